This design comes from an exercise in tuning for small area, a short achievable clock period and few clock cycles on the open sky130 flow, not from production work.
At most, simulation tests tie the RTL to the original design; equivalence was not proved.
The runs stand in the order in which they began. Some may have run side by side, so a run need not build on the results above it, and the first need not be the original design.
Not every run is shown, and edits may drop behaviour that the tests do not exercise.
Function not checked in run 5: the RTL went through the layout flow alone.
Power is estimated from default activity; no workload was simulated.

### run.sh
#!/bin/bash
# synth_recipe.tcl (not shown) runs the flow's synth.tcl, then flattens the netlist and writes it again
# the make line also repeats each setting of config.mk as NAME=value (left out here)
make -C /OpenROAD-flow-scripts/flow DESIGN_CONFIG=/design/flow/config.mk WORK_HOME=/design/flow/orfs CLKGATE_MAP_FILE= SYNTH_SCRIPT=/design/flow/synth_recipe.tcl finish
### config.mk
export PLATFORM = sky130hd
export DESIGN_NAME = scr1_pipe_ialu
export DESIGN_NICKNAME = scr1_pipe_ialu
export VERILOG_FILES = /design/flow/design.v
export SDC_FILE = /design/flow/constraint.sdc
export NUM_CORES = 4
export LEC_CHECK = 0
export CAP_MARGIN = 20
export CORE_MARGIN = 2
export CORE_UTILIZATION = 40
export SLEW_MARGIN = 20
### constraint.sdc
create_clock -name core_clock -period 16.5 [get_ports {clk}]
set_input_delay 3.3000 -clock core_clock [delete_from_list [all_inputs] [get_ports {clk}]]
set_output_delay 3.3000 -clock core_clock [all_outputs]
set_load 0.01 [all_outputs]
### design.v
parameter int unsigned SCR1_MTVEC_BASE_WR_BITS = 26;     
parameter int unsigned SCR1_TDU_TRIG_NUM = 2;    
parameter bit [32-1:0]          SCR1_ARCH_RST_VECTOR        = 'h200;             
parameter bit [32-1:0]          SCR1_ARCH_MTVEC_BASE        = 'h1C0;             
parameter bit [32-1:0]   SCR1_TCM_ADDR_MASK          = 'hFFFF0000;        
parameter bit [32-1:0]   SCR1_TCM_ADDR_PATTERN       = 'h00480000;        
parameter bit [32-1:0]   SCR1_TIMER_ADDR_MASK        = 'hFFFFFFE0;        
parameter bit [32-1:0]   SCR1_TIMER_ADDR_PATTERN     = 'h00490000;        
localparam [32-1:0]      SCR1_SIM_EXIT_ADDR      = 32'h0000_00F8;
localparam [32-1:0]      SCR1_SIM_PRINT_ADDR     = 32'hF000_0000;
localparam [32-1:0]      SCR1_SIM_EXT_IRQ_ADDR   = 32'hF000_0100;
localparam [32-1:0]      SCR1_SIM_SOFT_IRQ_ADDR  = 32'hF000_0200;
typedef logic [32-1:0]  type_scr1_mprf_v;
typedef logic [32-1:0]  type_scr1_pc_v;
parameter int unsigned  SCR1_CSR_ADDR_WIDTH             = 12;
parameter int unsigned  SCR1_CSR_MTVEC_BASE_ZERO_BITS   = 6;
parameter int unsigned  SCR1_CSR_MTVEC_BASE_VAL_BITS    = 32-SCR1_CSR_MTVEC_BASE_ZERO_BITS;
parameter bit [32-1:SCR1_CSR_MTVEC_BASE_ZERO_BITS]  SCR1_CSR_MTVEC_BASE_WR_RST_VAL    =
                                      SCR1_CSR_MTVEC_BASE_VAL_BITS'(SCR1_ARCH_MTVEC_BASE >> SCR1_CSR_MTVEC_BASE_ZERO_BITS);
parameter int unsigned  SCR1_CSR_MTVEC_BASE_RO_BITS = (32-(SCR1_CSR_MTVEC_BASE_ZERO_BITS+SCR1_MTVEC_BASE_WR_BITS));
parameter int unsigned SCR1_EXC_CODE_WIDTH_E    = 4;
typedef enum logic [SCR1_EXC_CODE_WIDTH_E-1:0] {
    SCR1_EXC_CODE_INSTR_MISALIGN        = 4'd0,      
    SCR1_EXC_CODE_INSTR_ACCESS_FAULT    = 4'd1,      
    SCR1_EXC_CODE_ILLEGAL_INSTR         = 4'd2,      
    SCR1_EXC_CODE_BREAKPOINT            = 4'd3,      
    SCR1_EXC_CODE_LD_ADDR_MISALIGN      = 4'd4,      
    SCR1_EXC_CODE_LD_ACCESS_FAULT       = 4'd5,      
    SCR1_EXC_CODE_ST_ADDR_MISALIGN      = 4'd6,      
    SCR1_EXC_CODE_ST_ACCESS_FAULT       = 4'd7,      
    SCR1_EXC_CODE_ECALL_M               = 4'd11      
} type_scr1_exc_code_e;
parameter bit [SCR1_EXC_CODE_WIDTH_E-1:0] SCR1_EXC_CODE_IRQ_M_SOFTWARE      = 4'd3;
parameter bit [SCR1_EXC_CODE_WIDTH_E-1:0] SCR1_EXC_CODE_IRQ_M_TIMER         = 4'd7;
parameter bit [SCR1_EXC_CODE_WIDTH_E-1:0] SCR1_EXC_CODE_IRQ_M_EXTERNAL      = 4'd11;
parameter bit [SCR1_EXC_CODE_WIDTH_E-1:0] SCR1_EXC_CODE_RESET               = 4'd0;
typedef enum logic [1:0] {
    SCR1_OP_WIDTH_BYTE  = 2'b00,
    SCR1_OP_WIDTH_HALF  = 2'b01,
    SCR1_OP_WIDTH_WORD  = 2'b10
} type_scr1_op_width_e;
typedef enum logic [1:0] {
    SCR1_INSTR_RVC0     = 2'b00,
    SCR1_INSTR_RVC1     = 2'b01,
    SCR1_INSTR_RVC2     = 2'b10,
    SCR1_INSTR_RVI      = 2'b11
} type_scr1_instr_type_e;
typedef enum logic [6:2] {
    SCR1_OPCODE_LOAD        = 5'b00000,
    SCR1_OPCODE_MISC_MEM    = 5'b00011,
    SCR1_OPCODE_OP_IMM      = 5'b00100,
    SCR1_OPCODE_AUIPC       = 5'b00101,
    SCR1_OPCODE_STORE       = 5'b01000,
    SCR1_OPCODE_OP          = 5'b01100,
    SCR1_OPCODE_LUI         = 5'b01101,
    SCR1_OPCODE_BRANCH      = 5'b11000,
    SCR1_OPCODE_JALR        = 5'b11001,
    SCR1_OPCODE_JAL         = 5'b11011,
    SCR1_OPCODE_SYSTEM      = 5'b11100
} type_scr1_rvi_opcode_e;
localparam SCR1_IALU_OP_ALL_NUM_E = 2;
localparam SCR1_IALU_OP_WIDTH_E   = $clog2(SCR1_IALU_OP_ALL_NUM_E);
typedef enum logic [SCR1_IALU_OP_WIDTH_E-1:0] {
    SCR1_IALU_OP_REG_IMM,           
    SCR1_IALU_OP_REG_REG            
} type_scr1_ialu_op_sel_e;
localparam SCR1_IALU_CMD_ALL_NUM_E    = 23;
localparam SCR1_IALU_CMD_WIDTH_E      = $clog2(SCR1_IALU_CMD_ALL_NUM_E);
typedef enum logic [SCR1_IALU_CMD_WIDTH_E-1:0] {
    SCR1_IALU_CMD_NONE  = '0,    
    SCR1_IALU_CMD_AND,           
    SCR1_IALU_CMD_OR,            
    SCR1_IALU_CMD_XOR,           
    SCR1_IALU_CMD_ADD,           
    SCR1_IALU_CMD_SUB,           
    SCR1_IALU_CMD_SUB_LT,        
    SCR1_IALU_CMD_SUB_LTU,       
    SCR1_IALU_CMD_SUB_EQ,        
    SCR1_IALU_CMD_SUB_NE,        
    SCR1_IALU_CMD_SUB_GE,        
    SCR1_IALU_CMD_SUB_GEU,       
    SCR1_IALU_CMD_SLL,           
    SCR1_IALU_CMD_SRL,           
    SCR1_IALU_CMD_SRA            
    ,
    SCR1_IALU_CMD_MUL,           
    SCR1_IALU_CMD_MULHU,         
    SCR1_IALU_CMD_MULHSU,        
    SCR1_IALU_CMD_MULH,          
    SCR1_IALU_CMD_DIV,           
    SCR1_IALU_CMD_DIVU,          
    SCR1_IALU_CMD_REM,           
    SCR1_IALU_CMD_REMU           
} type_scr1_ialu_cmd_sel_e;
localparam SCR1_SUM2_OP_ALL_NUM_E    = 2;
localparam SCR1_SUM2_OP_WIDTH_E      = $clog2(SCR1_SUM2_OP_ALL_NUM_E);
typedef enum logic [SCR1_SUM2_OP_WIDTH_E-1:0] {
    SCR1_SUM2_OP_PC_IMM,         
    SCR1_SUM2_OP_REG_IMM         
} type_scr1_ialu_sum2_op_sel_e;
localparam SCR1_LSU_CMD_ALL_NUM_E   = 9;
localparam SCR1_LSU_CMD_WIDTH_E     = $clog2(SCR1_LSU_CMD_ALL_NUM_E);
typedef enum logic [SCR1_LSU_CMD_WIDTH_E-1:0] {
    SCR1_LSU_CMD_NONE = '0,
    SCR1_LSU_CMD_LB,
    SCR1_LSU_CMD_LH,
    SCR1_LSU_CMD_LW,
    SCR1_LSU_CMD_LBU,
    SCR1_LSU_CMD_LHU,
    SCR1_LSU_CMD_SB,
    SCR1_LSU_CMD_SH,
    SCR1_LSU_CMD_SW
} type_scr1_lsu_cmd_sel_e;
localparam SCR1_CSR_OP_ALL_NUM_E   = 2;
localparam SCR1_CSR_OP_WIDTH_E     = $clog2(SCR1_CSR_OP_ALL_NUM_E);
typedef enum logic [SCR1_CSR_OP_WIDTH_E-1:0] {
    SCR1_CSR_OP_IMM,
    SCR1_CSR_OP_REG
} type_scr1_csr_op_sel_e;
localparam SCR1_CSR_CMD_ALL_NUM_E   = 4;
localparam SCR1_CSR_CMD_WIDTH_E     = $clog2(SCR1_CSR_CMD_ALL_NUM_E);
typedef enum logic [SCR1_CSR_CMD_WIDTH_E-1:0] {
    SCR1_CSR_CMD_NONE = '0,
    SCR1_CSR_CMD_WRITE,
    SCR1_CSR_CMD_SET,
    SCR1_CSR_CMD_CLEAR
} type_scr1_csr_cmd_sel_e;
localparam SCR1_RD_WB_ALL_NUM_E = 7;
localparam SCR1_RD_WB_WIDTH_E   = $clog2(SCR1_RD_WB_ALL_NUM_E);
typedef enum logic [SCR1_RD_WB_WIDTH_E-1:0] {
    SCR1_RD_WB_NONE = '0,
    SCR1_RD_WB_IALU,             
    SCR1_RD_WB_SUM2,             
    SCR1_RD_WB_IMM,              
    SCR1_RD_WB_INC_PC,           
    SCR1_RD_WB_LSU,              
    SCR1_RD_WB_CSR               
} type_scr1_rd_wb_sel_e;
localparam SCR1_GPR_FIELD_WIDTH = 5;
typedef struct packed {
    logic                               instr_rvc;       
    type_scr1_ialu_op_sel_e             ialu_op;
    type_scr1_ialu_cmd_sel_e            ialu_cmd;
    type_scr1_ialu_sum2_op_sel_e        sum2_op;
    type_scr1_lsu_cmd_sel_e             lsu_cmd;
    type_scr1_csr_op_sel_e              csr_op;
    type_scr1_csr_cmd_sel_e             csr_cmd;
    type_scr1_rd_wb_sel_e               rd_wb_sel;
    logic                               jump_req;
    logic                               branch_req;
    logic                               mret_req;
    logic                               fencei_req;
    logic                               wfi_req;
    logic [SCR1_GPR_FIELD_WIDTH-1:0]    rs1_addr;        
    logic [SCR1_GPR_FIELD_WIDTH-1:0]    rs2_addr;
    logic [SCR1_GPR_FIELD_WIDTH-1:0]    rd_addr;
    logic [32-1:0]              imm;             
    logic                               exc_req;
    type_scr1_exc_code_e                exc_code;
} type_scr1_exu_cmd_s;
module scr1_pipe_ialu (
    input   logic                           clk,                         
    input   logic                           rst_n,                       
    input   logic                           exu2ialu_rvm_cmd_vd_i,       
    output  logic                           ialu2exu_rvm_res_rdy_o,      
    input   logic [32-1:0]          exu2ialu_main_op1_i,         
    input   logic [32-1:0]          exu2ialu_main_op2_i,         
    input   logic [SCR1_IALU_CMD_WIDTH_E-1:0] exu2ialu_cmd_i,             
    output  logic [32-1:0]          ialu2exu_main_res_o,         
    output  logic                           ialu2exu_cmp_res_o,          
    input   logic [32-1:0]          exu2ialu_addr_op1_i,         
    input   logic [32-1:0]          exu2ialu_addr_op2_i,         
    output  logic [32-1:0]          ialu2exu_addr_res_o          
);
localparam SCR1_MUL_WIDTH     = 32;
localparam SCR1_MUL_RES_WIDTH = 2 * 32;
localparam SCR1_MDU_SUM_WIDTH = 32 + 1;
localparam SCR1_DIV_WIDTH     = 1;
localparam SCR1_DIV_CNT_INIT  = 32'b1 << (32/SCR1_DIV_WIDTH - 2);
typedef struct packed {
    logic       z;       
    logic       s;       
    logic       o;       
    logic       c;       
} type_scr1_ialu_flags_s;
typedef enum logic [1:0] {
    SCR1_IALU_MDU_FSM_IDLE,
    SCR1_IALU_MDU_FSM_ITER,
    SCR1_IALU_MDU_FSM_CORR
} type_scr1_ialu_fsm_state;
typedef enum logic [1:0] {
   SCR1_IALU_MDU_NONE,
   SCR1_IALU_MDU_MUL,
   SCR1_IALU_MDU_DIV
} type_scr1_ialu_mdu_cmd;
logic        [32:0]                 main_sum_res;        
type_scr1_ialu_flags_s                      main_sum_flags;      
logic                                       main_sum_pos_ovflw;  
logic                                       main_sum_neg_ovflw;  
logic                                       main_ops_diff_sgn;   
logic                                       main_ops_non_zero;   
logic                                       ialu_cmd_shft;       
logic signed [32-1:0]               shft_op1;            
logic        [4:0]                          shft_op2;            
logic        [1:0]                          shft_cmd;            
logic        [32-1:0]               shft_res;            
logic                                       mdu_cmd_is_iter;     
logic                                       mdu_iter_req;        
logic                                       mdu_iter_rdy;        
logic                                       mdu_corr_req;        
logic                                       div_corr_req;        
logic                                       rem_corr_req;        
type_scr1_ialu_fsm_state                    mdu_fsm_ff;          
type_scr1_ialu_fsm_state                    mdu_fsm_next;        
logic                                       mdu_fsm_idle;        
logic                                       mdu_fsm_corr;        
type_scr1_ialu_mdu_cmd                      mdu_cmd;             
logic                                       mdu_cmd_mul;         
logic                                       mdu_cmd_div;         
logic        [1:0]                          mul_cmd;             
logic                                       mul_cmd_hi;          
logic        [1:0]                          div_cmd;             
logic                                       div_cmd_div;         
logic                                       div_cmd_rem;         
logic                                       mul_op1_is_sgn;      
logic                                       mul_op2_is_sgn;      
logic                                       mul_op1_sgn;         
logic                                       mul_op2_sgn;         
logic signed [32:0]                 mul_op1;             
logic signed [SCR1_MUL_WIDTH:0]             mul_op2;             
logic signed [SCR1_MUL_RES_WIDTH-1:0]       mul_res;             
logic                                       div_ops_are_sgn;
logic                                       div_op1_is_neg;
logic                                       div_op2_is_neg;
logic                                       div_res_rem_c;
logic        [32-1:0]               div_res_rem;
logic        [32-1:0]               div_res_quo;
logic                                       div_quo_bit;
logic                                       div_dvdnd_lo_upd;
logic        [32-1:0]               div_dvdnd_lo_ff;
logic        [32-1:0]               div_dvdnd_lo_next;
logic                                       mdu_sum_sub;         
logic signed [SCR1_MDU_SUM_WIDTH-1:0]       mdu_sum_op1;         
logic signed [SCR1_MDU_SUM_WIDTH-1:0]       mdu_sum_op2;         
logic signed [SCR1_MDU_SUM_WIDTH-1:0]       mdu_sum_res;         
logic                                       mdu_iter_cnt_en;
logic        [32-1:0]               mdu_iter_cnt;
logic        [32-1:0]               mdu_iter_cnt_next;
logic                                       mdu_res_upd;
logic                                       mdu_res_c_ff;
logic                                       mdu_res_c_next;
logic        [32-1:0]               mdu_res_hi_ff;
logic        [32-1:0]               mdu_res_hi_next;
logic        [32-1:0]               mdu_res_lo_ff;
logic        [32-1:0]               mdu_res_lo_next;
always_comb begin
    main_sum_res = (exu2ialu_cmd_i != SCR1_IALU_CMD_ADD)
                 ? ({1'b0, exu2ialu_main_op1_i} - {1'b0, exu2ialu_main_op2_i})    
                 : ({1'b0, exu2ialu_main_op1_i} + {1'b0, exu2ialu_main_op2_i});   
    main_sum_pos_ovflw = ~exu2ialu_main_op1_i[32-1]
                       &  exu2ialu_main_op2_i[32-1]
                       &  main_sum_res[32-1];
    main_sum_neg_ovflw =  exu2ialu_main_op1_i[32-1]
                       & ~exu2ialu_main_op2_i[32-1]
                       & ~main_sum_res[32-1];
    main_sum_flags.c = main_sum_res[32];
    main_sum_flags.z = ~|main_sum_res[32-1:0];
    main_sum_flags.s = main_sum_res[32-1];
    main_sum_flags.o = main_sum_pos_ovflw | main_sum_neg_ovflw;
end
assign ialu2exu_addr_res_o = exu2ialu_addr_op1_i + exu2ialu_addr_op2_i;
assign ialu_cmd_shft = (exu2ialu_cmd_i == SCR1_IALU_CMD_SLL)
                     | (exu2ialu_cmd_i == SCR1_IALU_CMD_SRL)
                     | (exu2ialu_cmd_i == SCR1_IALU_CMD_SRA);
assign shft_cmd      = ialu_cmd_shft
                     ? {(exu2ialu_cmd_i != SCR1_IALU_CMD_SLL),
                        (exu2ialu_cmd_i == SCR1_IALU_CMD_SRA)}
                     : 2'b00;
always_comb begin
    shft_op1 = exu2ialu_main_op1_i;
    shft_op2 = exu2ialu_main_op2_i[4:0];
    case (shft_cmd)
        2'b10   : shft_res = shft_op1  >> shft_op2;
        2'b11   : shft_res = shft_op1 >>> shft_op2;
        default : shft_res = shft_op1  << shft_op2;
    endcase
end
assign mdu_cmd_div = (exu2ialu_cmd_i == SCR1_IALU_CMD_DIV)
                   | (exu2ialu_cmd_i == SCR1_IALU_CMD_DIVU)
                   | (exu2ialu_cmd_i == SCR1_IALU_CMD_REM)
                   | (exu2ialu_cmd_i == SCR1_IALU_CMD_REMU);
assign mdu_cmd_mul = (exu2ialu_cmd_i == SCR1_IALU_CMD_MUL)
                   | (exu2ialu_cmd_i == SCR1_IALU_CMD_MULH)
                   | (exu2ialu_cmd_i == SCR1_IALU_CMD_MULHU)
                   | (exu2ialu_cmd_i == SCR1_IALU_CMD_MULHSU);
assign mdu_cmd     = mdu_cmd_div ? SCR1_IALU_MDU_DIV
                   : mdu_cmd_mul ? SCR1_IALU_MDU_MUL
                                 : SCR1_IALU_MDU_NONE;
assign main_ops_non_zero = |exu2ialu_main_op1_i & |exu2ialu_main_op2_i;
assign main_ops_diff_sgn = exu2ialu_main_op1_i[32-1]
                         ^ exu2ialu_main_op2_i[32-1];
    assign mdu_cmd_is_iter = mdu_cmd_div;
assign mdu_iter_req = mdu_cmd_is_iter ? (main_ops_non_zero & mdu_fsm_idle) : 1'b0;
assign mdu_iter_rdy = mdu_iter_cnt[0];
assign div_cmd_div = (div_cmd == 2'b00);
assign div_cmd_rem = div_cmd[1];
assign div_corr_req = div_cmd_div & main_ops_diff_sgn;
assign rem_corr_req = div_cmd_rem & |div_res_rem & (div_op1_is_neg ^ div_res_rem_c);
assign mdu_corr_req = mdu_cmd_div & (div_corr_req | rem_corr_req);
assign mdu_iter_cnt_en = exu2ialu_rvm_cmd_vd_i & ~ialu2exu_rvm_res_rdy_o;
always_ff @(posedge clk) begin
    if (mdu_iter_cnt_en) begin
        mdu_iter_cnt <= mdu_iter_cnt_next;
    end
end
assign mdu_iter_cnt_next = ~mdu_fsm_idle ? mdu_iter_cnt >> 1
                         : mdu_cmd_div   ? SCR1_DIV_CNT_INIT
                                         : mdu_iter_cnt;
always_ff @(posedge clk, negedge rst_n) begin
    if (~rst_n) begin
        mdu_fsm_ff <= SCR1_IALU_MDU_FSM_IDLE;
    end else begin
        mdu_fsm_ff <= mdu_fsm_next;
    end
end
always_comb begin
    mdu_fsm_next = SCR1_IALU_MDU_FSM_IDLE;
    if (exu2ialu_rvm_cmd_vd_i) begin
        case (mdu_fsm_ff)
            SCR1_IALU_MDU_FSM_IDLE : begin
                mdu_fsm_next = mdu_iter_req  ? SCR1_IALU_MDU_FSM_ITER
                                             : SCR1_IALU_MDU_FSM_IDLE;
            end
            SCR1_IALU_MDU_FSM_ITER : begin
                mdu_fsm_next = ~mdu_iter_rdy ? SCR1_IALU_MDU_FSM_ITER
                             : mdu_corr_req  ? SCR1_IALU_MDU_FSM_CORR
                                             : SCR1_IALU_MDU_FSM_IDLE;
            end
            SCR1_IALU_MDU_FSM_CORR : begin
                mdu_fsm_next = SCR1_IALU_MDU_FSM_IDLE;
            end
        endcase
    end
end
assign mdu_fsm_idle = (mdu_fsm_ff == SCR1_IALU_MDU_FSM_IDLE);
assign mdu_fsm_corr = (mdu_fsm_ff == SCR1_IALU_MDU_FSM_CORR);
assign mul_cmd  = {((exu2ialu_cmd_i == SCR1_IALU_CMD_MULHU) | (exu2ialu_cmd_i == SCR1_IALU_CMD_MULHSU)),
                   ((exu2ialu_cmd_i == SCR1_IALU_CMD_MULHU) | (exu2ialu_cmd_i == SCR1_IALU_CMD_MULH))};
assign mul_cmd_hi     = |mul_cmd;
assign mul_op1_is_sgn = ~&mul_cmd;
assign mul_op2_is_sgn = ~mul_cmd[1];
assign mul_op1_sgn    = mul_op1_is_sgn & exu2ialu_main_op1_i[32-1];
assign mul_op2_sgn    = mul_op2_is_sgn & exu2ialu_main_op2_i[32-1];
assign mul_op1 = mdu_cmd_mul ? $signed({mul_op1_sgn, exu2ialu_main_op1_i}) : '0;
assign mul_op2 = mdu_cmd_mul ? $signed({mul_op2_sgn, exu2ialu_main_op2_i}) : '0;
assign mul_res = mdu_cmd_mul ? mul_op1 * mul_op2                           : $signed('0);
assign div_cmd  = {((exu2ialu_cmd_i == SCR1_IALU_CMD_REM)   | (exu2ialu_cmd_i == SCR1_IALU_CMD_REMU)),
                   ((exu2ialu_cmd_i == SCR1_IALU_CMD_REMU)  | (exu2ialu_cmd_i == SCR1_IALU_CMD_DIVU))};
assign div_ops_are_sgn = ~div_cmd[0];
assign div_op1_is_neg  = div_ops_are_sgn & exu2ialu_main_op1_i[32-1];
assign div_op2_is_neg  = div_ops_are_sgn & exu2ialu_main_op2_i[32-1];
always_comb begin
    div_res_rem_c = '0;
    div_res_rem   = '0;
    div_res_quo   = '0;
    div_quo_bit   = 1'b0;
    if (mdu_cmd_div & ~mdu_fsm_corr) begin
        div_res_rem_c = mdu_sum_res[SCR1_MDU_SUM_WIDTH-1];
        div_res_rem   = mdu_sum_res[SCR1_MDU_SUM_WIDTH-2:0];
        div_quo_bit   = ~(div_op1_is_neg ^ div_res_rem_c)
                      | (div_op1_is_neg & ({mdu_sum_res, div_dvdnd_lo_next} == '0));
        div_res_quo   = mdu_fsm_idle
                      ? {'0, div_quo_bit}
                      : {mdu_res_lo_ff[32-2:0], div_quo_bit};
    end
end
assign div_dvdnd_lo_upd = exu2ialu_rvm_cmd_vd_i & ~ialu2exu_rvm_res_rdy_o;
always_ff @(posedge clk) begin
    if (div_dvdnd_lo_upd) begin
        div_dvdnd_lo_ff <= div_dvdnd_lo_next;
    end
end
assign div_dvdnd_lo_next = (~mdu_cmd_div | mdu_fsm_corr) ? '0
                         : mdu_fsm_idle                  ? exu2ialu_main_op1_i << 1
                                                         : div_dvdnd_lo_ff     << 1;
always_comb begin
    mdu_sum_sub    = 1'b0;
    mdu_sum_op1    = '0;
    mdu_sum_op2    = '0;
    case (mdu_cmd)
        SCR1_IALU_MDU_DIV : begin
            logic           sgn;
            logic           inv;
            sgn         = mdu_fsm_corr ? div_op1_is_neg ^ mdu_res_c_ff
                        : mdu_fsm_idle ? 1'b0
                                       : ~mdu_res_lo_ff[0];
            inv         = div_ops_are_sgn & main_ops_diff_sgn;
            mdu_sum_sub = ~inv ^ sgn;
            mdu_sum_op1 = mdu_fsm_corr ? $signed({1'b0, mdu_res_hi_ff})
                        : mdu_fsm_idle ? $signed({div_op1_is_neg, exu2ialu_main_op1_i[32-1]})
                                       : $signed({mdu_res_hi_ff, div_dvdnd_lo_ff[32-1]});
            mdu_sum_op2 = $signed({div_op2_is_neg, exu2ialu_main_op2_i});
        end
        default : begin end
    endcase
    mdu_sum_res = mdu_sum_sub
                ? (mdu_sum_op1 - mdu_sum_op2)
                : (mdu_sum_op1 + mdu_sum_op2);
end
assign mdu_res_upd = exu2ialu_rvm_cmd_vd_i & ~ialu2exu_rvm_res_rdy_o;
always_ff @(posedge clk) begin
    if (mdu_res_upd) begin
        mdu_res_c_ff  <= mdu_res_c_next;
        mdu_res_hi_ff <= mdu_res_hi_next;
        mdu_res_lo_ff <= mdu_res_lo_next;
    end
end
assign mdu_res_c_next  = mdu_cmd_div ? div_res_rem_c : mdu_res_c_ff;
assign mdu_res_hi_next = mdu_cmd_div ? div_res_rem
                                     : mdu_res_hi_ff;
assign mdu_res_lo_next = mdu_cmd_div ? div_res_quo
                                     : mdu_res_lo_ff;
always_comb begin
    ialu2exu_main_res_o    = '0;
    ialu2exu_cmp_res_o     = 1'b0;
    ialu2exu_rvm_res_rdy_o = 1'b1;
    case (exu2ialu_cmd_i)
        SCR1_IALU_CMD_AND : begin
            ialu2exu_main_res_o = exu2ialu_main_op1_i & exu2ialu_main_op2_i;
        end
        SCR1_IALU_CMD_OR : begin
            ialu2exu_main_res_o = exu2ialu_main_op1_i | exu2ialu_main_op2_i;
        end
        SCR1_IALU_CMD_XOR : begin
            ialu2exu_main_res_o = exu2ialu_main_op1_i ^ exu2ialu_main_op2_i;
        end
        SCR1_IALU_CMD_ADD : begin
            ialu2exu_main_res_o = main_sum_res[32-1:0];
        end
        SCR1_IALU_CMD_SUB : begin
            ialu2exu_main_res_o = main_sum_res[32-1:0];
        end
        SCR1_IALU_CMD_SUB_LT : begin
            ialu2exu_main_res_o = {31'd0, main_sum_flags.s ^ main_sum_flags.o};
            ialu2exu_cmp_res_o  = main_sum_flags.s ^ main_sum_flags.o;
        end
        SCR1_IALU_CMD_SUB_LTU : begin
            ialu2exu_main_res_o = {31'd0, main_sum_flags.c};
            ialu2exu_cmp_res_o  = main_sum_flags.c;
        end
        SCR1_IALU_CMD_SUB_EQ : begin
            ialu2exu_main_res_o = {31'd0, main_sum_flags.z};
            ialu2exu_cmp_res_o  = main_sum_flags.z;
        end
        SCR1_IALU_CMD_SUB_NE : begin
            ialu2exu_main_res_o = {31'd0, ~main_sum_flags.z};
            ialu2exu_cmp_res_o  = ~main_sum_flags.z;
        end
        SCR1_IALU_CMD_SUB_GE : begin
            ialu2exu_main_res_o = {31'd0, ~(main_sum_flags.s ^ main_sum_flags.o)};
            ialu2exu_cmp_res_o  = ~(main_sum_flags.s ^ main_sum_flags.o);
        end
        SCR1_IALU_CMD_SUB_GEU : begin
            ialu2exu_main_res_o = {31'd0, ~main_sum_flags.c};
            ialu2exu_cmp_res_o  = ~main_sum_flags.c;
        end
        SCR1_IALU_CMD_SLL,
        SCR1_IALU_CMD_SRL,
        SCR1_IALU_CMD_SRA: begin
            ialu2exu_main_res_o = shft_res;
        end
        SCR1_IALU_CMD_MUL,
        SCR1_IALU_CMD_MULHU,
        SCR1_IALU_CMD_MULHSU,
        SCR1_IALU_CMD_MULH : begin
            ialu2exu_main_res_o = mul_cmd_hi
                                ? mul_res[SCR1_MUL_RES_WIDTH-1:32]
                                : mul_res[32-1:0];
        end
        SCR1_IALU_CMD_DIV,
        SCR1_IALU_CMD_DIVU,
        SCR1_IALU_CMD_REM,
        SCR1_IALU_CMD_REMU : begin
            case (mdu_fsm_ff)
                SCR1_IALU_MDU_FSM_IDLE : begin
                    ialu2exu_main_res_o    = (|exu2ialu_main_op2_i | div_cmd_rem)
                                           ? exu2ialu_main_op1_i
                                           : '1;
                    ialu2exu_rvm_res_rdy_o = ~mdu_iter_req;
                end
                SCR1_IALU_MDU_FSM_ITER : begin
                    ialu2exu_main_res_o    = div_cmd_rem ? div_res_rem : div_res_quo;
                    ialu2exu_rvm_res_rdy_o = mdu_iter_rdy & ~mdu_corr_req;
                end
                SCR1_IALU_MDU_FSM_CORR : begin
                    ialu2exu_main_res_o    = div_cmd_rem
                                           ? mdu_sum_res[32-1:0]
                                           : -mdu_res_lo_ff[32-1:0];
                    ialu2exu_rvm_res_rdy_o = 1'b1;
                end
            endcase
        end
        default : begin end
    endcase
end
endmodule
==> flow_results.xml, run 1 <==
<?xml version="1.0" encoding="UTF-8"?>
<metrics>
  <group name="global_routing">
    <metric name="globalRoute.totalOverflow" unit="">0</metric>
    <metric name="grt_use_total" unit="%">32.37</metric>
    <metric name="first_global_vias" unit="">54880</metric>
    <metric name="antenna_found_initial" unit="">24</metric>
    <metric name="grt_pass1_wl" unit="um">362600</metric>
    <metric name="grt_start_max_net_pins" unit="">111</metric>
  </group>
  <group name="worst_setup_path">
    <metric name="startpoint_type" unit="">input pin</metric>
    <metric name="timing.reg2reg.worst_path_depth" unit="">22</metric>
    <metric name="critical-path-top-delay-family" unit="">adder cells</metric>
    <metric name="path_buf_inv" unit="">15</metric>
    <metric name="setup.worst_path.class" unit="">input pin to output pin</metric>
    <metric name="ff2ff_setup_slack" unit="ns">7.77</metric>
    <metric name="worst_path_most_repeated_cell" unit="">sky130_fd_sc_hd__fa_1</metric>
    <metric name="cpMaxStageDelayCell" unit="">sky130_fd_sc_hd__clkdlybuf4s50_1</metric>
    <metric name="worstPathArrival" unit="ns">12.97</metric>
    <metric name="timing.critical_path.slowest_cell_delay" unit="ns">0.61</metric>
    <metric name="crit-reg2reg-launch" unit="">mdu_fsm_ff[1]$_DFF_PN0_</metric>
    <metric name="timing.critical_path.fanout_max" unit="">18</metric>
    <metric name="crit-reg2reg-capture" unit="">mdu_res_lo_ff[31]$_DFFE_PP_</metric>
    <metric name="end_kind" unit="">output pin</metric>
    <metric name="worst-endpoint-required" unit="ns">13.20</metric>
  </group>
  <group name="drt">
    <metric name="route.detailed.drc" unit="">0</metric>
    <metric name="routed_wl" unit="um">243900</metric>
    <metric name="initialDrtViolationCount" unit="">5184</metric>
    <metric name="antenna_left" unit="">0</metric>
    <metric name="via_per_inst" unit="">5.733</metric>
    <metric name="via_count" unit="">52720</metric>
    <metric name="routed_wire_length_per_instance" unit="um">26.53</metric>
    <metric name="drtPass1Iterations" unit="">6</metric>
  </group>
  <group name="logic_synthesis">
    <metric name="ys_seq_elements" unit="">129</metric>
    <metric name="synthesis.instances" unit="">7034</metric>
    <metric name="syn_avg_cell_area" unit="um2">8.345</metric>
    <metric name="yosysWarningCount" unit="">1</metric>
    <metric name="syn_nets" unit="">8675</metric>
    <metric name="synth_ff_type" unit="">sky130_fd_sc_hd__edfxtp_1</metric>
    <metric name="synthArstFlopShare" unit="%">1.550</metric>
    <metric name="ys_seq_area_share" unit="%">6.582</metric>
    <metric name="synth_cell_type_count" unit="">95</metric>
    <metric name="synth.cell_area" unit="um2">58700</metric>
    <metric name="synth-edff-count" unit="">127</metric>
  </group>
  <group name="floorplan">
    <metric name="io-pin-count" unit="">202</metric>
    <metric name="die-height" unit="um">387.1</metric>
    <metric name="die-width" unit="um">387.1</metric>
    <metric name="design.core.area" unit="um2">145700</metric>
    <metric name="rows" unit="">140</metric>
    <metric name="initial_core_utilization" unit="%">40.28</metric>
    <metric name="dieArea" unit="um2">149800</metric>
  </group>
  <group name="placed_design">
    <metric name="globalplace.congestion" unit="">1.029</metric>
    <metric name="dp.final_hpwl" unit="um">194900</metric>
    <metric name="post-place-cells" unit="">9130</metric>
    <metric name="io_buffer_count" unit="">201</metric>
    <metric name="placed_cell_area" unit="um2">65170</metric>
  </group>
  <group name="sta">
    <metric name="setup_viol_count_final" unit="">0</metric>
    <metric name="report.final.slew_viol_count" unit="">0</metric>
    <metric name="max-slew-margin-rel" unit="%">14.62</metric>
    <metric name="clock-skew-final" unit="ns">0.01069</metric>
    <metric name="finalHoldViolations" unit="">0</metric>
    <metric name="maxClockFrequency" unit="MHz">61.45</metric>
    <metric name="worst_pin_slew" unit="ns">1.270</metric>
    <metric name="final_min_period_over_clock_period" unit="%">98.62</metric>
    <metric name="setup_repair_after_global_routing_missed_its_margin" unit="">true</metric>
    <metric name="fin_crit" unit="ns">16.27</metric>
  </group>
  <group name="min_path">
    <metric name="min-delay-path-class" unit="">flip-flop to flip-flop</metric>
    <metric name="min_delay_worst_endpoint" unit="">mdu_iter_cnt[14]$_SDFFCE_PP0P_</metric>
    <metric name="min_delay_path_depth" unit="">1</metric>
    <metric name="holdCritStartpoint" unit="">mdu_iter_cnt[15]$_SDFFCE_PP0P_</metric>
  </group>
  <group name="finish">
    <metric name="drive_gt1_share" unit="%">8.928</metric>
    <metric name="final_nets" unit="">8886</metric>
    <metric name="final-instance-count-excl-fill" unit="">9196</metric>
    <metric name="finished_layout_cell_area" unit="um2">66220</metric>
    <metric name="mostFrequentLayoutCells" unit="">sky130_fd_sc_hd__inv_1 (1,243), sky130_fd_sc_hd__fa_1 (1,123), sky130_fd_sc_hd__nand2_1 (824)</metric>
    <metric name="syn_to_final_growth" unit="%">12.82</metric>
    <metric name="final_common_cell" unit="">sky130_fd_sc_hd__inv_1</metric>
  </group>
  <group name="power_and_ir_drop">
    <metric name="pwr-share-seq" unit="%">7.4</metric>
    <metric name="powerDensity" unit="nW/um2">73.81</metric>
    <metric name="power_switching" unit="mW">2.671</metric>
    <metric name="leakagePower" unit="nW">31.86</metric>
    <metric name="internal_power" unit="mW">2.218</metric>
    <metric name="peakVddDrop" unit="V">0.00006867</metric>
    <metric name="netSwitchingFraction" unit="%">54.63</metric>
    <metric name="power_frac_clock" unit="%">7.3</metric>
    <metric name="pwr-share-comb" unit="%">85.3</metric>
  </group>
  <group name="job">
    <metric name="drv_cap" unit="">0</metric>
  </group>
  <group name="clock_tree">
    <metric name="cts_inserted_buffers" unit="">17</metric>
    <metric name="cts.sinks" unit="">129</metric>
    <metric name="worst_setup_hold_path_clk_slew" unit="ns">0.06</metric>
    <metric name="clock_tree.root_cell" unit="">sky130_fd_sc_hd__clkbuf_16</metric>
    <metric name="hold_buffers" unit="">0</metric>
    <metric name="insertion_delay" unit="ns">0.44</metric>
    <metric name="cts_buffer_depth" unit="">2</metric>
    <metric name="tritoncts" unit="">yes</metric>
    <metric name="clock_tree.htree_level_count" unit="">4</metric>
  </group>
  <group name="outcome">
    <metric name="result_of_the_run" unit="">finished clean</metric>
  </group>
</metrics>
[cells by family after synthesis]
logic type | share of synthesized area [%]
simple gates | 18.74
buf+inv | 10.82
fa+ha+maj | 46.50
compound gates | 12.10
xor+xnor | 3.163
flops | 6.582
mux | 2.082
[what timing repair did]
action,4_1_cts,5_1_grt
gates resized for setup,3,62
cloned,0,6
buffers inserted,0,8
endpoints found under the setup margin,6,26
pin swaps,0,15
[state kept, by name (all words and copies together), names as in the netlist]
name,cells
mdu_res_hi_ff,32
mdu_res_c_ff,1
mdu_res_lo_ff,32
mdu_fsm_ff,2
mdu_iter_cnt,31
div_dvdnd_lo_ff,31
[Yosys cell counts (15+ instances only)]
cell	count	area share, %
sky130_fd_sc_hd__xnor2_1	149	2.2
sky130_fd_sc_hd__a211oi_1	34	0.43
sky130_fd_sc_hd__buf_1	28	0.18
sky130_fd_sc_hd__nand3_1	80	0.68
sky130_fd_sc_hd__clkbuf_1	414	2.6
sky130_fd_sc_hd__mux2i_1	85	1.4
sky130_fd_sc_hd__nand2_1	829	5.3
sky130_fd_sc_hd__a21oi_1	385	3.3
sky130_fd_sc_hd__or3_1	17	0.18
sky130_fd_sc_hd__o31ai_1	17	0.22
sky130_fd_sc_hd__edfxtp_1	127	6.5
sky130_fd_sc_hd__o22ai_1	34	0.36
sky130_fd_sc_hd__o21bai_1	16	0.20
sky130_fd_sc_hd__nand2b_1	50	0.53
sky130_fd_sc_hd__o211ai_1	46	0.59
sky130_fd_sc_hd__a221oi_1	39	0.58
sky130_fd_sc_hd__fa_1	1128	38
sky130_fd_sc_hd__o21ai_0	263	2.2
sky130_fd_sc_hd__ha_1	377	8.0
sky130_fd_sc_hd__a21o_1	71	0.91
sky130_fd_sc_hd__o21a_1	23	0.29
sky130_fd_sc_hd__nand4_1	36	0.38
sky130_fd_sc_hd__nor2b_1	26	0.28
sky130_fd_sc_hd__a31oi_1	38	0.40
sky130_fd_sc_hd__and2_1	520	5.5
sky130_fd_sc_hd__a22oi_1	16	0.20
sky130_fd_sc_hd__inv_1	1243	7.9
sky130_fd_sc_hd__nor2_1	397	2.5
sky130_fd_sc_hd__xor2_1	63	0.94
sky130_fd_sc_hd__or2_2	15	0.16
sky130_fd_sc_hd__and3_1	117	1.2
sky130_fd_sc_hd__nor3_1	84	0.72
sky130_fd_sc_hd__nor4_1	33	0.35
[metrics by stage]
| step | setup TNS, ns | util [%] | total power, mW | hold slack [ns] | setup WS (ns) |
|---|---|---|---|---|---|
| floorplan | 0 | - | 2.535 | 0.4967 | 1.220 |
| CTS | 0 | 45.09 | 4.771 | 0.5247 | 0.004417 |
| finish | 0 | 45.44 | 4.888 | 0.5210 | 0.2274 |
| global placement | -0.05679 | 44.72 | 4.367 | 0.5041 | -0.03248 |
| detailed placement | -0.4457 | 44.72 | 4.383 | 0.5070 | -0.1355 |
| global route | -1.106 | 45.43 | 5.236 | 0.5394 | -0.1803 |
[worst register-to-register path, cell delays in order (launching register included)]
cell and delay, ns:
sky130_fd_sc_hd__dfrtp_2 0.63, sky130_fd_sc_hd__buf_4 0.67, sky130_fd_sc_hd__a21oi_1 0.17, sky130_fd_sc_hd__o31a_1 0.30, sky130_fd_sc_hd__a311oi_4 0.60, sky130_fd_sc_hd__buf_4 0.42
sky130_fd_sc_hd__nor2_1 0.11, sky130_fd_sc_hd__xnor2_1 0.44, sky130_fd_sc_hd__nand2_1 0.22, sky130_fd_sc_hd__ha_1 0.44, sky130_fd_sc_hd__and3_1 0.25, sky130_fd_sc_hd__and2_1 0.18
sky130_fd_sc_hd__a221oi_1 0.61, sky130_fd_sc_hd__nand2_1 0.24, sky130_fd_sc_hd__a31oi_1 0.34, sky130_fd_sc_hd__o31ai_1 0.17, sky130_fd_sc_hd__xnor2_1 0.48, sky130_fd_sc_hd__inv_1 0.08
sky130_fd_sc_hd__or2_2 0.32, sky130_fd_sc_hd__nor4_2 0.58, sky130_fd_sc_hd__nand4b_1 0.50, sky130_fd_sc_hd__a211oi_4 0.11, sky130_fd_sc_hd__buf_4 0.46
[power by group through the flow]
stage	logic, mW	clock network (mW)	registers (mW)
4_1_cts	4.04	0.365	0.362
3_3_place_gp	4.00	0	0.369
2_1_floorplan	2.17	0	0.368
5_1_grt	4.50	0.375	0.363
3_5_place_dp	4.01	0	0.369
6_report	4.17	0.358	0.362
[worst max path at each step]
stage | start | endpoint | slack, ns | cells after the start
after floorplan | exu2ialu_cmd_i[2] | ialu2exu_main_res_o[24] | 1.22 | 34
after global placement | exu2ialu_cmd_i[4] | ialu2exu_main_res_o[22] | -0.03 | 39
after detailed placement | exu2ialu_cmd_i[4] | ialu2exu_main_res_o[24] | -0.14 | 39
after CTS | exu2ialu_cmd_i[4] | ialu2exu_main_res_o[17] | 0.004 | 39
after global routing | exu2ialu_cmd_i[4] | ialu2exu_main_res_o[17] | -0.18 | 39
final | exu2ialu_cmd_i[4] | ialu2exu_main_res_o[17] | 0.23 | 39
[per-layer routing]
metal	up-vias	global-route usage, %	part of all wire, %
li1	22760	-	-
met4	4	17.95	6.5
met2	2705	50.97	45
met3	604	5.794	9.2
met5	-	0	0.0098
met1	26660	42.22	39
[cell type report]
class                      instances  area, um2
antenna                           21      52.55
clock buffer                      20      436.7
clock inverter                    12      93.84
fill                           14490      79520
inverter                        1248       4684
multi-input combinational       5213      48970
sequential                       129       3869
tap                             1917       2399
timing repair buffer             636       5722
Testbench counts, summed over its fixed seeds: cycles 158,901.
==> run 2: changes to the inputs <==
==> design.v (replaced) <==
parameter int unsigned SCR1_MTVEC_BASE_WR_BITS = 26;     
parameter int unsigned SCR1_TDU_TRIG_NUM = 2;    
parameter bit [32-1:0]          SCR1_ARCH_RST_VECTOR        = 'h200;             
parameter bit [32-1:0]          SCR1_ARCH_MTVEC_BASE        = 'h1C0;             
parameter bit [32-1:0]   SCR1_TCM_ADDR_MASK          = 'hFFFF0000;        
parameter bit [32-1:0]   SCR1_TCM_ADDR_PATTERN       = 'h00480000;        
parameter bit [32-1:0]   SCR1_TIMER_ADDR_MASK        = 'hFFFFFFE0;        
parameter bit [32-1:0]   SCR1_TIMER_ADDR_PATTERN     = 'h00490000;        
localparam [32-1:0]      SCR1_SIM_EXIT_ADDR      = 32'h0000_00F8;
localparam [32-1:0]      SCR1_SIM_PRINT_ADDR     = 32'hF000_0000;
localparam [32-1:0]      SCR1_SIM_EXT_IRQ_ADDR   = 32'hF000_0100;
localparam [32-1:0]      SCR1_SIM_SOFT_IRQ_ADDR  = 32'hF000_0200;
typedef logic [32-1:0]  type_scr1_mprf_v;
typedef logic [32-1:0]  type_scr1_pc_v;
parameter int unsigned  SCR1_CSR_ADDR_WIDTH             = 12;
parameter int unsigned  SCR1_CSR_MTVEC_BASE_ZERO_BITS   = 6;
parameter int unsigned  SCR1_CSR_MTVEC_BASE_VAL_BITS    = 32-SCR1_CSR_MTVEC_BASE_ZERO_BITS;
parameter bit [32-1:SCR1_CSR_MTVEC_BASE_ZERO_BITS]  SCR1_CSR_MTVEC_BASE_WR_RST_VAL    =
                                      SCR1_CSR_MTVEC_BASE_VAL_BITS'(SCR1_ARCH_MTVEC_BASE >> SCR1_CSR_MTVEC_BASE_ZERO_BITS);
parameter int unsigned  SCR1_CSR_MTVEC_BASE_RO_BITS = (32-(SCR1_CSR_MTVEC_BASE_ZERO_BITS+SCR1_MTVEC_BASE_WR_BITS));
parameter int unsigned SCR1_EXC_CODE_WIDTH_E    = 4;
typedef enum logic [SCR1_EXC_CODE_WIDTH_E-1:0] {
    SCR1_EXC_CODE_INSTR_MISALIGN        = 4'd0,      
    SCR1_EXC_CODE_INSTR_ACCESS_FAULT    = 4'd1,      
    SCR1_EXC_CODE_ILLEGAL_INSTR         = 4'd2,      
    SCR1_EXC_CODE_BREAKPOINT            = 4'd3,      
    SCR1_EXC_CODE_LD_ADDR_MISALIGN      = 4'd4,      
    SCR1_EXC_CODE_LD_ACCESS_FAULT       = 4'd5,      
    SCR1_EXC_CODE_ST_ADDR_MISALIGN      = 4'd6,      
    SCR1_EXC_CODE_ST_ACCESS_FAULT       = 4'd7,      
    SCR1_EXC_CODE_ECALL_M               = 4'd11      
} type_scr1_exc_code_e;
parameter bit [SCR1_EXC_CODE_WIDTH_E-1:0] SCR1_EXC_CODE_IRQ_M_SOFTWARE      = 4'd3;
parameter bit [SCR1_EXC_CODE_WIDTH_E-1:0] SCR1_EXC_CODE_IRQ_M_TIMER         = 4'd7;
parameter bit [SCR1_EXC_CODE_WIDTH_E-1:0] SCR1_EXC_CODE_IRQ_M_EXTERNAL      = 4'd11;
parameter bit [SCR1_EXC_CODE_WIDTH_E-1:0] SCR1_EXC_CODE_RESET               = 4'd0;
typedef enum logic [1:0] {
    SCR1_OP_WIDTH_BYTE  = 2'b00,
    SCR1_OP_WIDTH_HALF  = 2'b01,
    SCR1_OP_WIDTH_WORD  = 2'b10
} type_scr1_op_width_e;
typedef enum logic [1:0] {
    SCR1_INSTR_RVC0     = 2'b00,
    SCR1_INSTR_RVC1     = 2'b01,
    SCR1_INSTR_RVC2     = 2'b10,
    SCR1_INSTR_RVI      = 2'b11
} type_scr1_instr_type_e;
typedef enum logic [6:2] {
    SCR1_OPCODE_LOAD        = 5'b00000,
    SCR1_OPCODE_MISC_MEM    = 5'b00011,
    SCR1_OPCODE_OP_IMM      = 5'b00100,
    SCR1_OPCODE_AUIPC       = 5'b00101,
    SCR1_OPCODE_STORE       = 5'b01000,
    SCR1_OPCODE_OP          = 5'b01100,
    SCR1_OPCODE_LUI         = 5'b01101,
    SCR1_OPCODE_BRANCH      = 5'b11000,
    SCR1_OPCODE_JALR        = 5'b11001,
    SCR1_OPCODE_JAL         = 5'b11011,
    SCR1_OPCODE_SYSTEM      = 5'b11100
} type_scr1_rvi_opcode_e;
localparam SCR1_IALU_OP_ALL_NUM_E = 2;
localparam SCR1_IALU_OP_WIDTH_E   = $clog2(SCR1_IALU_OP_ALL_NUM_E);
typedef enum logic [SCR1_IALU_OP_WIDTH_E-1:0] {
    SCR1_IALU_OP_REG_IMM,           
    SCR1_IALU_OP_REG_REG            
} type_scr1_ialu_op_sel_e;
localparam SCR1_IALU_CMD_ALL_NUM_E    = 23;
localparam SCR1_IALU_CMD_WIDTH_E      = $clog2(SCR1_IALU_CMD_ALL_NUM_E);
typedef enum logic [SCR1_IALU_CMD_WIDTH_E-1:0] {
    SCR1_IALU_CMD_NONE  = '0,    
    SCR1_IALU_CMD_AND,           
    SCR1_IALU_CMD_OR,            
    SCR1_IALU_CMD_XOR,           
    SCR1_IALU_CMD_ADD,           
    SCR1_IALU_CMD_SUB,           
    SCR1_IALU_CMD_SUB_LT,        
    SCR1_IALU_CMD_SUB_LTU,       
    SCR1_IALU_CMD_SUB_EQ,        
    SCR1_IALU_CMD_SUB_NE,        
    SCR1_IALU_CMD_SUB_GE,        
    SCR1_IALU_CMD_SUB_GEU,       
    SCR1_IALU_CMD_SLL,           
    SCR1_IALU_CMD_SRL,           
    SCR1_IALU_CMD_SRA            
    ,
    SCR1_IALU_CMD_MUL,           
    SCR1_IALU_CMD_MULHU,         
    SCR1_IALU_CMD_MULHSU,        
    SCR1_IALU_CMD_MULH,          
    SCR1_IALU_CMD_DIV,           
    SCR1_IALU_CMD_DIVU,          
    SCR1_IALU_CMD_REM,           
    SCR1_IALU_CMD_REMU           
} type_scr1_ialu_cmd_sel_e;
localparam SCR1_SUM2_OP_ALL_NUM_E    = 2;
localparam SCR1_SUM2_OP_WIDTH_E      = $clog2(SCR1_SUM2_OP_ALL_NUM_E);
typedef enum logic [SCR1_SUM2_OP_WIDTH_E-1:0] {
    SCR1_SUM2_OP_PC_IMM,         
    SCR1_SUM2_OP_REG_IMM         
} type_scr1_ialu_sum2_op_sel_e;
localparam SCR1_LSU_CMD_ALL_NUM_E   = 9;
localparam SCR1_LSU_CMD_WIDTH_E     = $clog2(SCR1_LSU_CMD_ALL_NUM_E);
typedef enum logic [SCR1_LSU_CMD_WIDTH_E-1:0] {
    SCR1_LSU_CMD_NONE = '0,
    SCR1_LSU_CMD_LB,
    SCR1_LSU_CMD_LH,
    SCR1_LSU_CMD_LW,
    SCR1_LSU_CMD_LBU,
    SCR1_LSU_CMD_LHU,
    SCR1_LSU_CMD_SB,
    SCR1_LSU_CMD_SH,
    SCR1_LSU_CMD_SW
} type_scr1_lsu_cmd_sel_e;
localparam SCR1_CSR_OP_ALL_NUM_E   = 2;
localparam SCR1_CSR_OP_WIDTH_E     = $clog2(SCR1_CSR_OP_ALL_NUM_E);
typedef enum logic [SCR1_CSR_OP_WIDTH_E-1:0] {
    SCR1_CSR_OP_IMM,
    SCR1_CSR_OP_REG
} type_scr1_csr_op_sel_e;
localparam SCR1_CSR_CMD_ALL_NUM_E   = 4;
localparam SCR1_CSR_CMD_WIDTH_E     = $clog2(SCR1_CSR_CMD_ALL_NUM_E);
typedef enum logic [SCR1_CSR_CMD_WIDTH_E-1:0] {
    SCR1_CSR_CMD_NONE = '0,
    SCR1_CSR_CMD_WRITE,
    SCR1_CSR_CMD_SET,
    SCR1_CSR_CMD_CLEAR
} type_scr1_csr_cmd_sel_e;
localparam SCR1_RD_WB_ALL_NUM_E = 7;
localparam SCR1_RD_WB_WIDTH_E   = $clog2(SCR1_RD_WB_ALL_NUM_E);
typedef enum logic [SCR1_RD_WB_WIDTH_E-1:0] {
    SCR1_RD_WB_NONE = '0,
    SCR1_RD_WB_IALU,             
    SCR1_RD_WB_SUM2,             
    SCR1_RD_WB_IMM,              
    SCR1_RD_WB_INC_PC,           
    SCR1_RD_WB_LSU,              
    SCR1_RD_WB_CSR               
} type_scr1_rd_wb_sel_e;
localparam SCR1_GPR_FIELD_WIDTH = 5;
typedef struct packed {
    logic                               instr_rvc;       
    type_scr1_ialu_op_sel_e             ialu_op;
    type_scr1_ialu_cmd_sel_e            ialu_cmd;
    type_scr1_ialu_sum2_op_sel_e        sum2_op;
    type_scr1_lsu_cmd_sel_e             lsu_cmd;
    type_scr1_csr_op_sel_e              csr_op;
    type_scr1_csr_cmd_sel_e             csr_cmd;
    type_scr1_rd_wb_sel_e               rd_wb_sel;
    logic                               jump_req;
    logic                               branch_req;
    logic                               mret_req;
    logic                               fencei_req;
    logic                               wfi_req;
    logic [SCR1_GPR_FIELD_WIDTH-1:0]    rs1_addr;        
    logic [SCR1_GPR_FIELD_WIDTH-1:0]    rs2_addr;
    logic [SCR1_GPR_FIELD_WIDTH-1:0]    rd_addr;
    logic [32-1:0]              imm;             
    logic                               exc_req;
    type_scr1_exc_code_e                exc_code;
} type_scr1_exu_cmd_s;
module scr1_pipe_ialu (
    input   logic                           clk,
    input   logic                           rst_n,
    input   logic                           exu2ialu_rvm_cmd_vd_i,
    output  logic                           ialu2exu_rvm_res_rdy_o,
    input   logic [32-1:0]          exu2ialu_main_op1_i,
    input   logic [32-1:0]          exu2ialu_main_op2_i,
    input   logic [SCR1_IALU_CMD_WIDTH_E-1:0] exu2ialu_cmd_i,
    output  logic [32-1:0]          ialu2exu_main_res_o,
    output  logic                           ialu2exu_cmp_res_o,
    input   logic [32-1:0]          exu2ialu_addr_op1_i,
    input   logic [32-1:0]          exu2ialu_addr_op2_i,
    output  logic [32-1:0]          ialu2exu_addr_res_o
);
logic [31:0] a, b;
logic [4:0]  cmd;
assign a   = exu2ialu_main_op1_i;
assign b   = exu2ialu_main_op2_i;
assign cmd = exu2ialu_cmd_i;
logic cmd_sll, cmd_sra, cmd_shr;
logic cmd_mul, cmd_div, cmd_mdu;
logic mul_hi, mul_a_sgn, mul_b_sgn;
logic div_sgn, div_rem;
assign cmd_sll   = (cmd == SCR1_IALU_CMD_SLL);
assign cmd_sra   = (cmd == SCR1_IALU_CMD_SRA);
assign cmd_shr   = (cmd == SCR1_IALU_CMD_SRL) | cmd_sra;
assign cmd_mul   = (cmd >= SCR1_IALU_CMD_MUL) & (cmd <= SCR1_IALU_CMD_MULH);
assign cmd_div   = (cmd >= SCR1_IALU_CMD_DIV) & (cmd <= SCR1_IALU_CMD_REMU);
assign cmd_mdu   = cmd_mul | cmd_div;
assign mul_hi    = (cmd != SCR1_IALU_CMD_MUL);
assign mul_a_sgn = (cmd == SCR1_IALU_CMD_MULH) | (cmd == SCR1_IALU_CMD_MULHSU);
assign mul_b_sgn = (cmd == SCR1_IALU_CMD_MULH);
assign div_sgn   = (cmd == SCR1_IALU_CMD_DIV) | (cmd == SCR1_IALU_CMD_REM);
assign div_rem   = (cmd == SCR1_IALU_CMD_REM) | (cmd == SCR1_IALU_CMD_REMU);
assign ialu2exu_addr_res_o = exu2ialu_addr_op1_i + exu2ialu_addr_op2_i;
logic        sum_sub;
logic [32:0] sum_res;
logic        cmp_lt, cmp_ltu, cmp_eq;
assign sum_sub = (cmd != SCR1_IALU_CMD_ADD);
assign sum_res = {1'b0, a} + {1'b0, b ^ {32{sum_sub}}} + {32'd0, sum_sub};
assign cmp_ltu = ~sum_res[32];
assign cmp_lt  = (a[31] ^ b[31]) ? a[31] : sum_res[31];
assign cmp_eq  = (a == b);
logic        busy_ff;            
logic [3:0]  cnt_ff, cnt_next;   
logic [31:0] hi_ff, hi_next;     
logic [31:0] lo_ff, lo_next;     
logic [31:0] dvs_ff;             
logic        dvs_ci_ff;          
logic        cnt_zero;
logic        mdu_rdy;
logic [31:0] mdu_res;
assign cnt_zero = (cnt_ff == 4'd0);
logic        div_a_neg, div_b_neg;
logic [31:0] div_a_abs;
logic [4:0]  lz_a, lz_b;
logic        z_a, z_b;
logic        div_b_zero;
logic [6:0]  div_q_est;          
logic        div_imm;            
logic [5:0]  div_qq;             
function automatic logic [5:0] lzc32(input logic [31:0] x);    
    logic [15:0] y16;
    logic [7:0]  y8;
    logic [3:0]  y4;
    logic [1:0]  y2;
    logic [4:0]  n;
    n[4] = ~|x[31:16];
    y16  = n[4] ? x[15:0] : x[31:16];
    n[3] = ~|y16[15:8];
    y8   = n[3] ? y16[7:0] : y16[15:8];
    n[2] = ~|y8[7:4];
    y4   = n[2] ? y8[3:0] : y8[7:4];
    n[1] = ~|y4[3:2];
    y2   = n[1] ? y4[1:0] : y4[3:2];
    n[0] = ~y2[1];
    lzc32 = {~|x, n};
endfunction
assign div_a_neg  = div_sgn & a[31];
assign div_b_neg  = div_sgn & b[31];
logic [31:0] neg_in, neg_out;
logic        neg_en;
assign neg_out   = (neg_in ^ {32{neg_en}}) + {31'd0, neg_en};
assign div_a_abs = neg_out;
assign {z_a, lz_a} = lzc32(a ^ {32{div_a_neg}});
assign {z_b, lz_b} = lzc32(b ^ {32{div_b_neg}});
assign div_b_zero = (b == 32'd0);
always_comb begin
    logic [6:0] nb_a, nb_b;
    nb_a = (z_a ? 7'd0 : 7'd32 - {2'd0, lz_a}) + {6'd0, div_a_neg};
    nb_b =  z_b ? 7'd0 : 7'd32 - {2'd0, lz_b};
    div_q_est = nb_a - nb_b + 7'd1;
end
always_comb begin
    logic [32:0] x, m;
    x = div_a_neg ? {~a, 1'b1} : {1'b0, a};
    m = x;
    for (int i = 1; i < 33; i = i * 2) m = m | (m >> i);
    div_imm = div_b_zero | |({1'b0, b ^ {32{div_b_neg}}} & ~m);
end
always_comb begin
    logic [6:0] q;
    q = (~div_q_est[6] & (div_q_est > 7'd32)) ? 7'd32 : div_q_est;
    div_qq = {q[5:1] + {4'd0, q[0]}, 1'b0};
end
logic [31:0] sh_in, sh_out, shft_res;
always_comb for (int i = 0; i < 32; i++) sh_in[i] = cmd_sll ? a[31-i] : a[i];
assign sh_out = 32'($signed({cmd_sra & a[31], sh_in}) >>> b[4:0]);
always_comb for (int i = 0; i < 32; i++) shft_res[i] = cmd_sll ? sh_out[31-i] : sh_out[i];
logic [31:0] nrm_hi, nrm_lo;
always_comb begin
    logic [63:0] v;
    v = {div_a_abs, 32'd0};
    if (div_qq[1]) v = {2'd0,  v[63:2]};
    if (div_qq[2]) v = {4'd0,  v[63:4]};
    if (div_qq[3]) v = {8'd0,  v[63:8]};
    if (div_qq[4]) v = {16'd0, v[63:16]};
    if (div_qq[5]) v = {32'd0, v[63:32]};
    nrm_hi = v[63:32];
    nrm_lo = v[31:0];
end
logic [31:0] div_r_next, div_q_next;
logic [31:0] div_res;
always_comb begin
    logic [32:0] t;
    logic [33:0] d;
    logic [31:0] r, q;
    r = hi_ff[31:0];
    q = lo_ff;
    for (int i = 0; i < 2; i++) begin
        t = {r, q[31]};
        d = {1'b0, t} + {2'b11, dvs_ff} + {33'd0, dvs_ci_ff};
        r = d[33] ? t[31:0] : d[31:0];
        q = {q[30:0], ~d[33]};
    end
    div_r_next = r;
    div_q_next = q;
end
assign neg_in = ~busy_ff ? a : div_rem ? div_r_next : div_q_next;
assign neg_en = ~busy_ff ? div_a_neg : div_rem ? div_a_neg : (div_a_neg ^ div_b_neg);
assign div_res = busy_ff ? neg_out : div_rem ? a : {32{div_b_zero}};
logic [31:0] mul_res;
logic [63:0] mul_acc_next;
logic [1:0]  mul_ny;             
function automatic logic [1:0] sig_bytes(input logic [31:0] y, input logic sgn);
    logic s;
    logic [3:0] ext;             
    s = sgn & y[31];
    for (int i = 1; i < 4; i++)
        ext[i] = (y[8*i +: 8] == {8{s}}) & (~sgn | (y[8*i-1] == s));
    ext[0] = 1'b0;
    if      (~ext[3])           sig_bytes = 2'd3;
    else if (~ext[2])           sig_bytes = 2'd2;
    else if (~ext[1])           sig_bytes = 2'd1;
    else                        sig_bytes = 2'd0;
endfunction
always_comb begin
    logic [1:0]  ny_a, ny_b, idx;
    logic        swap, first, sx, sy, cy;
    logic [31:0] x, y;
    logic [7:0]  c;
    logic [63:0] accrow, sxrow;
    ny_a  = sig_bytes(a, mul_a_sgn);
    ny_b  = sig_bytes(b, mul_b_sgn);
    swap  = (ny_a < ny_b);
    x     = swap ? b : a;
    y     = swap ? a : b;
    sx    = swap ? (mul_b_sgn & b[31]) : (mul_a_sgn & a[31]);
    sy    = swap ? mul_a_sgn : mul_b_sgn;
    mul_ny = swap ? ny_a : ny_b;
    first = ~busy_ff;
    idx   = first ? mul_ny : 2'(cnt_ff - 4'd1);
    c     = y[8*idx +: 8];
    cy    = first & sy & c[7];                   
    accrow = first ? {24'hFF_FFFF, ~(x & {32{cy}}), 8'd0} + 64'h100
                   : {hi_ff[23:0], lo_ff, 8'd0};
    sxrow  = {24'hFF_FFFF, ~(c & {8{sx}}), 32'd0} + 64'h1_0000_0000
           + {23'd0, sx & cy, 40'd0};
    mul_acc_next = accrow + sxrow + {32'd0, x} * {56'd0, c};
end
assign mul_res = mul_hi ? hi_ff[31:0] : lo_ff;
assign mdu_rdy = busy_ff ? cnt_zero : (cmd_div & div_imm);
assign mdu_res = cmd_mul ? mul_res : div_res;
always_comb begin
    if (busy_ff)      cnt_next = cnt_ff - 4'd1;
    else if (cmd_mul) cnt_next = {2'd0, mul_ny};
    else              cnt_next = 4'(div_qq[5:1] - 5'd1);
end
assign hi_next = ~cmd_mul ? (busy_ff ? div_r_next : nrm_hi)
                          : mul_acc_next[63:32];
assign lo_next = ~cmd_mul ? (busy_ff ? div_q_next : nrm_lo)
                          : mul_acc_next[31:0];
always_ff @(posedge clk, negedge rst_n) begin
    if (~rst_n) busy_ff <= 1'b0;
    else        busy_ff <= exu2ialu_rvm_cmd_vd_i & cmd_mdu & ~mdu_rdy;
end
always_ff @(posedge clk) begin
    cnt_ff    <= cnt_next;
    hi_ff     <= hi_next;
    lo_ff     <= lo_next;
    dvs_ff    <= b ^ {32{~div_b_neg}};
    dvs_ci_ff <= ~div_b_neg;
end
always_comb begin
    ialu2exu_main_res_o    = '0;
    ialu2exu_cmp_res_o     = 1'b0;
    ialu2exu_rvm_res_rdy_o = 1'b1;
    case (cmd)
        SCR1_IALU_CMD_AND     : ialu2exu_main_res_o = a & b;
        SCR1_IALU_CMD_OR      : ialu2exu_main_res_o = a | b;
        SCR1_IALU_CMD_XOR     : ialu2exu_main_res_o = a ^ b;
        SCR1_IALU_CMD_ADD,
        SCR1_IALU_CMD_SUB     : ialu2exu_main_res_o = sum_res[31:0];
        SCR1_IALU_CMD_SUB_LT  : ialu2exu_cmp_res_o  = cmp_lt;
        SCR1_IALU_CMD_SUB_LTU : ialu2exu_cmp_res_o  = cmp_ltu;
        SCR1_IALU_CMD_SUB_EQ  : ialu2exu_cmp_res_o  = cmp_eq;
        SCR1_IALU_CMD_SUB_NE  : ialu2exu_cmp_res_o  = ~cmp_eq;
        SCR1_IALU_CMD_SUB_GE  : ialu2exu_cmp_res_o  = ~cmp_lt;
        SCR1_IALU_CMD_SUB_GEU : ialu2exu_cmp_res_o  = ~cmp_ltu;
        SCR1_IALU_CMD_SLL,
        SCR1_IALU_CMD_SRL,
        SCR1_IALU_CMD_SRA     : ialu2exu_main_res_o = shft_res;
        SCR1_IALU_CMD_MUL,
        SCR1_IALU_CMD_MULHU,
        SCR1_IALU_CMD_MULHSU,
        SCR1_IALU_CMD_MULH,
        SCR1_IALU_CMD_DIV,
        SCR1_IALU_CMD_DIVU,
        SCR1_IALU_CMD_REM,
        SCR1_IALU_CMD_REMU    : begin
            ialu2exu_main_res_o    = mdu_res;
            ialu2exu_rvm_res_rdy_o = mdu_rdy;
        end
        default : begin end
    endcase
    if ((cmd >= SCR1_IALU_CMD_SUB_LT) & (cmd <= SCR1_IALU_CMD_SUB_GEU))
        ialu2exu_main_res_o = {31'd0, ialu2exu_cmp_res_o};
end
endmodule
--- a/config.mk
+++ b/config.mk
@@ -7,5 +7,6 @@
 export LEC_CHECK = 0
 export CAP_MARGIN = 20
 export CORE_MARGIN = 2
-export CORE_UTILIZATION = 40
+export CORE_UTILIZATION = 50
+export SETUP_SLACK_MARGIN = 5
 export SLEW_MARGIN = 20
==> run 2 against run 1 <==
Area after synthesis decreased by 38%. Routed wire length decreased by 13%. Maximum frequency increased by 26%. Via count decreased by 12%. Core utilization increased by 22 points. Clock skew increased by 0.010 ns. Critical path depth increased by 9. Critical endpoint is now hi_ff[30]$_DFF_P_. Final cell count decreased by 29%. Die area decreased by 50%. Still clean on timing, DRC and antenna. Hold slack improved by 0.058 ns. First-iteration DRC count increased by 48%. Critical path type is now input pin to flip-flop. Global-route usage increased by 21 points.
==> flow_results.xml, run 2 <==
<?xml version="1.0" encoding="UTF-8"?>
<metrics>
  <group name="logic_synthesis">
    <metric name="yosys-mux-area-fraction" unit="%">8.122</metric>
    <metric name="syn_avg_cell_area" unit="um2">7.281</metric>
    <metric name="synth_adder_area_share" unit="%">24.39</metric>
    <metric name="ys_seq_area_share" unit="%">5.602</metric>
    <metric name="synth_xor_xnor_area_share" unit="%">7.454</metric>
    <metric name="synth_cell_type_count" unit="">114</metric>
    <metric name="synth_simple_gate_area_share" unit="%">19.79</metric>
    <metric name="synth_compound_gate_area_share" unit="%">26.62</metric>
    <metric name="synth_ff_type" unit="">sky130_fd_sc_hd__dfxtp_1</metric>
    <metric name="post-synth-top-area-cell" unit="">sky130_fd_sc_hd__fa_1</metric>
    <metric name="synthMostInstantiatedCell" unit="">sky130_fd_sc_hd__nand2_1</metric>
    <metric name="syn_nets" unit="">5730</metric>
    <metric name="post_synth_most_frequent_cells" unit="">sky130_fd_sc_hd__nand2_1 (508), sky130_fd_sc_hd__nor2_1 (484), sky130_fd_sc_hd__inv_1 (453)</metric>
    <metric name="synth_top_family_by_area" unit="">compound AO/OA/AOI/OAI gates</metric>
    <metric name="yosysWarningCount" unit="">1</metric>
    <metric name="synth.top_cell.area_share" unit="%">12.55</metric>
    <metric name="largest_cells_by_area_after_synthesis" unit="">sky130_fd_sc_hd__fa_1 (13%), sky130_fd_sc_hd__ha_1 (12%), sky130_fd_sc_hd__xnor2_1 (5.8%)</metric>
    <metric name="synth-edff-count" unit="">0</metric>
    <metric name="ys_seq_elements" unit="">102</metric>
    <metric name="synthArstFlopShare" unit="%">0.9804</metric>
    <metric name="synth.cell_area" unit="um2">36540</metric>
    <metric name="synthesis.instances" unit="">5019</metric>
  </group>
  <group name="finish">
    <metric name="filler_cell_count" unit="">6115</metric>
    <metric name="largest_registers" unit="">dvs_ff (32), hi_ff (32), lo_ff (32)</metric>
    <metric name="syn_to_final_growth" unit="%">34.50</metric>
    <metric name="final_common_cell" unit="">sky130_fd_sc_hd__nand2_1</metric>
    <metric name="drive_gt1_share" unit="%">26.25</metric>
    <metric name="final_nets" unit="">6272</metric>
    <metric name="mostFrequentLayoutCells" unit="">sky130_fd_sc_hd__nand2_1 (481), sky130_fd_sc_hd__buf_4 (470), sky130_fd_sc_hd__nor2_1 (455)</metric>
    <metric name="finished_layout_cell_area" unit="um2">49150</metric>
  </group>
  <group name="drt">
    <metric name="via_count" unit="">46660</metric>
    <metric name="drtPass1Iterations" unit="">11</metric>
    <metric name="routed_wl" unit="um">213400</metric>
    <metric name="routed_wire_length_per_instance" unit="um">32.63</metric>
    <metric name="via_per_inst" unit="">7.135</metric>
    <metric name="route.detailed.drc" unit="">0</metric>
    <metric name="initialDrtViolationCount" unit="">7672</metric>
    <metric name="antenna_left" unit="">0</metric>
  </group>
  <group name="worst_setup_path">
    <metric name="startpoint_type" unit="">input pin</metric>
    <metric name="setup.worst_path.class" unit="">input pin to flip-flop</metric>
    <metric name="end_kind" unit="">flip-flop</metric>
    <metric name="worstPathArrival" unit="ns">13.28</metric>
    <metric name="timing.critical_path.slowest_cell_delay" unit="ns">0.70</metric>
    <metric name="cpMaxStageDelayCell" unit="">sky130_fd_sc_hd__clkdlybuf4s15_2</metric>
    <metric name="timing.critical_path.fanout_max" unit="">8</metric>
    <metric name="worst-endpoint-required" unit="ns">16.81</metric>
    <metric name="timing.reg2reg.worst_path_depth" unit="">43</metric>
  </group>
  <group name="clock_tree">
    <metric name="cts_inserted_buffers" unit="">9</metric>
    <metric name="cts.sinks" unit="">102</metric>
    <metric name="tritoncts" unit="">yes</metric>
    <metric name="worst_setup_hold_path_clk_slew" unit="ns">0.09</metric>
    <metric name="insertion_delay" unit="ns">0.42</metric>
    <metric name="cts_buffer_depth" unit="">2</metric>
    <metric name="clock_tree.htree_level_count" unit="">3</metric>
    <metric name="clock_tree.root_cell" unit="">sky130_fd_sc_hd__clkbuf_16</metric>
  </group>
  <group name="floorplan">
    <metric name="design.core.area" unit="um2">72710</metric>
    <metric name="io-pin-count" unit="">202</metric>
    <metric name="initial_core_utilization" unit="%">50.26</metric>
    <metric name="dieArea" unit="um2">75260</metric>
    <metric name="rows" unit="">99</metric>
    <metric name="die-width" unit="um">274.3</metric>
    <metric name="die-height" unit="um">274.3</metric>
  </group>
  <group name="placed_design">
    <metric name="dp.final_hpwl" unit="um">152100</metric>
    <metric name="placed_cell_area" unit="um2">40140</metric>
    <metric name="globalplace.congestion" unit="">1.114</metric>
    <metric name="io_buffer_count" unit="">201</metric>
    <metric name="preCtsSetupSlack" unit="ns">1.137</metric>
  </group>
  <group name="global_routing">
    <metric name="antenna_found_initial" unit="">13</metric>
    <metric name="first_global_vias" unit="">42190</metric>
    <metric name="grt_use_total" unit="%">53.42</metric>
    <metric name="grt_start_max_net_pins" unit="">71</metric>
    <metric name="globalRoute.totalOverflow" unit="">0</metric>
    <metric name="grt_pass1_wl" unit="um">292100</metric>
  </group>
  <group name="sta">
    <metric name="final.hold.worst_slack" unit="ns">0.5786</metric>
    <metric name="final_min_period_over_clock_period" unit="%">78.58</metric>
    <metric name="total_negative_slack" unit="ns">0</metric>
    <metric name="final_critical_path_setup_slack" unit="ns">3.535</metric>
    <metric name="setup_viol_count_final" unit="">0</metric>
    <metric name="worst_pin_slew" unit="ns">1.293</metric>
    <metric name="fin_crit" unit="ns">12.96</metric>
    <metric name="clock-skew-final" unit="ns">0.02093</metric>
    <metric name="maxClockFrequency" unit="MHz">77.13</metric>
    <metric name="setup_repair_after_global_routing_missed_its_margin" unit="">true</metric>
    <metric name="report.final.slew_viol_count" unit="">0</metric>
    <metric name="max-slew-margin-rel" unit="%">13.80</metric>
    <metric name="finalHoldViolations" unit="">0</metric>
  </group>
  <group name="outcome">
    <metric name="result_of_the_run" unit="">finished clean</metric>
  </group>
  <group name="min_path">
    <metric name="min_delay_path_depth" unit="">2</metric>
    <metric name="min-delay-path-class" unit="">flip-flop to flip-flop</metric>
  </group>
  <group name="job">
    <metric name="drv_cap" unit="">0</metric>
  </group>
</metrics>
==> run 2: cell types whose count changed in the layout (fill, tap and decap cells not counted), moves of 82 or more <==
cell,delta
sky130_fd_sc_hd__fa_1,-906
sky130_fd_sc_hd__inv_1,-814
sky130_fd_sc_hd__and2_1,-493
sky130_fd_sc_hd__nand2_1,-343
sky130_fd_sc_hd__edfxtp_1,-127
sky130_fd_sc_hd__ha_1,-93
sky130_fd_sc_hd__and3_1,-92
sky130_fd_sc_hd__mux2i_1,+91
sky130_fd_sc_hd__buf_6,+87
sky130_fd_sc_hd__buf_4,+82
==> run 2: repair_timing <==
item	CTS	global route
endpoints found under the setup margin	109	108
gates resized for setup	836	458
hold endpoints to repair	0	0
gates cloned	19	3
setup buffers	328	145
pin swaps	241	309
hold buffers	0	0
==> run 2: final timing paths <==
| kind | startpoint | to | slack [ns] |
|---|---|---|---|
| worst min-delay path | cnt_ff[2]$_DFF_P_ | cnt_ff[2]$_DFF_P_ | 0.58 |
| worst min register to register | cnt_ff[2]$_DFF_P_ | cnt_ff[2]$_DFF_P_ | 0.58 |
| min in group asynchronous | rst_n | busy_ff$_DFF_PN0_ | 3.03 |
| worst max register to register | busy_ff$_DFF_PN0_ | hi_ff[30]$_DFF_P_ | 6.78 |
| max in group asynchronous | rst_n | busy_ff$_DFF_PN0_ | 13.36 |
| worst max-delay path | exu2ialu_main_op2_i[27] | hi_ff[30]$_DFF_P_ | 3.54 |
==> run 2: layout make-up <==
cell class / instances / area (um2) / area share [%]
inverters: 461 / 1784 / 3.630
repair buffers: 829 / 7812 / 15.90
multi-input cells: 4157 / 35920 / 73.08
well taps: 959 / 1200 / 2.441
flip-flops and latches: 102 / 2100 / 4.272
clock inverters: 5 / 51.30 / 0.1044
diodes: 14 / 35.03 / 0.07128
clock buffers: 11 / 242.7 / 0.4939
repair inverters: 1 / 5.005 / 0.01018
==> run 2: cells by family (layout without fill, tap and decap cells) <==
| logic type | after synthesis | count (layout) |
|---|---|---|
| flip-flops | 102 | 102 |
| AO/OA/AOI/OAI | 1452 | 1453 |
| adder cells (fa/ha/maj) | 575 | 575 |
| multiplexers | 250 | 253 |
| buffers and inverters | 768 | 1307 |
| XOR/XNOR | 311 | 311 |
| other | 0 | 14 |
| AND/OR/NAND/NOR | 1561 | 1565 |
==> run 2: through the flow <==
stage          util [%]  cells
5_1_grt           67.55   6527
3_5_place_dp      55.20   6012
3_3_place_gp      55.19   6011
6_report          67.60   6539
2_1_floorplan         -   5019
4_1_cts           63.38   6375
==> run 2: worst max-delay path: cells and delay by family <==
family | cells | cell delay [ns]
mux | 1 | 0.30
fa+ha+maj | 8 | 2.93
simple gates | 11 | 1.46
compound gates | 21 | 3.88
buf+inv | 7 | 1.39
==> run 2: layer usage <==
metal / wire [um] / global-route usage [%]
met4: 23700 / 42.95
met5: 461 / 1.476
met1: 72470 / 62.28
met3: 34700 / 25.63
met2: 82020 / 73.91
Testbench counts for the RTL of run 2, summed over its fixed seeds: cycles 43,040.
Power of run 2 is not shown: the default activity estimate is doubtful for this run.
==> run 3: changes to the inputs <==
--- a/config.mk
+++ b/config.mk
@@ -5,8 +5,8 @@
 export SDC_FILE = /design/flow/constraint.sdc
 export NUM_CORES = 4
 export LEC_CHECK = 0
-export CAP_MARGIN = 20
+export CAP_MARGIN = 0
 export CORE_MARGIN = 2
-export CORE_UTILIZATION = 50
+export CORE_UTILIZATION = 65
 export SETUP_SLACK_MARGIN = 5
-export SLEW_MARGIN = 20
+export SLEW_MARGIN = 0
==> run 3 against run 2 <==
The run now fails in global routing. Synthesized cell count unchanged. Area after synthesis stayed put.
==> flow_results.xml, run 3 <==
<?xml version="1.0" encoding="UTF-8"?>
<metrics>
  <group name="logic_synthesis">
    <metric name="syn_nets" unit="">5730</metric>
    <metric name="synth.cell_area" unit="um2">36540</metric>
    <metric name="ys_seq_area_share" unit="%">5.602</metric>
    <metric name="synthMostInstantiatedCell" unit="">sky130_fd_sc_hd__nand2_1</metric>
    <metric name="largest_cells_by_area_after_synthesis" unit="">sky130_fd_sc_hd__fa_1 (13%), sky130_fd_sc_hd__ha_1 (12%), sky130_fd_sc_hd__xnor2_1 (5.8%)</metric>
    <metric name="post-synth-top-area-cell" unit="">sky130_fd_sc_hd__fa_1</metric>
    <metric name="syn_avg_cell_area" unit="um2">7.281</metric>
    <metric name="synth_cell_type_count" unit="">114</metric>
    <metric name="synth_ff_type" unit="">sky130_fd_sc_hd__dfxtp_1</metric>
    <metric name="synthArstFlopShare" unit="%">0.9804</metric>
    <metric name="ys_seq_elements" unit="">102</metric>
    <metric name="post_synth_most_frequent_cells" unit="">sky130_fd_sc_hd__nand2_1 (508), sky130_fd_sc_hd__nor2_1 (484), sky130_fd_sc_hd__inv_1 (453)</metric>
    <metric name="yosysWarningCount" unit="">1</metric>
    <metric name="synthesis.instances" unit="">5019</metric>
    <metric name="synth-edff-count" unit="">0</metric>
    <metric name="synth.top_cell.area_share" unit="%">12.55</metric>
  </group>
  <group name="floorplan">
    <metric name="initial_core_utilization" unit="%">66.07</metric>
    <metric name="die-height" unit="um">241.1</metric>
    <metric name="die-width" unit="um">241.1</metric>
    <metric name="io-pin-count" unit="">202</metric>
    <metric name="rows" unit="">86</metric>
  </group>
  <group name="placed_design">
    <metric name="dp.final_hpwl" unit="um">141800</metric>
    <metric name="post-place-cells" unit="">5778</metric>
    <metric name="io_buffer_count" unit="">201</metric>
    <metric name="globalplace.congestion" unit="">1.167</metric>
  </group>
  <group name="clock_tree">
    <metric name="cts.sinks" unit="">102</metric>
    <metric name="clock_tree.htree_level_count" unit="">3</metric>
    <metric name="cts_inserted_buffers" unit="">9</metric>
    <metric name="clock_tree.root_cell" unit="">sky130_fd_sc_hd__clkbuf_16</metric>
    <metric name="cts_buffer_depth" unit="">2</metric>
    <metric name="hold_buffers" unit="">0</metric>
  </group>
  <group name="global_routing">
    <metric name="first_global_vias" unit="">51820</metric>
    <metric name="globalRoute.totalOverflow" unit="">131</metric>
    <metric name="grt_start_max_net_pins" unit="">76</metric>
    <metric name="grt_use_total" unit="%">80.59</metric>
    <metric name="grt_pass1_wl" unit="um">348100</metric>
  </group>
  <group name="outcome">
    <metric name="error_that_ended_the_run" unit="">[ERROR GRT-0116] Global routing finished with congestion. Check the congestion regions in the DRC Viewer.</metric>
    <metric name="result_of_the_run" unit="">aborted with a tool error</metric>
    <metric name="failing_step" unit="">global routing</metric>
  </group>
</metrics>
## run 3: cell counts after synthesis
No cell type changed its count.
## run 3: logic make-up after synthesis
logic type,synth area share [%]
simple gates,19.79
compound gates,26.62
buf+inv,8.019
flops,5.602
xor+xnor,7.454
mux,8.122
fa+ha+maj,24.39
## run 3: per-stage QoR
step	worst slack (ns)	cell area [um2]
after CTS	4.012	45470
after detailed placement	1.245	39720
after global placement	1.536	39720
after floorplan	3.669	37030
## run 3: repair_timing
item	in CTS
setup buffers	305
endpoints found under the setup margin	109
endpoints found under the hold margin	0
gates resized for setup	821
cloned	19
pin swaps	209
## run 3: worst min-delay path by stage
stage                                   end  slack [ns]
after floorplan           cnt_ff[3]$_DFF_P_        0.53
after global placement    cnt_ff[3]$_DFF_P_        0.54
after detailed placement  cnt_ff[2]$_DFF_P_        0.55
after CTS                 cnt_ff[2]$_DFF_P_        0.57
## run 3: routing by layer
metal | GRT overflow | global-route usage [%]
met1 | 1 | 81.41
met2 | 70 | 93.90
met3 | 4 | 68.92
met4 | 54 | 78.45
met5 | 2 | 37.79
==> run 4: changes to the inputs <==
--- a/config.mk
+++ b/config.mk
@@ -5,8 +5,9 @@
 export SDC_FILE = /design/flow/constraint.sdc
 export NUM_CORES = 4
 export LEC_CHECK = 0
-export CAP_MARGIN = 0
+export ABC_AREA = 1
+export CAP_MARGIN = 20
 export CORE_MARGIN = 2
-export CORE_UTILIZATION = 65
+export CORE_UTILIZATION = 50
 export SETUP_SLACK_MARGIN = 5
-export SLEW_MARGIN = 0
+export SLEW_MARGIN = 20
==> run 4 against run 3 <==
The run now finishes clean. Area after synthesis rose by 3.7%. Synthesized cell count rose by 28%.
==> flow_results.xml, run 4 <==
<?xml version="1.0" encoding="UTF-8"?>
<metrics>
  <group name="outcome">
    <metric name="result_of_the_run" unit="">finished clean</metric>
  </group>
  <group name="clock_tree">
    <metric name="clock_tree.htree_level_count" unit="">3</metric>
    <metric name="cts_inserted_buffers" unit="">9</metric>
    <metric name="cts.sinks" unit="">102</metric>
    <metric name="cts_buffer_depth" unit="">2</metric>
    <metric name="worst_setup_hold_path_clk_slew" unit="ns">0.09</metric>
    <metric name="clock_tree.root_cell" unit="">sky130_fd_sc_hd__clkbuf_16</metric>
    <metric name="tritoncts" unit="">yes</metric>
    <metric name="insertion_delay" unit="ns">0.40</metric>
  </group>
  <group name="worst_setup_path">
    <metric name="timing.critical_path.fanout_max" unit="">8</metric>
    <metric name="setup.worst_path.class" unit="">input pin to flip-flop</metric>
    <metric name="critical-path-top-delay-family" unit="">adder cells</metric>
    <metric name="startpoint_type" unit="">input pin</metric>
    <metric name="end_kind" unit="">flip-flop</metric>
    <metric name="cpMaxStageDelayCell" unit="">sky130_fd_sc_hd__fa_1</metric>
    <metric name="worstPathArrival" unit="ns">12.36</metric>
    <metric name="timing.critical_path.slowest_cell_delay" unit="ns">0.73</metric>
    <metric name="path_buf_inv" unit="">18</metric>
    <metric name="worst-endpoint-required" unit="ns">16.79</metric>
    <metric name="worst_path_most_repeated_cell" unit="">sky130_fd_sc_hd__buf_6</metric>
  </group>
  <group name="drt">
    <metric name="route.detailed.drc" unit="">0</metric>
    <metric name="via_per_inst" unit="">6.384</metric>
    <metric name="initialDrtViolationCount" unit="">7699</metric>
    <metric name="routed_wire_length_per_instance" unit="um">26.75</metric>
    <metric name="antenna_left" unit="">0</metric>
    <metric name="via_count" unit="">49300</metric>
    <metric name="routed_wl" unit="um">206600</metric>
    <metric name="drtPass1Iterations" unit="">12</metric>
  </group>
  <group name="sta">
    <metric name="final_min_period_over_clock_period" unit="%">73.16</metric>
    <metric name="total_negative_slack" unit="ns">0</metric>
    <metric name="fin_crit" unit="ns">12.07</metric>
    <metric name="final.hold.worst_slack" unit="ns">0.5977</metric>
    <metric name="clock-skew-final" unit="ns">0.01801</metric>
    <metric name="max-slew-margin-rel" unit="%">17.07</metric>
    <metric name="finalHoldViolations" unit="">0</metric>
    <metric name="setup_viol_count_final" unit="">0</metric>
    <metric name="worst_pin_slew" unit="ns">1.244</metric>
    <metric name="report.final.slew_viol_count" unit="">0</metric>
    <metric name="maxClockFrequency" unit="MHz">82.84</metric>
    <metric name="setup_repair_after_global_routing_missed_its_margin" unit="">true</metric>
  </group>
  <group name="finish">
    <metric name="final-instance-count-excl-fill" unit="">7722</metric>
    <metric name="final_common_cell" unit="">sky130_fd_sc_hd__nand2_1</metric>
    <metric name="syn_to_final_growth" unit="%">21.72</metric>
    <metric name="filler_cell_count" unit="">6958</metric>
    <metric name="largest_registers" unit="">dvs_ff (32), hi_ff (32), lo_ff (32)</metric>
    <metric name="mostFrequentLayoutCells" unit="">sky130_fd_sc_hd__nand2_1 (1,695), sky130_fd_sc_hd__inv_1 (816), sky130_fd_sc_hd__nand3_1 (549)</metric>
    <metric name="ff_latch_area" unit="um2">2077</metric>
    <metric name="drive_gt1_share" unit="%">14.92</metric>
    <metric name="finished_layout_cell_area" unit="um2">46120</metric>
    <metric name="multi_input_comb_area" unit="um2">33550</metric>
    <metric name="final_nets" unit="">7449</metric>
  </group>
  <group name="placed_design">
    <metric name="dp.final_hpwl" unit="um">154600</metric>
    <metric name="placed_cell_area" unit="um2">40500</metric>
    <metric name="post-place-cells" unit="">7407</metric>
    <metric name="io_buffer_count" unit="">201</metric>
    <metric name="globalplace.congestion" unit="">1.109</metric>
  </group>
  <group name="global_routing">
    <metric name="first_global_vias" unit="">44600</metric>
    <metric name="grt_use_total" unit="%">49.15</metric>
    <metric name="grt_start_max_net_pins" unit="">76</metric>
    <metric name="globalRoute.totalOverflow" unit="">0</metric>
    <metric name="antenna_found_initial" unit="">24</metric>
    <metric name="grt_pass1_wl" unit="um">285000</metric>
  </group>
  <group name="logic_synthesis">
    <metric name="post-synth-top-area-cell" unit="">sky130_fd_sc_hd__nand2_1</metric>
    <metric name="syn_avg_cell_area" unit="um2">5.900</metric>
    <metric name="synth.cell_area" unit="um2">37890</metric>
    <metric name="synthesis.instances" unit="">6422</metric>
    <metric name="synth-edff-count" unit="">0</metric>
    <metric name="synthArstFlopShare" unit="%">0.9804</metric>
    <metric name="ys_seq_area_share" unit="%">5.403</metric>
    <metric name="yosysWarningCount" unit="">1</metric>
    <metric name="synth.top_cell.area_share" unit="%">17.28</metric>
    <metric name="post_synth_most_frequent_cells" unit="">sky130_fd_sc_hd__nand2_1 (1,744), sky130_fd_sc_hd__inv_1 (890), sky130_fd_sc_hd__nand3_1 (573)</metric>
    <metric name="largest_cells_by_area_after_synthesis" unit="">sky130_fd_sc_hd__nand2_1 (17%), sky130_fd_sc_hd__fa_1 (12%), sky130_fd_sc_hd__ha_1 (11%)</metric>
    <metric name="synth_ff_type" unit="">sky130_fd_sc_hd__dfxtp_1</metric>
    <metric name="synth_cell_type_count" unit="">78</metric>
    <metric name="syn_nets" unit="">7133</metric>
    <metric name="ys_seq_elements" unit="">102</metric>
    <metric name="synthMostInstantiatedCell" unit="">sky130_fd_sc_hd__nand2_1</metric>
  </group>
  <group name="floorplan">
    <metric name="initial_core_utilization" unit="%">50.72</metric>
    <metric name="design.core.area" unit="um2">74700</metric>
    <metric name="dieArea" unit="um2">77990</metric>
    <metric name="die-width" unit="um">279.3</metric>
    <metric name="die-height" unit="um">279.3</metric>
    <metric name="io-pin-count" unit="">202</metric>
    <metric name="rows" unit="">100</metric>
  </group>
  <group name="job">
    <metric name="drv_cap" unit="">0</metric>
  </group>
  <group name="min_path">
    <metric name="min-delay-path-class" unit="">flip-flop to flip-flop</metric>
  </group>
</metrics>
run 4: worst min-delay path: cells and delay by family (launching register included):
kind                   cells  cell delay, ns
AO/OA/AOI/OAI              1            0.06
buffers and inverters      1            0.08
flip-flops                 1            0.31
AND/OR/NAND/NOR            2            0.11
run 4: final timing paths:
kind / from / endpoint / slack (ns) / cells past startpoint
max in group asynchronous: rst_n / busy_ff$_DFF_PN0_ / 13.19 / 1
min reg2reg: cnt_ff[3]$_DFF_P_ / cnt_ff[3]$_DFF_P_ / 0.60 / 4
min in group asynchronous: rst_n / busy_ff$_DFF_PN0_ / 3.10 / 1
min: cnt_ff[3]$_DFF_P_ / cnt_ff[3]$_DFF_P_ / 0.60 / 4
max reg2reg: busy_ff$_DFF_PN0_ / hi_ff[17]$_DFF_P_ / 7.49 / 42
max: exu2ialu_main_op1_i[24] / hi_ff[17]$_DFF_P_ / 4.43 / 50
run 4: kinds of logic after synthesis:
group                    count (synthesis)  share of synthesized area (%)
buffers and inverters                 1193                          12.47
AND/OR/NAND/NOR                       3220                          36.65
AO/OA/AOI/OAI                         1113                          16.85
multiplexers                             6                         0.1585
XOR/XNOR                               213                          4.944
flip-flops                             102                          5.403
adder cells (fa/ha/maj)                575                          23.53
run 4: timing repair:
| action | CTS | global route |
|---|---|---|
| gates resized for setup | 400 | 402 |
| gates cloned | 10 | 10 |
| setup buffers | 141 | 128 |
| endpoints found under the setup margin | 101 | 99 |
| pin swaps | 110 | 161 |
| hold buffers | 0 | 0 |
run 4: through the flow:
stage / utilization (%) / worst slack (ns)
floorplan: - / 5.066
global placement: 54.22 / 2.116
detailed placement: 54.22 / 1.896
CTS: 58.02 / 4.880
global route: 61.71 / 4.225
finish: 61.74 / 4.428
run 4: metal layers:
layer | vias up | track usage [%] | routed length [um]
met1 | 22420 | 60.94 | 72670
met2 | 4076 | 71.18 | 81570
met3 | 1238 | 16.15 | 30680
li1 | 21550 | - | -
met4 | 20 | 35.14 | 21450
met5 | - | 1.438 | 199
run 4: layout make-up:
type	instances	share of cell area, %
sequential	102	4.504
inverter	938	8.063
timing repair buffer	548	11.23
clock buffer	9	0.4883
tap	969	2.629
timing repair inverter	5	0.07325
clock inverter	7	0.2170
antenna	10	0.05426
multi-input combinational	5134	72.74
Power of run 4 is not shown: the default activity estimate is doubtful for this run.
==> run 5: changes to the inputs <==
--- a/design.v
+++ b/design.v
@@ -204,9 +204,10 @@
 logic        busy_ff;            
 logic [3:0]  cnt_ff, cnt_next;   
 logic [31:0] hi_ff, hi_next;     
-logic [31:0] lo_ff, lo_next;     
+logic [32:0] lo_ff, lo_next;     
 logic [31:0] dvs_ff;             
 logic        dvs_ci_ff;          
+logic        neg_q_ff, neg_r_ff;  
 logic        cnt_zero;
 logic        mdu_rdy;
 logic [31:0] mdu_res;
@@ -218,7 +219,7 @@
 logic        div_b_zero;
 logic [6:0]  div_q_est;          
 logic        div_imm;            
-logic [5:0]  div_qq;             
+logic [3:0]  div_m;              
 function automatic logic [5:0] lzc32(input logic [31:0] x);    
     logic [15:0] y16;
     logic [7:0]  y8;
@@ -261,47 +262,55 @@
 always_comb begin
     logic [6:0] q;
     q = (~div_q_est[6] & (div_q_est > 7'd32)) ? 7'd32 : div_q_est;
-    div_qq = {q[5:1] + {4'd0, q[0]}, 1'b0};
+    div_m = 4'd1;
+    for (int i = 1; i <= 11; i++)
+        if (q > 7'(3 * i - 3) && q <= 7'(3 * i)) div_m = 4'(i);
 end
 logic [31:0] sh_in, sh_out, shft_res;
 always_comb for (int i = 0; i < 32; i++) sh_in[i] = cmd_sll ? a[31-i] : a[i];
 assign sh_out = 32'($signed({cmd_sra & a[31], sh_in}) >>> b[4:0]);
 always_comb for (int i = 0; i < 32; i++) shft_res[i] = cmd_sll ? sh_out[31-i] : sh_out[i];
-logic [31:0] nrm_hi, nrm_lo;
+logic [31:0] nrm_hi;
+logic [32:0] nrm_lo;
 always_comb begin
-    logic [63:0] v;
-    v = {div_a_abs, 32'd0};
-    if (div_qq[1]) v = {2'd0,  v[63:2]};
-    if (div_qq[2]) v = {4'd0,  v[63:4]};
-    if (div_qq[3]) v = {8'd0,  v[63:8]};
-    if (div_qq[4]) v = {16'd0, v[63:16]};
-    if (div_qq[5]) v = {32'd0, v[63:32]};
-    nrm_hi = v[63:32];
-    nrm_lo = v[31:0];
+    logic [64:0] v;
+    v = {div_a_abs, 33'd0};
+    if (div_m[0]) v = {3'd0,  v[64:3]};
+    if (div_m[1]) v = {6'd0,  v[64:6]};
+    if (div_m[2]) v = {12'd0, v[64:12]};
+    if (div_m[3]) v = {24'd0, v[64:24]};
+    nrm_hi = v[64:33];
+    nrm_lo = v[32:0];
 end
-logic [31:0] div_r_next, div_q_next;
+logic [31:0] div_r_next;
+logic [32:0] div_q_next;
 logic [31:0] div_res;
 always_comb begin
     logic [32:0] t;
     logic [33:0] d;
-    logic [31:0] r, q;
+    logic [31:0] r;
+    logic [32:0] q;
     r = hi_ff[31:0];
     q = lo_ff;
-    for (int i = 0; i < 2; i++) begin
-        t = {r, q[31]};
+    for (int i = 0; i < 3; i++) begin
+        t = {r, q[32]};
         d = {1'b0, t} + {2'b11, dvs_ff} + {33'd0, dvs_ci_ff};
         r = d[33] ? t[31:0] : d[31:0];
-        q = {q[30:0], ~d[33]};
+        q = {q[31:0], ~d[33]};
     end
     div_r_next = r;
     div_q_next = q;
 end
-assign neg_in = ~busy_ff ? a : div_rem ? div_r_next : div_q_next;
-assign neg_en = ~busy_ff ? div_a_neg : div_rem ? div_a_neg : (div_a_neg ^ div_b_neg);
+assign neg_in = ~busy_ff ? a : div_rem ? div_r_next : div_q_next[31:0];
+assign neg_en = ~busy_ff ? div_a_neg : div_rem ? neg_r_ff : neg_q_ff;
 assign div_res = busy_ff ? neg_out : div_rem ? a : {32{div_b_zero}};
 logic [31:0] mul_res;
 logic [63:0] mul_acc_next;
 logic [1:0]  mul_ny;             
+logic        mul_swap;
+logic [31:0] mul_x, mul_y;
+logic [31:0] mul_y_ff;
+logic        mul_sx_ff, mul_sy_ff, mul_first_ff;
 function automatic logic [1:0] sig_bytes(input logic [31:0] y, input logic sgn);
     logic s;
     logic [3:0] ext;             
@@ -315,41 +324,38 @@
     else                        sig_bytes = 2'd0;
 endfunction
 always_comb begin
-    logic [1:0]  ny_a, ny_b, idx;
-    logic        swap, first, sx, sy, cy;
-    logic [31:0] x, y;
+    logic [1:0] ny_a, ny_b;
+    ny_a     = sig_bytes(a, mul_a_sgn);
+    ny_b     = sig_bytes(b, mul_b_sgn);
+    mul_swap = (ny_a < ny_b);
+    mul_x    = mul_swap ? b : a;
+    mul_y    = mul_swap ? a : b;
+    mul_ny   = mul_swap ? ny_a : ny_b;
+end
+always_comb begin
+    logic        cy;
     logic [7:0]  c;
     logic [63:0] accrow, sxrow;
-    ny_a  = sig_bytes(a, mul_a_sgn);
-    ny_b  = sig_bytes(b, mul_b_sgn);
-    swap  = (ny_a < ny_b);
-    x     = swap ? b : a;
-    y     = swap ? a : b;
-    sx    = swap ? (mul_b_sgn & b[31]) : (mul_a_sgn & a[31]);
-    sy    = swap ? mul_a_sgn : mul_b_sgn;
-    mul_ny = swap ? ny_a : ny_b;
-    first = ~busy_ff;
-    idx   = first ? mul_ny : 2'(cnt_ff - 4'd1);
-    c     = y[8*idx +: 8];
-    cy    = first & sy & c[7];                   
-    accrow = first ? {24'hFF_FFFF, ~(x & {32{cy}}), 8'd0} + 64'h100
-                   : {hi_ff[23:0], lo_ff, 8'd0};
-    sxrow  = {24'hFF_FFFF, ~(c & {8{sx}}), 32'd0} + 64'h1_0000_0000
-           + {23'd0, sx & cy, 40'd0};
-    mul_acc_next = accrow + sxrow + {32'd0, x} * {56'd0, c};
+    c  = mul_y_ff[8*cnt_ff[1:0] +: 8];
+    cy = mul_first_ff & mul_sy_ff & c[7];         
+    accrow = mul_first_ff ? {24'hFF_FFFF, ~(dvs_ff & {32{cy}}), 8'd0} + 64'h100
+                          : {hi_ff[23:0], lo_ff[31:0], 8'd0};
+    sxrow  = {24'hFF_FFFF, ~(c & {8{mul_sx_ff}}), 32'd0} + 64'h1_0000_0000
+           + {23'd0, mul_sx_ff & cy, 40'd0};
+    mul_acc_next = accrow + sxrow + {32'd0, dvs_ff} * {56'd0, c};
 end
-assign mul_res = mul_hi ? hi_ff[31:0] : lo_ff;
+assign mul_res = mul_hi ? mul_acc_next[63:32] : mul_acc_next[31:0];
 assign mdu_rdy = busy_ff ? cnt_zero : (cmd_div & div_imm);
 assign mdu_res = cmd_mul ? mul_res : div_res;
 always_comb begin
     if (busy_ff)      cnt_next = cnt_ff - 4'd1;
     else if (cmd_mul) cnt_next = {2'd0, mul_ny};
-    else              cnt_next = 4'(div_qq[5:1] - 5'd1);
+    else              cnt_next = div_m - 4'd1;
 end
 assign hi_next = ~cmd_mul ? (busy_ff ? div_r_next : nrm_hi)
                           : mul_acc_next[63:32];
 assign lo_next = ~cmd_mul ? (busy_ff ? div_q_next : nrm_lo)
-                          : mul_acc_next[31:0];
+                          : {1'b0, mul_acc_next[31:0]};
 always_ff @(posedge clk, negedge rst_n) begin
     if (~rst_n) busy_ff <= 1'b0;
     else        busy_ff <= exu2ialu_rvm_cmd_vd_i & cmd_mdu & ~mdu_rdy;
@@ -358,8 +364,14 @@
     cnt_ff    <= cnt_next;
     hi_ff     <= hi_next;
     lo_ff     <= lo_next;
-    dvs_ff    <= b ^ {32{~div_b_neg}};
+    dvs_ff    <= cmd_mul ? mul_x : (b ^ {32{~div_b_neg}});
     dvs_ci_ff <= ~div_b_neg;
+    mul_y_ff  <= mul_y;
+    mul_sx_ff <= mul_swap ? (mul_b_sgn & b[31]) : (mul_a_sgn & a[31]);
+    mul_sy_ff <= mul_swap ? mul_a_sgn : mul_b_sgn;
+    mul_first_ff <= ~busy_ff;
+    neg_q_ff  <= div_a_neg ^ div_b_neg;
+    neg_r_ff  <= div_a_neg;
 end
 always_comb begin
     ialu2exu_main_res_o    = '0;
--- a/config.mk
+++ b/config.mk
@@ -8,6 +8,6 @@
 export ABC_AREA = 1
 export CAP_MARGIN = 20
 export CORE_MARGIN = 2
-export CORE_UTILIZATION = 50
+export CORE_UTILIZATION = 40
 export SETUP_SLACK_MARGIN = 5
 export SLEW_MARGIN = 20
==> run 5 against run 4 <==
Clock skew grew 0.0060 ns. Synthesized cell count up 7.1%. Sequential cell count grew 38. Clock-buffer cell count grew 10. Critical path type is now flip-flop to output pin. Highest routed layer unchanged.
==> flow_results.xml, run 5 <==
<?xml version="1.0" encoding="UTF-8"?>
<metrics>
  <group name="outcome">
    <metric name="result_of_the_run" unit="">finished clean</metric>
  </group>
  <group name="logic_synthesis">
    <metric name="syn_nets" unit="">7621</metric>
    <metric name="synth.top_cell.area_share" unit="%">17.56</metric>
    <metric name="synth.cell_area" unit="um2">40930</metric>
    <metric name="synthArstFlopShare" unit="%">0.7143</metric>
    <metric name="synthesis.instances" unit="">6879</metric>
    <metric name="synthMostInstantiatedCell" unit="">sky130_fd_sc_hd__nand2_1</metric>
    <metric name="ys_seq_elements" unit="">140</metric>
    <metric name="ys_seq_area_share" unit="%">6.859</metric>
    <metric name="yosysWarningCount" unit="">1</metric>
    <metric name="syn_avg_cell_area" unit="um2">5.950</metric>
    <metric name="post_synth_most_frequent_cells" unit="">sky130_fd_sc_hd__nand2_1 (1,915), sky130_fd_sc_hd__inv_1 (922), sky130_fd_sc_hd__nor2_1 (596)</metric>
    <metric name="post-synth-top-area-cell" unit="">sky130_fd_sc_hd__nand2_1</metric>
    <metric name="synth-edff-count" unit="">0</metric>
    <metric name="synth_ff_type" unit="">sky130_fd_sc_hd__dfxtp_1</metric>
    <metric name="largest_cells_by_area_after_synthesis" unit="">sky130_fd_sc_hd__nand2_1 (18%), sky130_fd_sc_hd__ha_1 (11%), sky130_fd_sc_hd__fa_1 (11%)</metric>
    <metric name="synth_cell_type_count" unit="">71</metric>
  </group>
  <group name="finish">
    <metric name="mostFrequentLayoutCells" unit="">sky130_fd_sc_hd__nand2_1 (1,753), sky130_fd_sc_hd__inv_1 (901), sky130_fd_sc_hd__nor2_1 (539)</metric>
    <metric name="drive_gt1_share" unit="%">18.60</metric>
    <metric name="final_common_cell" unit="">sky130_fd_sc_hd__nand2_1</metric>
    <metric name="largest_register_ffs" unit="">33</metric>
    <metric name="final_nets" unit="">7983</metric>
    <metric name="syn_to_final_growth" unit="%">27.21</metric>
    <metric name="max_flop_register" unit="">lo_ff</metric>
  </group>
  <group name="floorplan">
    <metric name="die-height" unit="um">323.9</metric>
    <metric name="design.core.area" unit="um2">101600</metric>
    <metric name="rows" unit="">117</metric>
    <metric name="initial_core_utilization" unit="%">40.29</metric>
    <metric name="die-width" unit="um">323.9</metric>
    <metric name="dieArea" unit="um2">104900</metric>
    <metric name="io-pin-count" unit="">202</metric>
  </group>
  <group name="clock_tree">
    <metric name="clock_tree.root_cell" unit="">sky130_fd_sc_hd__clkbuf_16</metric>
    <metric name="hold_buffers" unit="">0</metric>
    <metric name="cts_buffer_depth" unit="">2</metric>
    <metric name="cts.sinks" unit="">140</metric>
    <metric name="worst_setup_hold_path_clk_slew" unit="ns">0.06</metric>
    <metric name="insertion_delay" unit="ns">0.48</metric>
    <metric name="clock_tree.htree_level_count" unit="">4</metric>
    <metric name="cts_inserted_buffers" unit="">17</metric>
    <metric name="tritoncts" unit="">yes</metric>
  </group>
  <group name="min_path">
    <metric name="min-delay-path-class" unit="">flip-flop to flip-flop</metric>
    <metric name="min_delay_path_depth" unit="">2</metric>
    <metric name="min_delay_worst_endpoint" unit="">lo_ff[7]$_DFF_P_</metric>
    <metric name="holdCritStartpoint" unit="">lo_ff[4]$_DFF_P_</metric>
  </group>
  <group name="global_routing">
    <metric name="globalRoute.totalOverflow" unit="">0</metric>
    <metric name="antenna_found_initial" unit="">9</metric>
    <metric name="grt_start_max_net_pins" unit="">134</metric>
    <metric name="first_global_vias" unit="">46750</metric>
    <metric name="grt_pass1_wl" unit="um">316100</metric>
    <metric name="grt_use_total" unit="%">41.13</metric>
  </group>
  <group name="sta">
    <metric name="report.final.slew_viol_count" unit="">0</metric>
    <metric name="max-slew-margin-rel" unit="%">32.16</metric>
    <metric name="setup_repair_after_global_routing_missed_its_margin" unit="">true</metric>
    <metric name="final_min_period_over_clock_period" unit="%">73.32</metric>
    <metric name="worst_pin_slew" unit="ns">1.010</metric>
    <metric name="setup_viol_count_final" unit="">0</metric>
    <metric name="clock-skew-final" unit="ns">0.02405</metric>
    <metric name="finalHoldViolations" unit="">0</metric>
    <metric name="fin_crit" unit="ns">12.10</metric>
    <metric name="maxClockFrequency" unit="MHz">82.66</metric>
    <metric name="total_negative_slack" unit="ns">0</metric>
  </group>
  <group name="drt">
    <metric name="routed_wl" unit="um">226200</metric>
    <metric name="via_per_inst" unit="">5.972</metric>
    <metric name="route.detailed.drc" unit="">0</metric>
    <metric name="antenna_left" unit="">0</metric>
    <metric name="initialDrtViolationCount" unit="">6865</metric>
    <metric name="drtPass1Iterations" unit="">8</metric>
    <metric name="routed_wire_length_per_instance" unit="um">26.22</metric>
    <metric name="via_count" unit="">51520</metric>
  </group>
  <group name="worst_setup_path">
    <metric name="timing.critical_path.slowest_cell_delay" unit="ns">0.53</metric>
    <metric name="timing.reg2reg.worst_path_depth" unit="">46</metric>
    <metric name="timing.critical_path.fanout_max" unit="">4</metric>
    <metric name="startpoint_type" unit="">flip-flop</metric>
    <metric name="worstPathArrival" unit="ns">8.80</metric>
    <metric name="end_kind" unit="">output pin</metric>
    <metric name="cpMaxStageDelayCell" unit="">sky130_fd_sc_hd__fa_1</metric>
    <metric name="crit-reg2reg-launch" unit="">cnt_ff[0]$_DFF_P_</metric>
    <metric name="setup.worst_path.class" unit="">flip-flop to output pin</metric>
    <metric name="crit-reg2reg-capture" unit="">hi_ff[29]$_DFF_P_</metric>
    <metric name="ff2ff_setup_slack" unit="ns">7.71</metric>
    <metric name="worst-endpoint-required" unit="ns">13.20</metric>
  </group>
  <group name="placed_design">
    <metric name="dp.final_hpwl" unit="um">177500</metric>
    <metric name="globalplace.congestion" unit="">1.091</metric>
    <metric name="io_buffer_count" unit="">201</metric>
  </group>
  <group name="job">
    <metric name="drv_cap" unit="">0</metric>
  </group>
</metrics>
==> run 5: cell types whose count changed after synthesis, moves of 31 or more <==
cell	before	now
sky130_fd_sc_hd__o21ai_0	382	431
sky130_fd_sc_hd__inv_1	890	922
sky130_fd_sc_hd__dfxtp_1	101	139
sky130_fd_sc_hd__nand2_1	1744	1915
sky130_fd_sc_hd__nand3_1	573	505
sky130_fd_sc_hd__a21oi_1	359	439
sky130_fd_sc_hd__xnor2_1	46	77
==> run 5: layout make-up <==
cell class,count,area [um2]
Antenna cell,5,12.51
Clock buffer,19,442.9
Clock inverter,13,153.9
Fill cell,10580,49520
Inverter,988,3799
Multi-Input combinational cell,5516,37760
Sequential cell,140,2834
Tap cell,1368,1712
Timing Repair Buffer,577,5349
Timing Repair inverter,1,8.758
==> run 5: critical path: cells and delay by family, from the launching register on <==
family / cells / cell delay [ns]
fa+ha+maj: 6 / 2.67
flops: 1 / 0.37
simple gates: 20 / 2.63
xor+xnor: 2 / 0.35
buf+inv: 12 / 1.22
compound gates: 6 / 1.07
==> run 5: logic make-up (layout without fill, tap and decap cells) <==
group / Yosys count / count (layout) / share of synthesized area, %
and+or+nand+nor: 3388 / 3401 / 35.54
buffers and inverters: 1236 / 1598 / 11.84
muxes: 3 / 3 / 0.07337
AOI/OAI and AO/OA: 1235 / 1235 / 17.13
DFF: 140 / 140 / 6.859
adders and majority gates: 606 / 606 / 22.76
other: 0 / 5 / 0
xor gates and xnor gates: 271 / 271 / 5.799
==> run 5: worst max path at each step <==
stage / slack, ns / end / cells after the start / startpoint
2_1_floorplan: 5.58 / ialu2exu_main_res_o[16] / 48 / cnt_ff[0]$_DFF_P_
3_3_place_gp: 2.49 / ialu2exu_main_res_o[16] / 49 / cnt_ff[0]$_DFF_P_
3_5_place_dp: 2.44 / ialu2exu_main_res_o[16] / 49 / cnt_ff[0]$_DFF_P_
4_1_cts: 4.23 / ialu2exu_main_res_o[29] / 48 / cnt_ff[0]$_DFF_P_
5_1_grt: 4.18 / ialu2exu_main_res_o[29] / 47 / cnt_ff[0]$_DFF_P_
6_report: 4.40 / ialu2exu_main_res_o[23] / 46 / cnt_ff[0]$_DFF_P_
==> run 5: through the flow <==
stage / setup WS [ns] / hold WS [ns] / instances / utilization (%) / cell area (um2)
global route: 4.178 / 0.5489 / 8622 / 51.24 / 52060
global placement: 2.486 / 0.4861 / 8327 / 43.85 / 44550
detailed placement: 2.435 / 0.4913 / 8327 / 43.85 / 44550
finish: 4.402 / 0.5127 / 8627 / 51.25 / 52070
CTS: 4.230 / 0.5016 / 8492 / 47.95 / 48710
floorplan: 5.582 / 0.4716 / 6879 / - / 40930
==> run 5: timing repair <==
| item | in CTS | in global routing |
|---|---|---|
| pin swaps | 142 | 203 |
| endpoints found under the setup margin | 98 | 98 |
| buffers inserted | 124 | 119 |
| cloned | 9 | 11 |
| gates resized for setup | 668 | 506 |
==> run 5: per-layer routing <==
metal	GRT usage, %	vias to the layer above	wire length, um
met5	0	-	44
li1	-	23090	-
met1	55.15	24300	89200
met3	12.41	712	30590
met4	21.12	6	15220
met2	59.20	3418	91180
Power of run 5 is not shown: default switching activity piles up to over one toggle a cycle in this logic, so the estimate is an artifact.
==> run 6: changes to the inputs <==
--- a/design.v
+++ b/design.v
@@ -197,7 +197,7 @@
 logic [32:0] sum_res;
 logic        cmp_lt, cmp_ltu, cmp_eq;
 assign sum_sub = (cmd != SCR1_IALU_CMD_ADD);
-assign sum_res = {1'b0, a} + {1'b0, b ^ {32{sum_sub}}} + {32'd0, sum_sub};
+assign sum_res = 33'(({1'b0, a, 1'b1} + {1'b0, b ^ {32{sum_sub}}, sum_sub}) >> 1);
 assign cmp_ltu = ~sum_res[32];
 assign cmp_lt  = (a[31] ^ b[31]) ? a[31] : sum_res[31];
 assign cmp_eq  = (a == b);
@@ -285,6 +285,24 @@
 logic [31:0] div_r_next;
 logic [32:0] div_q_next;
 logic [31:0] div_res;
+function automatic logic [34:0] bk_add34(input logic [33:0] x, input logic [33:0] y, input logic ci);
+    logic [33:0] g, p, h;
+    g = x & y;
+    h = x ^ y;
+    p = h;
+    g[0] = g[0] | (p[0] & ci);
+    for (int d = 1; d < 34; d = d * 2)
+        for (int i = 2 * d - 1; i < 34; i = i + 2 * d) begin
+            g[i] = g[i] | (p[i] & g[i - d]);
+            p[i] = p[i] & p[i - d];
+        end
+    for (int d = 16; d >= 1; d = d / 2)
+        for (int i = 3 * d - 1; i < 34; i = i + 2 * d) begin
+            g[i] = g[i] | (p[i] & g[i - d]);
+            p[i] = p[i] & p[i - d];
+        end
+    bk_add34 = {g[33], h ^ {g[32:0], ci}};
+endfunction
 always_comb begin
     logic [32:0] t;
     logic [33:0] d;
@@ -294,7 +312,7 @@
     q = lo_ff;
     for (int i = 0; i < 3; i++) begin
         t = {r, q[32]};
-        d = {1'b0, t} + {2'b11, dvs_ff} + {33'd0, dvs_ci_ff};
+        d = 34'(bk_add34({1'b0, t}, {2'b11, dvs_ff}, dvs_ci_ff));
         r = d[33] ? t[31:0] : d[31:0];
         q = {q[31:0], ~d[33]};
     end
@@ -309,7 +327,8 @@
 logic [1:0]  mul_ny;             
 logic        mul_swap;
 logic [31:0] mul_x, mul_y;
-logic [31:0] mul_y_ff;
+logic [8:0]  mul_c_next;
+logic [8:0]  mul_c_ff;           
 logic        mul_sx_ff, mul_sy_ff, mul_first_ff;
 function automatic logic [1:0] sig_bytes(input logic [31:0] y, input logic sgn);
     logic s;
@@ -324,6 +343,11 @@
     else                        sig_bytes = 2'd0;
 endfunction
 always_comb begin
+    logic [1:0] idx;
+    idx = busy_ff ? 2'(cnt_ff - 4'd1) : mul_ny;
+    mul_c_next = {mul_y[8*idx +: 8], (idx == 2'd0) ? 1'b0 : mul_y[8*idx - 1]};
+end
+always_comb begin
     logic [1:0] ny_a, ny_b;
     ny_a     = sig_bytes(a, mul_a_sgn);
     ny_b     = sig_bytes(b, mul_b_sgn);
@@ -333,16 +357,31 @@
     mul_ny   = mul_swap ? ny_a : ny_b;
 end
 always_comb begin
-    logic        cy;
-    logic [7:0]  c;
-    logic [63:0] accrow, sxrow;
-    c  = mul_y_ff[8*cnt_ff[1:0] +: 8];
-    cy = mul_first_ff & mul_sy_ff & c[7];         
-    accrow = mul_first_ff ? {24'hFF_FFFF, ~(dvs_ff & {32{cy}}), 8'd0} + 64'h100
+    logic [32:0] xs;             
+    logic [8:0]  ce;             
+    logic        u;
+    logic [63:0] accrow, rows, negs;
+    xs   = {mul_sx_ff, dvs_ff};
+    ce   = mul_c_ff;
+    u    = mul_first_ff & ~mul_sy_ff & ce[8];
+    rows = '0;
+    negs = '0;
+    for (int j = 0; j < 4; j++) begin
+        logic [2:0]  t;
+        logic        neg, one, two;
+        logic [33:0] m, r;
+        t   = ce[2*j +: 3];
+        neg = t[2] & ~(t[1] & t[0]);
+        one = t[1] ^ t[0];
+        two = t[2] ? (~t[1] & ~t[0]) : (t[1] & t[0]);
+        m   = ({34{one}} & {xs[32], xs}) | ({34{two}} & {xs, 1'b0});
+        r   = m ^ {34{neg}};
+        rows = rows + ({30'd0, ~r[33], r[32:0]} << (2 * j));
+        negs[2*j] = neg;
+    end
+    accrow = mul_first_ff ? ({{31{u & xs[32]}}, xs & {33{u}}} << 8)
                           : {hi_ff[23:0], lo_ff[31:0], 8'd0};
-    sxrow  = {24'hFF_FFFF, ~(c & {8{mul_sx_ff}}), 32'd0} + 64'h1_0000_0000
-           + {23'd0, mul_sx_ff & cy, 40'd0};
-    mul_acc_next = accrow + sxrow + {32'd0, dvs_ff} * {56'd0, c};
+    mul_acc_next = accrow + rows + negs + 64'hFFFF_FF56_0000_0000;
 end
 assign mul_res = mul_hi ? mul_acc_next[63:32] : mul_acc_next[31:0];
 assign mdu_rdy = busy_ff ? cnt_zero : (cmd_div & div_imm);
@@ -366,7 +405,7 @@
     lo_ff     <= lo_next;
     dvs_ff    <= cmd_mul ? mul_x : (b ^ {32{~div_b_neg}});
     dvs_ci_ff <= ~div_b_neg;
-    mul_y_ff  <= mul_y;
+    mul_c_ff  <= mul_c_next;
     mul_sx_ff <= mul_swap ? (mul_b_sgn & b[31]) : (mul_a_sgn & a[31]);
     mul_sy_ff <= mul_swap ? mul_a_sgn : mul_b_sgn;
     mul_first_ff <= ~busy_ff;
==> run 6 against run 5 <==
Synthesized cell count fell by 16%. Clock-buffer cell count fell by 2. Largest cell class unchanged. Final cell count fell by 16%. First-iteration DRC count fell by 21%.
==> flow_results.xml, run 6 <==
<?xml version="1.0" encoding="UTF-8"?>
<metrics>
  <group name="logic_synthesis">
    <metric name="syn_nets" unit="">6444</metric>
    <metric name="synth_compound_gate_area_share" unit="%">22.17</metric>
    <metric name="synth_adder_area_share" unit="%">22.26</metric>
    <metric name="post-synth-top-area-cell" unit="">sky130_fd_sc_hd__nand2_1</metric>
    <metric name="synthMostInstantiatedCell" unit="">sky130_fd_sc_hd__nand2_1</metric>
    <metric name="synth-edff-count" unit="">0</metric>
    <metric name="post_synth_most_frequent_cells" unit="">sky130_fd_sc_hd__nand2_1 (1,367), sky130_fd_sc_hd__inv_1 (667), sky130_fd_sc_hd__nand3_1 (457)</metric>
    <metric name="synth_cell_type_count" unit="">76</metric>
    <metric name="ys_seq_area_share" unit="%">6.621</metric>
    <metric name="synthArstFlopShare" unit="%">0.8547</metric>
    <metric name="largest_cells_by_area_after_synthesis" unit="">sky130_fd_sc_hd__nand2_1 (14%), sky130_fd_sc_hd__ha_1 (14%), sky130_fd_sc_hd__fa_1 (8.2%)</metric>
    <metric name="synth.cell_area" unit="um2">35450</metric>
    <metric name="yosys-mux-area-fraction" unit="%">0.2294</metric>
    <metric name="synth_xor_xnor_area_share" unit="%">9.099</metric>
    <metric name="synth_simple_gate_area_share" unit="%">28.79</metric>
    <metric name="ys_seq_elements" unit="">117</metric>
    <metric name="yosysWarningCount" unit="">1</metric>
    <metric name="synth.top_cell.area_share" unit="%">14.47</metric>
    <metric name="synthesis.instances" unit="">5765</metric>
    <metric name="syn_avg_cell_area" unit="um2">6.149</metric>
    <metric name="synth_top_family_by_area" unit="">simple AND/OR/NAND/NOR gates</metric>
    <metric name="synth_ff_type" unit="">sky130_fd_sc_hd__dfxtp_1</metric>
  </group>
  <group name="sta">
    <metric name="maxClockFrequency" unit="MHz">83.66</metric>
    <metric name="max-slew-margin-rel" unit="%">6.741</metric>
    <metric name="clock-skew-final" unit="ns">0.02263</metric>
    <metric name="final_min_period_over_clock_period" unit="%">72.45</metric>
    <metric name="finalHoldViolations" unit="">0</metric>
    <metric name="total_negative_slack" unit="ns">0</metric>
    <metric name="fin_crit" unit="ns">11.95</metric>
    <metric name="setup_viol_count_final" unit="">0</metric>
    <metric name="worst_pin_slew" unit="ns">1.381</metric>
    <metric name="report.final.slew_viol_count" unit="">0</metric>
    <metric name="setup_repair_after_global_routing_missed_its_margin" unit="">true</metric>
  </group>
  <group name="job">
    <metric name="drv_cap" unit="">0</metric>
  </group>
  <group name="drt">
    <metric name="via_count" unit="">44510</metric>
    <metric name="routed_wire_length_per_instance" unit="um">28.52</metric>
    <metric name="drtPass1Iterations" unit="">6</metric>
    <metric name="antenna_left" unit="">0</metric>
    <metric name="route.detailed.drc" unit="">0</metric>
    <metric name="initialDrtViolationCount" unit="">5420</metric>
    <metric name="via_per_inst" unit="">6.127</metric>
    <metric name="routed_wl" unit="um">207200</metric>
  </group>
  <group name="worst_setup_path">
    <metric name="timing.reg2reg.worst_path_depth" unit="">88</metric>
    <metric name="crit-reg2reg-launch" unit="">dvs_ff[0]$_DFF_P_</metric>
    <metric name="startpoint_type" unit="">flip-flop</metric>
    <metric name="timing.critical_path.fanout_max" unit="">6</metric>
    <metric name="cpMaxStageDelayCell" unit="">sky130_fd_sc_hd__fa_1</metric>
    <metric name="ff2ff_setup_slack" unit="ns">5.11</metric>
    <metric name="path_buf_inv" unit="">9</metric>
    <metric name="worst-endpoint-required" unit="ns">13.20</metric>
    <metric name="end_kind" unit="">output pin</metric>
    <metric name="timing.critical_path.slowest_cell_delay" unit="ns">0.57</metric>
    <metric name="crit-reg2reg-capture" unit="">lo_ff[32]$_SDFF_PP0_</metric>
    <metric name="critical-path-top-delay-family" unit="">simple AND/OR/NAND/NOR gates</metric>
    <metric name="setup.worst_path.class" unit="">flip-flop to output pin</metric>
    <metric name="worst_path_most_repeated_cell" unit="">sky130_fd_sc_hd__nand2_2</metric>
    <metric name="worstPathArrival" unit="ns">8.65</metric>
  </group>
  <group name="clock_tree">
    <metric name="clock_tree.root_cell" unit="">sky130_fd_sc_hd__clkbuf_16</metric>
    <metric name="tritoncts" unit="">yes</metric>
    <metric name="insertion_delay" unit="ns">0.46</metric>
    <metric name="cts_buffer_depth" unit="">2</metric>
    <metric name="worst_setup_hold_path_clk_slew" unit="ns">0.07</metric>
    <metric name="cts_inserted_buffers" unit="">17</metric>
    <metric name="clock_tree.htree_level_count" unit="">4</metric>
    <metric name="hold_buffers" unit="">0</metric>
    <metric name="cts.sinks" unit="">117</metric>
  </group>
  <group name="min_path">
    <metric name="min-delay-path-class" unit="">flip-flop to flip-flop</metric>
    <metric name="holdCritStartpoint" unit="">lo_ff[6]$_DFF_P_</metric>
    <metric name="min_delay_path_depth" unit="">2</metric>
    <metric name="min_delay_worst_endpoint" unit="">lo_ff[9]$_DFF_P_</metric>
  </group>
  <group name="finish">
    <metric name="layout.core_utilization" unit="%">51.53</metric>
    <metric name="drive_gt1_share" unit="%">18.75</metric>
    <metric name="final_nets" unit="">6761</metric>
    <metric name="max_flop_register" unit="">lo_ff</metric>
    <metric name="filler_cell_count" unit="">9063</metric>
    <metric name="mostFrequentLayoutCells" unit="">sky130_fd_sc_hd__nand2_1 (1,180), sky130_fd_sc_hd__inv_1 (642), sky130_fd_sc_hd__o21ai_0 (401)</metric>
    <metric name="largest_register_ffs" unit="">33</metric>
    <metric name="syn_to_final_growth" unit="%">28.05</metric>
    <metric name="largest_registers" unit="">lo_ff (33), dvs_ff (32), hi_ff (32)</metric>
    <metric name="final_common_cell" unit="">sky130_fd_sc_hd__nand2_1</metric>
  </group>
  <group name="floorplan">
    <metric name="io-pin-count" unit="">202</metric>
    <metric name="design.core.area" unit="um2">88100</metric>
    <metric name="dieArea" unit="um2">91030</metric>
    <metric name="rows" unit="">109</metric>
    <metric name="die-height" unit="um">301.7</metric>
    <metric name="die-width" unit="um">301.7</metric>
    <metric name="initial_core_utilization" unit="%">40.24</metric>
  </group>
  <group name="placed_design">
    <metric name="io_buffer_count" unit="">201</metric>
    <metric name="globalplace.congestion" unit="">1.081</metric>
    <metric name="dp.final_hpwl" unit="um">162200</metric>
  </group>
  <group name="global_routing">
    <metric name="antenna_found_initial" unit="">4</metric>
    <metric name="first_global_vias" unit="">41220</metric>
    <metric name="grt_start_max_net_pins" unit="">96</metric>
    <metric name="globalRoute.totalOverflow" unit="">0</metric>
    <metric name="grt_pass1_wl" unit="um">287600</metric>
    <metric name="grt_use_total" unit="%">43.44</metric>
  </group>
  <group name="outcome">
    <metric name="result_of_the_run" unit="">finished clean</metric>
  </group>
</metrics>
-- run 6: changes by cell type in the layout (fill, tap and decap cells not counted), moves of 37 or more --
cell,before,now
sky130_fd_sc_hd__nand3_1,433,349
sky130_fd_sc_hd__a21oi_2,58,21
sky130_fd_sc_hd__o22ai_1,16,180
sky130_fd_sc_hd__nor2_1,539,302
sky130_fd_sc_hd__fa_1,222,138
sky130_fd_sc_hd__ha_4,75,30
sky130_fd_sc_hd__ha_1,284,367
sky130_fd_sc_hd__inv_1,901,642
sky130_fd_sc_hd__nand2_1,1753,1180
sky130_fd_sc_hd__xor2_1,165,281
sky130_fd_sc_hd__dfxtp_1,123,85
-- run 6: per-stage QoR --
| step | cells | hold slack, ns | setup WS, ns | area, um2 |
|---|---|---|---|---|
| global placement | 6983 | 0.4878 | 2.380 | 38740 |
| detailed placement | 6983 | 0.4918 | 2.262 | 38740 |
| finish | 7264 | 0.5064 | 4.546 | 45400 |
| floorplan | 5765 | 0.4716 | 5.654 | 35450 |
| CTS | 7156 | 0.5076 | 4.791 | 42590 |
| global route | 7260 | 0.5161 | 4.177 | 45390 |
-- run 6: layout make-up --
class                      instances  area, um2  area share, %
tap                             1165       1458          3.211
timing repair buffer             542       4971          10.95
sequential                       117       2407          5.303
inverter                         725       2809          6.188
multi-input combinational       4679      33110          72.93
clock inverter                    15      207.7         0.4575
antenna                            4      10.01        0.02205
clock buffer                      17      425.4         0.9371
-- run 6: worst max path at each step --
| stage | cells past startpoint | slack (ns) | to | from |
|---|---|---|---|---|
| 5_1_grt | 51 | 4.18 | ialu2exu_main_res_o[24] | dvs_ff[13]$_DFF_P_ |
| 2_1_floorplan | 52 | 5.65 | ialu2exu_main_res_o[26] | dvs_ff[0]$_DFF_P_ |
| 4_1_cts | 52 | 4.79 | ialu2exu_main_res_o[24] | dvs_ci_ff$_DFF_P_ |
| 3_3_place_gp | 50 | 2.38 | ialu2exu_main_res_o[26] | dvs_ff[0]$_DFF_P_ |
| 3_5_place_dp | 50 | 2.26 | ialu2exu_main_res_o[26] | dvs_ff[0]$_DFF_P_ |
| 6_report | 54 | 4.55 | ialu2exu_main_res_o[31] | dvs_ff[0]$_DFF_P_ |
-- run 6: timing repair --
item | CTS | global route
buffers inserted | 131 | 97
pin swaps | 129 | 174
setup endpoints to repair | 99 | 98
resized for setup | 585 | 461
cloned | 10 | 6
endpoints found under the hold margin | 0 | 0
-- run 6: per-layer routing --
layer / share of wire, % / track usage (%) / vias up
met5: 0.0063 / 0 / -
met3: 8.2 / 5.482 / 721
li1: - / - / 20050
met4: 9.5 / 34.31 / 2
met2: 44 / 68.08 / 2657
met1: 39 / 53.94 / 21080
-- run 6: cells by family (layout without fill, tap and decap cells) --
group	count (synthesis)	after routing
buffers and inverters	982	1299
multiplexers	8	8
flip-flops	117	117
AND/OR/NAND/NOR	2387	2400
other	0	4
adder cells (fa/ha/maj)	543	543
AO/OA/AOI/OAI	1364	1364
XOR/XNOR	364	364
-- run 6: tightest hold or removal path, delay by kind of cell (launching register included) --
kind             cells  cell delay (ns)
and+or+nand+nor      2             0.14
DFF                  1             0.31
Testbench counts for the RTL of run 6, summed over its fixed seeds: cycles 38,987.
Power of run 6 is left out for the same reason.
==> run 7: changes to the inputs <==
--- a/design.v
+++ b/design.v
@@ -356,15 +356,36 @@
     mul_y    = mul_swap ? a : b;
     mul_ny   = mul_swap ? ny_a : ny_b;
 end
+function automatic logic [63:0] bk_add64(input logic [63:0] x, input logic [63:0] y);
+    logic [63:0] g, p, h;
+    g = x & y;
+    h = x ^ y;
+    p = h;
+    for (int d = 1; d < 64; d = d * 2)
+        for (int i = 2 * d - 1; i < 64; i = i + 2 * d) begin
+            g[i] = g[i] | (p[i] & g[i - d]);
+            p[i] = p[i] & p[i - d];
+        end
+    for (int d = 16; d >= 1; d = d / 2)
+        for (int i = 3 * d - 1; i < 64; i = i + 2 * d) begin
+            g[i] = g[i] | (p[i] & g[i - d]);
+            p[i] = p[i] & p[i - d];
+        end
+    bk_add64 = h ^ {g[62:0], 1'b0};
+endfunction
+function automatic logic [127:0] csa64(input logic [63:0] x, input logic [63:0] y, input logic [63:0] z);
+    csa64 = {x ^ y ^ z, ((x & y) | (x & z) | (y & z)) << 1};
+endfunction
 always_comb begin
     logic [32:0] xs;             
     logic [8:0]  ce;             
     logic        u;
-    logic [63:0] accrow, rows, negs;
+    logic [63:0] accrow, negs;
+    logic [63:0] br [4];
+    logic [63:0] s1, c1, s2, c2, s3, c3, s4, c4, s5, c5;
     xs   = {mul_sx_ff, dvs_ff};
     ce   = mul_c_ff;
     u    = mul_first_ff & ~mul_sy_ff & ce[8];
-    rows = '0;
     negs = '0;
     for (int j = 0; j < 4; j++) begin
         logic [2:0]  t;
@@ -376,12 +397,17 @@
         two = t[2] ? (~t[1] & ~t[0]) : (t[1] & t[0]);
         m   = ({34{one}} & {xs[32], xs}) | ({34{two}} & {xs, 1'b0});
         r   = m ^ {34{neg}};
-        rows = rows + ({30'd0, ~r[33], r[32:0]} << (2 * j));
+        br[j] = {30'd0, ~r[33], r[32:0]} << (2 * j);
         negs[2*j] = neg;
     end
     accrow = mul_first_ff ? ({{31{u & xs[32]}}, xs & {33{u}}} << 8)
                           : {hi_ff[23:0], lo_ff[31:0], 8'd0};
-    mul_acc_next = accrow + rows + negs + 64'hFFFF_FF56_0000_0000;
+    {s1, c1} = csa64(accrow, br[0], br[1]);
+    {s2, c2} = csa64(br[2], br[3], negs);
+    {s3, c3} = csa64(s1, c1, s2);
+    {s4, c4} = csa64(s3, c3, c2);
+    {s5, c5} = csa64(s4, c4, 64'hFFFF_FF56_0000_0000);
+    mul_acc_next = bk_add64(s5, c5);
 end
 assign mul_res = mul_hi ? mul_acc_next[63:32] : mul_acc_next[31:0];
 assign mdu_rdy = busy_ff ? cnt_zero : (cmd_div & div_imm);
==> run 7 against run 6 <==
Critical path depth is 4 lower. Sequential cell count stayed put. Clock-buffer cell count is 6 higher. Routed wire length is 7.8% lower. Design area is 3.2% lower. Via count is 4.4% lower. Maximum frequency is 0.33% lower. Hold slack worse by 0.0034 ns.
==> flow_results.xml, run 7 <==
<?xml version="1.0" encoding="UTF-8"?>
<metrics>
  <group name="worst_setup_path">
    <metric name="worst-endpoint-required" unit="ns">13.20</metric>
    <metric name="cpMaxStageDelayCell" unit="">sky130_fd_sc_hd__dfxtp_2</metric>
    <metric name="crit-reg2reg-launch" unit="">dvs_ff[7]$_DFF_P_</metric>
    <metric name="startpoint_type" unit="">flip-flop</metric>
    <metric name="worstPathArrival" unit="ns">8.69</metric>
    <metric name="timing.critical_path.fanout_max" unit="">6</metric>
    <metric name="setup.worst_path.class" unit="">flip-flop to output pin</metric>
    <metric name="worst_path_most_repeated_cell" unit="">sky130_fd_sc_hd__nand2_2</metric>
    <metric name="path_buf_inv" unit="">7</metric>
    <metric name="critical-path-top-delay-family" unit="">simple AND/OR/NAND/NOR gates</metric>
    <metric name="timing.critical_path.slowest_cell_delay" unit="ns">0.66</metric>
    <metric name="end_kind" unit="">output pin</metric>
    <metric name="crit-reg2reg-capture" unit="">hi_ff[14]$_DFF_P_</metric>
    <metric name="ff2ff_setup_slack" unit="ns">4.71</metric>
    <metric name="timing.reg2reg.worst_path_depth" unit="">90</metric>
  </group>
  <group name="drt">
    <metric name="routed_wire_length_per_instance" unit="um">27.66</metric>
    <metric name="initialDrtViolationCount" unit="">5689</metric>
    <metric name="via_count" unit="">42560</metric>
    <metric name="routed_wl" unit="um">191000</metric>
    <metric name="via_per_inst" unit="">6.163</metric>
    <metric name="route.detailed.drc" unit="">0</metric>
    <metric name="antenna_left" unit="">0</metric>
    <metric name="drtPass1Iterations" unit="">7</metric>
  </group>
  <group name="logic_synthesis">
    <metric name="synth.cell_area" unit="um2">34160</metric>
    <metric name="largest_cells_by_area_after_synthesis" unit="">sky130_fd_sc_hd__ha_1 (14%), sky130_fd_sc_hd__nand2_1 (14%), sky130_fd_sc_hd__fa_1 (10%)</metric>
    <metric name="synthArstFlopShare" unit="%">0.8547</metric>
    <metric name="syn_avg_cell_area" unit="um2">6.317</metric>
    <metric name="synthMostInstantiatedCell" unit="">sky130_fd_sc_hd__nand2_1</metric>
    <metric name="syn_nets" unit="">6110</metric>
    <metric name="synth_ff_type" unit="">sky130_fd_sc_hd__dfxtp_1</metric>
    <metric name="post-synth-top-area-cell" unit="">sky130_fd_sc_hd__ha_1</metric>
    <metric name="yosysWarningCount" unit="">2</metric>
    <metric name="synthesis.instances" unit="">5408</metric>
    <metric name="ys_seq_elements" unit="">117</metric>
    <metric name="synth-edff-count" unit="">0</metric>
    <metric name="post_synth_most_frequent_cells" unit="">sky130_fd_sc_hd__nand2_1 (1,282), sky130_fd_sc_hd__inv_1 (602), sky130_fd_sc_hd__nand3_1 (472)</metric>
    <metric name="synth_cell_type_count" unit="">70</metric>
    <metric name="ys_seq_area_share" unit="%">6.871</metric>
    <metric name="synth.top_cell.area_share" unit="%">14.32</metric>
  </group>
  <group name="sta">
    <metric name="clock-skew-final" unit="ns">0.01667</metric>
    <metric name="worst_pin_slew" unit="ns">1.202</metric>
    <metric name="setup_repair_after_global_routing_missed_its_margin" unit="">true</metric>
    <metric name="fin_crit" unit="ns">11.99</metric>
    <metric name="final_min_period_over_clock_period" unit="%">72.69</metric>
    <metric name="finalHoldViolations" unit="">0</metric>
    <metric name="total_negative_slack" unit="ns">0</metric>
    <metric name="maxClockFrequency" unit="MHz">83.38</metric>
    <metric name="max-slew-margin-rel" unit="%">19.87</metric>
    <metric name="setup_viol_count_final" unit="">0</metric>
    <metric name="report.final.slew_viol_count" unit="">0</metric>
  </group>
  <group name="finish">
    <metric name="largest_registers" unit="">lo_ff (33), dvs_ff (32), hi_ff (32)</metric>
    <metric name="mostFrequentLayoutCells" unit="">sky130_fd_sc_hd__nand2_1 (1,095), sky130_fd_sc_hd__inv_1 (581), sky130_fd_sc_hd__nand3_1 (396)</metric>
    <metric name="drive_gt1_share" unit="%">19.76</metric>
    <metric name="multi_input_comb_area" unit="um2">31630</metric>
    <metric name="final_nets" unit="">6450</metric>
    <metric name="filler_cell_count" unit="">8593</metric>
    <metric name="largest_register_ffs" unit="">33</metric>
    <metric name="max_flop_register" unit="">lo_ff</metric>
    <metric name="ff_latch_area" unit="um2">2425</metric>
    <metric name="syn_to_final_growth" unit="%">28.65</metric>
    <metric name="final_common_cell" unit="">sky130_fd_sc_hd__nand2_1</metric>
  </group>
  <group name="global_routing">
    <metric name="globalRoute.totalOverflow" unit="">0</metric>
    <metric name="grt_start_max_net_pins" unit="">72</metric>
    <metric name="grt_pass1_wl" unit="um">267700</metric>
    <metric name="antenna_found_initial" unit="">10</metric>
    <metric name="grt_use_total" unit="%">41.72</metric>
    <metric name="first_global_vias" unit="">39720</metric>
  </group>
  <group name="placed_design">
    <metric name="dp.final_hpwl" unit="um">143500</metric>
    <metric name="globalplace.congestion" unit="">1.110</metric>
    <metric name="io_buffer_count" unit="">201</metric>
  </group>
  <group name="floorplan">
    <metric name="die-width" unit="um">296.2</metric>
    <metric name="design.core.area" unit="um2">84880</metric>
    <metric name="die-height" unit="um">296.2</metric>
    <metric name="io-pin-count" unit="">202</metric>
    <metric name="initial_core_utilization" unit="%">40.25</metric>
    <metric name="rows" unit="">107</metric>
    <metric name="dieArea" unit="um2">87760</metric>
  </group>
  <group name="min_path">
    <metric name="min_delay_path_depth" unit="">2</metric>
    <metric name="holdCritStartpoint" unit="">cnt_ff[2]$_DFF_P_</metric>
    <metric name="min-delay-path-class" unit="">flip-flop to flip-flop</metric>
    <metric name="min_delay_worst_endpoint" unit="">cnt_ff[2]$_DFF_P_</metric>
  </group>
  <group name="clock_tree">
    <metric name="tritoncts" unit="">yes</metric>
    <metric name="cts.sinks" unit="">117</metric>
    <metric name="worst_setup_hold_path_clk_slew" unit="ns">0.06</metric>
    <metric name="cts_inserted_buffers" unit="">17</metric>
    <metric name="cts_buffer_depth" unit="">2</metric>
    <metric name="clock_tree.htree_level_count" unit="">4</metric>
    <metric name="hold_buffers" unit="">0</metric>
    <metric name="clock_tree.root_cell" unit="">sky130_fd_sc_hd__clkbuf_16</metric>
    <metric name="insertion_delay" unit="ns">0.48</metric>
  </group>
  <group name="job">
    <metric name="drv_cap" unit="">0</metric>
  </group>
  <group name="outcome">
    <metric name="result_of_the_run" unit="">finished clean</metric>
  </group>
</metrics>
==> run 7: cell types whose count changed in the layout (fill, tap and decap cells not counted), sizes merged, moves of 10 or more <==
cell,previous run,this run
clkbuf,21,32
nor2,369,311
fa,146,175
a21oi,416,320
or2,8,18
nand3,466,483
nand2,1409,1326
o22ai,180,169
o2111ai,24,39
xor2,309,277
o21ai,490,429
buf,366,385
a31oi,63,28
inv,699,628
==> run 7: cell families (layout without fill, tap and decap cells) <==
| logic type | Yosys count | after routing | share of synthesized area, % |
|---|---|---|---|
| xor gates and xnor gates | 329 | 329 | 8.435 |
| buffers and inverters | 918 | 1260 | 10.61 |
| muxes | 15 | 16 | 0.4395 |
| other | 0 | 2 | 0 |
| AOI/OAI and AO/OA | 1185 | 1185 | 20.43 |
| and+or+nand+nor | 2278 | 2287 | 28.64 |
| DFF | 117 | 117 | 6.871 |
| adders and majority gates | 566 | 566 | 24.58 |
==> run 7: repair_timing <==
action	CTS	global route
endpoints found under the setup margin	98	101
pin swaps	128	194
resized for setup	568	475
gates cloned	11	6
buffers inserted	160	95
==> run 7: how the worst max path moves through the flow <==
stage / start / to / slack (ns) / depth (start not counted)
3_5_place_dp: dvs_ff[0]$_DFF_P_ / ialu2exu_main_res_o[20] / 2.44 / 48
6_report: dvs_ff[7]$_DFF_P_ / ialu2exu_main_res_o[28] / 4.51 / 50
2_1_floorplan: dvs_ff[0]$_DFF_P_ / ialu2exu_main_res_o[14] / 5.69 / 53
3_3_place_gp: dvs_ff[0]$_DFF_P_ / ialu2exu_main_res_o[20] / 2.59 / 48
5_1_grt: dvs_ff[7]$_DFF_P_ / ialu2exu_main_res_o[28] / 4.32 / 50
4_1_cts: mul_c_ff[6]$_DFF_P_ / ialu2exu_main_res_o[30] / 4.80 / 39
==> run 7: worst min-delay path, stage by stage, from the launching register on <==
cell                      delay (ns)
sky130_fd_sc_hd__dfxtp_1        0.32
sky130_fd_sc_hd__nand2_1        0.06
sky130_fd_sc_hd__nand3_1        0.07
==> run 7: through the flow <==
stage	area (um2)	setup WS (ns)	hold slack, ns	utilization (%)	cells
final	43950	4.506	0.5031	51.78	6906
after global placement	37330	2.591	0.4765	43.98	6601
after detailed placement	37330	2.439	0.4814	43.98	6601
after floorplan	34160	5.690	0.4563	-	5408
after global routing	43940	4.324	0.5430	51.77	6904
after CTS	41230	4.797	0.4970	48.57	6803
==> run 7: layout make-up <==
type                       count  area share [%]
multi-input combinational   4383           71.96
timing repair buffer         563           11.96
inverter                     665           5.870
sequential                   117           5.517
tap                         1144           3.257
clock buffer                  23           1.133
clock inverter                 8          0.2761
timing repair inverter         1         0.01708
antenna                        2         0.01139
==> run 7: layer usage <==
metal / part of all wire, % / vias up / global-route usage (%)
li1: - / 18900 / -
met1: 37 / 19860 / 51.53
met2: 41 / 2967 / 61.98
met3: 12 / 816 / 11.56
met4: 9.5 / 14 / 30.56
met5: 0.043 / - / 0
Testbench counts for the RTL of run 7, summed over its fixed seeds: cycles 38,987.
Power of run 7 is left out for the same reason.
==> run 8: changes to the inputs <==
--- a/config.mk
+++ b/config.mk
@@ -8,6 +8,7 @@
 export ABC_AREA = 1
 export CAP_MARGIN = 20
 export CORE_MARGIN = 2
-export CORE_UTILIZATION = 40
+export CORE_UTILIZATION = 55
 export SETUP_SLACK_MARGIN = 5
 export SLEW_MARGIN = 20
+export TNS_END_PERCENT = 0
==> run 8 against run 7 <==
Still clean. Area after synthesis unchanged. First-iteration DRC count increased by 39%. Final cell count decreased by 6.2%. Core utilization increased by 16 points. Design area decreased by 5.3%. Setup slack got worse by 0.44 ns. Synthesized cell count unchanged. Clock-buffer cell count decreased by 5. Clock skew decreased by 0.0017 ns. Critical path type unchanged. Largest cell class unchanged. Highest routed layer unchanged.
==> flow_results.xml, run 8 <==
<?xml version="1.0" encoding="UTF-8"?>
<metrics>
  <group name="outcome">
    <metric name="result_of_the_run" unit="">finished clean</metric>
  </group>
  <group name="logic_synthesis">
    <metric name="post-synth-top-area-cell" unit="">sky130_fd_sc_hd__ha_1</metric>
    <metric name="syn_nets" unit="">6110</metric>
    <metric name="ys_seq_elements" unit="">117</metric>
    <metric name="synth-edff-count" unit="">0</metric>
    <metric name="post_synth_most_frequent_cells" unit="">sky130_fd_sc_hd__nand2_1 (1,282), sky130_fd_sc_hd__inv_1 (602), sky130_fd_sc_hd__nand3_1 (472)</metric>
    <metric name="synth.top_cell.area_share" unit="%">14.32</metric>
    <metric name="syn_avg_cell_area" unit="um2">6.317</metric>
    <metric name="yosysWarningCount" unit="">2</metric>
    <metric name="synthesis.instances" unit="">5408</metric>
    <metric name="largest_cells_by_area_after_synthesis" unit="">sky130_fd_sc_hd__ha_1 (14%), sky130_fd_sc_hd__nand2_1 (14%), sky130_fd_sc_hd__fa_1 (10%)</metric>
    <metric name="synth_cell_type_count" unit="">70</metric>
    <metric name="synthMostInstantiatedCell" unit="">sky130_fd_sc_hd__nand2_1</metric>
    <metric name="synth_ff_type" unit="">sky130_fd_sc_hd__dfxtp_1</metric>
    <metric name="synthArstFlopShare" unit="%">0.8547</metric>
    <metric name="synth.cell_area" unit="um2">34160</metric>
    <metric name="ys_seq_area_share" unit="%">6.871</metric>
  </group>
  <group name="global_routing">
    <metric name="grt_start_max_net_pins" unit="">97</metric>
    <metric name="first_global_vias" unit="">39740</metric>
    <metric name="globalRoute.totalOverflow" unit="">0</metric>
    <metric name="antenna_found_initial" unit="">18</metric>
    <metric name="grt_pass1_wl" unit="um">259500</metric>
    <metric name="grt_use_total" unit="%">54.96</metric>
  </group>
  <group name="finish">
    <metric name="mostFrequentLayoutCells" unit="">sky130_fd_sc_hd__nand2_1 (1,129), sky130_fd_sc_hd__inv_1 (588), sky130_fd_sc_hd__nand3_1 (418)</metric>
    <metric name="finished_layout_cell_area" unit="um2">41600</metric>
    <metric name="largest_register_ffs" unit="">33</metric>
    <metric name="syn_to_final_growth" unit="%">21.78</metric>
    <metric name="final-instance-count-excl-fill" unit="">6481</metric>
    <metric name="largest_registers" unit="">lo_ff (33), dvs_ff (32), hi_ff (32)</metric>
    <metric name="final_nets" unit="">6325</metric>
    <metric name="drive_gt1_share" unit="%">15.67</metric>
    <metric name="final_common_cell" unit="">sky130_fd_sc_hd__nand2_1</metric>
    <metric name="max_flop_register" unit="">lo_ff</metric>
  </group>
  <group name="sta">
    <metric name="final.hold.worst_slack" unit="ns">0.5143</metric>
    <metric name="setup_repair_after_global_routing_missed_its_margin" unit="">true</metric>
    <metric name="fin_crit" unit="ns">12.43</metric>
    <metric name="total_negative_slack" unit="ns">0</metric>
    <metric name="worst_pin_slew" unit="ns">1.242</metric>
    <metric name="maxClockFrequency" unit="MHz">80.43</metric>
    <metric name="setup_viol_count_final" unit="">0</metric>
    <metric name="finalHoldViolations" unit="">0</metric>
    <metric name="clock-skew-final" unit="ns">0.01495</metric>
    <metric name="final_min_period_over_clock_period" unit="%">75.35</metric>
    <metric name="max-slew-margin-rel" unit="%">16.32</metric>
    <metric name="report.final.slew_viol_count" unit="">0</metric>
  </group>
  <group name="placed_design">
    <metric name="placed_cell_area" unit="um2">36860</metric>
    <metric name="post-place-cells" unit="">6282</metric>
    <metric name="io_buffer_count" unit="">201</metric>
    <metric name="globalplace.congestion" unit="">1.162</metric>
    <metric name="dp.final_hpwl" unit="um">134100</metric>
  </group>
  <group name="worst_setup_path">
    <metric name="ff2ff_setup_slack" unit="ns">4.24</metric>
    <metric name="setup.worst_path.class" unit="">flip-flop to output pin</metric>
    <metric name="timing.critical_path.fanout_max" unit="">5</metric>
    <metric name="worst-endpoint-required" unit="ns">13.20</metric>
    <metric name="crit-reg2reg-capture" unit="">hi_ff[9]$_DFF_P_</metric>
    <metric name="worst_path_most_repeated_cell" unit="">sky130_fd_sc_hd__nand2_1</metric>
    <metric name="timing.critical_path.slowest_cell_delay" unit="ns">0.45</metric>
    <metric name="end_kind" unit="">output pin</metric>
    <metric name="startpoint_type" unit="">flip-flop</metric>
    <metric name="timing.reg2reg.worst_path_depth" unit="">88</metric>
    <metric name="cpMaxStageDelayCell" unit="">sky130_fd_sc_hd__a21oi_4</metric>
    <metric name="crit-reg2reg-launch" unit="">lo_ff[32]$_SDFF_PP0_</metric>
    <metric name="worstPathArrival" unit="ns">9.13</metric>
  </group>
  <group name="min_path">
    <metric name="holdCritStartpoint" unit="">cnt_ff[2]$_DFF_P_</metric>
    <metric name="min_delay_path_depth" unit="">2</metric>
    <metric name="min_delay_worst_endpoint" unit="">cnt_ff[2]$_DFF_P_</metric>
    <metric name="min-delay-path-class" unit="">flip-flop to flip-flop</metric>
  </group>
  <group name="floorplan">
    <metric name="design.core.area" unit="um2">61600</metric>
    <metric name="rows" unit="">91</metric>
    <metric name="die-height" unit="um">253.2</metric>
    <metric name="initial_core_utilization" unit="%">55.46</metric>
    <metric name="io-pin-count" unit="">202</metric>
    <metric name="dieArea" unit="um2">64120</metric>
    <metric name="die-width" unit="um">253.2</metric>
  </group>
  <group name="clock_tree">
    <metric name="tritoncts" unit="">yes</metric>
    <metric name="cts.sinks" unit="">117</metric>
    <metric name="clock_tree.root_cell" unit="">sky130_fd_sc_hd__clkbuf_16</metric>
    <metric name="cts_inserted_buffers" unit="">17</metric>
    <metric name="worst_setup_hold_path_clk_slew" unit="ns">0.07</metric>
    <metric name="insertion_delay" unit="ns">0.46</metric>
    <metric name="clock_tree.htree_level_count" unit="">4</metric>
    <metric name="cts_buffer_depth" unit="">2</metric>
  </group>
  <group name="drt">
    <metric name="antenna_left" unit="">0</metric>
    <metric name="initialDrtViolationCount" unit="">7923</metric>
    <metric name="via_count" unit="">43920</metric>
    <metric name="drtPass1Iterations" unit="">13</metric>
    <metric name="routed_wire_length_per_instance" unit="um">28.48</metric>
    <metric name="routed_wl" unit="um">184600</metric>
    <metric name="via_per_inst" unit="">6.777</metric>
    <metric name="route.detailed.drc" unit="">0</metric>
  </group>
  <group name="job">
    <metric name="drv_cap" unit="">0</metric>
  </group>
</metrics>
## run 8: logic make-up after synthesis
family | count (synthesis) | synth area share, %
XOR/XNOR | 329 | 8.435
multiplexers | 15 | 0.4395
AO/OA/AOI/OAI | 1185 | 20.43
AND/OR/NAND/NOR | 2278 | 28.64
adder cells (fa/ha/maj) | 566 | 24.58
flip-flops | 117 | 6.871
buffers and inverters | 918 | 10.61
## run 8: critical path: cells and delay by family (launching register included)
kind / cells / cell delay (ns)
buffers and inverters: 8 / 1.08
adders and majority gates: 7 / 2.24
DFF: 1 / 0.34
AOI/OAI and AO/OA: 9 / 1.53
and+or+nand+nor: 27 / 3.23
xor gates and xnor gates: 1 / 0.22
## run 8: repair_timing
| item | 4_1_cts | 5_1_grt |
|---|---|---|
| setup buffers | 84 | 58 |
| hold buffers | 0 | 0 |
| endpoints found under the setup margin | 99 | 101 |
| pin swaps | 88 | 157 |
| gates resized for setup | 446 | 300 |
| cloned | 9 | 6 |
## run 8: area by class of cell
| type | instances | area (um2) |
|---|---|---|
| multi-input combinational | 4382 | 30920 |
| fill | 5451 | 20000 |
| timing repair buffer | 440 | 4095 |
| inverter | 665 | 2544 |
| sequential | 117 | 2401 |
| tap | 837 | 1047 |
| clock buffer | 18 | 429.2 |
| clock inverter | 14 | 142.6 |
| antenna | 8 | 20.02 |
## run 8: how the worst max path moves through the flow
stage                          from                       to  slack, ns  depth (start not counted)
2_1_floorplan     dvs_ff[0]$_DFF_P_  ialu2exu_main_res_o[14]       5.69                         53
4_1_cts        lo_ff[32]$_SDFF_PP0_  ialu2exu_main_res_o[31]       4.83                         54
6_report       lo_ff[32]$_SDFF_PP0_  ialu2exu_main_res_o[19]       4.07                         52
3_3_place_gp      dvs_ff[0]$_DFF_P_  ialu2exu_main_res_o[14]       3.07                         52
5_1_grt        lo_ff[32]$_SDFF_PP0_  ialu2exu_main_res_o[31]       4.09                         53
3_5_place_dp      dvs_ff[0]$_DFF_P_  ialu2exu_main_res_o[14]       2.80                         49
## run 8: through the flow
step / setup slack [ns] / utilization (%)
5_1_grt: 4.087 / 67.50
3_3_place_gp: 3.069 / 59.84
3_5_place_dp: 2.796 / 59.84
2_1_floorplan: 5.690 / -
4_1_cts: 4.828 / 64.75
6_report: 4.067 / 67.54
## run 8: metal layers
layer	share of wire (%)	vias up	global-route usage, %
met5	0.17	-	2.857
met4	12	22	48.91
met3	16	1373	23.09
met2	39	3988	77.16
met1	33	19870	63.24
li1	-	18670	-
Power of run 8 is left out for the same reason.
==> run 9: changes to the inputs <==
--- a/design.v
+++ b/design.v
@@ -328,7 +328,9 @@
 logic        mul_swap;
 logic [31:0] mul_x, mul_y;
 logic [8:0]  mul_c_next;
-logic [8:0]  mul_c_ff;           
+logic [11:0] mul_bd_ff;          
+logic        mul_u_ff;           
+logic [11:0] mul_bd_next;
 logic        mul_sx_ff, mul_sy_ff, mul_first_ff;
 function automatic logic [1:0] sig_bytes(input logic [31:0] y, input logic sgn);
     logic s;
@@ -346,6 +348,13 @@
     logic [1:0] idx;
     idx = busy_ff ? 2'(cnt_ff - 4'd1) : mul_ny;
     mul_c_next = {mul_y[8*idx +: 8], (idx == 2'd0) ? 1'b0 : mul_y[8*idx - 1]};
+    for (int j = 0; j < 4; j++) begin
+        logic [2:0] t;
+        t = mul_c_next[2*j +: 3];
+        mul_bd_next[3*j +: 3] = {t[2] & ~(t[1] & t[0]),
+                                 t[1] ^ t[0],
+                                 t[2] ? (~t[1] & ~t[0]) : (t[1] & t[0])};
+    end
 end
 always_comb begin
     logic [1:0] ny_a, ny_b;
@@ -378,23 +387,17 @@
 endfunction
 always_comb begin
     logic [32:0] xs;             
-    logic [8:0]  ce;             
     logic        u;
     logic [63:0] accrow, negs;
     logic [63:0] br [4];
     logic [63:0] s1, c1, s2, c2, s3, c3, s4, c4, s5, c5;
     xs   = {mul_sx_ff, dvs_ff};
-    ce   = mul_c_ff;
-    u    = mul_first_ff & ~mul_sy_ff & ce[8];
+    u    = mul_u_ff;
     negs = '0;
     for (int j = 0; j < 4; j++) begin
-        logic [2:0]  t;
         logic        neg, one, two;
         logic [33:0] m, r;
-        t   = ce[2*j +: 3];
-        neg = t[2] & ~(t[1] & t[0]);
-        one = t[1] ^ t[0];
-        two = t[2] ? (~t[1] & ~t[0]) : (t[1] & t[0]);
+        {neg, one, two} = mul_bd_ff[3*j +: 3];
         m   = ({34{one}} & {xs[32], xs}) | ({34{two}} & {xs, 1'b0});
         r   = m ^ {34{neg}};
         br[j] = {30'd0, ~r[33], r[32:0]} << (2 * j);
@@ -431,7 +434,8 @@
     lo_ff     <= lo_next;
     dvs_ff    <= cmd_mul ? mul_x : (b ^ {32{~div_b_neg}});
     dvs_ci_ff <= ~div_b_neg;
-    mul_c_ff  <= mul_c_next;
+    mul_bd_ff <= mul_bd_next;
+    mul_u_ff  <= ~busy_ff & ~(mul_swap ? mul_a_sgn : mul_b_sgn) & mul_c_next[8];
     mul_sx_ff <= mul_swap ? (mul_b_sgn & b[31]) : (mul_a_sgn & a[31]);
     mul_sy_ff <= mul_swap ? mul_a_sgn : mul_b_sgn;
     mul_first_ff <= ~busy_ff;
==> run 9 against run 8 <==
Still clean. Non-clock buffer count decreased by 60. Via count decreased by 2.5%. Sequential share of layout area increased by 0.35 points. Global-route usage decreased by 1.9 points. Routed wire length decreased by 3.8%. First-iteration DRC count decreased by 13%. Die area increased by 0.38%. Core utilization decreased by 2.5 points. Clock-buffer cell count decreased by 1. Hold slack got worse by 0.010 ns. Sequential cell count increased by 3. Clock skew increased by 0.0099 ns. Critical path type unchanged. Largest cell class unchanged.
==> flow_results.xml, run 9 <==
<?xml version="1.0" encoding="UTF-8"?>
<metrics>
  <group name="outcome">
    <metric name="result_of_the_run" unit="">finished clean</metric>
  </group>
  <group name="finish">
    <metric name="ff_latch_area" unit="um2">2457</metric>
    <metric name="mostFrequentLayoutCells" unit="">sky130_fd_sc_hd__nand2_1 (1,204), sky130_fd_sc_hd__inv_1 (569), sky130_fd_sc_hd__nand3_1 (419)</metric>
    <metric name="syn_to_final_growth" unit="%">17.05</metric>
    <metric name="largest_registers" unit="">lo_ff (33), dvs_ff (32), hi_ff (32)</metric>
    <metric name="drive_gt1_share" unit="%">11.90</metric>
    <metric name="max_flop_register" unit="">lo_ff</metric>
    <metric name="final_common_cell" unit="">sky130_fd_sc_hd__nand2_1</metric>
    <metric name="multi_input_comb_area" unit="um2">30150</metric>
    <metric name="layout.core_utilization" unit="%">65.05</metric>
    <metric name="largest_register_ffs" unit="">33</metric>
    <metric name="final_nets" unit="">6281</metric>
    <metric name="filler_cell_count" unit="">5680</metric>
  </group>
  <group name="global_routing">
    <metric name="globalRoute.totalOverflow" unit="">0</metric>
    <metric name="gr-usage-met2" unit="%">79.03</metric>
    <metric name="first_global_vias" unit="">39220</metric>
    <metric name="grt_util_met1" unit="%">58.72</metric>
    <metric name="grt_most_used_layer" unit="">met2</metric>
    <metric name="grt_pass1_wl" unit="um">251100</metric>
    <metric name="grt_use_total" unit="%">53.04</metric>
    <metric name="antenna_found_initial" unit="">15</metric>
    <metric name="groute.layer.met3.usage" unit="%">19.69</metric>
    <metric name="grt_start_max_net_pins" unit="">90</metric>
  </group>
  <group name="drt">
    <metric name="via_per_inst" unit="">6.656</metric>
    <metric name="initialDrtViolationCount" unit="">6893</metric>
    <metric name="routed_wl" unit="um">177700</metric>
    <metric name="drtPass1Iterations" unit="">12</metric>
    <metric name="routed_wire_length_per_instance" unit="um">27.62</metric>
    <metric name="route.detailed.drc" unit="">0</metric>
    <metric name="via_count" unit="">42820</metric>
    <metric name="antenna_left" unit="">0</metric>
  </group>
  <group name="job">
    <metric name="drv_cap" unit="">0</metric>
  </group>
  <group name="clock_tree">
    <metric name="insertion_delay" unit="ns">0.47</metric>
    <metric name="cts_inserted_buffers" unit="">17</metric>
    <metric name="worst_setup_hold_path_clk_slew" unit="ns">0.07</metric>
    <metric name="cts.sinks" unit="">120</metric>
    <metric name="clock_tree.htree_level_count" unit="">4</metric>
    <metric name="clock_tree.root_cell" unit="">sky130_fd_sc_hd__clkbuf_16</metric>
    <metric name="hold_buffers" unit="">0</metric>
    <metric name="tritoncts" unit="">yes</metric>
    <metric name="cts_buffer_depth" unit="">2</metric>
  </group>
  <group name="sta">
    <metric name="total_negative_slack" unit="ns">0</metric>
    <metric name="setup_repair_after_global_routing_missed_its_margin" unit="">true</metric>
    <metric name="max-slew-margin-rel" unit="%">3.588</metric>
    <metric name="clock-skew-final" unit="ns">0.02487</metric>
    <metric name="final_min_period_over_clock_period" unit="%">74.69</metric>
    <metric name="report.final.slew_viol_count" unit="">0</metric>
    <metric name="maxClockFrequency" unit="MHz">81.15</metric>
    <metric name="setup_viol_count_final" unit="">0</metric>
    <metric name="fin_crit" unit="ns">12.32</metric>
    <metric name="worst_pin_slew" unit="ns">1.431</metric>
    <metric name="finalHoldViolations" unit="">0</metric>
  </group>
  <group name="logic_synthesis">
    <metric name="post-synth-top-area-cell" unit="">sky130_fd_sc_hd__ha_1</metric>
    <metric name="syn_nets" unit="">6136</metric>
    <metric name="synth_top_family_by_area" unit="">simple AND/OR/NAND/NOR gates</metric>
    <metric name="syn_avg_cell_area" unit="um2">6.315</metric>
    <metric name="synth.cell_area" unit="um2">34290</metric>
    <metric name="synth_cell_type_count" unit="">73</metric>
    <metric name="synth_compound_gate_area_share" unit="%">20.92</metric>
    <metric name="synth-edff-count" unit="">0</metric>
    <metric name="yosysWarningCount" unit="">2</metric>
    <metric name="ys_seq_elements" unit="">120</metric>
    <metric name="synthesis.instances" unit="">5431</metric>
    <metric name="synth.top_cell.area_share" unit="%">14.37</metric>
    <metric name="synthArstFlopShare" unit="%">0.8333</metric>
    <metric name="yosys-mux-area-fraction" unit="%">0.4123</metric>
    <metric name="post_synth_most_frequent_cells" unit="">sky130_fd_sc_hd__nand2_1 (1,289), sky130_fd_sc_hd__inv_1 (583), sky130_fd_sc_hd__nand3_1 (451)</metric>
    <metric name="synth_simple_gate_area_share" unit="%">28.13</metric>
    <metric name="ys_seq_area_share" unit="%">7.020</metric>
    <metric name="synthMostInstantiatedCell" unit="">sky130_fd_sc_hd__nand2_1</metric>
    <metric name="synth_ff_type" unit="">sky130_fd_sc_hd__dfxtp_1</metric>
    <metric name="largest_cells_by_area_after_synthesis" unit="">sky130_fd_sc_hd__ha_1 (14%), sky130_fd_sc_hd__nand2_1 (14%), sky130_fd_sc_hd__fa_1 (10%)</metric>
    <metric name="synth_xor_xnor_area_share" unit="%">8.556</metric>
    <metric name="synth_adder_area_share" unit="%">24.59</metric>
  </group>
  <group name="worst_setup_path">
    <metric name="timing.critical_path.fanout_max" unit="">11</metric>
    <metric name="worstPathArrival" unit="ns">9.02</metric>
    <metric name="timing.critical_path.slowest_cell_delay" unit="ns">0.52</metric>
    <metric name="worst_path_most_repeated_cell" unit="">sky130_fd_sc_hd__nand2_1</metric>
    <metric name="worst-endpoint-required" unit="ns">13.20</metric>
    <metric name="end_kind" unit="">output pin</metric>
    <metric name="setup.worst_path.class" unit="">flip-flop to output pin</metric>
    <metric name="startpoint_type" unit="">flip-flop</metric>
    <metric name="cpMaxStageDelayCell" unit="">sky130_fd_sc_hd__fa_2</metric>
  </group>
  <group name="min_path">
    <metric name="min-delay-path-class" unit="">flip-flop to flip-flop</metric>
  </group>
  <group name="placed_design">
    <metric name="dp.final_hpwl" unit="um">133400</metric>
    <metric name="globalplace.congestion" unit="">1.155</metric>
    <metric name="io_buffer_count" unit="">201</metric>
  </group>
  <group name="floorplan">
    <metric name="io-pin-count" unit="">202</metric>
    <metric name="rows" unit="">91</metric>
    <metric name="die-width" unit="um">253.7</metric>
    <metric name="initial_core_utilization" unit="%">55.57</metric>
    <metric name="die-height" unit="um">253.7</metric>
    <metric name="design.core.area" unit="um2">61710</metric>
    <metric name="dieArea" unit="um2">64370</metric>
  </group>
</metrics>
-- run 9: what timing repair did --
item / 4_1_cts / 5_1_grt
gates cloned: 5 / 1
resized for setup: 321 / 188
setup endpoints to repair: 98 / 99
pin swaps: 78 / 104
setup buffers: 47 / 45
-- run 9: metrics by stage --
stage	worst slack, ns	instance area (um2)	std cells	hold slack, ns
2_1_floorplan	5.313	34290	5431	0.4565
3_3_place_gp	3.102	36930	6296	0.4846
3_5_place_dp	2.909	36940	6296	0.4839
4_1_cts	4.578	38970	6380	0.4993
5_1_grt	3.969	40120	6426	0.5332
6_report	4.176	40140	6433	0.5039
-- run 9: layout make-up --
type	count	area share [%]
diodes	7	0.04364
clock buffers	17	1.060
clock inverters	15	0.3616
inverters	649	6.175
multi-input cells	4408	75.12
flip-flops and latches	120	6.122
well taps	837	2.609
repair buffers	380	8.512
-- run 9: path summary, 6_finish.rpt --
| check | cells past startpoint | endpoint | start | slack, ns |
|---|---|---|---|---|
| max in group asynchronous | 1 | busy_ff$_DFF_PN0_ | rst_n | 13.21 |
| min | 2 | cnt_ff[2]$_DFF_P_ | cnt_ff[2]$_DFF_P_ | 0.50 |
| max | 49 | ialu2exu_main_res_o[31] | lo_ff[32]$_SDFF_PP0_ | 4.18 |
| max reg2reg | 49 | hi_ff[19]$_DFF_P_ | lo_ff[32]$_SDFF_PP0_ | 7.46 |
| min in group asynchronous | 1 | busy_ff$_DFF_PN0_ | rst_n | 3.07 |
| min reg2reg | 2 | cnt_ff[2]$_DFF_P_ | cnt_ff[2]$_DFF_P_ | 0.50 |
-- run 9: critical path, delay by kind of cell, from the launching register on --
family          cells  cell delay [ns]
simple gates       24             2.63
fa+ha+maj           7             2.50
flops               1             0.38
compound gates     11             2.13
buf+inv             7             0.89
-- run 9: per-layer routing --
metal  share of wire, %  vias to the layer above
met3                 14                     1210
met5              0.069                        -
met1                 33                    19470
met4                 12                       16
met2                 41                     3497
li1                   -                    18620
-- run 9: cells by family (layout without fill, tap and decap cells) --
kind of cell	count (synthesis)	count (layout)
AO/OA/AOI/OAI	1231	1231
AND/OR/NAND/NOR	2254	2259
multiplexers	14	14
adder cells (fa/ha/maj)	569	569
buffers and inverters	908	1061
other	0	7
flip-flops	120	120
XOR/XNOR	335	335
Testbench counts for the RTL of run 9, summed over its fixed seeds: cycles 38,987.
Power of run 9 is left out for the same reason.

==> separate check: timing with driven ports <==
The results above use ideal ports. As a check the final layouts listed here were re-extracted and re-timed, cells and wires unchanged.
Step 1 sets driving cells, clkbuf_16 on the clock port and buf_2 on the other inputs (assumed; they add their load-dependent delay and slew).
Step 2 also shifts input and output timing later by t, the mid clock arrival at the registers, as if the neighbouring blocks saw the same clock.
Slacks: ideal / step 1 / step 2; pairs: ideal / step 1.
run	t, ns	setup slack, ns	clock arrival spread, ns	slew at the worst register clock pin (ns)
run 1	0.496	0.227 / 0.200 / 0.200	0.010 / 0.011	0.06 / 0.06
run 2	0.472	3.535 / 3.566 / 3.095	0.021 / 0.021	0.10 / 0.10
run 4	0.445	4.428 / 4.440 / 3.995	0.018 / 0.018	0.09 / 0.09
run 5	0.536	4.402 / 4.330 / 4.741	0.024 / 0.024	0.08 / 0.08
run 6	0.513	4.546 / 4.478 / 4.663	0.023 / 0.022	0.08 / 0.08
run 7	0.536	4.506 / 4.437 / 4.707	0.017 / 0.017	0.07 / 0.07
run 8	0.521	4.067 / 4.000 / 4.236	0.015 / 0.014	0.08 / 0.08
run 9	0.530	4.176 / 4.106 / 4.232	0.025 / 0.024	0.07 / 0.07
After both steps setup and hold are still met in every run listed. For run 2, which loses most, drivers alone change the setup slack by +0.031 ns; drivers and shift together by -0.440 ns.
